This is an optimization exercise on Yosys and OpenROAD, whose aim is small area, a short achievable clock period and few clock cycles, not a production implementation. Where RTL was checked, it was by simulation tests only, not by an equivalence proof against the original. Runs are listed by start time; runs that overlapped did not see each other's results, and the first one shown may already differ from the original design. Not every run is shown, and edits may drop behaviour that the tests do not exercise. Function not checked in runs 2 to 8 and 11 to 14: the RTL went through the layout flow alone.

==> design/flow/constraint.sdc <==
create_clock -name core_clock -period 6.0 [get_ports {clk}]
set_input_delay 1.2000 -clock core_clock [delete_from_list [all_inputs] [get_ports {clk}]]
set_output_delay 1.2000 -clock core_clock [all_outputs]
set_load 0.01 [all_outputs]
==> design/flow/design.v <==
module dffen(q,d,clk,reset,en);
   parameter N = 1;
   input logic [N-1:0] d;
   input logic 	       clk;
   input logic 	       reset;
   input logic 	       en;
   output logic [N-1:0] q;
   always_ff@(posedge clk)
     begin
	if(reset)
	  begin
	     q <= 1'b0;
	  end
	else
	  begin
	     q <= en ? d : q;
	  end
     end  
endmodule  
module shiftregbit(clk,reset,b,valid,out);
   input logic clk;
   input logic reset;
   input logic b;
   input logic valid;
   parameter W = 32;
   output logic [W-1:0] out;
   for(genvar i = 0; i < W; i = i + 1)
     begin : sr
	if(i==0)
	  begin
	     dffen #(.N(1)) ff (.clk(clk), .reset(reset), .en(valid), .d(b), .q(out[0]));
	  end
	else
	  begin
	     dffen #(.N(1)) ff (.clk(clk), .reset(reset), .en(valid), .d(out[i-1]), .q(out[i]));	     
	  end
     end
endmodule
module divider(clk,
	       reset,
	       srcA,
	       srcB,
	       rob_ptr_in,
	       prf_ptr_in,	     
	       is_signed_div,
	       is_rem,
	       start_div,
	       y,
	       rob_ptr_out,
	       prf_ptr_out,
	       ready,
	       complete
	       );
   parameter LG_W = 5;
   localparam W = 1<<LG_W;
   localparam W2 = 2*W;
   input logic clk;
   input logic reset;
   input logic [W-1:0] srcA;
   input logic [W-1:0] srcB;
   input logic [5-1:0] rob_ptr_in;
   input logic [6-1:0] prf_ptr_in;
   input logic 	      is_signed_div;
   input logic 	      is_rem;
   input logic 	      start_div;
   output logic [W2-1:0] y;
   output logic [5-1:0] rob_ptr_out;
   output logic [6-1:0] prf_ptr_out;
   output logic        ready;
   output logic        complete;
   typedef enum logic [1:0] {IDLE = 'd0,
			     DIVIDE = 'd1,
			     PACK_OUTPUT = 'd2,
			     WAIT_FOR_WB = 'd3
			     } state_t;
   state_t r_state, n_state;
   logic 	r_is_signed, n_is_signed;
   logic 	r_sign, n_sign;
   logic 	r_rem_sign, n_rem_sign;
   logic 	r_is_rem_op, n_is_rem_op;
   logic [5-1:0] r_rob_ptr, n_rob_ptr;
   logic [6-1:0] r_gpr_prf_ptr, n_gpr_prf_ptr;
   logic [W-1:0] 		    r_A, n_A, r_B, n_B;
   logic [W2-1:0] 		    r_Y, n_Y;
   logic [W2-1:0] 		    r_D, n_D, r_R, n_R;
   logic [W-1:0] 		    t_ss;
   logic [LG_W-1:0] 		    r_idx, n_idx;
   logic 			    t_bit,t_valid;
   always_ff@(posedge clk)
     begin
	if(reset)
	  begin
	     r_state <= IDLE;
	     r_rob_ptr <= 'd0;
	     r_gpr_prf_ptr <= 'd0;
	     r_is_signed <= 1'b0;
	     r_sign <= 1'b0;
	     r_rem_sign <= 1'b0;
	     r_is_rem_op <= 1'b0;
	     r_A <= 'd0;
	     r_B <= 'd0;
	     r_Y <= 'd0;
	     r_D <= 'd0;
	     r_R <= 'd0;
	     r_idx <= 'd0;
	  end
	else
	  begin
	     r_state <= n_state;
	     r_rob_ptr <= n_rob_ptr;
	     r_gpr_prf_ptr <= n_gpr_prf_ptr;
	     r_is_signed <= n_is_signed;
	     r_sign <= n_sign;
	     r_rem_sign <= n_rem_sign;
	     r_is_rem_op <= n_is_rem_op;
	     r_A <= n_A;
	     r_B <= n_B;
	     r_Y <= n_Y;
	     r_D <= n_D;
	     r_R <= n_R;
	     r_idx <= n_idx;
	  end
     end
   shiftregbit #(.W(W)) ss
     (.clk(clk), .reset(reset), .b(t_bit), .valid(t_valid), .out(t_ss));
   always_comb
     begin
	n_rob_ptr = r_rob_ptr;
	n_gpr_prf_ptr = r_gpr_prf_ptr;
	n_state = r_state;
	n_is_signed = r_is_signed;
	n_sign = r_sign;
	n_rem_sign = r_rem_sign;
	n_is_rem_op = r_is_rem_op;
	n_A = r_A;
	n_B = r_B;
	n_Y = r_Y;
	n_D = r_D;
	n_R = r_R;
	n_idx = r_idx;
	t_bit = 1'b0;
	t_valid = 1'b0;
	ready = (r_state == IDLE) & !start_div;
	rob_ptr_out = r_rob_ptr;
	prf_ptr_out = r_gpr_prf_ptr;
	y = r_Y;
	complete = 1'b0;
	unique case (r_state)
	  IDLE:
	    begin
	       n_rob_ptr = rob_ptr_in;
	       n_gpr_prf_ptr = prf_ptr_in;
	       n_is_rem_op = is_rem;
	       n_is_signed = is_signed_div;
	       n_state = start_div ? DIVIDE : IDLE;
	       n_idx = W-1;
	       n_sign = srcA[W-1] ^ srcB[W-1];
	       n_rem_sign = srcA[W-1];
	       n_A = is_signed_div & srcA[W-1] ? ((~srcA) + 'd1) : srcA;
	       n_B = is_signed_div & srcB[W-1] ? ((~srcB) + 'd1) : srcB;
	       n_D = {n_B, {W{1'b0}}};
	       n_R = {{W{1'b0}}, n_A};
	    end
	  DIVIDE:
	    begin
	       if({r_R[W2-2:0], 1'b0} >= r_D)
		 begin
		    n_R = {r_R[W2-2:0], 1'b0} - r_D;
		    t_bit = 1'b1;
		    t_valid = 1'b1;		    
		 end
	       else
		 begin
		    n_R = {r_R[W2-2:0], 1'b0};
		    t_bit = 1'b0;
		    t_valid = 1'b1;
		 end
	       n_state = (r_idx == 'd0) ? PACK_OUTPUT : DIVIDE;
	       n_idx = r_idx - 'd1;
	    end  
	  PACK_OUTPUT:
	    begin
	       n_state = WAIT_FOR_WB;	       
	       n_Y[W-1:0] = t_ss;
	       n_Y[W2-1:W] = n_R[W2-1:W];
	       if(r_is_signed && r_sign)
		 begin
		    n_Y[W-1:0] = (~t_ss) +'d1;
		 end
	       if(r_is_signed && r_rem_sign)
		 begin
		    n_Y[W2-1:W] = (~n_R[W2-1:W]) + 'd1;
		 end
	       if(r_is_rem_op)
		 begin
		    n_Y[W-1:0] = n_Y[W2-1:W];
		 end
	    end
	  WAIT_FOR_WB:
	    begin
	       complete =1'b1;
	       n_state = IDLE;
	    end
	  default:
	    begin
	    end
	endcase  
     end  
endmodule  
==> design/flow/config.mk <==
export PLATFORM = sky130hd
export DESIGN_NAME = divider
export DESIGN_NICKNAME = divider
export VERILOG_FILES = /design/flow/design.v
export SDC_FILE = /design/flow/constraint.sdc
export NUM_CORES = 4
export LEC_CHECK = 0
export CAP_MARGIN = 20
export CORE_MARGIN = 2
export CORE_UTILIZATION = 40
export SLEW_MARGIN = 20
==> design/flow/run.sh <==
#!/bin/bash
# synth_recipe.tcl (not shown) runs the flow's synth.tcl, then flattens the netlist and writes it again
# the make line also repeats each setting of config.mk as NAME=value (left out here)
make -C /OpenROAD-flow-scripts/flow DESIGN_CONFIG=/design/flow/config.mk WORK_HOME=/design/flow/orfs CLKGATE_MAP_FILE= SYNTH_SCRIPT=/design/flow/synth_recipe.tcl finish
==> results.json, run 1 <==
{
  "clock_latency_ps": 530,
  "syn_area_mm2": 0.0128,
  "critPathKind": "input pin to flop",
  "hold_path.class": "flop to flop",
  "io_buffers": 156,
  "start_util_pct": 40.7,
  "grt-ovfl-total": 0,
  "dieHeight_um": 183,
  "avgSynthCellArea_um2": 7.54,
  "postCtsSetupBuffers": 0,
  "rsz0062_at_grt": "no",
  "antenna_found_initial": 1,
  "synth_edf_count": 0,
  "vias": 12200,
  "cts_tree": "built",
  "n_fill_cell": 3200,
  "cp_max_fo": 6,
  "place.gp.congestion": 0.896,
  "wire_per_inst_um": 16.9,
  "required_ps": 6420,
  "slew_violations": 0,
  "grt_max_degree": 71,
  "post-route-drc-count": 0,
  "critPathArrivalTime_ps": 4380,
  "endpoint_kind": "flop",
  "hpwl_um": 27700,
  "drive_gt1_share_pct": 4.82,
  "clk_pin_slew_ps": 60,
  "fin_skew_ps": 17.0,
  "grt_usage_pct": 22.1,
  "pre_cts_ws_ps": 1600,
  "multiInputGateArea_mm2": 0.00792,
  "r2r_cells": 10,
  "cp-start-kind": "input pin",
  "hold_viol_final": 0,
  "dr.pass1.iters": 5,
  "finalCriticalPeriod_ps": 3960,
  "cts.sinks": 214,
  "clockBufferDepth": 3,
  "hold_path_depth": 2,
  "setup_viol": 0,
  "vias_per_cell": 5.53,
  "die_w_um": 183,
  "maxSlewHeadroom_pct": 41.7,
  "post_dp_cell_area_mm2": 0.0146,
  "grt_pass1_wl_um": 60800,
  "ys_seq_elements": 214,
  "cap_viol_max_count": 0,
  "synthDistinctLibCells": 72,
  "wirelength_um": 37400,
  "cts-root-buf": "clkbuf_16",
  "synth_cells": 1703,
  "cts_buffers": 25,
  "fin_setup_tns_ps": 0,
  "seqCellArea_mm2": 0.00429,
  "area_growth_pct": 20.3,
  "postRouteAntennaNets": 0,
  "min_period_over_period_pct": 66.0,
  "final_nets": 1905,
  "core_area_mm2": 0.0316,
  "synth_seq_area_share_pct": 33.4,
  "tightest_slew_ps": 865,
  "status": "timing/DRC/antenna clean",
  "die_area_mm2": 0.0335,
  "synth_ff_type": "dfxtp_1",
  "ctsResizeCount": 0,
  "rows": 65,
  "layout_commonest_cell": "nand2_1",
  "mostFrequentLayoutCells": "237 x nand2_1, 211 x dfxtp_1, 193 x nor2_1, 184 x a21oi_1, 155 x clkdlybuf4s50_1",
  "layout_setup_ws_ps": 2040,
  "fin_util_pct": 48.9,
  "synth_nets": 1821,
  "synthArstFlopShare_pct": 0,
  "ios": 157,
  "fin_area_mm2": 0.0154,
  "cts_hold_buffers": 0,
  "h-tree-depth": 1,
  "drt-initial-drc-count": 779,
  "clock.fmax_mhz": 252,
  "yosysWarnings": 2,
  "grt_pass1_vias": 11600
}
path summary, 6_finish.rpt:
check,startpoint,to,slack [ps]
max,srcB[2],r_D[60],2040
min,r_rob_ptr[3],r_rob_ptr[3],450
max reg2reg,r_R[32],r_R[56],2670
min reg2reg,r_rob_ptr[3],r_rob_ptr[3],450
metal layers:
layer	vias to the layer above	part of all wire [%]	track usage, %
li1	6191	-	-
met3	50	4.6	3.34
met1	5702	46	29.8
met4	2	2.3	5.60
met5	-	0.035	0
met2	266	47	37.0
final cells by class:
| class | count | area share (%) |
|---|---|---|
| Clock buffer | 38 | 4.95 |
| Tap cell | 402 | 3.26 |
| Sequential cell | 214 | 27.8 |
| Multi-Input combinational cell | 1319 | 51.3 |
| Timing Repair Buffer | 167 | 10.7 |
| Inverter | 60 | 1.46 |
| Antenna cell | 1 | 0.0162 |
| Clock inverter | 7 | 0.624 |
worst max-delay path, stage by stage:
cell and delay, ps:
clkdlybuf4s50_1 490, nor4_1 700, nand3_1 280, nor3_1 500, nand3_1 190, nor4_1 440
a21oi_1 160, xnor2_1 160, a211oi_1 250
logic make-up after synthesis:
kind of cell | Yosys count | share of synthesized area [%]
flip-flops | 214 | 33.4
AO/OA/AOI/OAI | 484 | 23.5
adder cells (fa/ha/maj) | 38 | 3.76
XOR/XNOR | 135 | 9.21
AND/OR/NAND/NOR | 628 | 22.3
buffers and inverters | 170 | 5.13
multiplexers | 34 | 2.66
sequential cells by signal (all words and copies together) (netlist names), named ones only:
name / flops
r_rem_sign: 1
r_idx: 5
r_is_rem_op: 1
ss.sr.genblk1.ff.q: 32
r_gpr_prf_ptr: 6
r_Y: 64
r_D: 32
r_is_signed: 1
r_rob_ptr: 5
r_state: 1
r_R: 64
r_sign: 1
cells in the mapped netlist, drive strengths merged, types with 13 or more instances:
cell type | count | share of area [%]
nand2 | 237 | 6.9
dfxtp | 214 | 33
nor2 | 194 | 5.7
a21oi | 184 | 7.2
o21ai | 101 | 3.9
clkbuf | 94 | 2.7
xnor2 | 69 | 4.7
xor2 | 66 | 4.5
inv | 60 | 1.8
a211oi | 57 | 3.3
nor3 | 44 | 1.9
ha | 37 | 3.6
mux2i | 33 | 2.6
o211ai | 25 | 1.5
nor4 | 21 | 1.1
nand3 | 20 | 0.78
or3 | 19 | 0.93
and3 | 16 | 0.78
buf | 16 | 0.62
o31ai | 16 | 1.0
nand4 | 14 | 0.68
a31oi | 13 | 0.63
or4 | 13 | 0.88
stage by stage:
step	cells	hold slack, ps
CTS	2207	454
finish	2208	453
global route	2207	468
floorplan	1703	432
detailed placement	2162	446
global placement	2162	443
Testbench counts, summed over its fixed seeds: cycles 83,992.
Power of run 1 is not shown: the default activity estimate is doubtful for this run.
==> run 2, diff against run 1 <==
==> design/flow/design.v (replaced) <==
module shiftregbit(clk,reset,b,valid,out);
   input logic clk;
   input logic reset;
   input logic b;
   input logic valid;
   parameter W = 32;
   output logic [W-1:0] out;
   always_ff@(posedge clk)
     begin
	if(reset)
	  out <= 'd0;
	else if(valid)
	  out <= {out[W-2:0], b};
     end
endmodule
module divider(clk,
	       reset,
	       srcA,
	       srcB,
	       rob_ptr_in,
	       prf_ptr_in,
	       is_signed_div,
	       is_rem,
	       start_div,
	       y,
	       rob_ptr_out,
	       prf_ptr_out,
	       ready,
	       complete
	       );
   input logic clk;
   input logic reset;
   input logic [31:0] srcA;
   input logic [31:0] srcB;
   input logic [5-1:0] rob_ptr_in;
   input logic [6-1:0] prf_ptr_in;
   input logic 	      is_signed_div;
   input logic 	      is_rem;
   input logic 	      start_div;
   output logic [63:0] y;
   output logic [5-1:0] rob_ptr_out;
   output logic [6-1:0] prf_ptr_out;
   output logic        ready;
   output logic        complete;
   localparam logic [2:0] IDLE = 3'd0,
			  NORM = 3'd1,
			  ITER = 3'd2,
			  FIX  = 3'd3,
			  DONE = 3'd4;
   logic [2:0] r_state, n_state;
   logic [31:0] r_R, n_R;    
   logic [31:0] r_D, n_D;    
   logic [31:0] r_Q, n_Q;    
   logic [4:0] 	r_cnt, n_cnt;
   logic 	r_negq, n_negq, r_negr, n_negr, r_is_rem, n_is_rem;
   logic [5-1:0] r_rob_ptr, n_rob_ptr;
   logic [6-1:0] r_prf_ptr, n_prf_ptr;
   function automatic [5:0] lzc32(input [31:0] x);
      integer i;
      begin
	 lzc32 = 6'd32;
	 for (i = 0; i < 32; i = i + 1)
	   if (x[i]) lzc32 = 6'(31 - i);
      end
   endfunction
   logic 	accept;
   logic [5:0] 	t_la, t_lb, t_k;
   logic [32:0] t_diff;
   logic 	t_ge;
   always_ff@(posedge clk)
     begin
	if(reset)
	  r_state <= IDLE;
	else
	  r_state <= n_state;
	r_R <= n_R;
	r_D <= n_D;
	r_Q <= n_Q;
	r_cnt <= n_cnt;
	r_negq <= n_negq;
	r_negr <= n_negr;
	r_is_rem <= n_is_rem;
	r_rob_ptr <= n_rob_ptr;
	r_prf_ptr <= n_prf_ptr;
     end
   always_comb
     begin
	ready = ((r_state == IDLE) | (r_state == DONE)) & !start_div;
	accept = ((r_state == IDLE) | (r_state == DONE)) & start_div;
	complete = (r_state == DONE);
	y = {r_R, r_is_rem ? r_R : r_Q};
	rob_ptr_out = r_rob_ptr;
	prf_ptr_out = r_prf_ptr;
	t_la = lzc32(r_R);
	t_lb = lzc32(r_D);
	t_k = t_lb - t_la;
	t_diff = {1'b0, r_R} - {1'b0, r_D};
	t_ge = !t_diff[32];
	n_state = r_state;
	n_R = r_R;
	n_D = r_D;
	n_Q = r_Q;
	n_cnt = r_cnt;
	n_negq = r_negq;
	n_negr = r_negr;
	n_is_rem = r_is_rem;
	n_rob_ptr = r_rob_ptr;
	n_prf_ptr = r_prf_ptr;
	case (r_state)
	  NORM:
	    begin
	       n_cnt = t_k[4:0];
	       n_D = r_D << t_k[4:0];
	       if (r_D == 32'd0)
		 begin
		    n_Q = 32'hffffffff;
		    n_state = (r_negr | (r_negq & !r_is_rem)) ? FIX : DONE;
		 end
	       else if (t_k[5])
		 begin
		    n_Q = 32'd0;
		    n_state = (r_negr | (r_negq & !r_is_rem)) ? FIX : DONE;
		 end
	       else
		 begin
		    n_Q = 32'd0;
		    n_state = ITER;
		 end
	    end
	  ITER:
	    begin
	       if (t_ge)
		 n_R = t_diff[31:0];
	       n_Q = {r_Q[30:0], t_ge};
	       n_D = r_D >> 1;
	       n_cnt = r_cnt - 5'd1;
	       if (r_cnt == 5'd0)
		 n_state = (r_negr | (r_negq & !r_is_rem)) ? FIX : DONE;
	    end
	  FIX:
	    begin
	       if (r_negr)
		 n_R = (~r_R) + 32'd1;
	       if (r_negq)
		 n_Q = (~r_Q) + 32'd1;
	       n_state = DONE;
	    end
	  DONE:
	    n_state = IDLE;
	  default:
	    begin
	    end
	endcase
	if (accept)
	  begin
	     n_state = NORM;
	     n_R = (is_signed_div & srcA[31]) ? ((~srcA) + 32'd1) : srcA;
	     n_D = (is_signed_div & srcB[31]) ? ((~srcB) + 32'd1) : srcB;
	     n_negq = is_signed_div & (srcA[31] ^ srcB[31]);
	     n_negr = is_signed_div & srcA[31];
	     n_is_rem = is_rem;
	     n_rob_ptr = rob_ptr_in;
	     n_prf_ptr = prf_ptr_in;
	  end
     end
endmodule
==> results.json, run 2 <==
{
  "status": "timing/DRC/antenna clean",
  "clock.fmax_mhz": 180,
  "cts_hold_buffers": 0,
  "avgSynthCellArea_um2": 8.33,
  "grt_usage_pct": 26.3,
  "postCtsSetupBuffers": 0,
  "fin_skew_ps": 15.7,
  "grt-ovfl-total": 0,
  "cts.sinks": 118,
  "cts-root-buf": "clkbuf_16",
  "core_area_mm2": 0.0298,
  "vias": 11900,
  "drive_gt1_share_pct": 8.83,
  "synth_cells": 1457,
  "hold_path.class": "flop to flop",
  "grt_pass1_wl_um": 64200,
  "post_dp_cell_area_mm2": 0.0141,
  "io_buffers": 156,
  "synth_nets": 1585,
  "wire_per_inst_um": 21.2,
  "crit_cells": 18,
  "required_ps": 6160,
  "ctsResizeCount": 0,
  "finalCriticalPeriod_ps": 5550,
  "whs_ps": 637,
  "num_antenna_cells": 0,
  "rows": 63,
  "ios": 157,
  "ys_seq_elements": 118,
  "cap_viol_max_count": 0,
  "synth_ff_type": "edfxtp_1",
  "tightest_slew_ps": 992,
  "postRouteAntennaNets": 0,
  "vias_per_cell": 6.05,
  "r2r_cells": 18,
  "synthTopCellsByArea": "edfxtp_1 28%, xnor2_1 5.3%, a21oi_1 5.1%",
  "clk_pin_slew_ps": 70,
  "h-tree-depth": 4,
  "slowest_delay_ps": 560,
  "dieHeight_um": 178,
  "synth_edf_count": 115,
  "hold_path_depth": 1,
  "post-route-drc-count": 0,
  "fin_setup_tns_ps": 0,
  "endpoint_kind": "flop",
  "grt_pass1_vias": 11000,
  "grt_max_degree": 82,
  "area_growth_pct": 21.1,
  "rsz0062_at_grt": "no",
  "slew_violations": 0,
  "critPathKind": "flop to flop",
  "die_area_mm2": 0.0318,
  "synth_top_area_share_pct": 28.5,
  "clockBufferDepth": 2,
  "crit_buf_inv": 1,
  "syn_area_mm2": 0.0121,
  "mostFrequentLayoutCells": "156 x clkdlybuf4s50_1, 144 x nand2_1, 132 x nor2_1, 123 x a21oi_1, 115 x edfxtp_1",
  "synth_commonest_cells": "144 x nand2_1, 133 x nor2_1, 123 x a21oi_1, 115 x edfxtp_1, 97 x o21ai_0",
  "wirelength_um": 41900,
  "path_cells": "nor2_1, o311ai_0, a311oi_1, o31ai_1, a211oi_1, o311ai_0, a311o_1, a311oi_1, nor3_1, fa_1, buf_4, mux4_2, mux2i_1, a211oi_1, a31oi_1, nor2_1, a211oi_1, a21oi_1",
  "cp_max_fo": 31,
  "yosysWarnings": 1,
  "cts_tree": "built",
  "cts_buffers": 17,
  "crit_path_frequent_cell": "a211oi_1",
  "start_util_pct": 40.7,
  "hpwl_um": 31500,
  "reg_top3": "r_D: 32 flops, r_Q: 32 flops, r_R: 32 flops",
  "final_nets": 1700,
  "yosysTopAreaCell": "edfxtp_1",
  "synthDistinctLibCells": 76,
  "layout_commonest_cell": "clkdlybuf4s50_1",
  "path_delay_family": "compound AO/OA/AOI/OAI gates",
  "clock_latency_ps": 430,
  "cp-start-kind": "flop",
  "hold_viol_final": 0,
  "place.gp.congestion": 0.909,
  "yosysMostFrequentCell": "nand2_1",
  "min_period_over_period_pct": 92.5,
  "antenna_found_initial": 2,
  "dr.pass1.iters": 5,
  "fin_area_mm2": 0.0147,
  "cp_slowest_cell": "fa_1",
  "critPathArrivalTime_ps": 5710,
  "synthArstFlopShare_pct": 0,
  "setup_viol": 0,
  "drt-initial-drc-count": 1101,
  "maxSlewHeadroom_pct": 33.6,
  "synth_seq_area_share_pct": 28.9,
  "die_w_um": 178
}
run 2: stage by stage:
stage | utilization [%] | std cells | setup WS [ps]
floorplan | - | 1457 | 1370
global placement | 47.3 | 1943 | 665
detailed placement | 47.3 | 1943 | 630
CTS | 49.3 | 1975 | 614
global route | 49.3 | 1975 | 154
finish | 49.3 | 1975 | 450
run 2: cell type report:
class / count / area, um^2
multi-input combinational: 1188 / 8090
sequential: 118 / 3510
tap: 390 / 488
timing repair buffer: 181 / 1760
fill: 2894 / 15100
clock inverter: 15 / 169
clock buffer: 17 / 425
inverter: 66 / 248
run 2: logic make-up after synthesis:
group	Yosys count	synth area share (%)
mux	91	9.40
xor+xnor	120	8.66
simple gates	468	18.5
fa+ha+maj	48	5.07
buf+inv	151	4.72
flops	118	28.9
compound gates	461	24.7
run 2: path summary, 6_finish.rpt:
check,start,to,slack [ps]
worst max-delay path,r_D[0],r_D[23],450
worst min-delay path,r_cnt[0],r_cnt[0],640
worst max register to register,r_D[0],r_D[23],450
worst min register to register,r_cnt[0],r_cnt[0],640
run 2: metal layers:
| layer | part of all wire (%) | global-route usage, % |
|---|---|---|
| met4 | 1.7 | 7.15 |
| met3 | 7.0 | 4.54 |
| met5 | 0.076 | 0 |
| met1 | 45 | 37.1 |
| met2 | 46 | 41.4 |
Power of run 2 is not shown: the default activity estimate is doubtful for this run.
==> run 3, diff against run 2 <==
--- a/design/flow/design.v
+++ b/design/flow/design.v
@@ -113,11 +113,12 @@
 	       n_D = r_D << t_k[4:0];
+	       n_Q = {32{r_negq}};
 	       if (r_D == 32'd0)
 		 begin
-		    n_Q = 32'hffffffff;
-		    n_state = (r_negr | (r_negq & !r_is_rem)) ? FIX : DONE;
+		    n_Q = r_negq ? 32'd1 : 32'hffffffff;
+		    n_state = r_negr ? FIX : DONE;
 		 end
-	       else if (t_k[5])
+	       else if (!t_ge)
 		 begin
 		    n_Q = 32'd0;
-		    n_state = (r_negr | (r_negq & !r_is_rem)) ? FIX : DONE;
+		    n_state = r_negr ? FIX : DONE;
 		 end
@@ -125,3 +126,4 @@
 		 begin
-		    n_Q = 32'd0;
+		    if (r_negq)
+		      n_R = t_diff[31:0];
 		    n_state = ITER;
@@ -133,3 +135,3 @@
 		 n_R = t_diff[31:0];
-	       n_Q = {r_Q[30:0], t_ge};
+	       n_Q = {r_Q[30:0], t_ge ^ r_negq};
 	       n_D = r_D >> 1;
@@ -137,3 +139,3 @@
 	       if (r_cnt == 5'd0)
-		 n_state = (r_negr | (r_negq & !r_is_rem)) ? FIX : DONE;
+		 n_state = r_negr ? FIX : DONE;
 	    end
@@ -141,6 +143,3 @@
 	    begin
-	       if (r_negr)
-		 n_R = (~r_R) + 32'd1;
-	       if (r_negq)
-		 n_Q = (~r_Q) + 32'd1;
+	       n_R = (~r_R) + 32'd1;
 	       n_state = DONE;
--- a/design/flow/config.mk
+++ b/design/flow/config.mk
@@ -7,2 +7,3 @@
 export LEC_CHECK = 0
+export ABC_CLOCK_PERIOD_IN_PS = 3000
 export CAP_MARGIN = 20
@@ -10,2 +11,3 @@
 export CORE_UTILIZATION = 40
+export SETUP_SLACK_MARGIN = 3.0
 export SLEW_MARGIN = 20
==> results.json, run 3 <==
{
  "status": "timing/DRC/antenna clean",
  "cp_max_fo": 6,
  "cp_slowest_cell": "fa_4",
  "core_area_mm2": 0.0285,
  "start_util_pct": 40.5,
  "final_nets": 1699,
  "cts_buffers": 17,
  "post_dp_cell_area_mm2": 0.0137,
  "yosysMostFrequentCell": "nor2_1",
  "vias_per_cell": 6.05,
  "synth_commonest_cells": "119 x nor2_1, 115 x edfxtp_1, 105 x a21oi_1, 103 x nand2_1, 73 x o21ai_0",
  "r2r_cells": 18,
  "dieHeight_um": 174,
  "syn_area_mm2": 0.0116,
  "synth_top_area_share_pct": 29.9,
  "clk_pin_slew_ps": 60,
  "min_to": "r_Q[7]",
  "clock_latency_ps": 430,
  "crit_path_frequent_cell": "a21oi_1",
  "critPathKind": "flop to flop",
  "cp-startpoint": "r_D[1]",
  "synthTopCellsByArea": "edfxtp_1 30%, ha_1 4.8%, xnor2_1 4.6%",
  "area_growth_pct": 40.2,
  "cts-root-buf": "clkbuf_16",
  "cap_viol_max_count": 0,
  "clock.fmax_mhz": 206,
  "fin_area_mm2": 0.0162,
  "setup_viol": 0,
  "required_ps": 6180,
  "die_w_um": 174,
  "yosysTopAreaCell": "edfxtp_1",
  "grt_pass1_vias": 11400,
  "cts.sinks": 118,
  "tightest_slew_ps": 919,
  "reg2reg_from": "r_D[1]",
  "grt_usage_pct": 28.0,
  "min_period_over_period_pct": 81.1,
  "maxSlewHeadroom_pct": 38.7,
  "wirelength_um": 44000,
  "synth_edf_count": 115,
  "cp-start-kind": "flop",
  "drt-initial-drc-count": 1165,
  "drive_gt1_share_pct": 25.0,
  "critPathArrivalTime_ps": 5050,
  "synthArstFlopShare_pct": 0,
  "mostFrequentLayoutCells": "115 x edfxtp_1, 113 x buf_4, 109 x nor2_1, 108 x clkdlybuf4s50_1, 99 x nand2_1",
  "antenna_found_initial": 0,
  "fin_setup_tns_ps": 0,
  "synth_cells": 1316,
  "synth_ff_type": "edfxtp_1",
  "die_area_mm2": 0.0303,
  "cts_hold_buffers": 0,
  "reg_top3": "r_D: 32 flops, r_Q: 32 flops, r_R: 32 flops",
  "path_cells": "nand2b_1, a21oi_1, o21ai_0, a21oi_1, o21ai_0, a21oi_1, o221ai_1, a311o_1, ha_4, fa_4, buf_12, buf_6, mux4_2, nand2_2, o21ai_2, o211ai_1, a21oi_1, a221o_1",
  "avgSynthCellArea_um2": 8.78,
  "reg2reg_slack_ps": 1140,
  "synth_nets": 1442,
  "endpoint_kind": "flop",
  "grt_pass1_wl_um": 65900,
  "hold_viol_final": 0,
  "rows": 62,
  "fin_skew_ps": 10.6,
  "hold_path.class": "flop to flop",
  "rsz0062_at_grt": "yes",
  "dr.pass1.iters": 5,
  "ios": 157,
  "yosysWarnings": 1,
  "slew_violations": 0,
  "wire_per_inst_um": 22.4,
  "hold_path_depth": 1,
  "ys_seq_elements": 118,
  "hpwl_um": 29900,
  "num_antenna_cells": 0,
  "vias": 11900,
  "r2r_end": "r_D[19]",
  "path_delay_family": "compound AO/OA/AOI/OAI gates",
  "synth_seq_area_share_pct": 30.4,
  "h-tree-depth": 4,
  "grt-ovfl-total": 0,
  "postRouteAntennaNets": 0,
  "layout_commonest_cell": "edfxtp_1",
  "clockBufferDepth": 2,
  "cts_tree": "built",
  "grt_max_degree": 74,
  "synthDistinctLibCells": 81,
  "slowest_delay_ps": 830,
  "crit_buf_inv": 2,
  "post-route-drc-count": 0,
  "io_buffers": 156,
  "place.gp.congestion": 0.936,
  "finalCriticalPeriod_ps": 4860,
  "min_from": "r_Q[6]"
}
-- run 3: area by class of cell --
class / count / area, um^2
clock buffers: 17 / 425
multi-input cells: 1064 / 8380
inverters: 62 / 239
repair buffers: 310 / 3050
flip-flops and latches: 118 / 3510
clock inverters: 12 / 115
fillers: 2601 / 12300
well taps: 384 / 480
-- run 3: worst max-delay path by stage --
stage	slack, ps	cells past startpoint	endpoint
after floorplan	1770	21	r_D[25]
after global placement	780	19	r_D[25]
after detailed placement	710	19	r_D[25]
after CTS	1340	18	r_D[25]
after global routing	1030	18	r_D[19]
final	1140	18	r_D[19]
-- run 3: kinds of logic after synthesis --
kind of cell | count (synthesis) | synth area share [%]
xor gates and xnor gates | 115 | 8.84
buffers and inverters | 134 | 4.57
AOI/OAI and AO/OA | 411 | 23.6
DFF | 118 | 30.4
adders and majority gates | 46 | 5.11
muxes | 97 | 10.5
and+or+nand+nor | 395 | 17.0
-- run 3: per-stage QoR --
step	hold slack, ps	cells	util (%)	worst slack (ps)
2_1_floorplan	516	1316	-	1770
3_3_place_gp	524	1811	48.0	780
3_5_place_dp	530	1811	48.0	710
4_1_cts	542	1917	54.1	1340
5_1_grt	550	1967	56.8	1030
6_report	543	1967	56.8	1140
-- run 3: timing repair --
action,4_1_cts,5_1_grt
gates resized for setup,176,101
cloned,7,2
endpoints found under the setup margin,169,123
buffers inserted,70,48
pin swaps,36,44
-- run 3: routing by layer --
| layer | routed length [um] | part of all wire, % | GRT usage [%] | vias to the layer above |
|---|---|---|---|---|
| met5 | 0 | 0 | 0 | - |
| met4 | 1580 | 3.6 | 11.5 | 0 |
| met3 | 3230 | 7.3 | 5.03 | 106 |
| met2 | 20500 | 47 | 46.5 | 550 |
| met1 | 18700 | 42 | 36.0 | 5760 |
| li1 | - | - | - | 5475 |
-- run 3: worst register-to-register path, stage by stage (launching register included) --
cell and delay (ps):
edfxtp_1 450, nand2b_1 190, a21oi_1 170, o21ai_0 120
a21oi_1 170, o21ai_0 120, a21oi_1 210, o221ai_1 150
a311o_1 410, ha_4 180, fa_4 830, buf_12 150
buf_6 90, mux4_2 540, nand2_2 90, o21ai_2 70
o211ai_1 250, a21oi_1 130, a221o_1 290
Power of run 3 is not shown: default switching activity piles up to over one toggle a cycle in this logic, so the estimate is an artifact.
==> run 4, diff against run 3 <==
--- a/design/flow/config.mk
+++ b/design/flow/config.mk
@@ -7,3 +7,3 @@
 export LEC_CHECK = 0
-export ABC_CLOCK_PERIOD_IN_PS = 3000
+export ABC_CLOCK_PERIOD_IN_PS = 3500
 export CAP_MARGIN = 20
@@ -11,3 +11,3 @@
 export CORE_UTILIZATION = 40
-export SETUP_SLACK_MARGIN = 3.0
+export SETUP_SLACK_MARGIN = 2.5
 export SLEW_MARGIN = 20
==> results.json, run 4 <==
{
  "vias": 11700,
  "synth_nets": 1442,
  "h-tree-depth": 4,
  "r2r_cells": 20,
  "wire_per_inst_um": 21.4,
  "num_antenna_cells": 0,
  "die_w_um": 174,
  "cts_buffers": 17,
  "finalCriticalPeriod_ps": 4750,
  "required_ps": 6170,
  "antenna_found_initial": 0,
  "clk_pin_slew_ps": 70,
  "reg_top3": "r_D: 32 flops, r_Q: 32 flops, r_R: 32 flops",
  "synth_seq_area_share_pct": 30.4,
  "die_area_mm2": 0.0303,
  "crit_path_frequent_cell": "o31ai_1",
  "hold_viol_final": 0,
  "clockBufferDepth": 2,
  "post_dp_cell_area_mm2": 0.0136,
  "rsz0062_at_grt": "yes",
  "mostFrequentLayoutCells": "154 x clkdlybuf4s50_1, 115 x nor2_1, 115 x edfxtp_1, 104 x buf_4, 100 x nand2_1",
  "vias_per_cell": 6.04,
  "ys_seq_elements": 118,
  "crit_buf_inv": 4,
  "drive_gt1_share_pct": 20.6,
  "layout_commonest_cell": "clkdlybuf4s50_1",
  "reg2reg_slack_ps": 1250,
  "yosysMostFrequentCell": "nor2_1",
  "final_nets": 1674,
  "synth_top_area_share_pct": 29.9,
  "fin_area_mm2": 0.0156,
  "synthTopCellsByArea": "edfxtp_1 30%, ha_1 4.8%, xnor2_1 4.6%",
  "yosysTopAreaCell": "edfxtp_1",
  "synthArstFlopShare_pct": 0,
  "synth_cells": 1316,
  "fin_setup_tns_ps": 0,
  "core_area_mm2": 0.0285,
  "slowest_delay_ps": 840,
  "endpoint_kind": "flop",
  "cts-root-buf": "clkbuf_16",
  "clock.fmax_mhz": 211,
  "place.gp.congestion": 0.929,
  "hold_path.class": "flop to flop",
  "yosysWarnings": 1,
  "synth_commonest_cells": "119 x nor2_1, 115 x edfxtp_1, 105 x a21oi_1, 103 x nand2_1, 73 x o21ai_0",
  "synth_edf_count": 115,
  "dr.pass1.iters": 7,
  "cts_tree": "built",
  "dieHeight_um": 174,
  "cap_viol_max_count": 0,
  "cp_slowest_cell": "fa_4",
  "hpwl_um": 28800,
  "tightest_slew_ps": 915,
  "slew_violations": 0,
  "hold_path_depth": 1,
  "drt-initial-drc-count": 1241,
  "setup_viol": 0,
  "path_cells": "buf_4, inv_2, ha_4, o31ai_1, a21boi_0, o31ai_1, a21boi_1, o31ai_1, a211o_1, a31o_2, fa_4, buf_12, mux4_2, buf_4, nand2_1, nand2_1, mux2i_1, o21ai_1, a22oi_1, o21ai_1",
  "clock_latency_ps": 430,
  "synthDistinctLibCells": 81,
  "critPathArrivalTime_ps": 4920,
  "start_util_pct": 40.5,
  "cp-start-kind": "flop",
  "post-route-drc-count": 0,
  "critPathKind": "flop to flop",
  "io_buffers": 156,
  "postRouteAntennaNets": 0,
  "rows": 62,
  "fin_skew_ps": 11.1,
  "grt_pass1_vias": 11300,
  "ios": 157,
  "path_delay_family": "compound AO/OA/AOI/OAI gates",
  "min_period_over_period_pct": 79.1,
  "status": "timing/DRC/antenna clean",
  "grt-ovfl-total": 0,
  "area_growth_pct": 35.4,
  "crit_cells": 20,
  "grt_usage_pct": 26.9,
  "wirelength_um": 41600,
  "maxSlewHeadroom_pct": 39.0,
  "cts.sinks": 118,
  "cp_max_fo": 7,
  "grt_pass1_wl_um": 63900,
  "synth_ff_type": "edfxtp_1",
  "cts_hold_buffers": 0,
  "syn_area_mm2": 0.0116,
  "grt_max_degree": 75,
  "avgSynthCellArea_um2": 8.78
}
run 4: worst reg2reg max path: cells and delay by family (launching register included):
family                   cells  cell delay, ps
multiplexers                 2             760
AO/OA/AOI/OAI               10            1660
adder cells (fa/ha/maj)      2            1010
flip-flops                   1             400
AND/OR/NAND/NOR              2             110
buffers and inverters        4             540
run 4: kinds of logic after synthesis:
| family | Yosys count | share of synthesized area (%) |
|---|---|---|
| AOI/OAI and AO/OA | 411 | 23.6 |
| and+or+nand+nor | 395 | 17.0 |
| buffers and inverters | 134 | 4.57 |
| DFF | 118 | 30.4 |
| xor gates and xnor gates | 115 | 8.84 |
| muxes | 97 | 10.5 |
| adders and majority gates | 46 | 5.11 |
run 4: path summary, 6_finish.rpt:
| check | startpoint | to |
|---|---|---|
| worst min-delay path | r_Q[1] | r_Q[2] |
| worst max-delay path | r_R[0] | r_D[29] |
| worst max register to register | r_R[0] | r_D[29] |
| worst min register to register | r_Q[1] | r_Q[2] |
run 4: final cells by class:
cell class,count,area [um^2]
clock buffers,17,425
clock inverters,15,141
fillers,2621,12900
inverters,62,233
multi-input cells,1067,8120
flip-flops and latches,118,3510
well taps,384,480
repair buffers,282,2730
run 4: routing by layer:
layer	routed length [um]	vias to the layer above	GRT usage, %
met5	0	-	0
met2	19100	584	43.6
met1	17800	5603	35.5
met3	3060	111	4.20
li1	-	5441	-
met4	1630	0	11.8
run 4: timing repair:
item	4_1_cts	5_1_grt
buffers inserted	77	28
endpoints found under the setup margin	108	103
gates resized for setup	86	40
gates cloned	5	0
pin swaps	39	25
run 4: metrics by stage:
stage	hold WS, ps	setup slack (ps)	instances	utilization [%]
after floorplan	517	1770	1316	-
after global placement	525	836	1803	47.5
after detailed placement	531	744	1803	47.5
after CTS	545	1360	1917	53.5
after global routing	567	1080	1945	54.8
final	538	1250	1945	54.8
Power of run 4 is left out for the same reason.
==> run 5, diff against run 4 <==
--- a/design/flow/design.v
+++ b/design/flow/design.v
@@ -53,4 +53,5 @@
    logic [31:0] r_Q, n_Q;    
-   logic [4:0] 	r_cnt, n_cnt;
-   logic 	r_negq, n_negq, r_negr, n_negr, r_is_rem, n_is_rem;
+   logic [5:0] 	r_cnt, n_cnt;  
+   logic 	r_bz, n_bz;      
+   logic 	r_sa, n_sa, r_sb, n_sb, r_is_rem, n_is_rem;
    logic [5-1:0] r_rob_ptr, n_rob_ptr;
@@ -65,4 +66,27 @@
    endfunction
-   logic 	accept;
-   logic [5:0] 	t_la, t_lb, t_k;
+   function automatic mask32(input [31:0] x);
+      integer i;
+      begin
+	 mask32 = 1'b1;
+	 for (i = 0; i < 31; i = i + 1)
+	   if (x[i+1] & !x[i]) mask32 = 1'b0;
+      end
+   endfunction
+   function automatic [31:0] neg32(input [31:0] x, input c);
+      integer i;
+      logic   any;
+      begin
+	 any = 1'b0;
+	 for (i = 0; i < 32; i = i + 1)
+	   begin
+	      neg32[i] = x[i] ^ (c & any);
+	      any = any | x[i];
+	   end
+      end
+   endfunction
+   logic 	idle, triv, accept, negq;
+   logic 	t_sa, t_sb;
+   logic [31:0] t_ta, t_tb;
+   logic [5:0] 	t_la, t_lb;
+   logic [31:0] t_opa, t_opb;
    logic [32:0] t_diff;
@@ -79,4 +103,5 @@
 	r_cnt <= n_cnt;
-	r_negq <= n_negq;
-	r_negr <= n_negr;
+	r_bz <= n_bz;
+	r_sa <= n_sa;
+	r_sb <= n_sb;
 	r_is_rem <= n_is_rem;
@@ -87,5 +112,8 @@
      begin
-	ready = ((r_state == IDLE) | (r_state == DONE)) & !start_div;
-	accept = ((r_state == IDLE) | (r_state == DONE)) & start_div;
-	complete = (r_state == DONE);
+	negq = r_sa ^ r_sb;
+	triv = r_bz | r_cnt[5];
+	idle = (r_state == IDLE) | (r_state == DONE) | ((r_state == NORM) & triv);
+	ready = idle & !start_div;
+	accept = idle & start_div;
+	complete = (r_state == DONE) | ((r_state == NORM) & triv);
 	y = {r_R, r_is_rem ? r_R : r_Q};
@@ -93,6 +121,11 @@
 	prf_ptr_out = r_prf_ptr;
-	t_la = lzc32(r_R);
-	t_lb = lzc32(r_D);
-	t_k = t_lb - t_la;
-	t_diff = {1'b0, r_R} - {1'b0, r_D};
+	t_sa = is_signed_div & srcA[31];
+	t_sb = is_signed_div & srcB[31];
+	t_ta = srcA ^ {32{t_sa}};
+	t_tb = srcB ^ {32{t_sb}};
+	t_la = lzc32(t_ta) - 6'(t_sa & mask32(t_ta));
+	t_lb = lzc32(t_tb) - 6'(t_sb & mask32(t_tb));
+	t_opa = neg32(r_R, ((r_state == NORM) & r_sa) | (r_state == FIX));
+	t_opb = neg32(r_D, (r_state == NORM) & r_sb);
+	t_diff = {1'b0, t_opa} - {1'b0, t_opb};
 	t_ge = !t_diff[32];
@@ -103,4 +136,5 @@
 	n_cnt = r_cnt;
-	n_negq = r_negq;
-	n_negr = r_negr;
+	n_bz = r_bz;
+	n_sa = r_sa;
+	n_sb = r_sb;
 	n_is_rem = r_is_rem;
@@ -111,10 +145,4 @@
 	    begin
-	       n_cnt = t_k[4:0];
-	       n_D = r_D << t_k[4:0];
-	       n_Q = {32{r_negq}};
-	       if (r_D == 32'd0)
-		 begin
-		    n_Q = r_negq ? 32'd1 : 32'hffffffff;
-		    n_state = r_negr ? FIX : DONE;
-		 end
+	       if (triv)
+		 n_state = IDLE;
 	       else if (!t_ge)
@@ -122,3 +150,3 @@
 		    n_Q = 32'd0;
-		    n_state = r_negr ? FIX : DONE;
+		    n_state = DONE;
 		 end
@@ -126,4 +154,5 @@
 		 begin
-		    if (r_negq)
-		      n_R = t_diff[31:0];
+		    n_R = negq ? t_diff[31:0] : t_opa;
+		    n_D = t_opb << r_cnt[4:0];
+		    n_Q = {32{negq}};
 		    n_state = ITER;
@@ -135,7 +164,7 @@
 		 n_R = t_diff[31:0];
-	       n_Q = {r_Q[30:0], t_ge ^ r_negq};
+	       n_Q = {r_Q[30:0], t_ge ^ negq};
 	       n_D = r_D >> 1;
-	       n_cnt = r_cnt - 5'd1;
-	       if (r_cnt == 5'd0)
-		 n_state = r_negr ? FIX : DONE;
+	       n_cnt = r_cnt - 6'd1;
+	       if (r_cnt[4:0] == 5'd0)
+		 n_state = r_sa ? FIX : DONE;
 	    end
@@ -143,3 +172,3 @@
 	    begin
-	       n_R = (~r_R) + 32'd1;
+	       n_R = t_opa;
 	       n_state = DONE;
@@ -155,6 +184,9 @@
 	     n_state = NORM;
-	     n_R = (is_signed_div & srcA[31]) ? ((~srcA) + 32'd1) : srcA;
-	     n_D = (is_signed_div & srcB[31]) ? ((~srcB) + 32'd1) : srcB;
-	     n_negq = is_signed_div & (srcA[31] ^ srcB[31]);
-	     n_negr = is_signed_div & srcA[31];
+	     n_R = srcA;
+	     n_D = srcB;
+	     n_bz = (srcB == 32'd0);
+	     n_Q = n_bz ? {{31{!t_sa}}, 1'b1} : 32'd0;
+	     n_cnt = t_lb - t_la;
+	     n_sa = t_sa;
+	     n_sb = t_sb;
 	     n_is_rem = is_rem;
--- a/design/flow/config.mk
+++ b/design/flow/config.mk
@@ -7,3 +7,3 @@
 export LEC_CHECK = 0
-export ABC_CLOCK_PERIOD_IN_PS = 3500
+export ABC_AREA = 1
 export CAP_MARGIN = 20
@@ -11,3 +11,2 @@
 export CORE_UTILIZATION = 40
-export SETUP_SLACK_MARGIN = 2.5
 export SLEW_MARGIN = 20
==> results.json, run 5 <==
{
  "slowest_delay_ps": 500,
  "maxSlewHeadroom_pct": 32.7,
  "wire_per_inst_um": 17.3,
  "h-tree-depth": 4,
  "drt-initial-drc-count": 1085,
  "grt_max_degree": 93,
  "antenna_found_initial": 0,
  "cts-root-buf": "clkbuf_16",
  "vias": 13000,
  "yosys.area_share.simple_pct": 27.1,
  "die_w_um": 180,
  "ios": 157,
  "top_layer_used": "met4",
  "endpoint_kind": "flop",
  "ys_seq_elements": 120,
  "synth_top_area_share_pct": 28.3,
  "clock.fmax_mhz": 177,
  "clk_pin_slew_ps": 60,
  "hpwl_um": 32900,
  "wl_met2_um": 19000,
  "synth_edf_count": 117,
  "synthDistinctLibCells": 53,
  "drive_gt1_share_pct": 8.44,
  "synthArstFlopShare_pct": 0,
  "synth_cells": 1850,
  "mostFrequentLayoutCells": "508 x nand2_1, 272 x o21ai_0, 212 x inv_1, 154 x clkdlybuf4s50_1, 127 x nor2_1",
  "dr.pass1.iters": 5,
  "fin_area_mm2": 0.0155,
  "grt-ovfl-total": 0,
  "min_period_over_period_pct": 94.0,
  "reg_top3": "r_D: 32 flops, r_Q: 32 flops, r_R: 32 flops",
  "crit_buf_inv": 4,
  "syn_area_mm2": 0.0124,
  "grt_pass1_wl_um": 67100,
  "area_growth_pct": 25.1,
  "num_antenna_cells": 0,
  "n_fill_cell": 3105,
  "synth_commonest_cells": "509 x nand2_1, 276 x o21ai_0, 213 x inv_1, 129 x nor2_1, 117 x edfxtp_1",
  "wirelength_met1_um": 19600,
  "synth_nets": 1978,
  "die_area_mm2": 0.0324,
  "cts_buffers": 17,
  "clockBufferDepth": 2,
  "cts_tree": "built",
  "layout_setup_ws_ps": 362,
  "path_delay_family": "adder cells",
  "vias_per_cell": 5.33,
  "dp.cells": 2398,
  "route.met3.wl_um": 2670,
  "synth_compound_area_share_pct": 19.2,
  "yosysTopAreaCell": "edfxtp_1",
  "yosysWarnings": 1,
  "place.gp.congestion": 0.949,
  "dieHeight_um": 180,
  "hold_path.class": "flop to flop",
  "final_nets": 2154,
  "fin_skew_ps": 12.2,
  "critPathKind": "input pin to flop",
  "yosys-mux-area-fraction_pct": 0.888,
  "cp-start-kind": "input pin",
  "cp_max_fo": 6,
  "post-route-drc-count": 0,
  "instances_no_fill": 2435,
  "slew_violations": 0,
  "grt_usage_pct": 26.0,
  "grt_pass1_vias": 12400,
  "post_dp_cell_area_mm2": 0.0148,
  "rsz0062_at_grt": "yes",
  "clock_latency_ps": 440,
  "cp_slowest_cell": "fa_1",
  "hold_viol_final": 0,
  "synth_ff_type": "edfxtp_1",
  "tightest_slew_ps": 1010,
  "start_util_pct": 40.5,
  "cts.sinks": 120,
  "cts_hold_buffers": 0,
  "synthTopCellsByArea": "edfxtp_1 28%, nand2_1 15%, o21ai_0 11%",
  "synth_xor_area_share_pct": 9.81,
  "status": "timing/DRC/antenna clean",
  "cap_viol_max_count": 0,
  "core_area_mm2": 0.0306,
  "synth_seq_area_share_pct": 28.8,
  "setup_viol": 0,
  "wirelength_um": 42200,
  "synth_top_family_by_area": "simple AND/OR/NAND/NOR gates",
  "pre_cts_ws_ps": -542,
  "postRouteAntennaNets": 0,
  "yosysMostFrequentCell": "nand2_1",
  "critPathArrivalTime_ps": 5780,
  "synthAdderAreaFrac_pct": 5.09,
  "io_buffers": 156,
  "avgSynthCellArea_um2": 6.70,
  "required_ps": 6140,
  "crit_path_frequent_cell": "nand2_1",
  "layout_commonest_cell": "nand2_1",
  "rows": 64,
  "finalCriticalPeriod_ps": 5640
}
-- run 5: changes by cell type after synthesis, moves of 32 or more --
cell	before	now
a21o_1	46	5
inv_1	62	213
mux2_2	38	0
mux2i_1	43	11
nand2_1	103	509
nand3_1	24	66
o21ai_0	73	276
xnor2_1	61	22
xor2_1	53	115
-- run 5: what timing repair did --
item	in CTS	in global routing
setup buffers	0	4
hold endpoints to repair	0	0
resized for setup	1	13
setup endpoints to repair	1	101
pin swaps	0	2
-- run 5: cells by family (layout without fill, tap and decap cells) --
| kind of cell | Yosys count | after routing |
|---|---|---|
| buffers and inverters | 299 | 488 |
| muxes | 11 | 11 |
| DFF | 120 | 120 |
| and+or+nand+nor | 789 | 789 |
| AOI/OAI and AO/OA | 445 | 445 |
| xor gates and xnor gates | 138 | 138 |
| adders and majority gates | 48 | 48 |
-- run 5: through the flow --
| stage | util, % | hold slack (ps) | TNS [ps] |
|---|---|---|---|
| 2_1_floorplan | - | 466 | 0 |
| 3_3_place_gp | 48.4 | 494 | -913 |
| 3_5_place_dp | 48.4 | 496 | -1120 |
| 4_1_cts | 50.4 | 507 | 0 |
| 5_1_grt | 50.7 | 544 | -146 |
| 6_report | 50.7 | 511 | 0 |
-- run 5: cell type report --
cell class                 count  area [um^2]  share of cell area (%)
multi-input combinational   1431         7760                    50.0
clock buffer                  22          474                    3.06
timing repair buffer         241         2260                    14.6
clock inverter                10          144                   0.928
sequential                   120         3570                    23.0
inverter                     215          807                    5.20
tap                          396          495                    3.19
-- run 5: worst paths after layout --
kind,start,end,slack [ps],cells after the start
max,srcB[31],r_cnt[5],360,38
max reg2reg,r_R[2],r_Q[5],620,42
min reg2reg,r_state[2],r_state[2],510,2
min,r_state[2],r_state[2],510,2
-- run 5: worst reg2reg max path: cells and delay by family, from the launching register on --
kind                       cells  cell delay (ps)
xor gates and xnor gates       1              160
AOI/OAI and AO/OA              5              800
adders and majority gates      2              500
buffers and inverters          3              390
and+or+nand+nor               31             2830
DFF                            1              440
-- run 5: metal layers --
layer / global-route usage (%) / vias up
met5: 0 / -
met4: 7.52 / 0
met3: 3.80 / 53
met2: 42.3 / 412
met1: 35.9 / 6030
li1: - / 6484
Power of run 5 is not shown: the default activity estimate is doubtful for this run.
==> run 6, diff against run 5 <==
--- a/design/flow/config.mk
+++ b/design/flow/config.mk
@@ -7,3 +7,2 @@
 export LEC_CHECK = 0
-export ABC_AREA = 1
 export CAP_MARGIN = 20
==> results.json, run 6 <==
{
  "status": "timing/DRC/antenna clean",
  "area_growth_pct": 23.2,
  "synth_commonest_cells": "207 x nor2_1, 196 x nand2_1, 179 x a21oi_1, 174 x o21ai_0, 139 x clkbuf_1",
  "crit_cells": 24,
  "hold_path_depth": 2,
  "maxSlewHeadroom_pct": 29.9,
  "clock.fmax_mhz": 174,
  "vias_per_cell": 6.16,
  "dr.pass1.iters": 5,
  "vias": 15400,
  "drive_gt1_share_pct": 13.0,
  "synth_top_area_share_pct": 24.8,
  "avgSynthCellArea_um2": 7.48,
  "synthArstFlopShare_pct": 0,
  "synth_edf_count": 117,
  "antenna_found_initial": 0,
  "endpoint_kind": "flop",
  "grt_pass1_wl_um": 79500,
  "synthTopCellsByArea": "edfxtp_1 25%, a21oi_1 6.3%, o21ai_0 6.2%",
  "min_period_over_period_pct": 95.9,
  "grt_usage_pct": 27.6,
  "cp_max_fo": 3,
  "ios": 157,
  "rows": 68,
  "clock_latency_ps": 440,
  "grt_max_degree": 71,
  "post_dp_cell_area_mm2": 0.0167,
  "cp-start-kind": "input pin",
  "yosysWarnings": 1,
  "wirelength_um": 51600,
  "path_delay_family": "compound AO/OA/AOI/OAI gates",
  "dieHeight_um": 192,
  "h-tree-depth": 4,
  "r2r_cells": 23,
  "post-route-drc-count": 0,
  "layout_commonest_cell": "nor2_1",
  "yosysMostFrequentCell": "nor2_1",
  "die_area_mm2": 0.0369,
  "cts-root-buf": "clkbuf_16",
  "cp_slowest_cell": "fa_1",
  "synth_cells": 1892,
  "reg_top3": "r_D: 32 flops, r_Q: 32 flops, r_R: 32 flops",
  "crit_buf_inv": 3,
  "num_antenna_cells": 0,
  "grt-ovfl-total": 0,
  "die_w_um": 192,
  "critPathArrivalTime_ps": 5930,
  "hold_viol_final": 0,
  "critPathKind": "input pin to flop",
  "final_nets": 2163,
  "setup_viol": 0,
  "start_util_pct": 40.8,
  "clk_pin_slew_ps": 60,
  "slew_violations": 0,
  "clockBufferDepth": 2,
  "ys_seq_elements": 120,
  "crit_path_frequent_cell": "xnor2_1",
  "cts.sinks": 120,
  "required_ps": 6180,
  "mostFrequentLayoutCells": "205 x nor2_1, 195 x nand2_1, 175 x a21oi_1, 171 x o21ai_0, 152 x clkdlybuf4s50_1",
  "yosysTopAreaCell": "edfxtp_1",
  "fin_area_mm2": 0.0174,
  "place.gp.congestion": 0.939,
  "wire_per_inst_um": 20.6,
  "n_fill_cell": 3447,
  "synth_seq_area_share_pct": 25.2,
  "grt_pass1_vias": 14100,
  "path_cells": "clkdlybuf4s50_1, and3_1, nor2_2, a211oi_1, a211oi_2, buf_4, o41ai_1, o221ai_1, nand3_1, a21oi_2, o21ai_1, o221ai_1, o211ai_1, fa_2, fa_1, inv_2, ha_4, fa_2, a21o_1, a21oi_2, xnor2_1, xnor2_1, xnor2_1, a21oi_1",
  "cts_hold_buffers": 0,
  "syn_area_mm2": 0.0142,
  "synth_nets": 2020,
  "fin_skew_ps": 9.90,
  "drt-initial-drc-count": 1622,
  "postRouteAntennaNets": 0,
  "cts_buffers": 17,
  "core_area_mm2": 0.0347,
  "cap_viol_max_count": 0,
  "cts_tree": "built",
  "hold_path.class": "flop to flop",
  "slowest_delay_ps": 550,
  "hpwl_um": 39400,
  "io_buffers": 156,
  "finalCriticalPeriod_ps": 5750,
  "synth_ff_type": "edfxtp_1",
  "tightest_slew_ps": 1050,
  "synthDistinctLibCells": 96
}
==> run 6: changes by cell type after synthesis, moves of 78 or more <==
cell	delta
o21ai_0	-102
clkbuf_1	+78
nand2_1	-313
a21oi_1	+79
xor2_1	-100
inv_1	-156
nor2_1	+78
==> run 6: worst paths after layout <==
path              startpoint  endpoint  slack (ps)
hold / removal        r_Q[4]    r_Q[5]         660
setup reg to reg      r_R[0]    r_Q[8]         380
hold reg to reg       r_Q[4]    r_Q[5]         660
setup / recovery    srcA[15]  r_cnt[5]         250
==> run 6: layout make-up <==
cell class	count	area (um^2)	share of cell area (%)
repair buffers	288	2580	14.8
multi-input cells	1548	9860	56.6
flip-flops and latches	120	3570	20.5
clock inverters	15	194	1.11
inverters	60	229	1.31
well taps	455	569	3.26
clock buffers	17	425	2.44
==> run 6: what timing repair did <==
action | in CTS | in global routing
gates resized for setup | 3 | 28
buffers inserted | 0 | 5
cloned | 0 | 0
pin swaps | 2 | 18
setup endpoints to repair | 1 | 65
==> run 6: kinds of logic after synthesis <==
kind of cell | synth area share (%)
xor gates and xnor gates | 6.06
buffers and inverters | 5.99
adders and majority gates | 4.45
muxes | 6.64
AOI/OAI and AO/OA | 29.3
DFF | 25.2
and+or+nand+nor | 22.4
==> run 6: worst min-delay path, delay by kind of cell, from the launching register on <==
kind | cells | cell delay (ps)
flip-flops | 1 | 340
AO/OA/AOI/OAI | 2 | 190
==> run 6: layer usage <==
layer  vias to the layer above  wire [um]  track usage, %
met3                        69       4300            4.06
met5                         -          0               0
met1                      7352      22600            38.7
met4                         0       1080            7.69
li1                       7305          -               -
met2                       696      23600            43.9
==> run 6: metrics by stage <==
stage | setup TNS (ps) | cells | worst slack [ps] | util (%) | hold WS [ps]
6_report | 0 | 2503 | 247 | 50.2 | 655
5_1_grt | -27.4 | 2503 | -27.4 | 50.2 | 690
4_1_cts | 0 | 2498 | 7.84 | 49.8 | 651
3_5_place_dp | -594 | 2466 | -504 | 48.0 | 637
3_3_place_gp | -519 | 2466 | -458 | 48.0 | 618
2_1_floorplan | 0 | 1892 | 22.6 | - | 596
Power of run 6 is not shown: the default activity estimate is doubtful for this run.
==> run 7, diff against run 6 <==
--- a/design/flow/design.v
+++ b/design/flow/design.v
@@ -59,7 +59,31 @@
    function automatic [5:0] lzc32(input [31:0] x);
+      logic [15:0] z1; logic [15:0] c1;       
+      logic [7:0]  z2; logic [15:0] c2;       
+      logic [3:0]  z3; logic [11:0] c3;       
+      logic [1:0]  z4; logic [7:0]  c4;       
+      logic [4:0]  c5;
       integer i;
       begin
-	 lzc32 = 6'd32;
-	 for (i = 0; i < 32; i = i + 1)
-	   if (x[i]) lzc32 = 6'(31 - i);
+	 for (i = 0; i < 16; i = i + 1)
+	   begin
+	      z1[i] = !(x[2*i+1] | x[2*i]);
+	      c1[i] = !x[2*i+1];
+	   end
+	 for (i = 0; i < 8; i = i + 1)
+	   begin
+	      z2[i] = z1[2*i+1] & z1[2*i];
+	      c2[2*i +: 2] = z1[2*i+1] ? {1'b1, c1[2*i]} : {1'b0, c1[2*i+1]};
+	   end
+	 for (i = 0; i < 4; i = i + 1)
+	   begin
+	      z3[i] = z2[2*i+1] & z2[2*i];
+	      c3[3*i +: 3] = z2[2*i+1] ? {1'b1, c2[4*i +: 2]} : {1'b0, c2[4*i+2 +: 2]};
+	   end
+	 for (i = 0; i < 2; i = i + 1)
+	   begin
+	      z4[i] = z3[2*i+1] & z3[2*i];
+	      c4[4*i +: 4] = z3[2*i+1] ? {1'b1, c3[6*i +: 3]} : {1'b0, c3[6*i+3 +: 3]};
+	   end
+	 c5 = z4[1] ? {1'b1, c4[3:0]} : {1'b0, c4[7:4]};
+	 lzc32 = (z4[1] & z4[0]) ? 6'd32 : {1'b0, c5};
       end
@@ -71,3 +95,3 @@
 	 for (i = 0; i < 31; i = i + 1)
-	   if (x[i+1] & !x[i]) mask32 = 1'b0;
+	   mask32 = mask32 & (x[i] | !x[i+1]);
       end
@@ -75,11 +99,11 @@
    function automatic [31:0] neg32(input [31:0] x, input c);
-      integer i;
-      logic   any;
+      logic [31:0] p;
+      integer l, i;
       begin
-	 any = 1'b0;
-	 for (i = 0; i < 32; i = i + 1)
-	   begin
-	      neg32[i] = x[i] ^ (c & any);
-	      any = any | x[i];
-	   end
+	 p = x;
+	 for (l = 0; l < 5; l = l + 1)
+	   for (i = 0; i < 32; i = i + 1)
+	     if (i[l])
+	       p[i] = p[i] | p[((i >> (l+1)) << (l+1)) + (1 << l) - 1];
+	 neg32 = x ^ ({p[30:0], 1'b0} & {32{c}});
       end
@@ -90,3 +114,2 @@
    logic [5:0] 	t_la, t_lb;
-   logic [31:0] t_opa, t_opb;
    logic [32:0] t_diff;
@@ -114,6 +137,6 @@
 	triv = r_bz | r_cnt[5];
-	idle = (r_state == IDLE) | (r_state == DONE) | ((r_state == NORM) & triv);
+	complete = (r_state == DONE) | ((r_state == NORM) & triv & !r_sa);
+	idle = (r_state == IDLE) | complete;
 	ready = idle & !start_div;
 	accept = idle & start_div;
-	complete = (r_state == DONE) | ((r_state == NORM) & triv);
 	y = {r_R, r_is_rem ? r_R : r_Q};
@@ -127,5 +150,3 @@
 	t_lb = lzc32(t_tb) - 6'(t_sb & mask32(t_tb));
-	t_opa = neg32(r_R, ((r_state == NORM) & r_sa) | (r_state == FIX));
-	t_opb = neg32(r_D, (r_state == NORM) & r_sb);
-	t_diff = {1'b0, t_opa} - {1'b0, t_opb};
+	t_diff = {1'b0, r_R} - {1'b0, r_D};
 	t_ge = !t_diff[32];
@@ -146,3 +167,6 @@
 	       if (triv)
-		 n_state = IDLE;
+		 begin
+		    n_R = neg32(r_R, 1'b1);
+		    n_state = r_sa ? DONE : IDLE;
+		 end
 	       else if (!t_ge)
@@ -150,3 +174,3 @@
 		    n_Q = 32'd0;
-		    n_state = DONE;
+		    n_state = r_sa ? FIX : DONE;
 		 end
@@ -154,4 +178,5 @@
 		 begin
-		    n_R = negq ? t_diff[31:0] : t_opa;
-		    n_D = t_opb << r_cnt[4:0];
+		    if (negq)
+		      n_R = t_diff[31:0];
+		    n_D = r_D << r_cnt[4:0];
 		    n_Q = {32{negq}};
@@ -172,3 +197,3 @@
 	    begin
-	       n_R = t_opa;
+	       n_R = neg32(r_R, 1'b1);
 	       n_state = DONE;
@@ -184,4 +209,4 @@
 	     n_state = NORM;
-	     n_R = srcA;
-	     n_D = srcB;
+	     n_R = neg32(srcA, t_sa);
+	     n_D = neg32(srcB, t_sb);
 	     n_bz = (srcB == 32'd0);
==> results.json, run 7 <==
{
  "grt_pass1_wl_um": 69000,
  "cts_hold_buffers": 0,
  "place.gp.congestion": 0.969,
  "fin_skew_ps": 10.7,
  "cts_buffers": 17,
  "reg2reg_from": "r_D[0]",
  "r2r_cells": 13,
  "tightest_slew_ps": 1010,
  "core_area_mm2": 0.0323,
  "dieHeight_um": 184,
  "area_growth_pct": 21.8,
  "syn_area_mm2": 0.0130,
  "required_ps": 6150,
  "maxSlewHeadroom_pct": 32.8,
  "clk_pin_slew_ps": 60,
  "hold_path_depth": 1,
  "setup_viol": 0,
  "pre_cts_ws_ps": -52.3,
  "grt-ovfl-total": 0,
  "ios": 157,
  "post-route-drc-count": 0,
  "num_antenna_cells": 0,
  "synth_nets": 1766,
  "fin_setup_tns_ps": 0,
  "grt_usage_pct": 26.2,
  "critPathArrivalTime_ps": 5770,
  "vias": 13200,
  "clock.fmax_mhz": 178,
  "cts.sinks": 120,
  "vias_per_cell": 5.99,
  "synthAdderAreaFrac_pct": 5.51,
  "die_w_um": 184,
  "antenna_found_initial": 0,
  "rows": 66,
  "synth_cells": 1631,
  "wire_per_inst_um": 20.4,
  "hold_path.class": "flop to flop",
  "synth_ff_type": "edfxtp_1",
  "finalCriticalPeriod_ps": 5620,
  "hpwl_um": 34000,
  "synth_edf_count": 117,
  "layout_commonest_cell": "nand2_1",
  "cap_viol_max_count": 0,
  "r2r_end": "r_Q[28]",
  "dr.pass1.iters": 5,
  "synthTopCellsByArea": "edfxtp_1 27%, a21oi_1 5.9%, o21ai_0 5.5%",
  "yosysMostFrequentCell": "nand2_1",
  "hold_viol_final": 0,
  "status": "timing/DRC/antenna clean",
  "avgSynthCellArea_um2": 7.99,
  "wirelength_um": 44800,
  "yosys.area_share.simple_pct": 17.6,
  "slew_violations": 0,
  "h-tree-depth": 4,
  "clockBufferDepth": 2,
  "grt_pass1_vias": 12000,
  "min_to": "r_cnt[0]",
  "reg_top3": "r_D: 32 flops, r_Q: 32 flops, r_R: 32 flops",
  "synth_top_family_by_area": "compound AO/OA/AOI/OAI gates",
  "drive_gt1_share_pct": 11.4,
  "yosys-mux-area-fraction_pct": 8.73,
  "synth_xor_area_share_pct": 7.60,
  "final_nets": 1880,
  "drt-initial-drc-count": 1541,
  "cp_max_fo": 17,
  "mostFrequentLayoutCells": "186 x nand2_1, 156 x clkdlybuf4s50_1, 154 x a21oi_1, 141 x o21ai_0, 125 x nor2_1",
  "rsz0062_at_grt": "no",
  "die_area_mm2": 0.0340,
  "cts_tree": "built",
  "io_buffers": 156,
  "ctsResizeCount": 0,
  "synth_top_area_share_pct": 27.0,
  "ys_seq_elements": 120,
  "min_from": "r_cnt[0]",
  "layout_setup_ws_ps": 377,
  "synth_compound_area_share_pct": 26.8,
  "cts-root-buf": "clkbuf_16",
  "fin_util_pct": 49.2,
  "synthDistinctLibCells": 77,
  "synthArstFlopShare_pct": 0,
  "start_util_pct": 40.3,
  "cp-start-kind": "input pin",
  "grt_max_degree": 78,
  "critPathKind": "input pin to flop",
  "synth_seq_area_share_pct": 27.4,
  "yosysWarnings": 1,
  "yosysTopAreaCell": "edfxtp_1",
  "endpoint_kind": "flop",
  "postCtsSetupBuffers": 0,
  "min_period_over_period_pct": 93.7,
  "postRouteAntennaNets": 0,
  "clock_latency_ps": 440,
  "synth_commonest_cells": "187 x nand2_1, 154 x a21oi_1, 143 x o21ai_0, 126 x nor2_1, 117 x edfxtp_1",
  "reg2reg_slack_ps": 1650
}
[run 7: cell types whose count changed in the layout (fill, tap and decap cells not counted), moves of 19 or more]
cell,change
nor2b_1,-19
nor2_1,-80
inv_1,+25
a21oi_1,-21
o21ai_0,-30
xor2_1,+26
buf_4,-55
[run 7: worst max-delay path by stage]
| stage | startpoint | slack (ps) | cells after the start | end |
|---|---|---|---|---|
| 3_3_place_gp | is_signed_div | 100 | 22 | r_cnt[5] |
| 2_1_floorplan | is_signed_div | 140 | 23 | r_cnt[5] |
| 3_5_place_dp | is_signed_div | -50 | 19 | r_cnt[5] |
| 4_1_cts | is_signed_div | 410 | 19 | r_cnt[5] |
| 6_report | is_signed_div | 380 | 19 | r_cnt[5] |
| 5_1_grt | is_signed_div | 80 | 21 | r_cnt[5] |
[run 7: layout make-up]
class	count	area (um^2)
clock buffer	17	425
clock inverter	15	239
fill	3125	16400
inverter	82	310
multi-input combinational	1294	8650
sequential	120	3570
tap	442	553
timing repair buffer	230	2120
[run 7: kinds of logic after synthesis]
kind of cell | Yosys count
adder cells (fa/ha/maj) | 55
XOR/XNOR | 113
AO/OA/AOI/OAI | 553
flip-flops | 120
multiplexers | 80
buffers and inverters | 217
AND/OR/NAND/NOR | 493
[run 7: layer usage]
layer / share of wire [%] / track usage, % / routed length, um / up-vias
li1: - / - / - / 6265
met1: 46 / 38.6 / 20600 / 6200
met2: 43 / 38.6 / 19200 / 629
met3: 7.7 / 3.68 / 3450 / 74
met4: 3.2 / 9.73 / 1450 / 0
met5: 0 / 0 / 0 / -
[run 7: through the flow]
stage,cells,instance area [um^2],hold WS [ps]
after floorplan,1631,13000,594
after global placement,2168,15200,579
after detailed placement,2168,15200,589
after CTS,2200,15900,598
after global routing,2200,15900,631
final,2200,15900,593
[run 7: critical path, stage by stage]
cell and delay, ps:
clkdlybuf4s50_1 540, nand2_1 180, inv_1 210, buf_4 270, ha_1 290, a21oi_1 130
nand4_1 220, a31o_2 290, fa_1 390, inv_1 80, fa_1 420, ha_1 240
fa_1 410, a21o_1 190, a21oi_1 170, xnor2_1 150, xnor2_1 150, xnor2_1 140
o21ai_0 100
Power of run 7 is not shown: the default activity estimate is doubtful for this run.
==> run 8, diff against run 7 <==
--- a/design/flow/config.mk
+++ b/design/flow/config.mk
@@ -10,2 +10,3 @@
 export CORE_UTILIZATION = 40
+export SETUP_SLACK_MARGIN = 3.0
 export SLEW_MARGIN = 20
==> results.json, run 8 <==
{
  "synth_seq_area_share_pct": 27.4,
  "vias_per_cell": 6.09,
  "ys_seq_elements": 120,
  "area_growth_pct": 39.6,
  "rows": 66,
  "synthDistinctLibCells": 77,
  "cap_viol_max_count": 0,
  "synth_top_area_share_pct": 27.0,
  "path_cells": "buf_8, buf_4, a21o_1, nand3b_1, nand2_2, o21a_1, nand4_1, a31o_2, fa_2, inv_2, fa_2, ha_4, fa_2, a21o_1, a21oi_2, xnor2_1, xnor2_1, xnor2_1, o21ai_1",
  "instances_no_fill": 2323,
  "critPathKind": "input pin to flop",
  "post_dp_cell_area_mm2": 0.0154,
  "yosysWarnings": 1,
  "crit_buf_inv": 3,
  "die_area_mm2": 0.0340,
  "setup_viol": 0,
  "slew_violations": 0,
  "core_area_mm2": 0.0323,
  "clock.fmax_mhz": 213,
  "cp-start-kind": "input pin",
  "drive_gt1_share_pct": 32.8,
  "clockBufferDepth": 2,
  "hold_path.class": "flop to flop",
  "hpwl_um": 33800,
  "layout_commonest_cell": "nand2_1",
  "post-route-drc-count": 0,
  "yosysTopAreaCell": "edfxtp_1",
  "path_delay_family": "adder cells",
  "synth_nets": 1766,
  "pre_cts_ws_ps": 219,
  "drt-initial-drc-count": 1482,
  "maxSlewHeadroom_pct": 25.4,
  "grt_max_degree": 57,
  "dieHeight_um": 184,
  "synth_ff_type": "edfxtp_1",
  "vias": 14100,
  "seqCellArea_mm2": 0.00357,
  "multiInputGateArea_mm2": 0.0100,
  "status": "timing/DRC/antenna clean",
  "finalCriticalPeriod_ps": 4700,
  "cts_hold_buffers": 0,
  "required_ps": 6170,
  "avgSynthCellArea_um2": 7.99,
  "grt-ovfl-total": 0,
  "hold_viol_final": 0,
  "cp_slowest_cell": "fa_2",
  "die_w_um": 184,
  "layout_setup_ws_ps": 1300,
  "fin_area_mm2": 0.0182,
  "postRouteAntennaNets": 0,
  "clock_latency_ps": 440,
  "synth_cells": 1631,
  "antenna_found_initial": 0,
  "cts.sinks": 120,
  "tightest_slew_ps": 1120,
  "synth_commonest_cells": "187 x nand2_1, 154 x a21oi_1, 143 x o21ai_0, 126 x nor2_1, 117 x edfxtp_1",
  "grt_pass1_wl_um": 72800,
  "start_util_pct": 40.3,
  "slowest_delay_ps": 440,
  "dp.cells": 2148,
  "cts-root-buf": "clkbuf_16",
  "reg_top3": "r_D: 32 flops, r_Q: 32 flops, r_R: 32 flops",
  "mostFrequentLayoutCells": "170 x nand2_1, 151 x buf_4, 117 x edfxtp_1, 110 x nor2_1, 107 x a21oi_1",
  "cp_max_fo": 7,
  "synth_edf_count": 117,
  "final_nets": 2003,
  "synthArstFlopShare_pct": 0,
  "io_buffers": 156,
  "h-tree-depth": 4,
  "grt_pass1_vias": 12700,
  "n_fill_cell": 2956,
  "fin_skew_ps": 12.1,
  "wire_per_inst_um": 21.3,
  "endpoint_kind": "flop",
  "clk_pin_slew_ps": 60,
  "num_antenna_cells": 0,
  "grt_usage_pct": 27.5,
  "synthTopCellsByArea": "edfxtp_1 27%, a21oi_1 5.9%, o21ai_0 5.5%",
  "dr.pass1.iters": 7,
  "syn_area_mm2": 0.0130,
  "critPathArrivalTime_ps": 4860,
  "wirelength_um": 49500,
  "min_period_over_period_pct": 78.3,
  "rsz0062_at_grt": "yes",
  "place.gp.congestion": 0.964,
  "cts_buffers": 17,
  "cts_tree": "built",
  "ios": 157,
  "yosysMostFrequentCell": "nand2_1",
  "fin_setup_tns_ps": 0
}
[run 8: cell types whose count changed in the layout (fill, tap and decap cells not counted), moves of 15 or more]
cell and change:
a21oi_1 -47, buf_4 +77, a21oi_2 +46, clkbuf_2 +26
o21ai_2 +38, o21ai_0 -59, o21ai_1 +16, clkdlybuf4s50_1 -100
buf_6 +32, dlygate4sd2_1 +25, nand2_1 -16, nor2_1 -15
[run 8: worst paths after layout]
kind                               startpoint       end  slack [ps]  depth (start not counted)
worst max-delay path            is_signed_div  r_cnt[5]        1300                         19
worst max register to register         r_R[0]    r_Q[6]        2690                         14
worst min-delay path                  r_Q[28]   r_Q[29]         620                          2
worst min register to register        r_Q[28]   r_Q[29]         620                          2
[run 8: worst register-to-register path: stages (launching register included)]
cell and delay, ps:
edfxtp_1 410, inv_2 110, ha_4 140, inv_2 40, fa_2 410, a211oi_4 280
o21ai_2 90, a211oi_2 290, o22ai_2 120, a21oi_2 260, o21ai_4 110, ha_2 240
and2_2 300, a21oi_2 180, o21ai_2 70
[run 8: per-stage QoR]
step	hold slack, ps	util [%]
after detailed placement	620	47.6
after floorplan	587	-
after CTS	633	51.9
after global placement	614	47.6
final	619	56.3
after global routing	638	56.3
[run 8: cell families (layout without fill, tap and decap cells)]
logic type | Yosys count | after routing | share of synthesized area [%]
simple gates | 493 | 498 | 17.6
flops | 120 | 120 | 27.4
xor+xnor | 113 | 113 | 7.60
compound gates | 553 | 553 | 26.8
buf+inv | 217 | 462 | 6.39
fa+ha+maj | 55 | 55 | 5.51
mux | 80 | 80 | 8.73
[run 8: cell type report]
cell class | count | area share, %
repair inverters | 1 | 0.0344
multi-input cells | 1299 | 55.1
inverters | 82 | 1.79
clock inverters | 15 | 0.771
well taps | 442 | 3.04
clock buffers | 17 | 2.34
flip-flops and latches | 120 | 19.7
repair buffers | 347 | 17.3
[run 8: layer usage]
layer	GRT usage [%]	vias to the layer above	wire, um
li1	-	6517	-
met1	39.9	6821	21500
met4	8.54	0	1400
met2	42.0	702	22600
met3	4.21	96	3950
met5	0	-	0
[run 8: what timing repair did]
action	4_1_cts	5_1_grt
gates cloned	6	7
hold endpoints to repair	0	0
buffers inserted	47	83
pin swaps	59	84
gates resized for setup	322	255
setup endpoints to repair	182	165
Power of run 8 is not shown: the default activity estimate is doubtful for this run.
==> run 9, diff against run 8 <==
--- a/design/flow/design.v
+++ b/design/flow/design.v
@@ -45,6 +45,7 @@
    localparam logic [2:0] IDLE = 3'd0,
-			  NORM = 3'd1,
-			  ITER = 3'd2,
-			  FIX  = 3'd3,
-			  DONE = 3'd4;
+			  N1   = 3'd1,
+			  N2   = 3'd2,
+			  ITER = 3'd3,
+			  FIX  = 3'd4,
+			  DONE = 3'd5;
    logic [2:0] r_state, n_state;
@@ -53,3 +54,4 @@
    logic [31:0] r_Q, n_Q;    
-   logic [5:0] 	r_cnt, n_cnt;  
+   logic [4:0] 	r_cnt, n_cnt;  
+   logic 	r_triv, n_triv;  
    logic 	r_bz, n_bz;      
@@ -59,6 +61,6 @@
    function automatic [5:0] lzc32(input [31:0] x);
-      logic [15:0] z1; logic [15:0] c1;       
-      logic [7:0]  z2; logic [15:0] c2;       
-      logic [3:0]  z3; logic [11:0] c3;       
-      logic [1:0]  z4; logic [7:0]  c4;       
+      logic [15:0] z1; logic [15:0] c1;
+      logic [7:0]  z2; logic [15:0] c2;
+      logic [3:0]  z3; logic [11:0] c3;
+      logic [1:0]  z4; logic [7:0]  c4;
       logic [4:0]  c5;
@@ -88,10 +90,2 @@
 	 lzc32 = (z4[1] & z4[0]) ? 6'd32 : {1'b0, c5};
-      end
-   endfunction
-   function automatic mask32(input [31:0] x);
-      integer i;
-      begin
-	 mask32 = 1'b1;
-	 for (i = 0; i < 31; i = i + 1)
-	   mask32 = mask32 & (x[i] | !x[i+1]);
       end
@@ -110,6 +104,5 @@
    endfunction
-   logic 	idle, triv, accept, negq;
+   logic 	idle, accept, negq;
    logic 	t_sa, t_sb;
-   logic [31:0] t_ta, t_tb;
-   logic [5:0] 	t_la, t_lb;
+   logic [5:0] 	t_k;
    logic [32:0] t_diff;
@@ -126,2 +119,3 @@
 	r_cnt <= n_cnt;
+	r_triv <= n_triv;
 	r_bz <= n_bz;
@@ -136,4 +130,3 @@
 	negq = r_sa ^ r_sb;
-	triv = r_bz | r_cnt[5];
-	complete = (r_state == DONE) | ((r_state == NORM) & triv & !r_sa);
+	complete = (r_state == DONE) | ((r_state == N2) & r_triv & !r_sa);
 	idle = (r_state == IDLE) | complete;
@@ -146,6 +139,3 @@
 	t_sb = is_signed_div & srcB[31];
-	t_ta = srcA ^ {32{t_sa}};
-	t_tb = srcB ^ {32{t_sb}};
-	t_la = lzc32(t_ta) - 6'(t_sa & mask32(t_ta));
-	t_lb = lzc32(t_tb) - 6'(t_sb & mask32(t_tb));
+	t_k = lzc32(r_D) - lzc32(r_R);
 	t_diff = {1'b0, r_R} - {1'b0, r_D};
@@ -157,2 +147,3 @@
 	n_cnt = r_cnt;
+	n_triv = r_triv;
 	n_bz = r_bz;
@@ -164,5 +155,21 @@
 	case (r_state)
-	  NORM:
-	    begin
-	       if (triv)
+	  N1:
+	    begin
+	       n_cnt = t_k[4:0];
+	       n_triv = r_bz | !t_ge;
+	       if (r_bz)
+		 n_Q = {{31{!r_sa}}, 1'b1};
+	       else if (!t_ge)
+		 n_Q = 32'd0;
+	       else
+		 begin
+		    n_Q = {32{negq}};
+		    if (negq)
+		      n_R = t_diff[31:0];
+		 end
+	       n_state = N2;
+	    end
+	  N2:
+	    begin
+	       if (r_triv)
 		 begin
@@ -171,13 +178,5 @@
 		 end
-	       else if (!t_ge)
-		 begin
-		    n_Q = 32'd0;
-		    n_state = r_sa ? FIX : DONE;
-		 end
 	       else
 		 begin
-		    if (negq)
-		      n_R = t_diff[31:0];
-		    n_D = r_D << r_cnt[4:0];
-		    n_Q = {32{negq}};
+		    n_D = r_D << r_cnt;
 		    n_state = ITER;
@@ -191,4 +190,4 @@
 	       n_D = r_D >> 1;
-	       n_cnt = r_cnt - 6'd1;
-	       if (r_cnt[4:0] == 5'd0)
+	       n_cnt = r_cnt - 5'd1;
+	       if (r_cnt == 5'd0)
 		 n_state = r_sa ? FIX : DONE;
@@ -208,3 +207,3 @@
 	  begin
-	     n_state = NORM;
+	     n_state = N1;
 	     n_R = neg32(srcA, t_sa);
@@ -212,4 +211,2 @@
 	     n_bz = (srcB == 32'd0);
-	     n_Q = n_bz ? {{31{!t_sa}}, 1'b1} : 32'd0;
-	     n_cnt = t_lb - t_la;
 	     n_sa = t_sa;
--- a/design/flow/config.mk
+++ b/design/flow/config.mk
@@ -10,3 +10,2 @@
 export CORE_UTILIZATION = 40
-export SETUP_SLACK_MARGIN = 3.0
 export SLEW_MARGIN = 20
==> results.json, run 9 <==
{
  "io_buffers": 156,
  "min_to": "r_Q[16]",
  "tightest_slew_ps": 865,
  "yosysMostFrequentCell": "nand2_1",
  "fin_skew_ps": 11.3,
  "top_layer_used": "met4",
  "core_area_mm2": 0.0279,
  "slowest_delay_ps": 570,
  "synth_nets": 1417,
  "clockBufferDepth": 2,
  "synth_top_area_share_pct": 30.9,
  "final_nets": 1533,
  "route.met3.wl_um": 2110,
  "maxSlewHeadroom_pct": 42.2,
  "clk_pin_slew_ps": 60,
  "setup_viol": 0,
  "layout_setup_ws_ps": 1690,
  "wirelength_met1_um": 16400,
  "avgSynthCellArea_um2": 8.82,
  "synth_edf_count": 117,
  "critPathArrivalTime_ps": 4480,
  "n_fill_cell": 2676,
  "seqCellArea_mm2": 0.00357,
  "grt-ovfl-total": 0,
  "cp_slowest_cell": "or4_4",
  "path_delay_family": "simple AND/OR/NAND/NOR gates",
  "yosysTopAreaCell": "edfxtp_1",
  "cts_buffers": 17,
  "required_ps": 6170,
  "postRouteAntennaNets": 0,
  "mostFrequentLayoutCells": "156 x clkdlybuf4s50_1, 124 x nand2_1, 117 x edfxtp_1, 113 x a21oi_1, 103 x nor2_1",
  "reg_top3": "r_D: 32 flops, r_Q: 32 flops, r_R: 32 flops",
  "cts_hold_buffers": 0,
  "rsz0062_at_grt": "no",
  "clock_latency_ps": 430,
  "cap_viol_max_count": 0,
  "die_w_um": 173,
  "num_antenna_cells": 0,
  "place.gp.congestion": 0.913,
  "synthArstFlopShare_pct": 0,
  "wl_met2_um": 16900,
  "crit_buf_inv": 1,
  "hold_viol_final": 0,
  "rows": 61,
  "dr.pass1.iters": 5,
  "r2r_end": "r_cnt[4]",
  "die_area_mm2": 0.0298,
  "area_growth_pct": 22.1,
  "syn_area_mm2": 0.0114,
  "ios": 157,
  "h-tree-depth": 4,
  "reg2reg_from": "r_R[1]",
  "hpwl_um": 26400,
  "wirelength_um": 36000,
  "drive_gt1_share_pct": 9.58,
  "synth_cells": 1291,
  "pre_cts_ws_ps": 1240,
  "hold_path.class": "flop to flop",
  "finalCriticalPeriod_ps": 4310,
  "status": "timing/DRC/antenna clean",
  "path_cells": "clkdlybuf4s50_1, or4_4, or3_4, and4bb_4, nand3b_4, or4_4, or4_4, a211oi_2, nor3b_2",
  "vias_per_cell": 5.93,
  "cts-root-buf": "clkbuf_16",
  "layout_commonest_cell": "clkdlybuf4s50_1",
  "grt_max_degree": 60,
  "post-route-drc-count": 0,
  "hold_path_depth": 1,
  "cts_tree": "built",
  "grt_pass1_vias": 10200,
  "wire_per_inst_um": 20.0,
  "endpoint_kind": "flop",
  "synth_ff_type": "edfxtp_1",
  "synth_commonest_cells": "124 x nand2_1, 117 x edfxtp_1, 113 x a21oi_1, 105 x nor2_1, 68 x inv_1",
  "min_period_over_period_pct": 71.8,
  "cts.sinks": 120,
  "postCtsSetupBuffers": 0,
  "synthTopCellsByArea": "edfxtp_1 31%, xor2_1 5.2%, a21oi_1 5.0%",
  "grt_usage_pct": 23.6,
  "synthDistinctLibCells": 76,
  "reg2reg_slack_ps": 2040,
  "antenna_found_initial": 0,
  "yosysWarnings": 1,
  "slew_violations": 0,
  "critPathKind": "input pin to flop",
  "clock.fmax_mhz": 232,
  "vias": 10700,
  "min_from": "r_Q[15]",
  "r2r_cells": 15,
  "ys_seq_elements": 120,
  "ctsResizeCount": 0,
  "drt-initial-drc-count": 1120,
  "fin_setup_tns_ps": 0,
  "grt_pass1_wl_um": 57000,
  "cp-start-kind": "input pin",
  "crit_path_frequent_cell": "or4_4",
  "multiInputGateArea_mm2": 0.00728,
  "cp_max_fo": 7,
  "start_util_pct": 40.8,
  "dieHeight_um": 173,
  "synth_seq_area_share_pct": 31.4
}
[run 9: cell count changes after synthesis, moves of 10 or more]
cell	change
o21ai_0	-79
nand2_1	-63
clkbuf_1	-45
a21oi_1	-41
xnor2_1	-36
xor2_1	+26
a21o_1	+25
nand3_1	-22
nor2_1	-21
a31oi_1	-14
inv_1	-12
o211ai_1	-12
o21ai_1	+11
a22oi_1	-10
[run 9: worst reg2reg max path: cells and delay by family (launching register included)]
kind	cells	cell delay, ps
AO/OA/AOI/OAI	4	460
XOR/XNOR	2	310
adder cells (fa/ha/maj)	2	610
buffers and inverters	3	290
flip-flops	1	490
AND/OR/NAND/NOR	4	1520
[run 9: through the flow]
stage | instances | utilization (%) | hold slack, ps | instance area (um^2)
after floorplan | 1291 | - | 517 | 11400
after global placement | 1765 | 47.5 | 525 | 13300
after detailed placement | 1765 | 47.5 | 531 | 13300
after CTS | 1797 | 49.7 | 548 | 13900
after global routing | 1798 | 49.8 | 554 | 13900
final | 1798 | 49.8 | 547 | 13900
[run 9: worst max path at each step]
stage	from	to	slack [ps]	cells after the start
4_1_cts	srcB[1]	r_D[30]	1700	9
2_1_floorplan	srcB[1]	r_D[30]	1850	9
3_5_place_dp	srcB[1]	r_D[30]	1240	9
3_3_place_gp	srcB[1]	r_D[30]	1290	9
6_report	srcB[1]	r_D[30]	1690	9
5_1_grt	srcB[1]	r_D[30]	1610	9
[run 9: cells by family (layout without fill, tap and decap cells)]
| logic type | count (synthesis) | in the layout | synth area share [%] |
|---|---|---|---|
| AOI/OAI and AO/OA | 407 | 407 | 23.6 |
| and+or+nand+nor | 380 | 380 | 16.1 |
| buffers and inverters | 146 | 275 | 4.88 |
| DFF | 120 | 120 | 31.4 |
| xor gates and xnor gates | 103 | 103 | 7.92 |
| muxes | 89 | 89 | 10.9 |
| adders and majority gates | 46 | 46 | 5.19 |
[run 9: final cells by class]
cell class              instances  share of cell area, %
multi-input cells            1025                   52.4
flip-flops and latches        120                   25.7
inverters                      69                   1.87
clock inverters                14                   1.30
clock buffers                  18                   3.09
repair buffers                174                   12.2
well taps                     378                   3.40
[run 9: metal layers]
layer | GRT usage (%) | up-vias
met4 | 6.74 | 0
met5 | 0 | -
met1 | 32.6 | 5123
li1 | - | 5108
met3 | 4.16 | 49
met2 | 38.2 | 379
Testbench counts for the RTL of run 9, summed over its fixed seeds: cycles 20,765.
Power of run 9 is not shown: the default activity estimate is doubtful for this run.
==> run 10, diff against run 9 <==
--- a/design/flow/config.mk
+++ b/design/flow/config.mk
@@ -10,2 +10,3 @@
 export CORE_UTILIZATION = 40
+export SETUP_SLACK_MARGIN = 3.0
 export SLEW_MARGIN = 20
==> results.json, run 10 <==
{
  "h-tree-depth": 4,
  "post-route-drc-count": 0,
  "yosysMostFrequentCell": "nand2_1",
  "synth_nets": 1417,
  "vias_per_cell": 5.97,
  "r2r_cells": 16,
  "dp.cells": 1763,
  "setup_viol": 0,
  "clock.fmax_mhz": 268,
  "min_period_over_period_pct": 62.1,
  "grt-ovfl-total": 0,
  "hold_path_depth": 1,
  "synth_cells": 1291,
  "maxSlewHeadroom_pct": 43.5,
  "layout_commonest_cell": "buf_4",
  "die_w_um": 173,
  "reg_top3": "r_D: 32 flops, r_Q: 32 flops, r_R: 32 flops",
  "crit_buf_inv": 1,
  "rows": 61,
  "slew_violations": 0,
  "io_buffers": 156,
  "start_util_pct": 40.8,
  "synth_commonest_cells": "124 x nand2_1, 117 x edfxtp_1, 113 x a21oi_1, 105 x nor2_1, 68 x inv_1",
  "cp-start-kind": "input pin",
  "wire_per_inst_um": 20.8,
  "synth_seq_area_share_pct": 31.4,
  "mostFrequentLayoutCells": "149 x buf_4, 121 x nand2_1, 117 x edfxtp_1, 98 x a21oi_1, 98 x clkdlybuf4s50_1",
  "tightest_slew_ps": 847,
  "wirelength_um": 40700,
  "drt-initial-drc-count": 1065,
  "cts_buffers": 17,
  "ys_seq_elements": 120,
  "cap_viol_max_count": 0,
  "clockBufferDepth": 2,
  "required_ps": 6180,
  "cts_tree": "built",
  "whs_ps": 536,
  "hold_path.class": "flop to flop",
  "pre_cts_ws_ps": 1290,
  "rsz0062_at_grt": "yes",
  "critPathKind": "input pin to flop",
  "synthDistinctLibCells": 76,
  "yosysTopAreaCell": "edfxtp_1",
  "synthArstFlopShare_pct": 0,
  "finalCriticalPeriod_ps": 3730,
  "antenna_found_initial": 0,
  "place.gp.congestion": 0.916,
  "synthTopCellsByArea": "edfxtp_1 31%, xor2_1 5.2%, a21oi_1 5.0%",
  "cts-root-buf": "clkbuf_16",
  "num_antenna_cells": 0,
  "grt_pass1_vias": 11000,
  "path_delay_family": "simple AND/OR/NAND/NOR gates",
  "status": "timing/DRC/antenna clean",
  "hpwl_um": 26000,
  "dieHeight_um": 173,
  "dr.pass1.iters": 6,
  "instances_no_fill": 1953,
  "core_area_mm2": 0.0279,
  "fin_setup_tns_ps": 0,
  "synth_edf_count": 117,
  "grt_usage_pct": 25.8,
  "final_nets": 1688,
  "synth_top_area_share_pct": 30.9,
  "slowest_delay_ps": 540,
  "path_cells": "buf_6, or4_4, or3_4, and4bb_4, nand3b_4, or4_4, or4_4, a211oi_2, nor3b_2",
  "cts_hold_buffers": 0,
  "hold_viol_final": 0,
  "endpoint_kind": "flop",
  "drive_gt1_share_pct": 28.1,
  "fin_skew_ps": 14.3,
  "vias": 11700,
  "syn_area_mm2": 0.0114,
  "die_area_mm2": 0.0298,
  "synth_ff_type": "edfxtp_1",
  "grt_max_degree": 74,
  "yosysWarnings": 1,
  "cts.sinks": 120,
  "ios": 157,
  "postRouteAntennaNets": 0,
  "avgSynthCellArea_um2": 8.82,
  "crit_path_frequent_cell": "or4_4",
  "clk_pin_slew_ps": 70,
  "cp_slowest_cell": "or4_4",
  "grt_pass1_wl_um": 61500,
  "critPathArrivalTime_ps": 3910,
  "clock_latency_ps": 440,
  "area_growth_pct": 39.5,
  "layout_setup_ws_ps": 2270,
  "cp_max_fo": 4,
  "crit_cells": 9
}
run 10: repair_timing:
item	in CTS	in global routing
gates resized for setup	171	114
pin swaps	51	61
setup endpoints to repair	164	132
buffers inserted	93	55
endpoints found under the hold margin	0	0
gates cloned	6	3
run 10: final timing paths:
path | startpoint | to | slack, ps
hold / removal | r_Q[24] | r_Q[25] | 540
setup / recovery | srcB[3] | r_D[30] | 2270
hold reg to reg | r_Q[24] | r_Q[25] | 540
setup reg to reg | r_R[0] | r_Q[5] | 2720
run 10: layout make-up:
cell class                 count  area, um^2
sequential                   120        3580
clock inverter                14         173
fill                        2527       12100
timing repair buffer         325        2920
timing repair inverter         1        7.51
inverter                      69         267
multi-input combinational   1028        8030
tap                          378         473
clock buffer                  18         429
run 10: kinds of logic (layout without fill, tap and decap cells):
group / count (synthesis) / count (layout) / share of synthesized area [%]
AO/OA/AOI/OAI: 407 / 410 / 23.6
XOR/XNOR: 103 / 103 / 7.92
adder cells (fa/ha/maj): 46 / 46 / 5.19
buffers and inverters: 146 / 427 / 4.88
flip-flops: 120 / 120 / 31.4
multiplexers: 89 / 89 / 10.9
AND/OR/NAND/NOR: 380 / 380 / 16.1
run 10: routing by layer:
| metal | vias up | wire, um | GRT usage [%] |
|---|---|---|---|
| met5 | - | 0 | 0 |
| met4 | 0 | 1160 | 8.86 |
| met3 | 86 | 3060 | 4.64 |
| met2 | 490 | 19000 | 41.8 |
| met1 | 5649 | 17500 | 34.8 |
| li1 | 5431 | - | - |
run 10: per-stage QoR:
stage / instance area, um^2 / util [%]
after floorplan: 11600 / -
after global placement: 13400 / 48.0
after detailed placement: 13400 / 48.0
after CTS: 15200 / 54.4
after global routing: 15900 / 56.9
final: 15900 / 56.9
Power of run 10 is not shown: the default activity estimate is doubtful for this run.
==> run 11, diff against run 10 <==
--- a/design/flow/design.v
+++ b/design/flow/design.v
@@ -52,5 +52,5 @@
    logic [31:0] r_R, n_R;    
-   logic [31:0] r_D, n_D;    
+   logic [33:0] r_D, n_D;    
    logic [31:0] r_Q, n_Q;    
-   logic [4:0] 	r_cnt, n_cnt;  
+   logic [5:0] 	r_cnt, n_cnt;  
    logic 	r_triv, n_triv;  
@@ -104,6 +104,18 @@
    endfunction
+   function automatic [33:0] shl34(input [33:0] x, input [5:0] n, input f);
+      integer l;
+      begin
+	 for (l = 0; l < 6; l = l + 1)
+	   if (n[l])
+	     x = (x << (1 << l)) | ~({34{1'b1}} << (1 << l)) & {34{f}};
+	 shl34 = x;
+      end
+   endfunction
    logic 	idle, accept, negq;
    logic 	t_sa, t_sb;
-   logic [5:0] 	t_k;
-   logic [32:0] t_diff;
+   logic [6:0] 	t_k;
+   logic [35:0] t_sum;
+   logic 	t_n1;
+   logic [31:0] t_neg;
+   logic [34:0] t_diff;
    logic 	t_ge;
@@ -127,2 +139,4 @@
      end
+   assign t_n1 = (r_state == N1) & r_sa;
+   assign t_neg = neg32(r_R ^ {32{t_n1}}, t_n1 | (r_state == N2) | (r_state == FIX));
    always_comb
@@ -139,5 +153,6 @@
 	t_sb = is_signed_div & srcB[31];
-	t_k = lzc32(r_D) - lzc32(r_R);
-	t_diff = {1'b0, r_R} - {1'b0, r_D};
-	t_ge = !t_diff[32];
+	t_k = {1'b0, lzc32(r_D[31:0])} - {1'b0, lzc32(r_R)} + {6'd0, r_sa};
+	t_sum = {3'd0, r_R, 1'b1} + {1'b1, ~r_D, !r_sb};
+	t_diff = t_sum[35:1];
+	t_ge = !t_diff[34];
 	n_state = r_state;
@@ -157,14 +172,6 @@
 	    begin
-	       n_cnt = t_k[4:0];
-	       n_triv = r_bz | !t_ge;
-	       if (r_bz)
-		 n_Q = {{31{!r_sa}}, 1'b1};
-	       else if (!t_ge)
-		 n_Q = 32'd0;
-	       else
-		 begin
-		    n_Q = {32{negq}};
-		    if (negq)
-		      n_R = t_diff[31:0];
-		 end
+	       n_R = t_neg;
+	       n_cnt = t_k[5:0];
+	       n_triv = r_bz | t_k[6];
+	       n_Q = r_bz ? {{31{!r_sa}}, 1'b1} : 32'd0;
 	       n_state = N2;
@@ -175,3 +182,3 @@
 		 begin
-		    n_R = neg32(r_R, 1'b1);
+		    n_R = t_neg;
 		    n_state = r_sa ? DONE : IDLE;
@@ -180,4 +187,12 @@
 		 begin
-		    n_D = r_D << r_cnt;
-		    n_state = ITER;
+		    n_D = shl34(r_D, r_cnt, r_sb);
+		    if (!t_ge)
+		      n_state = r_sa ? FIX : DONE;
+		    else
+		      begin
+			 n_Q = {32{negq}};
+			 if (negq)
+			   n_R = t_diff[31:0];
+			 n_state = ITER;
+		      end
 		 end
@@ -190,4 +205,4 @@
 	       n_D = r_D >> 1;
-	       n_cnt = r_cnt - 5'd1;
-	       if (r_cnt == 5'd0)
+	       n_cnt = r_cnt - 6'd1;
+	       if (r_cnt == 6'd0)
 		 n_state = r_sa ? FIX : DONE;
@@ -196,3 +211,3 @@
 	    begin
-	       n_R = neg32(r_R, 1'b1);
+	       n_R = t_neg;
 	       n_state = DONE;
@@ -208,4 +223,4 @@
 	     n_state = N1;
-	     n_R = neg32(srcA, t_sa);
-	     n_D = neg32(srcB, t_sb);
+	     n_R = srcA ^ {32{t_sa}};
+	     n_D = {2'd0, srcB ^ {32{t_sb}}};
 	     n_bz = (srcB == 32'd0);
--- a/design/flow/config.mk
+++ b/design/flow/config.mk
@@ -10,3 +10,2 @@
 export CORE_UTILIZATION = 40
-export SETUP_SLACK_MARGIN = 3.0
 export SLEW_MARGIN = 20
==> results.json, run 11 <==
{
  "cp-startpoint": "r_state[2]",
  "dr.pass1.iters": 6,
  "dieHeight_um": 179,
  "tightest_slew_ps": 1010,
  "antenna_found_initial": 0,
  "grt-ovfl-total": 0,
  "setup_viol": 0,
  "yosysMostFrequentCell": "nand2_1",
  "synthAdderAreaFrac_pct": 5.03,
  "h-tree-depth": 4,
  "start_util_pct": 40.3,
  "layout_commonest_cell": "clkdlybuf4s50_1",
  "largest_reg_flops": 34,
  "postRouteAntennaNets": 0,
  "cts-root-buf": "clkbuf_16",
  "rsz0062_at_grt": "no",
  "r2r_cells": 18,
  "avgSynthCellArea_um2": 8.63,
  "wire_per_inst_um": 22.4,
  "ys_seq_elements": 123,
  "grt_usage_pct": 27.1,
  "synth_edf_count": 118,
  "critPathArrivalTime_ps": 2870,
  "drt-initial-drc-count": 1257,
  "synth_top_area_share_pct": 29.0,
  "reg2reg_slack_ps": 1970,
  "synth_nets": 1544,
  "cap_viol_max_count": 0,
  "yosys-mux-area-fraction_pct": 11.0,
  "postCtsSetupBuffers": 0,
  "n_fill_cell": 2902,
  "min_period_over_period_pct": 67.8,
  "syn_area_mm2": 0.0122,
  "vias": 11800,
  "largest-register": "r_D",
  "io_buffers": 156,
  "synthArstFlopShare_pct": 0,
  "ios": 157,
  "synthTopCellsByArea": "edfxtp_1 29%, xor2_1 5.5%, ha_1 4.7%",
  "reg_top3": "r_D: 34 flops, r_Q: 32 flops, r_R: 32 flops",
  "seqCellArea_mm2": 0.00364,
  "grt_pass1_wl_um": 66300,
  "synth_compound_area_share_pct": 23.2,
  "critPathKind": "flop to output pin",
  "cts_tree": "built",
  "clock.fmax_mhz": 246,
  "mostFrequentLayoutCells": "156 x clkdlybuf4s50_1, 121 x nand2_1, 118 x edfxtp_1, 108 x a21oi_1, 108 x nor2_1",
  "grt_pass1_vias": 11500,
  "ctsResizeCount": 0,
  "endpoint_kind": "output pin",
  "clockBufferDepth": 2,
  "slew_violations": 0,
  "area_growth_pct": 20.0,
  "vias_per_cell": 6.13,
  "cts_hold_buffers": 0,
  "status": "timing/DRC/antenna clean",
  "place.gp.congestion": 0.916,
  "multiInputGateArea_mm2": 0.00795,
  "synth_cells": 1416,
  "reg2reg_from": "r_D[2]",
  "cts.sinks": 123,
  "synth_seq_area_share_pct": 29.8,
  "hpwl_um": 31400,
  "die_w_um": 179,
  "finalCriticalPeriod_ps": 4070,
  "yosysWarnings": 1,
  "required_ps": 4800,
  "hold_path.class": "flop to flop",
  "drive_gt1_share_pct": 10.5,
  "cp_max_fo": 14,
  "synth_commonest_cells": "125 x nand2_1, 118 x edfxtp_1, 108 x a21oi_1, 108 x nor2_1, 105 x o21ai_0",
  "fin_util_pct": 48.4,
  "fin_skew_ps": 8.92,
  "rows": 64,
  "hold_viol_final": 0,
  "cts_buffers": 17,
  "yosys.area_share.simple_pct": 15.7,
  "r2r_end": "r_triv",
  "synth_xor_area_share_pct": 9.74,
  "clock_latency_ps": 430,
  "clk_pin_slew_ps": 60,
  "cp-start-kind": "flop",
  "wirelength_um": 42900,
  "die_area_mm2": 0.0320,
  "core_area_mm2": 0.0303,
  "post-route-drc-count": 0,
  "synth_ff_type": "edfxtp_1",
  "setup.worst_path.end": "ready",
  "synth_top_family_by_area": "compound AO/OA/AOI/OAI gates",
  "grt_max_degree": 73,
  "maxSlewHeadroom_pct": 32.8,
  "final_nets": 1637,
  "fin_setup_tns_ps": 0,
  "synthDistinctLibCells": 82,
  "num_antenna_cells": 0,
  "yosysTopAreaCell": "edfxtp_1"
}
-- run 11: critical path, stage by stage, from the launching register on --
cell             delay (ps)
dfxtp_1                 530
nand2b_1                270
inv_2                   180
o32ai_1                 720
nor2b_1                 200
clkdlybuf4s50_1         540
-- run 11: kinds of logic (layout without fill, tap and decap cells) --
logic type / count (synthesis) / after routing
compound gates: 439 / 439
xor+xnor: 136 / 136
fa+ha+maj: 48 / 48
buf+inv: 175 / 280
flops: 123 / 123
mux: 97 / 97
simple gates: 398 / 398
-- run 11: worst min path at each step --
| stage | start | endpoint | slack, ps | depth (start not counted) |
|---|---|---|---|---|
| floorplan | r_D[32] | r_D[32] | 470 | 2 |
| global placement | r_D[32] | r_D[32] | 500 | 2 |
| detailed placement | r_D[32] | r_D[32] | 500 | 2 |
| CTS | r_D[32] | r_D[32] | 510 | 2 |
| global route | r_Q[2] | r_Q[3] | 560 | 1 |
| finish | r_D[32] | r_D[32] | 520 | 2 |
-- run 11: stage by stage --
| stage | hold slack (ps) | std cells | worst slack [ps] | instance area [um^2] |
|---|---|---|---|---|
| floorplan | 470 | 1416 | 910 | 12200 |
| global placement | 498 | 1885 | 2030 | 14100 |
| detailed placement | 499 | 1885 | 2000 | 14100 |
| CTS | 509 | 1916 | 1950 | 14700 |
| global route | 563 | 1917 | 1680 | 14700 |
| finish | 521 | 1917 | 1930 | 14700 |
-- run 11: cell type report --
type	count	area share [%]
tap	396	3.38
sequential	123	24.8
multi-input combinational	1118	54.2
timing repair buffer	180	11.9
clock inverter	13	1.04
inverter	69	1.76
clock buffer	18	2.92
-- run 11: metal layers --
layer	vias to the layer above	part of all wire (%)	GRT usage, %
li1	5461	-	-
met1	5700	43	37.0
met5	-	0	0
met4	0	3.1	10.2
met2	516	47	44.2
met3	76	6.3	2.97
Power of run 11 is not shown: the default activity estimate is doubtful for this run.
==> run 12, diff against run 11 <==
--- a/design/flow/config.mk
+++ b/design/flow/config.mk
@@ -10,2 +10,3 @@
 export CORE_UTILIZATION = 40
+export SETUP_SLACK_MARGIN = 3.0
 export SLEW_MARGIN = 20
==> results.json, run 12 <==
{
  "hpwl_um": 30600,
  "reg2reg_slack_ps": 2550,
  "cts-root-buf": "clkbuf_16",
  "slew_violations": 0,
  "reg_top3": "r_D: 34 flops, r_Q: 32 flops, r_R: 32 flops",
  "n_fill_cell": 2699,
  "min_period_over_period_pct": 57.5,
  "dr.pass1.iters": 8,
  "grt_usage_pct": 29.4,
  "synth_ff_type": "edfxtp_1",
  "r2r_end": "r_triv",
  "cp-start-kind": "flop",
  "largest-register": "r_D",
  "rows": 64,
  "critPathArrivalTime_ps": 3630,
  "area_growth_pct": 37.4,
  "ios": 157,
  "ys_seq_elements": 123,
  "die_w_um": 179,
  "dieHeight_um": 179,
  "maxSlewHeadroom_pct": 38.0,
  "post-route-drc-count": 0,
  "die_area_mm2": 0.0320,
  "cts_tree": "built",
  "synthDistinctLibCells": 82,
  "largest_reg_flops": 34,
  "pre_cts_ws_ps": 2130,
  "yosysMostFrequentCell": "nand2_1",
  "yosysTopAreaCell": "edfxtp_1",
  "synth_commonest_cells": "125 x nand2_1, 118 x edfxtp_1, 108 x a21oi_1, 108 x nor2_1, 105 x o21ai_0",
  "synth_seq_area_share_pct": 29.8,
  "status": "timing/DRC/antenna clean",
  "num_antenna_cells": 0,
  "synthArstFlopShare_pct": 0,
  "hold_viol_final": 0,
  "avgSynthCellArea_um2": 8.63,
  "yosysWarnings": 1,
  "cts_buffers": 17,
  "reg2reg_from": "r_R[0]",
  "cap_viol_max_count": 0,
  "h-tree-depth": 4,
  "core_area_mm2": 0.0303,
  "fin_setup_tns_ps": 0,
  "clockBufferDepth": 2,
  "synth_cells": 1416,
  "synthTopCellsByArea": "edfxtp_1 29%, xor2_1 5.5%, ha_1 4.7%",
  "grt_max_degree": 67,
  "clk_pin_slew_ps": 60,
  "place.gp.congestion": 0.929,
  "final_nets": 1794,
  "vias_per_cell": 6.16,
  "required_ps": 6180,
  "r2r_cells": 15,
  "min_to": "r_D[32]",
  "critPathKind": "flop to flop",
  "clock_latency_ps": 440,
  "layout_commonest_cell": "buf_4",
  "cp-startpoint": "r_R[0]",
  "vias": 12800,
  "min_from": "r_D[32]",
  "grt-ovfl-total": 0,
  "wire_per_inst_um": 23.0,
  "hold_path.class": "flop to flop",
  "hold_path_depth": 2,
  "wirelength_um": 47700,
  "io_buffers": 156,
  "synth_edf_count": 118,
  "tightest_slew_ps": 927,
  "clock.fmax_mhz": 290,
  "mostFrequentLayoutCells": "142 x buf_4, 120 x clkdlybuf4s50_1, 119 x nand2_1, 118 x edfxtp_1, 99 x nor2_1",
  "drt-initial-drc-count": 1519,
  "seqCellArea_mm2": 0.00365,
  "antenna_found_initial": 0,
  "cp_max_fo": 3,
  "cts.sinks": 123,
  "start_util_pct": 40.3,
  "whs_ps": 526,
  "endpoint_kind": "flop",
  "layout_setup_ws_ps": 2550,
  "multiInputGateArea_mm2": 0.00867,
  "finalCriticalPeriod_ps": 3450,
  "rsz0062_at_grt": "yes",
  "synth_nets": 1544,
  "fin_skew_ps": 13.4,
  "grt_pass1_vias": 12300,
  "synth_top_area_share_pct": 29.0,
  "syn_area_mm2": 0.0122,
  "grt_pass1_wl_um": 71600,
  "drive_gt1_share_pct": 25.8,
  "setup_viol": 0,
  "postRouteAntennaNets": 0
}
## run 12: cell counts after synthesis
No cell type changed its count.
## run 12: worst max-delay path by stage
stage,endpoint,cells after the start,slack [ps]
floorplan,r_triv,18,2660
global placement,r_Q[1],10,2210
detailed placement,r_Q[1],10,2130
CTS,r_triv,17,2580
global route,r_triv,18,2360
finish,r_triv,15,2550
## run 12: cells by family (layout without fill, tap and decap cells)
group | after synthesis | after routing | synth area share (%)
flops | 123 | 123 | 29.8
xor+xnor | 136 | 136 | 9.74
simple gates | 398 | 398 | 15.7
fa+ha+maj | 48 | 48 | 5.03
compound gates | 439 | 440 | 23.2
mux | 97 | 97 | 11.0
buf+inv | 175 | 437 | 5.57
## run 12: metal layers
| layer | wire, um | vias up | track usage (%) |
|---|---|---|---|
| met5 | 0 | - | 0 |
| met4 | 1750 | 0 | 10.8 |
| met3 | 4350 | 126 | 5.77 |
| met2 | 22100 | 722 | 46.7 |
| met1 | 19500 | 6148 | 39.7 |
| li1 | - | 5781 | - |
## run 12: layout make-up
| type | count | share of cell area, % |
|---|---|---|
| sequential | 123 | 21.7 |
| inverter | 69 | 1.63 |
| timing repair inverter | 1 | 0.0298 |
| timing repair buffer | 335 | 18.8 |
| multi-input combinational | 1119 | 51.6 |
| clock buffer | 18 | 2.55 |
| tap | 396 | 2.95 |
| clock inverter | 14 | 0.737 |
## run 12: worst max-delay path: stages (launching register included)
cell,delay (ps)
edfxtp_1,400
buf_4,170
buf_4,130
nor4_1,430
o21ai_1,160
a21oi_1,230
o21ai_0,110
nand3_1,140
ha_1,250
ha_1,350
a21o_1,220
a21oi_2,160
o21bai_1,80
a21oi_1,160
xnor2_1,140
nand2b_1,80
## run 12: what timing repair did
item,in CTS,in global routing
gates cloned,6,2
setup endpoints to repair,189,134
pin swaps,43,56
setup buffers,118,37
gates resized for setup,147,90
hold buffers,0,0
## run 12: through the flow
step	instances	cell area (um^2)	utilization, %
finish	2075	16800	55.4
global route	2075	16800	55.4
CTS	2036	16200	53.2
detailed placement	1880	14100	46.6
global placement	1880	14100	46.6
floorplan	1416	12400	-
Power of run 12 is not shown: the default activity estimate is doubtful for this run.
==> run 13, diff against run 12 <==
--- a/design/flow/design.v
+++ b/design/flow/design.v
@@ -52,5 +52,5 @@
    logic [31:0] r_R, n_R;    
-   logic [33:0] r_D, n_D;    
+   logic [32:0] r_D, n_D;    
    logic [31:0] r_Q, n_Q;    
-   logic [5:0] 	r_cnt, n_cnt;  
+   logic [4:0] 	r_cnt, n_cnt;  
    logic 	r_triv, n_triv;  
@@ -104,9 +104,9 @@
    endfunction
-   function automatic [33:0] shl34(input [33:0] x, input [5:0] n, input f);
+   function automatic [32:0] shl33(input [32:0] x, input [4:0] n, input f);
       integer l;
       begin
-	 for (l = 0; l < 6; l = l + 1)
+	 for (l = 0; l < 5; l = l + 1)
 	   if (n[l])
-	     x = (x << (1 << l)) | ~({34{1'b1}} << (1 << l)) & {34{f}};
-	 shl34 = x;
+	     x = (x << (1 << l)) | ~({33{1'b1}} << (1 << l)) & {33{f}};
+	 shl33 = x;
       end
@@ -116,6 +116,6 @@
    logic [6:0] 	t_k;
-   logic [35:0] t_sum;
+   logic [34:0] t_sum;
    logic 	t_n1;
    logic [31:0] t_neg;
-   logic [34:0] t_diff;
+   logic [33:0] t_diff;
    logic 	t_ge;
@@ -153,6 +153,6 @@
 	t_sb = is_signed_div & srcB[31];
-	t_k = {1'b0, lzc32(r_D[31:0])} - {1'b0, lzc32(r_R)} + {6'd0, r_sa};
-	t_sum = {3'd0, r_R, 1'b1} + {1'b1, ~r_D, !r_sb};
-	t_diff = t_sum[35:1];
-	t_ge = !t_diff[34];
+	t_k = {1'b0, lzc32(r_D[31:0])} - {1'b0, lzc32(r_sa ? {r_R[30:0], 1'b1} : r_R)};
+	t_sum = {2'd0, r_R, 1'b1} + {1'b1, ~r_D, !r_sb};
+	t_diff = t_sum[34:1];
+	t_ge = !t_diff[33];
 	n_state = r_state;
@@ -173,3 +173,3 @@
 	       n_R = t_neg;
-	       n_cnt = t_k[5:0];
+	       n_cnt = t_k[5] ? 5'd31 : t_k[4:0];
 	       n_triv = r_bz | t_k[6];
@@ -187,3 +187,3 @@
 		 begin
-		    n_D = shl34(r_D, r_cnt, r_sb);
+		    n_D = shl33(r_D, r_cnt, r_sb);
 		    if (!t_ge)
@@ -205,4 +205,4 @@
 	       n_D = r_D >> 1;
-	       n_cnt = r_cnt - 6'd1;
-	       if (r_cnt == 6'd0)
+	       n_cnt = r_cnt - 5'd1;
+	       if (r_cnt == 5'd0)
 		 n_state = r_sa ? FIX : DONE;
@@ -224,3 +224,3 @@
 	     n_R = srcA ^ {32{t_sa}};
-	     n_D = {2'd0, srcB ^ {32{t_sb}}};
+	     n_D = {1'd0, srcB ^ {32{t_sb}}};
 	     n_bz = (srcB == 32'd0);
==> results.json, run 13 <==
{
  "status": "timing/DRC/antenna clean",
  "reg2reg_from": "r_sa",
  "largest_reg_flops": 33,
  "maxSlewHeadroom_pct": 21.5,
  "hpwl_um": 31200,
  "critPathKind": "flop to flop",
  "crit_cells": 15,
  "tightest_slew_ps": 1160,
  "slew_violations": 0,
  "num_antenna_cells": 0,
  "synth_ff_type": "edfxtp_1",
  "hold_path_depth": 2,
  "synth_top_area_share_pct": 28.3,
  "clockBufferDepth": 2,
  "synth_compound_area_share_pct": 26.6,
  "place.gp.congestion": 0.898,
  "antenna_found_initial": 0,
  "clock_latency_ps": 460,
  "yosysWarnings": 1,
  "hold_viol_final": 0,
  "r2r_cells": 15,
  "slowest_delay_ps": 510,
  "yosysTopAreaCell": "edfxtp_1",
  "cts.sinks": 121,
  "synthArstFlopShare_pct": 0,
  "die_area_mm2": 0.0325,
  "synthAdderAreaFrac_pct": 4.36,
  "cts_hold_buffers": 0,
  "wire_per_inst_um": 22.7,
  "layout_commonest_cell": "buf_4",
  "min_to": "r_D[32]",
  "dp.cells": 1958,
  "ys_seq_elements": 121,
  "vias_per_cell": 6.22,
  "grt_max_degree": 58,
  "vias": 13500,
  "fin_skew_ps": 22.2,
  "drive_gt1_share_pct": 24.2,
  "synth_seq_area_share_pct": 29.0,
  "min_period_over_period_pct": 57.9,
  "largest-register": "r_D",
  "synth_cells": 1529,
  "area_growth_pct": 37.9,
  "grt_pass1_wl_um": 74400,
  "synth_xor_area_share_pct": 9.24,
  "cp-start-kind": "flop",
  "fin_setup_tns_ps": 0,
  "grt_usage_pct": 29.1,
  "post-route-drc-count": 0,
  "start_util_pct": 40.6,
  "reg_top3": "r_D: 33 flops, r_Q: 32 flops, r_R: 32 flops",
  "min_from": "r_D[32]",
  "hold_path.class": "flop to flop",
  "grt_pass1_vias": 12900,
  "ios": 157,
  "drt-initial-drc-count": 1482,
  "setup_viol": 0,
  "reg2reg_slack_ps": 2530,
  "r2r_end": "r_cnt[4]",
  "instances_no_fill": 2179,
  "yosysMostFrequentCell": "nand2_1",
  "synthTopCellsByArea": "edfxtp_1 28%, a21oi_1 6.0%, o21ai_0 5.8%",
  "grt-ovfl-total": 0,
  "cts_tree": "built",
  "dr.pass1.iters": 7,
  "io_buffers": 156,
  "avgSynthCellArea_um2": 8.12,
  "finalCriticalPeriod_ps": 3470,
  "cts_buffers": 17,
  "cts-root-buf": "clkbuf_16",
  "synth_edf_count": 117,
  "rsz0062_at_grt": "yes",
  "post_dp_cell_area_mm2": 0.0142,
  "die_w_um": 180,
  "path_delay_family": "compound AO/OA/AOI/OAI gates",
  "fin_area_mm2": 0.0171,
  "synthDistinctLibCells": 76,
  "final_nets": 1892,
  "crit_buf_inv": 2,
  "postRouteAntennaNets": 0,
  "fin_util_pct": 55.9,
  "mostFrequentLayoutCells": "168 x buf_4, 162 x nand2_1, 137 x a21oi_1, 134 x o21ai_0, 122 x clkdlybuf4s50_1",
  "rows": 64,
  "critPathArrivalTime_ps": 3640,
  "cap_viol_max_count": 0,
  "synth_commonest_cells": "171 x nand2_1, 148 x a21oi_1, 143 x o21ai_0, 117 x edfxtp_1, 114 x clkbuf_1",
  "core_area_mm2": 0.0306,
  "yosys.area_share.simple_pct": 15.9,
  "yosys-mux-area-fraction_pct": 8.52,
  "dieHeight_um": 180,
  "path_cells": "buf_8, buf_2, a2111oi_4, nand3_2, nor2_4, mux2_4, ha_1, nor2b_1, o21ai_1, nand2b_1, a21o_1, a21oi_2, xnor2_2, nor3_1, a31oi_1",
  "wirelength_um": 49500,
  "cp_max_fo": 5,
  "synth_nets": 1651,
  "required_ps": 6160,
  "synth_top_family_by_area": "compound AO/OA/AOI/OAI gates",
  "syn_area_mm2": 0.0124,
  "clk_pin_slew_ps": 80,
  "cp_slowest_cell": "edfxtp_1",
  "clock.fmax_mhz": 288,
  "endpoint_kind": "flop",
  "h-tree-depth": 4
}
-- run 13: cell types whose count changed in the layout (fill, tap and decap cells not counted), sizes merged, moves of 8 or more --
cell	change
a21o	-22
a21oi	+40
buf	+18
clkdlybuf4s15	+9
dlygate4sd2	-11
mux2	-12
nand2	+46
nor3	+13
o211ai	+33
o21ai	+38
o221ai	-14
o311ai	+8
-- run 13: layer usage --
metal | global-route usage, % | vias to the layer above | part of all wire [%]
met5 | 0 | - | 0
met4 | 12.3 | 0 | 4.5
met3 | 4.41 | 135 | 8.6
met2 | 45.9 | 765 | 45
met1 | 39.7 | 6499 | 42
li1 | - | 6148 | -
-- run 13: worst max-delay path by stage --
stage	startpoint	to	slack [ps]
finish	r_sa	r_cnt[4]	2530
global route	r_sa	r_cnt[2]	2440
global placement	r_sb	r_R[12]	2240
floorplan	r_D[28]	r_cnt[4]	2850
CTS	r_sa	r_cnt[4]	2730
detailed placement	r_R[4]	r_Q[4]	2200
-- run 13: repair_timing --
action                                  4_1_cts  5_1_grt
buffers inserted                            140       38
resized for setup                           124       94
pin swaps                                    35       33
gates cloned                                  5        5
endpoints found under the setup margin      255      125
-- run 13: worst min-delay path: stages, from the launching register on --
cell	delay, ps
dfxtp_1	340
nand2_1	70
a21oi_1	60
-- run 13: area by class of cell --
cell class	instances	area [um^2]
clock buffers	18	429
flip-flops and latches	121	3600
well taps	396	495
fillers	2785	13500
repair buffers	356	3250
repair inverters	1	7.51
multi-input cells	1205	8850
clock inverters	14	209
inverters	68	270
-- run 13: stage by stage --
step	setup WS [ps]	hold WS (ps)
4_1_cts	2730	508
5_1_grt	2440	543
6_report	2530	511
2_1_floorplan	2850	446
3_3_place_gp	2240	499
3_5_place_dp	2200	494
-- run 13: kinds of logic (layout without fill, tap and decap cells) --
family	Yosys count	in the layout
fa+ha+maj	42	42
xor+xnor	131	131
compound gates	527	530
simple gates	427	427
mux	75	75
buf+inv	206	457
flops	121	121
Power of run 13 is not shown: the default activity estimate is doubtful for this run.
==> run 14, diff against run 13 <==
--- a/design/flow/design.v
+++ b/design/flow/design.v
@@ -52,5 +52,5 @@
    logic [31:0] r_R, n_R;    
-   logic [32:0] r_D, n_D;    
+   logic [34:0] r_D, n_D;    
    logic [31:0] r_Q, n_Q;    
-   logic [4:0] 	r_cnt, n_cnt;  
+   logic [5:0] 	r_cnt, n_cnt;  
    logic 	r_triv, n_triv;  
@@ -104,9 +104,9 @@
    endfunction
-   function automatic [32:0] shl33(input [32:0] x, input [4:0] n, input f);
+   function automatic [34:0] shl35(input [34:0] x, input [5:0] n, input f);
       integer l;
       begin
-	 for (l = 0; l < 5; l = l + 1)
+	 for (l = 0; l < 6; l = l + 1)
 	   if (n[l])
-	     x = (x << (1 << l)) | ~({33{1'b1}} << (1 << l)) & {33{f}};
-	 shl33 = x;
+	     x = (x << (1 << l)) | ~({35{1'b1}} << (1 << l)) & {35{f}};
+	 shl35 = x;
       end
@@ -116,7 +116,7 @@
    logic [6:0] 	t_k;
-   logic [34:0] t_sum;
    logic 	t_n1;
    logic [31:0] t_neg;
-   logic [33:0] t_diff;
-   logic 	t_ge;
+   logic [36:0] t_s1, t_s2, t_s3, t_d, t_d1, t_x, t_maj;
+   logic [37:0] t_a1, t_a2, t_a3;
+   logic 	t_q1, t_q2;
    always_ff@(posedge clk)
@@ -153,6 +153,15 @@
 	t_sb = is_signed_div & srcB[31];
-	t_k = {1'b0, lzc32(r_D[31:0])} - {1'b0, lzc32(r_sa ? {r_R[30:0], 1'b1} : r_R)};
-	t_sum = {2'd0, r_R, 1'b1} + {1'b1, ~r_D, !r_sb};
-	t_diff = t_sum[34:1];
-	t_ge = !t_diff[33];
+	t_k = {1'b0, lzc32(r_D[31:0])} - {1'b0, lzc32(r_R)} + {6'd0, r_sa};
+	t_d = {2'd0, r_D};
+	t_d1 = {3'd0, r_D[34:1]};
+	t_a1 = {5'd0, r_R, 1'b1} + {~t_d, !r_sb};
+	t_a2 = {5'd0, r_R, 1'b1} + {~t_d1, !r_sb};
+	t_x = {5'd0, r_R} ^ ~t_d ^ ~t_d1;
+	t_maj = ({5'd0, r_R} & ~t_d) | ({5'd0, r_R} & ~t_d1) | (~t_d & ~t_d1);
+	t_a3 = {t_x, 1'b1} + {t_maj[35:0], !r_sb, !r_sb};
+	t_s1 = t_a1[37:1];
+	t_s2 = t_a2[37:1];
+	t_s3 = t_a3[37:1];
+	t_q1 = !t_s1[36];
+	t_q2 = t_q1 ? !t_s3[36] : !t_s2[36];
 	n_state = r_state;
@@ -173,3 +182,3 @@
 	       n_R = t_neg;
-	       n_cnt = t_k[5] ? 5'd31 : t_k[4:0];
+	       n_cnt = t_k[5:0];
 	       n_triv = r_bz | t_k[6];
@@ -187,4 +196,5 @@
 		 begin
-		    n_D = shl33(r_D, r_cnt, r_sb);
-		    if (!t_ge)
+		    n_D = shl35(r_D, r_cnt | 6'd1, r_sb);
+		    n_cnt = {1'b0, r_cnt[5:1]};
+		    if (!t_q1)
 		      n_state = r_sa ? FIX : DONE;
@@ -194,3 +204,3 @@
 			 if (negq)
-			   n_R = t_diff[31:0];
+			   n_R = t_s1[31:0];
 			 n_state = ITER;
@@ -201,8 +211,10 @@
 	    begin
-	       if (t_ge)
-		 n_R = t_diff[31:0];
-	       n_Q = {r_Q[30:0], t_ge ^ negq};
-	       n_D = r_D >> 1;
-	       n_cnt = r_cnt - 5'd1;
-	       if (r_cnt == 5'd0)
+	       if (t_q1)
+		 n_R = t_q2 ? t_s3[31:0] : t_s1[31:0];
+	       else if (t_q2)
+		 n_R = t_s2[31:0];
+	       n_Q = {r_Q[29:0], t_q1 ^ negq, t_q2 ^ negq};
+	       n_D = r_D >> 2;
+	       n_cnt = r_cnt - 6'd1;
+	       if (r_cnt == 6'd0)
 		 n_state = r_sa ? FIX : DONE;
@@ -224,3 +236,3 @@
 	     n_R = srcA ^ {32{t_sa}};
-	     n_D = {1'd0, srcB ^ {32{t_sb}}};
+	     n_D = {3'd0, srcB ^ {32{t_sb}}};
 	     n_bz = (srcB == 32'd0);
--- a/design/flow/config.mk
+++ b/design/flow/config.mk
@@ -10,3 +10,2 @@
 export CORE_UTILIZATION = 40
-export SETUP_SLACK_MARGIN = 3.0
 export SLEW_MARGIN = 20
==> results.json, run 14 <==
{
  "setup_viol": 0,
  "cp_max_fo": 26,
  "mostFrequentLayoutCells": "179 x a21oi_1, 166 x nand2_1, 156 x clkdlybuf4s50_1, 146 x nor2_1, 146 x o21ai_0",
  "synth_ff_type": "edfxtp_1",
  "h-tree-depth": 4,
  "reg_top3": "r_D: 35 flops, r_Q: 32 flops, r_R: 32 flops",
  "cap_viol_max_count": 0,
  "synthArstFlopShare_pct": 0,
  "whs_ps": 540,
  "drt-initial-drc-count": 2020,
  "core_area_mm2": 0.0421,
  "grt_pass1_vias": 16300,
  "fin_area_mm2": 0.0199,
  "cp_slowest_cell": "o311ai_0",
  "yosysMostFrequentCell": "a21oi_1",
  "synth_edf_count": 118,
  "drive_gt1_share_pct": 8.85,
  "grt_max_degree": 77,
  "final_nets": 2398,
  "die_w_um": 211,
  "hold_viol_final": 0,
  "fin_skew_ps": 20.8,
  "area_growth_pct": 16.2,
  "synth_nets": 2298,
  "dieHeight_um": 211,
  "wire_per_inst_um": 26.0,
  "synthTopCellsByArea": "edfxtp_1 21%, ha_1 8.4%, a21oi_1 5.2%",
  "ctsResizeCount": 0,
  "synth_cells": 2068,
  "place.gp.congestion": 1.01,
  "min_from": "r_Q[20]",
  "start_util_pct": 40.7,
  "hold_path.class": "flop to flop",
  "cts.sinks": 124,
  "avgSynthCellArea_um2": 8.29,
  "layout_commonest_cell": "a21oi_1",
  "rows": 75,
  "status": "timing/DRC/antenna clean",
  "clock_latency_ps": 470,
  "vias_per_cell": 6.41,
  "num_antenna_cells": 0,
  "yosysTopAreaCell": "edfxtp_1",
  "clk_pin_slew_ps": 70,
  "vias": 17400,
  "hpwl_um": 53700,
  "grt-ovfl-total": 0,
  "clock.fmax_mhz": 189,
  "cp-startpoint": "r_D[21]",
  "synth_seq_area_share_pct": 21.4,
  "cp-start-kind": "flop",
  "postRouteAntennaNets": 0,
  "maxSlewHeadroom_pct": 22.2,
  "antenna_found_initial": 0,
  "grt_pass1_wl_um": 104000,
  "largest_reg_flops": 35,
  "cts_hold_buffers": 0,
  "dr.pass1.iters": 5,
  "syn_area_mm2": 0.0172,
  "required_ps": 6160,
  "rsz0062_at_grt": "no",
  "min_period_over_period_pct": 88.1,
  "critPathArrivalTime_ps": 5450,
  "fin_setup_tns_ps": 0,
  "postCtsSetupBuffers": 0,
  "clockBufferDepth": 2,
  "synth_top_area_share_pct": 20.7,
  "cts_buffers": 17,
  "path_cells": "inv_1, fa_1, ha_1, a211oi_1, nor3b_1, o41ai_1, o2111ai_1, a211o_1, nand2_1, buf_4, nor2_1, o311ai_0, a22oi_1",
  "slowest_delay_ps": 830,
  "grt_usage_pct": 31.2,
  "cts-root-buf": "clkbuf_16",
  "io_buffers": 156,
  "post-route-drc-count": 0,
  "wirelength_um": 70600,
  "endpoint_kind": "flop",
  "ys_seq_elements": 124,
  "critPathKind": "flop to flop",
  "tightest_slew_ps": 1160,
  "reg2reg_from": "r_D[21]",
  "synth_commonest_cells": "179 x a21oi_1, 169 x nand2_1, 146 x nor2_1, 146 x o21ai_0, 118 x edfxtp_1",
  "slew_violations": 0,
  "die_area_mm2": 0.0446,
  "ios": 157,
  "yosysWarnings": 1,
  "post_dp_cell_area_mm2": 0.0193,
  "synthDistinctLibCells": 91,
  "cts_tree": "built",
  "largest-register": "r_D",
  "finalCriticalPeriod_ps": 5290
}
[run 14: cell types whose count changed in the layout (fill, tap and decap cells not counted), moves of 24 or more]
| cell | change |
|---|---|
| nor2_1 | +47 |
| nand3_1 | +24 |
| a21oi_1 | +42 |
| clkdlybuf4s50_1 | +34 |
| xnor2_1 | +35 |
| a21o_1 | +64 |
| ha_1 | +92 |
| buf_4 | -121 |
| fa_1 | +35 |
[run 14: critical path, delay by kind of cell (launching register included)]
kind	cells	cell delay [ps]
flops	1	500
buf+inv	2	750
simple gates	3	330
fa+ha+maj	2	880
compound gates	6	2520
[run 14: through the flow]
| step | utilization, % | cells | setup WS, ps |
|---|---|---|---|
| 2_1_floorplan | - | 2068 | 716 |
| 3_3_place_gp | 45.9 | 2687 | 899 |
| 3_5_place_dp | 45.9 | 2687 | 906 |
| 4_1_cts | 47.3 | 2719 | 910 |
| 5_1_grt | 47.3 | 2720 | 677 |
| 6_report | 47.3 | 2720 | 713 |
[run 14: cell type report]
class	count	area [um^2]
Sequential cell	124	3660
Timing Repair Buffer	204	1940
Clock inverter	15	165
Fill cell	4086	22200
Inverter	80	300
Clock buffer	17	425
Multi-Input combinational cell	1741	12800
Tap cell	539	674
[run 14: per-layer routing]
metal | share of wire [%] | up-vias | track usage, % | wire [um]
li1 | - | 8026 | - | -
met1 | 44 | 8359 | 45.3 | 31200
met2 | 43 | 929 | 46.1 | 30400
met3 | 9.4 | 115 | 5.71 | 6640
met4 | 3.5 | 0 | 11.2 | 2450
met5 | 0 | - | 0 | 0
[run 14: logic make-up after synthesis]
logic type,count (synthesis),share of synthesized area [%]
AOI/OAI and AO/OA,732,28.2
and+or+nand+nor,585,16.6
buffers and inverters,203,4.59
xor gates and xnor gates,183,9.34
adders and majority gates,150,12.5
DFF,124,21.4
muxes,91,7.38
[run 14: worst paths after layout]
check	to	depth (start not counted)	slack (ps)
max	r_R[5]	13	710
min	r_Q[22]	1	540
max reg2reg	r_R[5]	13	710
min reg2reg	r_Q[22]	1	540
Power of run 14 is left out: the tool's default activity adds up to more than one toggle a clock period on the data nets, which glitch-free logic cannot reach.
==> run 15, diff against run 14 <==
==> design/flow/design.v: back to that of run 9 <==
--- a/design/flow/config.mk
+++ b/design/flow/config.mk
@@ -7,2 +7,3 @@
 export LEC_CHECK = 0
+export ABC_AREA = 1
 export CAP_MARGIN = 20
@@ -10,2 +11,3 @@
 export CORE_UTILIZATION = 40
+export SETUP_SLACK_MARGIN = 3.0
 export SLEW_MARGIN = 20
==> results.json, run 15 <==
{
  "synth_nets": 2142,
  "start_util_pct": 40.5,
  "hold_path.class": "flop to flop",
  "die_area_mm2": 0.0332,
  "layout_commonest_cell": "nand2_1",
  "clockBufferDepth": 2,
  "synth_commonest_cells": "658 x nand2_1, 283 x inv_1, 177 x o21ai_0, 152 x nand3_1, 126 x nor2_1",
  "setup_viol": 0,
  "cp_max_fo": 4,
  "post_dp_cell_area_mm2": 0.0145,
  "slew_violations": 0,
  "hpwl_um": 39100,
  "num_antenna_cells": 0,
  "wire_per_inst_um": 20.0,
  "grt_pass1_vias": 13200,
  "critPathArrivalTime_ps": 3230,
  "fin_util_pct": 51.8,
  "yosysTopAreaCell": "edfxtp_1",
  "syn_area_mm2": 0.0127,
  "required_ps": 6190,
  "grt_max_degree": 65,
  "endpoint_kind": "flop",
  "instances_no_fill": 2648,
  "yosysWarnings": 1,
  "area_growth_pct": 27.9,
  "crit_buf_inv": 3,
  "synth_edf_count": 117,
  "slowest_delay_ps": 540,
  "clk_pin_slew_ps": 70,
  "clock.fmax_mhz": 329,
  "yosysMostFrequentCell": "nand2_1",
  "finalCriticalPeriod_ps": 3040,
  "reg2reg_slack_ps": 2960,
  "grt-ovfl-total": 0,
  "io_buffers": 156,
  "avgSynthCellArea_um2": 6.31,
  "r2r_end": "r_cnt[4]",
  "antenna_found_initial": 0,
  "vias_per_cell": 5.53,
  "min_period_over_period_pct": 50.7,
  "hold_path_depth": 2,
  "grt_pass1_wl_um": 78700,
  "hold_viol_final": 0,
  "tightest_slew_ps": 863,
  "path_cells": "nor2_1, nand2_1, nor2_4, inv_2, o221ai_4, o21ai_0, ha_1, fa_1, inv_1, a31oi_1, inv_1, nand2_1, nand3_1, nand2_1, o21a_1",
  "cts.sinks": 120,
  "cp_slowest_cell": "edfxtp_1",
  "rows": 65,
  "fin_area_mm2": 0.0163,
  "core_area_mm2": 0.0314,
  "cts-root-buf": "clkbuf_16",
  "place.gp.congestion": 0.967,
  "mostFrequentLayoutCells": "649 x nand2_1, 257 x inv_1, 168 x o21ai_0, 149 x nand3_1, 121 x clkdlybuf4s50_1",
  "clock_latency_ps": 440,
  "synthArstFlopShare_pct": 0,
  "synth_ff_type": "edfxtp_1",
  "crit_path_frequent_cell": "nand2_1",
  "drt-initial-drc-count": 1784,
  "cap_viol_max_count": 0,
  "dp.cells": 2516,
  "n_fill_cell": 3179,
  "min_from": "r_Q[29]",
  "path_delay_family": "simple AND/OR/NAND/NOR gates",
  "synth_cells": 2016,
  "dr.pass1.iters": 6,
  "vias": 14600,
  "synthDistinctLibCells": 56,
  "die_w_um": 182,
  "post-route-drc-count": 0,
  "final_nets": 2359,
  "dieHeight_um": 182,
  "grt_usage_pct": 31.1,
  "ios": 157,
  "cp-start-kind": "flop",
  "synthTopCellsByArea": "edfxtp_1 28%, nand2_1 19%, inv_1 8.4%",
  "ys_seq_elements": 120,
  "synth_top_area_share_pct": 27.6,
  "rsz0062_at_grt": "yes",
  "min_to": "r_Q[30]",
  "h-tree-depth": 4,
  "reg2reg_from": "r_R[13]",
  "status": "timing/DRC/antenna clean",
  "cts_tree": "built",
  "synth_seq_area_share_pct": 28.1,
  "cts_buffers": 17,
  "fin_skew_ps": 11.4,
  "postRouteAntennaNets": 0,
  "maxSlewHeadroom_pct": 42.4,
  "fin_setup_tns_ps": 0,
  "r2r_cells": 15,
  "drive_gt1_share_pct": 12.7,
  "wirelength_um": 52900,
  "critPathKind": "flop to flop",
  "reg_top3": "r_D: 32 flops, r_Q: 32 flops, r_R: 32 flops"
}
[run 15: cells by family after synthesis]
family | synth area share (%)
and+or+nand+nor | 34.6
AOI/OAI and AO/OA | 17.4
buffers and inverters | 11.9
DFF | 28.1
adders and majority gates | 4.64
xor gates and xnor gates | 2.75
muxes | 0.551
[run 15: metal layers]
layer  up-vias  track usage, %  wire length [um]
li1       7052               -                 -
met1      6688            46.4             24100
met2       821            45.3             21500
met3        78            5.49              5740
met4         0            9.61              1580
met5         -               0                 0
[run 15: worst reg2reg max path, stage by stage, from the launching register on]
cell and delay [ps]:
edfxtp_1 540, nor2_1 220, nand2_1 180, nor2_4 130, inv_2 110, o221ai_4 230, o21ai_0 130, ha_1 230
fa_1 400, inv_1 70, a31oi_1 90, inv_1 60, nand2_1 70, nand3_1 80, nand2_1 50, o21a_1 200
[run 15: final cells by class]
class / instances / area [um^2] / area share [%]
Clock buffer: 17 / 425 / 2.62
Clock inverter: 15 / 215 / 1.32
Multi-Input combinational cell: 1529 / 7970 / 49.0
Inverter: 295 / 1130 / 6.96
Tap cell: 402 / 503 / 3.09
Timing Repair inverter: 2 / 15.0 / 0.0923
Sequential cell: 120 / 3570 / 22.0
Timing Repair Buffer: 268 / 2430 / 15.0
[run 15: through the flow]
stage                     hold slack [ps]  setup WS (ps)
after floorplan                       534           3040
final                                 596           2960
after CTS                             602           2840
after global routing                  614           2800
after detailed placement              593           2320
after global placement                585           2290
[run 15: how the worst max path moves through the flow]
stage | startpoint | end | slack [ps] | cells after the start
after floorplan | r_R[0] | r_R[10] | 3040 | 14
after global placement | start_div | r_R[28] | 2290 | 6
after detailed placement | start_div | r_R[25] | 2320 | 6
after CTS | r_is_rem | y[1] | 2840 | 4
after global routing | r_D[14] | r_cnt[4] | 2800 | 15
final | r_R[13] | r_cnt[4] | 2960 | 15
[run 15: timing repair]
item                                    in CTS  in global routing
pin swaps                                    7                  8
hold buffers                                 0                  0
resized for setup                          105                 38
buffers inserted                            52                 40
gates cloned                                 6                  2
endpoints found under the setup margin     170                 99
Testbench counts for the RTL of run 15, summed over its fixed seeds: cycles 20,765.
Power of run 15 is not shown: the default activity estimate is doubtful for this run.
==> run 16, diff against run 15 <==
--- a/design/flow/config.mk
+++ b/design/flow/config.mk
@@ -7,6 +7,6 @@
 export LEC_CHECK = 0
-export ABC_AREA = 1
 export CAP_MARGIN = 20
 export CORE_MARGIN = 2
-export CORE_UTILIZATION = 40
+export CORE_UTILIZATION = 60
+export PLACE_DENSITY = 0.75
 export SETUP_SLACK_MARGIN = 3.0
==> results.json, run 16 <==
{
  "grt_usage_pct": 41.6,
  "clockBufferDepth": 2,
  "cts_tree": "built",
  "hold_path_depth": 1,
  "hpwl_um": 25000,
  "setup_viol": 0,
  "place.gp.congestion": 0.963,
  "synth_nets": 1417,
  "synth_top_area_share_pct": 30.9,
  "crit_path_frequent_cell": "or4_4",
  "synth_commonest_cells": "124 x nand2_1, 117 x edfxtp_1, 113 x a21oi_1, 105 x nor2_1, 68 x inv_1",
  "cts-root-buf": "clkbuf_16",
  "die_area_mm2": 0.0201,
  "post-route-drc-count": 0,
  "status": "timing/DRC/antenna clean",
  "whs_ps": 548,
  "hold_viol_final": 0,
  "finalCriticalPeriod_ps": 3770,
  "cts.sinks": 120,
  "clock.fmax_mhz": 265,
  "ys_seq_elements": 120,
  "yosysTopAreaCell": "edfxtp_1",
  "n_fill_cell": 980,
  "critPathArrivalTime_ps": 3940,
  "num_antenna_cells": 0,
  "path_delay_family": "simple AND/OR/NAND/NOR gates",
  "layout_commonest_cell": "buf_4",
  "area_growth_pct": 41.5,
  "postRouteAntennaNets": 0,
  "wire_per_inst_um": 25.5,
  "dieHeight_um": 142,
  "min_period_over_period_pct": 62.8,
  "ios": 157,
  "crit_buf_inv": 1,
  "rows": 50,
  "synth_edf_count": 117,
  "start_util_pct": 61.1,
  "slowest_delay_ps": 530,
  "tightest_slew_ps": 865,
  "clk_pin_slew_ps": 60,
  "slew_violations": 0,
  "r2r_cells": 14,
  "fin_setup_tns_ps": 0,
  "antenna_found_initial": 0,
  "grt_pass1_vias": 11600,
  "dr.pass1.iters": 10,
  "required_ps": 6170,
  "fin_skew_ps": 12.4,
  "crit_cells": 9,
  "cts_buffers": 17,
  "final_nets": 1717,
  "core_area_mm2": 0.0186,
  "drive_gt1_share_pct": 30.5,
  "vias": 13200,
  "mostFrequentLayoutCells": "163 x buf_4, 117 x nand2_1, 117 x edfxtp_1, 99 x a21oi_1, 98 x nor2_1",
  "die_w_um": 142,
  "rsz0062_at_grt": "yes",
  "avgSynthCellArea_um2": 8.82,
  "cap_viol_max_count": 0,
  "endpoint_kind": "flop",
  "syn_area_mm2": 0.0114,
  "grt_pass1_wl_um": 64600,
  "cp-start-kind": "input pin",
  "hold_path.class": "flop to flop",
  "vias_per_cell": 7.20,
  "synth_ff_type": "edfxtp_1",
  "h-tree-depth": 4,
  "drt-initial-drc-count": 2128,
  "maxSlewHeadroom_pct": 42.4,
  "grt-ovfl-total": 0,
  "wirelength_um": 46900,
  "synthArstFlopShare_pct": 0,
  "cp_max_fo": 4,
  "path_cells": "buf_6, or4_4, or3_4, and4bb_4, nand3b_4, or4_4, or4_4, a211oi_2, nor3b_2",
  "yosysWarnings": 1,
  "grt_max_degree": 49,
  "critPathKind": "input pin to flop",
  "cp_slowest_cell": "or4_4",
  "synthDistinctLibCells": 76,
  "yosysMostFrequentCell": "nand2_1",
  "synth_cells": 1291,
  "io_buffers": 156,
  "synth_seq_area_share_pct": 31.4,
  "reg_top3": "r_D: 32 flops, r_Q: 32 flops, r_R: 32 flops",
  "synthTopCellsByArea": "edfxtp_1 31%, xor2_1 5.2%, a21oi_1 5.0%",
  "clock_latency_ps": 440
}
[run 16: cell type report]
type | count | area, um^2 | area share [%]
multi-input combinational | 1030 | 8210 | 50.9
sequential | 120 | 3580 | 22.2
timing repair buffer | 351 | 3170 | 19.7
clock buffer | 18 | 429 | 2.66
tap | 234 | 293 | 1.82
inverter | 69 | 273 | 1.69
clock inverter | 14 | 150 | 0.932
timing repair inverter | 2 | 12.5 | 0.0776
[run 16: cell families (layout without fill, tap and decap cells)]
group	count (synthesis)	after routing	synth area share, %
compound gates	407	410	23.6
simple gates	380	382	16.1
xor+xnor	103	103	7.92
mux	89	89	10.9
fa+ha+maj	46	46	5.19
flops	120	120	31.4
buf+inv	146	454	4.88
[run 16: metal layers]
metal,global-route usage [%],wire length (um),vias to the layer above
li1,-,-,5484
met1,53.0,16600,6157
met2,64.5,20500,1252
met3,13.1,6450,346
met4,20.3,3340,0
met5,0,0,-
[run 16: final timing paths]
check / from / endpoint / slack, ps
setup reg to reg: r_R[2] / r_Q[5] / 2380
setup / recovery: srcB[3] / r_D[30] / 2230
hold / removal: r_Q[28] / r_Q[29] / 550
hold reg to reg: r_Q[28] / r_Q[29] / 550
[run 16: timing repair]
action                                  4_1_cts  5_1_grt
hold buffers                                  0        0
endpoints found under the setup margin      163      127
pin swaps                                    73       84
buffers inserted                            116       62
resized for setup                           219      106
cloned                                       10        1
hold endpoints to repair                      0        0
[run 16: worst register-to-register path: stages (launching register included)]
cell,delay [ps]
edfxtp_1,520
ha_4,310
nor2b_4,130
o21ai_2,310
a21oi_2,200
o211ai_1,430
nand2_2,160
a21oi_4,190
a31oi_4,120
ha_4,200
mux2i_4,210
buf_6,140
nor2_4,60
buf_12,200
a21o_1,180
[run 16: stage by stage]
step                cells  area, um^2  setup slack [ps]  utilization, %
floorplan            1291       11600              1920               -
global placement     1617       13200              1360            70.9
detailed placement   1617       13200              1290            70.9
CTS                  1775       15300              2140            82.0
global route         1838       16100              2200            86.4
finish               1838       16100              2230            86.4
Power of run 16 is not shown: the default activity estimate is doubtful for this run.
==> run 17, diff against run 16 <==
==> design/flow/flow/run.sh (new file) <==
#!/bin/bash
# The standard layout, except that the port buffers are buf_2 cells in
# place of the clkdlybuf4s50_1 delay cells that buffer_ports picks by default.
# Each step's full output goes to a log file of its own in this folder.
set -euo pipefail
bash standard.sh synth > synth.log 2>&1
bash standard.sh "BUFFER_PORTS_ARGS=-buffer_cell sky130_fd_sc_hd__buf_2" finish > layout.log 2>&1
==> design/flow/standard.sh (new file) <==
#!/bin/bash
# synth_recipe.tcl (not shown) runs the flow's synth.tcl, then flattens the netlist and writes it again
# the make line also repeats each setting of config.mk as NAME=value (left out here)
make -C /OpenROAD-flow-scripts/flow DESIGN_CONFIG=/design/flow/config.mk WORK_HOME=/design/flow/orfs CLKGATE_MAP_FILE= SYNTH_SCRIPT=/design/flow/synth_recipe.tcl "${@:-finish}"
--- a/design/flow/config.mk
+++ b/design/flow/config.mk
@@ -9,4 +9,3 @@
 export CORE_MARGIN = 2
-export CORE_UTILIZATION = 60
-export PLACE_DENSITY = 0.75
+export CORE_UTILIZATION = 40
 export SETUP_SLACK_MARGIN = 3.0
removed: design/flow/run.sh
==> results.json, run 17 <==
{
  "status": "timing/DRC/antenna clean",
  "required_ps": 6180,
  "seqCellArea_mm2": 0.00357,
  "multiInputGateArea_mm2": 0.00799,
  "area_growth_pct": 32.2,
  "num_antenna_cells": 0,
  "cp_max_fo": 5,
  "whs_ps": 541,
  "reg_top3": "r_D: 32 flops, r_Q: 32 flops, r_R: 32 flops",
  "h-tree-depth": 4,
  "postRouteAntennaNets": 0,
  "cts.sinks": 120,
  "start_util_pct": 40.8,
  "n_fill_cell": 2583,
  "cap_viol_max_count": 0,
  "r2r_cells": 16,
  "synth_ff_type": "edfxtp_1",
  "drive_gt1_share_pct": 35.2,
  "critPathKind": "input pin to flop",
  "setup_viol": 0,
  "layout_commonest_cell": "buf_2",
  "min_to": "r_Q[30]",
  "fin_skew_ps": 10.4,
  "tightest_slew_ps": 845,
  "grt_usage_pct": 25.6,
  "post-route-drc-count": 0,
  "vias_per_cell": 6.01,
  "clk_pin_slew_ps": 60,
  "die_w_um": 173,
  "hpwl_um": 25900,
  "reg2reg_slack_ps": 2740,
  "r2r_end": "r_Q[1]",
  "wire_per_inst_um": 20.6,
  "antenna_found_initial": 0,
  "synth_top_area_share_pct": 30.9,
  "clock.fmax_mhz": 268,
  "ios": 157,
  "synthArstFlopShare_pct": 0,
  "cp-start-kind": "input pin",
  "min_from": "r_Q[29]",
  "place.gp.congestion": 0.896,
  "final_nets": 1669,
  "cts_tree": "built",
  "wirelength_um": 39800,
  "io_buffers": 156,
  "rsz0062_at_grt": "yes",
  "synthDistinctLibCells": 76,
  "endpoint_kind": "flop",
  "synth_edf_count": 117,
  "synth_nets": 1417,
  "drt-initial-drc-count": 1231,
  "grt_pass1_vias": 10800,
  "layout_setup_ws_ps": 2260,
  "dp.cells": 1763,
  "avgSynthCellArea_um2": 8.82,
  "dr.pass1.iters": 5,
  "slew_violations": 0,
  "instances_no_fill": 1934,
  "dieHeight_um": 173,
  "hold_path.class": "flop to flop",
  "clock_latency_ps": 440,
  "cts-root-buf": "clkbuf_16",
  "yosysMostFrequentCell": "nand2_1",
  "yosysWarnings": 1,
  "vias": 11600,
  "yosysTopAreaCell": "edfxtp_1",
  "maxSlewHeadroom_pct": 43.7,
  "min_period_over_period_pct": 62.3,
  "synth_seq_area_share_pct": 31.4,
  "die_area_mm2": 0.0298,
  "grt_pass1_wl_um": 60700,
  "core_area_mm2": 0.0279,
  "syn_area_mm2": 0.0114,
  "hold_viol_final": 0,
  "ys_seq_elements": 120,
  "cts_buffers": 17,
  "critPathArrivalTime_ps": 3910,
  "fin_setup_tns_ps": 0,
  "pre_cts_ws_ps": 1700,
  "finalCriticalPeriod_ps": 3740,
  "synth_commonest_cells": "124 x nand2_1, 117 x edfxtp_1, 113 x a21oi_1, 105 x nor2_1, 68 x inv_1",
  "reg2reg_from": "r_D[2]",
  "synthTopCellsByArea": "edfxtp_1 31%, xor2_1 5.2%, a21oi_1 5.0%",
  "rows": 61,
  "hold_path_depth": 1,
  "grt-ovfl-total": 0,
  "mostFrequentLayoutCells": "152 x buf_2, 132 x buf_4, 120 x nand2_1, 117 x edfxtp_1, 101 x a21oi_1",
  "cts_hold_buffers": 0,
  "grt_max_degree": 48,
  "synth_cells": 1291,
  "clockBufferDepth": 2
}
==> run 17: cell count changes in the layout (fill, tap and decap cells not counted), sizes merged, moves of 3 or more <==
cell,before,now
dlymetal6s2s,5,0
inv,69,66
dlygate4sd2,28,0
buf,205,307
clkinv,5,8
clkdlybuf4s15,6,0
clkbuf,28,18
clkdlybuf4s50,97,0
==> run 17: layout make-up <==
| cell class | instances | share of cell area (%) |
|---|---|---|
| clock inverter | 15 | 1.35 |
| clock buffer | 17 | 2.83 |
| timing repair buffer | 308 | 14.0 |
| sequential | 120 | 23.7 |
| multi-input combinational | 1026 | 53.1 |
| tap | 378 | 3.14 |
| inverter | 69 | 1.84 |
| timing repair inverter | 1 | 0.0499 |
==> run 17: worst max path at each step <==
| stage | cells past startpoint | endpoint | from | slack (ps) |
|---|---|---|---|---|
| floorplan | 9 | r_D[30] | srcB[1] | 1920 |
| global placement | 9 | r_D[30] | srcB[1] | 1730 |
| detailed placement | 9 | r_D[30] | srcB[1] | 1700 |
| CTS | 9 | r_D[30] | srcB[1] | 2270 |
| global route | 9 | r_D[30] | srcB[1] | 2230 |
| finish | 9 | r_D[30] | srcB[1] | 2260 |
==> run 17: through the flow <==
stage	cell area [um^2]	utilization [%]
after global placement	12600	45.2
after floorplan	11600	-
final	15100	53.9
after global routing	15100	53.9
after detailed placement	12600	45.2
after CTS	14500	51.8
==> run 17: layer usage <==
layer,wire length [um],vias to the layer above,track usage [%]
li1,-,5379,-
met3,2770,97,3.45
met4,1350,0,10.9
met1,16700,5554,34.3
met2,19000,589,41.5
met5,0,-,0
==> run 17: kinds of logic after synthesis <==
kind of cell             after synthesis  synth area share [%]
AO/OA/AOI/OAI                        407                  23.6
AND/OR/NAND/NOR                      380                  16.1
buffers and inverters                146                  4.88
flip-flops                           120                  31.4
XOR/XNOR                             103                  7.92
multiplexers                          89                  10.9
adder cells (fa/ha/maj)               46                  5.19
==> run 17: worst max-delay path: stages <==
cell and delay [ps]:
buf_8 90, or4_4 540, or3_4 370, and4bb_4 360
nand3b_4 80, or4_4 450, or4_4 520, a211oi_2 230
nor3b_2 70
==> run 17: what timing repair did <==
action | 4_1_cts | 5_1_grt
pin swaps | 30 | 59
endpoints found under the setup margin | 124 | 108
resized for setup | 88 | 69
buffers inserted | 102 | 32
cloned | 3 | 2
Power of run 17 is not shown: the default activity estimate is doubtful for this run.
==> run 18, diff against run 17 <==
--- a/design/flow/config.mk
+++ b/design/flow/config.mk
@@ -7,2 +7,3 @@
 export LEC_CHECK = 0
+export ABC_AREA = 1
 export CAP_MARGIN = 20
@@ -10,3 +11,3 @@
 export CORE_UTILIZATION = 40
-export SETUP_SLACK_MARGIN = 3.0
+export SETUP_SLACK_MARGIN = 3.5
 export SLEW_MARGIN = 20
==> results.json, run 18 <==
{
  "min_period_over_period_pct": 48.6,
  "critPathArrivalTime_ps": 3120,
  "synth_commonest_cells": "658 x nand2_1, 283 x inv_1, 177 x o21ai_0, 152 x nand3_1, 126 x nor2_1",
  "slowest_delay_ps": 490,
  "start_util_pct": 40.5,
  "synthArstFlopShare_pct": 0,
  "finalCriticalPeriod_ps": 2920,
  "cp-start-kind": "flop",
  "drt-initial-drc-count": 1823,
  "reg_top3": "r_D: 32 flops, r_Q: 32 flops, r_R: 32 flops",
  "layout_commonest_cell": "nand2_1",
  "die_area_mm2": 0.0332,
  "cts_buffers": 17,
  "post-route-drc-count": 0,
  "status": "timing/DRC/antenna clean",
  "slew_violations": 0,
  "clockBufferDepth": 2,
  "grt_pass1_vias": 13900,
  "clock.fmax_mhz": 343,
  "cap_viol_max_count": 0,
  "hpwl_um": 39100,
  "hold_path.class": "flop to flop",
  "mostFrequentLayoutCells": "577 x nand2_1, 237 x inv_1, 144 x buf_2, 137 x nand3_1, 131 x buf_4",
  "multiInputGateArea_mm2": 0.00911,
  "r2r_cells": 15,
  "r2r_end": "r_cnt[4]",
  "cts_hold_buffers": 0,
  "setup.worst_path.end": "r_cnt[4]",
  "seqCellArea_mm2": 0.00357,
  "route.met3.wl_um": 6330,
  "synth_nets": 2142,
  "yosysMostFrequentCell": "nand2_1",
  "hold_viol_final": 0,
  "cts_tree": "built",
  "wirelength_um": 56900,
  "top_layer_used": "met4",
  "required_ps": 6210,
  "crit_path_frequent_cell": "nand2_1",
  "crit_buf_inv": 3,
  "core_area_mm2": 0.0314,
  "synth_seq_area_share_pct": 28.1,
  "path_delay_family": "simple AND/OR/NAND/NOR gates",
  "grt-ovfl-total": 0,
  "grt_max_degree": 64,
  "cp_slowest_cell": "edfxtp_1",
  "io_buffers": 156,
  "rows": 65,
  "place.gp.congestion": 0.966,
  "synth_top_area_share_pct": 27.6,
  "fin_setup_tns_ps": 0,
  "n_fill_cell": 3005,
  "critPathKind": "flop to flop",
  "grt_pass1_wl_um": 82100,
  "fin_skew_ps": 12.6,
  "vias": 15400,
  "die_w_um": 182,
  "dr.pass1.iters": 6,
  "synth_cells": 2016,
  "endpoint_kind": "flop",
  "postRouteAntennaNets": 0,
  "area_growth_pct": 38.6,
  "ys_seq_elements": 120,
  "vias_per_cell": 5.65,
  "wirelength_met1_um": 24000,
  "synthDistinctLibCells": 56,
  "cts-root-buf": "clkbuf_16",
  "syn_area_mm2": 0.0127,
  "setup_viol": 0,
  "avgSynthCellArea_um2": 6.31,
  "cts.sinks": 120,
  "num_antenna_cells": 0,
  "cp_max_fo": 3,
  "reg2reg_slack_ps": 3080,
  "crit_cells": 15,
  "wire_per_inst_um": 20.9,
  "antenna_found_initial": 0,
  "final_nets": 2432,
  "path_cells": "inv_2, nand2_4, nor3_4, nand4_4, buf_6, buf_12, a21oi_1, ha_1, nand2_1, nand2_1, a31oi_4, nand2_1, nand3_2, nand2_2, o21a_1",
  "drive_gt1_share_pct": 30.5,
  "maxSlewHeadroom_pct": 49.9,
  "yosysTopAreaCell": "edfxtp_1",
  "cp-startpoint": "r_D[30]",
  "wl_met2_um": 24300,
  "reg2reg_from": "r_D[30]",
  "h-tree-depth": 4,
  "ios": 157,
  "grt_usage_pct": 32.8,
  "clk_pin_slew_ps": 60,
  "clock_latency_ps": 450,
  "synth_ff_type": "edfxtp_1",
  "yosysWarnings": 1,
  "tightest_slew_ps": 752,
  "synth_edf_count": 117,
  "synthTopCellsByArea": "edfxtp_1 28%, nand2_1 19%, inv_1 8.4%",
  "rsz0062_at_grt": "yes",
  "dieHeight_um": 182
}
-- run 18: changes by cell type after synthesis, moves of 31 or more --
cell | previous run | this run
xor2_1 | 67 | 26
o21ai_0 | 64 | 177
clkbuf_1 | 64 | 23
buf_2 | 0 | 35
nand3_1 | 18 | 152
nand2_1 | 124 | 658
inv_1 | 68 | 283
mux2_2 | 41 | 0
o21ai_1 | 14 | 45
a21o_1 | 46 | 5
-- run 18: cell type report --
type                            count  share of cell area, %
Timing Repair inverter              2                 0.0710
Timing Repair Buffer              338                   15.0
Clock inverter                     14                   1.11
Multi-Input combinational cell   1532                   51.7
Sequential cell                   120                   20.3
Tap cell                          402                   2.85
Clock buffer                       18                   2.43
Inverter                          295                   6.54
-- run 18: cells by family after synthesis --
group,Yosys count,synth area share [%]
flops,120,28.1
xor+xnor,40,2.75
simple gates,1032,34.6
buf+inv,371,11.9
mux,7,0.551
fa+ha+maj,46,4.64
compound gates,400,17.4
-- run 18: worst min path at each step --
stage	to	cells past startpoint	slack [ps]	start
finish	r_state[2]	2	590	r_state[2]
detailed placement	r_Q[0]	2	580	r_bz
global route	r_state[2]	2	630	r_state[2]
floorplan	r_Q[0]	2	530	r_bz
global placement	r_Q[0]	2	570	r_bz
CTS	r_state[2]	2	600	r_state[2]
-- run 18: metrics by stage --
stage | worst slack [ps] | cells | hold slack (ps) | util [%] | cell area (um^2)
after global placement | 2750 | 2512 | 568 | 44.0 | 13800
final | 3080 | 2721 | 592 | 56.2 | 17600
after CTS | 3140 | 2665 | 599 | 52.0 | 16300
after global routing | 2970 | 2721 | 625 | 56.2 | 17600
after detailed placement | 2710 | 2512 | 578 | 44.0 | 13800
after floorplan | 3360 | 2016 | 534 | - | 12800
-- run 18: routing by layer --
layer  global-route usage [%]  up-vias
met3                     7.70      146
li1                         -     7212
met2                     49.6      923
met5                        0        -
met4                     11.8        0
met1                     45.7     7097
-- run 18: worst reg2reg max path: stages, from the launching register on --
cell and delay (ps):
edfxtp_1 490, inv_2 140, nand2_4 60, nor3_4 170
nand4_4 150, buf_6 160, buf_12 120, a21oi_1 270
ha_1 340, nand2_1 90, nand2_1 90, a31oi_4 190
nand2_1 100, nand3_2 70, nand2_2 40, o21a_1 200
-- run 18: timing repair --
| action | 4_1_cts | 5_1_grt |
|---|---|---|
| gates resized for setup | 250 | 212 |
| pin swaps | 67 | 60 |
| gates cloned | 15 | 2 |
| endpoints found under the setup margin | 172 | 191 |
| buffers inserted | 106 | 54 |
| hold endpoints to repair | 0 | 0 |
Power of run 18 is not shown: the default activity estimate is doubtful for this run.
==> run 19, diff against run 18 <==
--- a/design/flow/design.v
+++ b/design/flow/design.v
@@ -57,2 +57,3 @@
    logic 	r_bz, n_bz;      
+   logic 	r_qz, n_qz;      
    logic 	r_sa, n_sa, r_sb, n_sb, r_is_rem, n_is_rem;
@@ -105,3 +106,4 @@
    logic 	idle, accept, negq;
-   logic 	t_sa, t_sb;
+   logic 	t_sa, t_sb, t_bz, t_qz;
+   logic [31:0] t_ta, t_tb;
    logic [5:0] 	t_k;
@@ -121,2 +123,3 @@
 	r_bz <= n_bz;
+	r_qz <= n_qz;
 	r_sa <= n_sa;
@@ -130,3 +133,4 @@
 	negq = r_sa ^ r_sb;
-	complete = (r_state == DONE) | ((r_state == N2) & r_triv & !r_sa);
+	complete = (r_state == DONE) | ((r_state == N2) & r_triv & !r_sa) |
+		   ((r_state == N1) & r_qz & !r_sa);
 	idle = (r_state == IDLE) | complete;
@@ -139,2 +143,9 @@
 	t_sb = is_signed_div & srcB[31];
+	t_ta = srcA ^ {32{t_sa}};
+	t_tb = srcB ^ {32{t_sb}};
+	t_bz = (srcB == 32'd0);
+	t_qz = t_bz;
+	for (int m = 4; m < 32; m = m + 4)
+	  if (((t_ta >> m) == 32'd0) && ((t_tb >> (m + 1)) != 32'd0))
+	    t_qz = 1'b1;
 	t_k = lzc32(r_D) - lzc32(r_R);
@@ -149,2 +160,3 @@
 	n_bz = r_bz;
+	n_qz = r_qz;
 	n_sa = r_sa;
@@ -156,2 +168,8 @@
 	  N1:
+	    if (r_qz)
+	      begin
+		 n_R = neg32(r_R, 1'b1);
+		 n_state = r_sa ? DONE : IDLE;
+	      end
+	    else
 	    begin
@@ -210,3 +228,5 @@
 	     n_D = neg32(srcB, t_sb);
-	     n_bz = (srcB == 32'd0);
+	     n_bz = t_bz;
+	     n_qz = t_qz;
+	     n_Q = t_bz ? {{31{!t_sa}}, 1'b1} : 32'd0;
 	     n_sa = t_sa;
--- a/design/flow/config.mk
+++ b/design/flow/config.mk
@@ -11,3 +11,3 @@
 export CORE_UTILIZATION = 40
-export SETUP_SLACK_MARGIN = 3.5
+export SETUP_SLACK_MARGIN = 3.0
 export SLEW_MARGIN = 20
==> results.json, run 19 <==
{
  "ios": 157,
  "clockBufferDepth": 2,
  "place.gp.congestion": 0.948,
  "synthDistinctLibCells": 55,
  "mostFrequentLayoutCells": "668 x nand2_1, 251 x inv_1, 206 x nand3_1, 166 x nor2_1, 156 x buf_2",
  "area_growth_pct": 20.6,
  "final_nets": 2421,
  "cts-root-buf": "clkbuf_16",
  "fin_skew_ps": 12.0,
  "finalCriticalPeriod_ps": 3090,
  "num_antenna_cells": 0,
  "drive_gt1_share_pct": 18.6,
  "post-route-drc-count": 0,
  "cts_hold_buffers": 0,
  "maxSlewHeadroom_pct": 38.8,
  "synth_cells": 2107,
  "hold_path.class": "flop to flop",
  "critPathArrivalTime_ps": 3270,
  "yosysMostFrequentCell": "nand2_1",
  "die_area_mm2": 0.0342,
  "ys_seq_elements": 121,
  "synth_edf_count": 118,
  "critPathKind": "flop to flop",
  "cp_max_fo": 8,
  "grt_usage_pct": 30.8,
  "slew_violations": 0,
  "synthArstFlopShare_pct": 0,
  "min_period_over_period_pct": 51.6,
  "yosysTopAreaCell": "edfxtp_1",
  "postRouteAntennaNets": 0,
  "clock.fmax_mhz": 323,
  "h-tree-depth": 4,
  "yosysWarnings": 1,
  "synth_nets": 2233,
  "vias_per_cell": 5.50,
  "synthTopCellsByArea": "edfxtp_1 27%, nand2_1 19%, nand3_1 8.1%",
  "grt_max_degree": 66,
  "hpwl_um": 40600,
  "drt-initial-drc-count": 1603,
  "hold_viol_final": 0,
  "layout_commonest_cell": "nand2_1",
  "wirelength_um": 53400,
  "cap_viol_max_count": 0,
  "grt_pass1_vias": 13600,
  "die_w_um": 185,
  "tightest_slew_ps": 917,
  "synth_seq_area_share_pct": 27.5,
  "dr.pass1.iters": 6,
  "r2r_cells": 14,
  "grt_pass1_wl_um": 79300,
  "antenna_found_initial": 0,
  "layout_setup_ws_ps": 2910,
  "vias": 15100,
  "synth_commonest_cells": "678 x nand2_1, 278 x inv_1, 212 x nand3_1, 174 x nor2_1, 151 x a21oi_1",
  "cts.sinks": 121,
  "rsz0062_at_grt": "yes",
  "cts_buffers": 17,
  "syn_area_mm2": 0.0131,
  "synth_ff_type": "edfxtp_1",
  "dieHeight_um": 185,
  "n_fill_cell": 3482,
  "core_area_mm2": 0.0324,
  "grt-ovfl-total": 0,
  "setup_viol": 0,
  "cts_tree": "built",
  "required_ps": 6180,
  "start_util_pct": 40.5,
  "avgSynthCellArea_um2": 6.22,
  "clk_pin_slew_ps": 60,
  "status": "timing/DRC/antenna clean",
  "rows": 66,
  "reg_top3": "r_D: 32 flops, r_Q: 32 flops, r_R: 32 flops",
  "io_buffers": 156,
  "clock_latency_ps": 440,
  "fin_setup_tns_ps": 0,
  "hold_path_depth": 2,
  "endpoint_kind": "flop",
  "pre_cts_ws_ps": 2230,
  "wire_per_inst_um": 19.4,
  "synth_top_area_share_pct": 27.0,
  "cp-start-kind": "flop"
}
[run 19: changes by cell type in the layout (fill, tap and decap cells not counted), moves of 14 or more]
cell,change
nand2_4,-29
buf_6,-39
nand2_1,+91
inv_1,+14
o21ai_2,-38
buf_4,-51
o21ai_1,-54
nor2_1,+65
inv_2,-16
xor2_1,+15
a21oi_1,+42
nand2_2,-37
nand3_1,+69
[run 19: through the flow]
stage                     area [um^2]  hold WS [ps]  instances  utilization, %
after global routing            15800           533       2750            48.8
after CTS                       15100           505       2704            46.6
final                           15800           499       2750            48.8
after floorplan                 13100           469       2107               -
after detailed placement        14200           498       2646            43.9
after global placement          14200           486       2646            43.9
[run 19: final cells by class]
cell class	count	area, um^2	share of cell area (%)
Timing Repair Buffer	241	1450	9.17
Inverter	288	1110	7.00
Clock inverter	15	144	0.910
Tap cell	442	553	3.50
Sequential cell	121	3600	22.8
Clock buffer	17	425	2.69
Multi-Input combinational cell	1626	8520	53.9
[run 19: what timing repair did]
item | CTS | global route
pin swaps | 6 | 14
cloned | 2 | 0
buffers inserted | 24 | 46
resized for setup | 41 | 95
endpoints found under the setup margin | 77 | 107
[run 19: cells by family (layout without fill, tap and decap cells)]
kind of cell               after synthesis  in the layout  synth area share, %
adders and majority gates               46             46                 4.50
buffers and inverters                  362            561                 11.1
muxes                                   15             15                 1.25
xor gates and xnor gates                49             49                 3.27
DFF                                    121            121                 27.5
AOI/OAI and AO/OA                      361            361                 15.3
and+or+nand+nor                       1153           1155                 37.1
[run 19: final timing paths]
check,startpoint,end,slack (ps)
worst max register to register,r_D[25],r_Q[15],2910
worst min-delay path,r_state[1],r_state[2],500
worst max-delay path,r_D[25],r_Q[15],2910
worst min register to register,r_state[1],r_state[2],500
[run 19: worst max-delay path, cell delays in order, from the launching register on]
cell and delay [ps]:
edfxtp_1 490, inv_2 120, ha_1 390, a21oi_2 230
nor2_1 60, nor2_1 170, o21ai_0 170, a21oi_4 260
inv_2 90, ha_4 170, o21ai_4 250, buf_12 150
nor2_4 70, a21oi_1 140, nand2_1 80
[run 19: per-layer routing]
layer	GRT usage, %	up-vias	part of all wire [%]
li1	-	7323	-
met1	43.1	6965	44
met2	45.1	741	42
met3	7.77	98	10
met4	12.2	0	3.7
met5	0	-	0
Testbench counts for the RTL of run 19, summed over its fixed seeds: cycles 19,775.
Power of run 19 is not shown: the default activity estimate is doubtful for this run.
==> run 20, diff against run 19 <==
==> design/flow/run.sh (new file) <==
#!/bin/bash
# synth_recipe.tcl (not shown) runs the flow's synth.tcl, then flattens the netlist and writes it again
# the make line also repeats each setting of config.mk as NAME=value (left out here)
make -C /OpenROAD-flow-scripts/flow DESIGN_CONFIG=/design/flow/config.mk WORK_HOME=/design/flow/orfs CLKGATE_MAP_FILE= SYNTH_SCRIPT=/design/flow/synth_recipe.tcl finish
removed: design/flow/flow/run.sh
removed: design/flow/standard.sh
==> results.json, run 20 <==
{
  "status": "timing/DRC/antenna clean",
  "cts-root-buf": "clkbuf_16",
  "hold_path.class": "flop to flop",
  "mostFrequentLayoutCells": "667 x nand2_1, 245 x inv_1, 204 x nand3_1, 160 x nor2_1, 133 x a21oi_1",
  "postRouteAntennaNets": 0,
  "wirelength_um": 56800,
  "die_area_mm2": 0.0342,
  "antenna_found_initial": 0,
  "hpwl_um": 42900,
  "wire_per_inst_um": 20.5,
  "synth_xor_area_share_pct": 3.27,
  "clockBufferDepth": 2,
  "yosysWarnings": 1,
  "clk_pin_slew_ps": 60,
  "endpoint_kind": "flop",
  "hold_viol_final": 0,
  "syn_area_mm2": 0.0131,
  "yosys-mux-area-fraction_pct": 1.25,
  "synthArstFlopShare_pct": 0,
  "core_area_mm2": 0.0324,
  "rsz0062_at_grt": "yes",
  "tightest_slew_ps": 921,
  "fin_skew_ps": 22.8,
  "vias_per_cell": 5.55,
  "slowest_delay_ps": 410,
  "synth_top_area_share_pct": 27.0,
  "start_util_pct": 40.5,
  "grt_pass1_vias": 13900,
  "grt_util_met3_pct": 4.35,
  "num_antenna_cells": 0,
  "dr.pass1.iters": 6,
  "synthTopCellsByArea": "edfxtp_1 27%, nand2_1 19%, nand3_1 8.1%",
  "synth_cells": 2107,
  "synth_ff_type": "edfxtp_1",
  "fin_setup_tns_ps": 0,
  "synth_top_family_by_area": "simple AND/OR/NAND/NOR gates",
  "whs_ps": 502,
  "setup_viol": 0,
  "cts.sinks": 121,
  "critPathKind": "flop to flop",
  "cap_viol_max_count": 0,
  "met2_usage_pct": 50.5,
  "critPathArrivalTime_ps": 3270,
  "layout_commonest_cell": "nand2_1",
  "cts_hold_buffers": 0,
  "cts_tree": "built",
  "required_ps": 6180,
  "synthAdderAreaFrac_pct": 4.50,
  "reg_top3": "r_D: 32 flops, r_Q: 32 flops, r_R: 32 flops",
  "io_buffers": 156,
  "synth_compound_area_share_pct": 15.3,
  "cts_buffers": 17,
  "synthDistinctLibCells": 55,
  "yosys.area_share.simple_pct": 37.1,
  "ys_seq_elements": 121,
  "die_w_um": 185,
  "grt_pass1_wl_um": 84000,
  "synth_edf_count": 118,
  "maxSlewHeadroom_pct": 38.6,
  "grt_usage_pct": 32.8,
  "dieHeight_um": 185,
  "cp-start-kind": "flop",
  "yosysTopAreaCell": "edfxtp_1",
  "path_cells": "inv_2, ha_2, or2_2, nand3_2, nand2_4, nand3_4, nand3_4, a21oi_4, inv_2, ha_4, o21ai_4, buf_12, nor2_4, clkbuf_16, a21oi_1, nand2_1",
  "post-route-drc-count": 0,
  "avgSynthCellArea_um2": 6.22,
  "cp_slowest_cell": "edfxtp_1",
  "min_period_over_period_pct": 51.4,
  "drt-initial-drc-count": 1961,
  "place.gp.congestion": 0.974,
  "synth_commonest_cells": "678 x nand2_1, 278 x inv_1, 212 x nand3_1, 174 x nor2_1, 151 x a21oi_1",
  "vias": 15400,
  "grt_util_met1_pct": 47.8,
  "area_growth_pct": 29.6,
  "rows": 66,
  "grt_max_degree": 66,
  "synth_seq_area_share_pct": 27.5,
  "finalCriticalPeriod_ps": 3080,
  "slew_violations": 0,
  "h-tree-depth": 4,
  "ios": 157,
  "gr-max-usage-layer": "met2",
  "grt-ovfl-total": 0,
  "clock_latency_ps": 440,
  "cp_max_fo": 7,
  "synth_nets": 2233,
  "clock.fmax_mhz": 324,
  "final_nets": 2452,
  "yosysMostFrequentCell": "nand2_1",
  "drive_gt1_share_pct": 13.5
}
run 20: cell counts after synthesis:
No cell type changed its count.
run 20: metrics by stage:
step	worst slack [ps]	instances	instance area (um^2)	utilization [%]
floorplan	3080	2107	13100	-
global placement	1870	2647	15000	46.3
detailed placement	1750	2647	15000	46.3
CTS	2820	2742	16300	50.4
global route	2770	2779	17000	52.5
finish	2920	2779	17000	52.5
run 20: final timing paths:
check | start | endpoint | slack [ps] | cells after the start
setup / recovery | r_D[3] | r_Q[24] | 2920 | 16
hold / removal | r_state[1] | r_state[2] | 500 | 2
setup reg to reg | r_D[3] | r_Q[24] | 2920 | 16
hold reg to reg | r_state[1] | r_state[2] | 500 | 2
run 20: cell families after synthesis:
group                      Yosys count
xor gates and xnor gates            49
AOI/OAI and AO/OA                  361
adders and majority gates           46
muxes                               15
buffers and inverters              362
DFF                                121
and+or+nand+nor                   1153
run 20: cell type report:
cell class | count | area (um^2)
Tap cell | 442 | 553
Timing Repair inverter | 2 | 10.0
Multi-Input combinational cell | 1630 | 8650
Fill cell | 3369 | 15400
Sequential cell | 121 | 3600
Timing Repair Buffer | 266 | 2500
Clock buffer | 20 | 437
Clock inverter | 10 | 105
Inverter | 288 | 1130
run 20: routing by layer:
metal | vias up | part of all wire [%] | wire [um]
met2 | 820 | 43 | 24700
li1 | 7392 | - | -
met5 | - | 0 | 0
met4 | 0 | 3.1 | 1770
met1 | 7106 | 45 | 25400
met3 | 97 | 8.7 | 4960
run 20: what timing repair did:
item	4_1_cts	5_1_grt
pin swaps	11	16
setup endpoints to repair	161	104
cloned	6	5
resized for setup	114	94
hold endpoints to repair	0	0
setup buffers	59	32
run 20: worst max-delay path: cells and delay by family (launching register included):
| family | cells | cell delay (ps) |
|---|---|---|
| AO/OA/AOI/OAI | 3 | 540 |
| adder cells (fa/ha/maj) | 2 | 500 |
| buffers and inverters | 4 | 560 |
| flip-flops | 1 | 410 |
| AND/OR/NAND/NOR | 7 | 790 |
Power of run 20 is not shown: the default activity estimate is doubtful for this run.
==> run 21, diff against run 20 <==
==> design/flow/flow/run.sh (new file) <==
#!/bin/bash
# The standard layout, except that the port buffers are buf_2 cells in
# place of the clkdlybuf4s50_1 delay cells that buffer_ports picks by default.
# Each step's full output goes to a log file of its own in this folder.
set -euo pipefail
bash standard.sh synth > synth.log 2>&1
bash standard.sh "BUFFER_PORTS_ARGS=-buffer_cell sky130_fd_sc_hd__buf_2" finish > layout.log 2>&1
==> design/flow/standard.sh (new file) <==
#!/bin/bash
# synth_recipe.tcl (not shown) runs the flow's synth.tcl, then flattens the netlist and writes it again
# the make line also repeats each setting of config.mk as NAME=value (left out here)
make -C /OpenROAD-flow-scripts/flow DESIGN_CONFIG=/design/flow/config.mk WORK_HOME=/design/flow/orfs CLKGATE_MAP_FILE= SYNTH_SCRIPT=/design/flow/synth_recipe.tcl "${@:-finish}"
--- a/design/flow/config.mk
+++ b/design/flow/config.mk
@@ -11,3 +11,3 @@
 export CORE_UTILIZATION = 40
-export SETUP_SLACK_MARGIN = 3.0
+export SETUP_SLACK_MARGIN = 2.5
 export SLEW_MARGIN = 20
removed: design/flow/run.sh
==> results.json, run 21 <==
{
  "clockBufferDepth": 2,
  "tightest_slew_ps": 816,
  "path_cells": "inv_1, ha_1, nand2_1, inv_1, a21oi_1, nand2_1, nand3_1, nand3_1, a21oi_4, inv_1, ha_1, o21ai_4, nor2_2, a21oi_1, nand2_1",
  "io_buffers": 156,
  "grt_max_degree": 66,
  "reg2reg_from": "r_D[6]",
  "slew_violations": 0,
  "cap_viol_max_count": 0,
  "setup_viol": 0,
  "avgSynthCellArea_um2": 6.22,
  "maxSlewHeadroom_pct": 45.6,
  "yosysWarnings": 1,
  "cts-root-buf": "clkbuf_16",
  "grt_pass1_wl_um": 77900,
  "grt_usage_pct": 30.2,
  "grt-ovfl-total": 0,
  "antenna_found_initial": 0,
  "synth_seq_area_share_pct": 27.5,
  "synth_top_area_share_pct": 27.0,
  "die_w_um": 185,
  "mostFrequentLayoutCells": "678 x nand2_1, 274 x inv_1, 212 x nand3_1, 172 x nor2_1, 156 x buf_2",
  "h-tree-depth": 4,
  "ys_seq_elements": 121,
  "hold_viol_final": 0,
  "reg_top3": "r_D: 32 flops, r_Q: 32 flops, r_R: 32 flops",
  "vias_per_cell": 5.48,
  "reg2reg_slack_ps": 2660,
  "wirelength_um": 51500,
  "synthDistinctLibCells": 55,
  "status": "timing/DRC/antenna clean",
  "clk_pin_slew_ps": 60,
  "synth_edf_count": 118,
  "core_area_mm2": 0.0324,
  "num_antenna_cells": 0,
  "min_from": "r_state[1]",
  "grt_pass1_vias": 13400,
  "layout_commonest_cell": "nand2_1",
  "required_ps": 6180,
  "place.gp.congestion": 0.948,
  "area_growth_pct": 13.2,
  "wire_per_inst_um": 19.2,
  "vias": 14700,
  "synthTopCellsByArea": "edfxtp_1 27%, nand2_1 19%, nand3_1 8.1%",
  "synth_cells": 2107,
  "yosysTopAreaCell": "edfxtp_1",
  "dr.pass1.iters": 6,
  "start_util_pct": 40.5,
  "synth_ff_type": "edfxtp_1",
  "fin_area_mm2": 0.0148,
  "finalCriticalPeriod_ps": 3340,
  "cts.sinks": 121,
  "synth_commonest_cells": "678 x nand2_1, 278 x inv_1, 212 x nand3_1, 174 x nor2_1, 151 x a21oi_1",
  "syn_area_mm2": 0.0131,
  "drive_gt1_share_pct": 12.3,
  "path_delay_family": "simple AND/OR/NAND/NOR gates",
  "rows": 66,
  "cts_hold_buffers": 0,
  "dieHeight_um": 185,
  "hold_path.class": "flop to flop",
  "r2r_cells": 15,
  "hpwl_um": 40600,
  "synthArstFlopShare_pct": 0,
  "ios": 157,
  "r2r_end": "r_Q[15]",
  "n_fill_cell": 3546,
  "final_nets": 2353,
  "slowest_delay_ps": 430,
  "post-route-drc-count": 0,
  "fin_skew_ps": 12.9,
  "cts_tree": "built",
  "hold_path_depth": 2,
  "endpoint_kind": "flop",
  "yosysMostFrequentCell": "nand2_1",
  "critPathArrivalTime_ps": 3510,
  "fin_setup_tns_ps": 0,
  "cp_slowest_cell": "edfxtp_1",
  "cp_max_fo": 15,
  "postRouteAntennaNets": 0,
  "min_to": "r_state[2]",
  "min_period_over_period_pct": 55.6,
  "die_area_mm2": 0.0342,
  "post_dp_cell_area_mm2": 0.0142,
  "synth_nets": 2233,
  "clock.fmax_mhz": 300,
  "crit_buf_inv": 3,
  "critPathKind": "flop to flop",
  "rsz0062_at_grt": "yes",
  "drt-initial-drc-count": 1489,
  "cts_buffers": 17,
  "clock_latency_ps": 440,
  "cp-start-kind": "flop"
}
-- run 21: what timing repair did --
action,in CTS,in global routing
setup endpoints to repair,1,33
cloned,0,1
setup buffers,1,2
pin swaps,0,4
gates resized for setup,0,15
-- run 21: kinds of logic after synthesis --
group,count (synthesis),synth area share (%)
xor gates and xnor gates,49,3.27
AOI/OAI and AO/OA,361,15.3
adders and majority gates,46,4.50
DFF,121,27.5
and+or+nand+nor,1153,37.1
buffers and inverters,362,11.1
muxes,15,1.25
-- run 21: final cells by class --
cell class / count / area [um^2] / area share [%]
Sequential cell: 121 / 3600 / 24.3
Timing Repair Buffer: 174 / 916 / 6.17
Clock buffer: 17 / 425 / 2.87
Tap cell: 442 / 553 / 3.73
Multi-Input combinational cell: 1625 / 8110 / 54.6
Clock inverter: 15 / 144 / 0.970
Inverter: 288 / 1090 / 7.34
-- run 21: worst max path at each step --
stage / from / end / slack, ps / cells past startpoint
after floorplan: r_R[1] / r_cnt[4] / 3080 / 16
after global placement: is_signed_div / r_qz / 2250 / 11
after global routing: r_R[0] / r_Q[27] / 2480 / 17
after detailed placement: is_signed_div / r_qz / 2230 / 11
final: r_D[6] / r_Q[15] / 2660 / 15
after CTS: r_R[0] / r_Q[19] / 2540 / 17
-- run 21: worst min-delay path: cells and delay by family, from the launching register on --
family	cells	cell delay [ps]
DFF	1	340
and+or+nand+nor	1	60
AOI/OAI and AO/OA	1	50
-- run 21: routing by layer --
metal | track usage [%] | up-vias | share of wire (%)
li1 | - | 7189 | -
met1 | 42.7 | 6736 | 44
met2 | 43.6 | 684 | 42
met3 | 7.71 | 94 | 10
met4 | 12.5 | 0 | 3.6
met5 | 0 | - | 0
-- run 21: stage by stage --
| stage | util [%] | worst slack, ps | instances | hold slack, ps |
|---|---|---|---|---|
| 6_report | 45.8 | 2660 | 2682 | 499 |
| 5_1_grt | 45.8 | 2480 | 2682 | 533 |
| 4_1_cts | 45.6 | 2540 | 2679 | 505 |
| 3_5_place_dp | 43.9 | 2230 | 2646 | 498 |
| 3_3_place_gp | 43.9 | 2250 | 2646 | 486 |
| 2_1_floorplan | - | 3080 | 2107 | 469 |
Power of run 21 is not shown: the default activity estimate is doubtful for this run.

## separate check: timing with driven ports
How much do the figures lean on ideal ports? The routed layouts below were timed once more, with nothing changed but the port constraints.
Step 1: set_driving_cell puts a clkbuf_16 on clk and a buf_2 on each other input, an assumption about the parent block.
Step 2 times the ports against the registers' clock, not the clock port: input delays grow and output delays shrink by t, the midpoint of the rising clock arrivals with the driver on.
Three values: no drivers, after step 1, after step 2; two values: the first two.
run | t, ns | setup slack, ns | hold WS [ns] | worst setup path after step 2
run 1 | 0.571 | 2.039 / 2.068 / 1.497 | 0.453 / 0.453 / 0.453 | input to register
run 2 | 0.474 | 0.450 / 0.450 / 0.450 | 0.637 / 0.637 / 0.637 | register to register
run 3 | 0.481 | 1.137 / 1.137 / 1.137 | 0.543 / 0.543 / 0.543 | register to register
run 4 | 0.479 | 1.254 / 1.254 / 1.254 | 0.538 / 0.538 / 0.538 | register to register
run 5 | 0.481 | 0.362 / 0.389 / -0.092 | 0.511 / 0.511 / 0.511 | input to register
run 6 | 0.490 | 0.247 / 0.275 / -0.215 | 0.655 / 0.655 / 0.655 | input to register
run 7 | 0.482 | 0.377 / 0.406 / -0.076 | 0.593 / 0.593 / 0.593 | input to register
run 8 | 0.481 | 1.303 / 1.308 / 0.827 | 0.619 / 0.619 / 0.619 | input to register
run 9 | 0.473 | 1.691 / 1.716 / 1.244 | 0.547 / 0.547 / 0.547 | input to register
run 10 | 0.480 | 2.271 / 2.284 / 1.804 | 0.536 / 0.536 / 0.536 | input to register
run 11 | 0.471 | 1.930 / 1.883 / 1.970 | 0.521 / 0.521 / 0.521 | register to register
run 12 | 0.484 | 2.551 / 2.551 / 2.551 | 0.526 / 0.526 / 0.526 | register to register
run 13 | 0.497 | 2.525 / 2.525 / 2.525 | 0.511 / 0.511 / 0.511 | register to register
run 14 | 0.510 | 0.713 / 0.713 / 0.713 | 0.540 / 0.540 / 0.540 | register to register
run 15 | 0.484 | 2.961 / 2.947 / 2.623 | 0.596 / 0.596 / 0.596 | input to register
run 16 | 0.478 | 2.232 / 2.245 / 1.767 | 0.548 / 0.548 / 0.548 | input to register
run 17 | 0.477 | 2.265 / 2.269 / 1.792 | 0.541 / 0.541 / 0.541 | input to register
run 18 | 0.502 | 3.082 / 3.082 / 3.082 | 0.592 / 0.592 / 0.592 | register to register
run 19 | 0.486 | 2.906 / 2.906 / 2.732 | 0.499 / 0.499 / 0.499 | input to register
run 20 | 0.476 | 2.918 / 2.918 / 2.580 | 0.502 / 0.502 / 0.502 | input to register
run 21 | 0.485 | 2.664 / 2.664 / 2.445 | 0.499 / 0.499 / 0.499 | input to register
With both steps, setup timing fails in run 5, run 6 and run 7, where it was met with ideal ports. For run 1, which loses most, drivers alone change the setup slack by +0.029 ns; drivers and shift together by -0.542 ns.
